Context: an optimization exercise on an open-source flow, tuned for small area. The choices shown serve that exercise and are no tape-out recipe. Where RTL was checked, it was by simulation tests only, not by an equivalence proof against the original. The runs stand in the order in which they began. Some may have run side by side, so a run need not build on the results above it, and the first need not be the original design. Not every run is shown, and edits may drop behaviour that the tests do not exercise. No functional check of the RTL was part of runs 2, 4 and 6.

`design/flow/design.v`:
```
module mul 
#(parameter WI = 8, 
parameter WO = 2*WI)(
input [WI-1:0] w,
input [WI-1:0] x,
output[WO-1:0] y
);
assign y = $signed(x) * $signed(w);
endmodule
module mac #(
parameter WI = 8, 
parameter N  = 16, 
parameter WN = $clog2(N),
parameter WO = 2*WI + WN)(
input clk,
input rstn,
input vld_i, 
input [N*WI-1:0] win, 
input [N*WI-1:0] din, 
output[WO+1:0] acc_o,
output  vld_o
);
reg [WN:0] vld_d;
wire[2*WI+1:0] y0[0:N-1];	 
reg [2*WI+2:0] y1[0:N/2-1];	 
reg [2*WI+3:0] y2[0:N/4-1];	 
reg [2*WI+4:0] y3[0:N/8-1];	 
reg [2*WI+5:0] y4         ;	 
reg [N*(WI+1)-1:0] weight;
reg [N*(WI+1)-1:0] activation;
integer i;
always@(posedge clk, negedge rstn) begin
	if(~rstn) begin
		weight 		<= 0;
		activation 	<= 0;
	end
	else begin
		for(i = 0; i < N; i=i+1) begin
			weight[i*(WI+1)+:(WI+1)] 		<= $signed($signed({win[( i*WI)+:WI],1'b0})+1);
			activation[i*(WI+1)+:(WI+1)] 	<= $signed({1'b0,din[ i*WI+:WI]});
		end		
	end
end
mul #(.WI(WI+1)) u_mul_00(.w(weight[( 0*(WI+1))+:(WI+1)]),.x(activation[( 0*(WI+1))+:(WI+1)]),.y(y0[ 0]));
mul #(.WI(WI+1)) u_mul_01(.w(weight[( 1*(WI+1))+:(WI+1)]),.x(activation[( 1*(WI+1))+:(WI+1)]),.y(y0[ 1]));
mul #(.WI(WI+1)) u_mul_02(.w(weight[( 2*(WI+1))+:(WI+1)]),.x(activation[( 2*(WI+1))+:(WI+1)]),.y(y0[ 2]));
mul #(.WI(WI+1)) u_mul_03(.w(weight[( 3*(WI+1))+:(WI+1)]),.x(activation[( 3*(WI+1))+:(WI+1)]),.y(y0[ 3]));
mul #(.WI(WI+1)) u_mul_04(.w(weight[( 4*(WI+1))+:(WI+1)]),.x(activation[( 4*(WI+1))+:(WI+1)]),.y(y0[ 4]));
mul #(.WI(WI+1)) u_mul_05(.w(weight[( 5*(WI+1))+:(WI+1)]),.x(activation[( 5*(WI+1))+:(WI+1)]),.y(y0[ 5]));
mul #(.WI(WI+1)) u_mul_06(.w(weight[( 6*(WI+1))+:(WI+1)]),.x(activation[( 6*(WI+1))+:(WI+1)]),.y(y0[ 6]));
mul #(.WI(WI+1)) u_mul_07(.w(weight[( 7*(WI+1))+:(WI+1)]),.x(activation[( 7*(WI+1))+:(WI+1)]),.y(y0[ 7]));
mul #(.WI(WI+1)) u_mul_08(.w(weight[( 8*(WI+1))+:(WI+1)]),.x(activation[( 8*(WI+1))+:(WI+1)]),.y(y0[ 8]));
mul #(.WI(WI+1)) u_mul_09(.w(weight[( 9*(WI+1))+:(WI+1)]),.x(activation[( 9*(WI+1))+:(WI+1)]),.y(y0[ 9]));
mul #(.WI(WI+1)) u_mul_10(.w(weight[(10*(WI+1))+:(WI+1)]),.x(activation[(10*(WI+1))+:(WI+1)]),.y(y0[10]));
mul #(.WI(WI+1)) u_mul_11(.w(weight[(11*(WI+1))+:(WI+1)]),.x(activation[(11*(WI+1))+:(WI+1)]),.y(y0[11]));
mul #(.WI(WI+1)) u_mul_12(.w(weight[(12*(WI+1))+:(WI+1)]),.x(activation[(12*(WI+1))+:(WI+1)]),.y(y0[12]));
mul #(.WI(WI+1)) u_mul_13(.w(weight[(13*(WI+1))+:(WI+1)]),.x(activation[(13*(WI+1))+:(WI+1)]),.y(y0[13]));
mul #(.WI(WI+1)) u_mul_14(.w(weight[(14*(WI+1))+:(WI+1)]),.x(activation[(14*(WI+1))+:(WI+1)]),.y(y0[14]));
mul #(.WI(WI+1)) u_mul_15(.w(weight[(15*(WI+1))+:(WI+1)]),.x(activation[(15*(WI+1))+:(WI+1)]),.y(y0[15]));
always@(posedge clk, negedge rstn) begin
	if(~rstn) begin
		for(i = 0; i < N/2; i=i+1) begin
			y1[i] <= 0;
		end
		for( i = 0; i < N/4; i=i+1) begin
			y2[i] <= 0;
		end
		for( i = 0; i < N/8; i=i+1) begin
			y3[i] <= 0;
		end
		y4 <=0;
	end
	else begin
		y1[0] <= $signed(y0[ 0]) + $signed(y0[ 1]);
		y1[1] <= $signed(y0[ 2]) + $signed(y0[ 3]);
		y1[2] <= $signed(y0[ 4]) + $signed(y0[ 5]);
		y1[3] <= $signed(y0[ 6]) + $signed(y0[ 7]);
		y1[4] <= $signed(y0[ 8]) + $signed(y0[ 9]);
		y1[5] <= $signed(y0[10]) + $signed(y0[11]);
		y1[6] <= $signed(y0[12]) + $signed(y0[13]);
		y1[7] <= $signed(y0[14]) + $signed(y0[15]);
		y2[0] <= $signed(y1[0]) + $signed(y1[ 1]);
		y2[1] <= $signed(y1[2]) + $signed(y1[ 3]);
		y2[2] <= $signed(y1[4]) + $signed(y1[ 5]);
		y2[3] <= $signed(y1[6]) + $signed(y1[ 7]);
		y3[0] <= $signed(y2[0]) + $signed(y2[ 1]);
		y3[1] <= $signed(y2[2]) + $signed(y2[ 3]);
		y4    <= $signed(y3[0]) + $signed(y3[ 1]);
	end
end
always@(posedge clk, negedge rstn) begin
	if(~rstn) begin
		vld_d <= 0;
	end
	else begin
		vld_d <= {vld_d[WN-1:0],vld_i};
	end
end
assign vld_o = vld_d[WN];
assign acc_o = $signed(y4);
endmodule
module mac_kern #(
parameter WI = 8, 
parameter N  = 16, 
parameter WN = $clog2(N),
parameter WO = 2*(WI+1) + WN)(
clk,
rstn,
is_conv3x3,			 
vld_i, 
win, 
din, 
acc_o,
vld_o
);
localparam CONV3x3_DELAY 	= 9;
localparam CONV3x3_DELAY_W 	= 4;	
input clk;
input rstn;
input is_conv3x3;			 
input vld_i; 
input [N*WI-1:0] win; 
input [N*WI-1:0] din; 
output[WO+CONV3x3_DELAY_W:0] acc_o;
output  reg vld_o;
wire[WO-1:0] sub_acc_o;	
wire sub_vld_o;
reg [WN+1:0] is_conv3x3_d;
reg [CONV3x3_DELAY:0] sub_vld_o_d;
reg [WO+CONV3x3_DELAY_W:0] psum;
reg [3:0] pix_idx;
mac u_mac(
. clk(clk),
. rstn(rstn),
. vld_i(vld_i), 
. win(win), 
. din(din), 
. acc_o(sub_acc_o),
. vld_o(sub_vld_o)
);
always@(posedge clk, negedge rstn) begin
	if(~rstn) begin
		psum <= 0;
	end
	else begin
		if(sub_vld_o) begin
			if(pix_idx == 0)
				psum <= $signed(sub_acc_o);
			else
				psum <= $signed(psum) + $signed(sub_acc_o);
		end
	end
end
always@(posedge clk, negedge rstn) begin
	if(~rstn) begin
		is_conv3x3_d <= 0;
		sub_vld_o_d <= 0;
	end
	else begin
		is_conv3x3_d <= {is_conv3x3_d[WN:0],is_conv3x3};
		sub_vld_o_d	 <= {sub_vld_o_d[CONV3x3_DELAY-1:0],sub_vld_o};
	end
end
assign acc_o = $signed(psum);
always@(posedge clk, negedge rstn) begin
	if(~rstn) begin
		vld_o <= 1'b0;
	end
	else begin
		if(~is_conv3x3_d[WN])	 
			vld_o <= sub_vld_o;
		else begin				 
			if(pix_idx == 8)
				vld_o <= 1'b1;
			else
				vld_o <= 1'b0;
		end			
	end
end
always@(posedge clk, negedge rstn) begin
	if(~rstn) begin
        pix_idx <= 0;
    end
	else begin
		if(is_conv3x3_d[WN] && sub_vld_o) begin
			if(pix_idx == 8)
				pix_idx <= 0;
			else
				pix_idx <= pix_idx + 1;			
		end
	end
end
endmodule
`timescale 1ns/1ps
module bias_shifter(
    d_in,
    n_shift,
    d_out
    );
    parameter DATA_BITS = 48;
    parameter SHIFT_W = 5;
	parameter OUT_DATA_BITS = 48;
    input [DATA_BITS-1:0] d_in;
    input [SHIFT_W-1:0] n_shift;
    output [OUT_DATA_BITS-1:0] d_out;
    reg [DATA_BITS-1:0] d_out_r;
    always @*
    begin
        case (n_shift)
            'd5 : d_out_r = {{ 5{d_in[DATA_BITS-1]}}, d_in[DATA_BITS-1:5]};
            'd6 : d_out_r = {{ 6{d_in[DATA_BITS-1]}}, d_in[DATA_BITS-1:6]};
            'd7 : d_out_r = {{ 7{d_in[DATA_BITS-1]}}, d_in[DATA_BITS-1:7]};
            'd8 : d_out_r = {{ 8{d_in[DATA_BITS-1]}}, d_in[DATA_BITS-1:8]};
            'd9 : d_out_r = {{ 9{d_in[DATA_BITS-1]}}, d_in[DATA_BITS-1:9]};
            'd10: d_out_r = {{10{d_in[DATA_BITS-1]}}, d_in[DATA_BITS-1:10]};
            'd11: d_out_r = {{11{d_in[DATA_BITS-1]}}, d_in[DATA_BITS-1:11]};
            'd12: d_out_r = {{12{d_in[DATA_BITS-1]}}, d_in[DATA_BITS-1:12]};
            'd13: d_out_r = {{13{d_in[DATA_BITS-1]}}, d_in[DATA_BITS-1:13]};
            'd14: d_out_r = {{14{d_in[DATA_BITS-1]}}, d_in[DATA_BITS-1:14]};
            'd15: d_out_r = {{15{d_in[DATA_BITS-1]}}, d_in[DATA_BITS-1:15]};
            'd16: d_out_r = {{16{d_in[DATA_BITS-1]}}, d_in[DATA_BITS-1:16]};
            'd17: d_out_r = {{17{d_in[DATA_BITS-1]}}, d_in[DATA_BITS-1:17]};
            'd18: d_out_r = {{18{d_in[DATA_BITS-1]}}, d_in[DATA_BITS-1:18]};
            'd19: d_out_r = {{19{d_in[DATA_BITS-1]}}, d_in[DATA_BITS-1:19]};
            'd20: d_out_r = {{20{d_in[DATA_BITS-1]}}, d_in[DATA_BITS-1:20]};
            'd21: d_out_r = {{21{d_in[DATA_BITS-1]}}, d_in[DATA_BITS-1:21]};
            'd22: d_out_r = {{22{d_in[DATA_BITS-1]}}, d_in[DATA_BITS-1:22]};
            'd23: d_out_r = {{23{d_in[DATA_BITS-1]}}, d_in[DATA_BITS-1:23]};
            'd24: d_out_r = {{24{d_in[DATA_BITS-1]}}, d_in[DATA_BITS-1:24]};
            'd25: d_out_r = {{25{d_in[DATA_BITS-1]}}, d_in[DATA_BITS-1:25]};
            default: d_out_r = 'h0;
        endcase
    end
    assign d_out = d_out_r[OUT_DATA_BITS-1:0];
endmodule
`timescale 1ns/1ps
module act_shifter(
    d_in,
    n_shift,
    d_out
    );
    parameter DATA_BITS = 32;
    parameter SHIFT_W = 3;
    input [DATA_BITS-1:0] d_in;
    input [SHIFT_W-1:0] n_shift;
    output [DATA_BITS-1:0] d_out;
    reg [DATA_BITS-1:0] d_out_r;
    always @*
    begin
        case (n_shift)
            'd0: d_out_r = d_in;
            'd1: d_out_r = {{1{d_in[DATA_BITS-1]}}, d_in[DATA_BITS-1:1]};
            'd2: d_out_r = {{2{d_in[DATA_BITS-1]}}, d_in[DATA_BITS-1:2]};
            'd3: d_out_r = {{3{d_in[DATA_BITS-1]}}, d_in[DATA_BITS-1:3]};
            'd4: d_out_r = {{4{d_in[DATA_BITS-1]}}, d_in[DATA_BITS-1:4]};
            'd5: d_out_r = {{5{d_in[DATA_BITS-1]}}, d_in[DATA_BITS-1:5]};
            'd6: d_out_r = {{6{d_in[DATA_BITS-1]}}, d_in[DATA_BITS-1:6]};
            'd7: d_out_r = {{7{d_in[DATA_BITS-1]}}, d_in[DATA_BITS-1:7]};
            default: d_out_r = 'h0;
        endcase
    end
    assign d_out = d_out_r;
endmodule
module bnorm_quant_act(
    clk,
    resetn,
    is_last_layer,
    scale,
    bias,
    act_shift,
    bias_shift,
    accum_in,
    accum_vld_in,
    accum_out,
    accum_vld_out
    );
	parameter PARAM_BITS 	= 16;
	parameter WEIGHT_BITS 	= 8;
	parameter ACT_BITS		= 8;
	parameter DATA_BITS 	= 27;
	localparam N_DELAY = 4;
    input clk;
    input resetn;
    input is_last_layer;
    input [PARAM_BITS-1:0] scale;
    input [PARAM_BITS-1:0] bias;
    input [2:0] act_shift;
    input [4:0] bias_shift;
    input [DATA_BITS-1:0] accum_in;
    input accum_vld_in;
    output [ACT_BITS-1:0] accum_out;
    output accum_vld_out;
    reg [N_DELAY-1:0] accum_vld;
    reg [2:0] act_shift_r;
    reg [4:0] bias_shift_r;
	reg [PARAM_BITS:0] scale_r;		 
    reg [PARAM_BITS-1:0] bias_r;
    reg [DATA_BITS-1:0] accum_in_r;
    reg [DATA_BITS+PARAM_BITS-1:0] acc_mult;
    wire [DATA_BITS-1:0] acc_mult_shift; 
    wire [DATA_BITS-1:0] acc_mean_shift; 
    reg [DATA_BITS-1:0] acc_mean;
    wire signed [DATA_BITS-1:0] acc_quant;   
    wire signed [DATA_BITS-1:0] acc_relu;
    reg signed [ACT_BITS-1:0] accum_relu;
    reg [ACT_BITS-1:0] accum_final;
    always @(posedge clk)
    begin
        accum_in_r <= accum_in;
        act_shift_r <= act_shift;
        bias_shift_r <= bias_shift;
        scale_r <= scale;
        bias_r <= bias;
    end
    always @(posedge clk)
    begin
        acc_mult <= $signed(accum_in_r) * $signed(scale_r);
    end
    bias_shifter #(
        .DATA_BITS (DATA_BITS+PARAM_BITS),.OUT_DATA_BITS(DATA_BITS),
        .SHIFT_W (5)
    )
    u_bias_shift (
        .d_in (acc_mult),
        .n_shift (bias_shift_r),
        .d_out (acc_mult_shift)
    );
    always @(posedge clk) begin
        acc_mean <= $signed(acc_mult_shift) + $signed(bias_r);
    end
    act_shifter #(
        .DATA_BITS (DATA_BITS),
        .SHIFT_W (3)
    )
    u_act_shift (
        .d_in (acc_mean),
        .n_shift(act_shift_r),
        .d_out (acc_mean_shift)
    );
   assign acc_relu = $signed(~acc_mean_shift[DATA_BITS-1] ? acc_mean_shift : 'h0);   
   assign acc_quant = (~is_last_layer) ? acc_relu :acc_mean_shift;  
   always @(posedge clk or negedge resetn)
     if(!resetn)  
		accum_relu <= 'h0;
    else begin
		accum_relu <= (acc_quant > 255) ? 255 : acc_quant[ACT_BITS-1:0];
	end
    always @(posedge clk or negedge resetn)
        if(!resetn) 
			accum_final <= 'h0;
        else         
			accum_final <= acc_quant;			 
    assign accum_out = is_last_layer ? accum_final : accum_relu;    
    always @(posedge clk or negedge resetn)
    begin
        if(!resetn) accum_vld <= 'h0;
        else        accum_vld <= {accum_vld[N_DELAY-2:0], accum_vld_in};
    end 
    assign accum_vld_out = accum_vld[N_DELAY-1];
endmodule
module conv_kern(
clk,
rstn,
is_last_layer,
scale,
bias,
act_shift,
bias_shift,
is_conv3x3,			 
vld_i, 
win, 
din, 
acc_o,
vld_o
);
parameter WI = 8;
parameter N  = 16; 
parameter WN = $clog2(N);
parameter WO = 2*(WI+1) + WN;
parameter PARAM_BITS 	= 16;
parameter WEIGHT_BITS 	= 8;
parameter ACT_BITS		= 8;
localparam CONV3x3_DELAY 	= 9;
localparam CONV3x3_DELAY_W 	= 4;	
parameter DATA_BITS 	= WO + CONV3x3_DELAY_W+1;
input clk;
input rstn;
input is_last_layer;
input [PARAM_BITS-1:0] scale;
input [PARAM_BITS-1:0] bias;
input [2:0] act_shift;
input [4:0] bias_shift;
input is_conv3x3;			 
input vld_i; 
input [N*WI-1:0] win; 
input [N*WI-1:0] din; 
output [ACT_BITS-1:0] acc_o;
output vld_o;
wire[DATA_BITS-1:0]  mac_kern_acc_o;
wire  				mac_kern_acc_vld_o;
mac_kern u_mac_kern(
. clk(clk),
. rstn(rstn),
. is_conv3x3(is_conv3x3),
. vld_i(vld_i), 
. win(win), 
. din(din), 
. acc_o(mac_kern_acc_o),
. vld_o(mac_kern_acc_vld_o)
);
bnorm_quant_act #(.DATA_BITS(DATA_BITS))
u_bnorm_quant_act
(
. clk(clk),
. resetn(rstn),
. is_last_layer(is_last_layer),
. scale(scale),
. bias(bias),
. act_shift(act_shift),
. bias_shift(bias_shift),
. accum_in(mac_kern_acc_o),
. accum_vld_in(mac_kern_acc_vld_o),
. accum_out(acc_o),
. accum_vld_out(vld_o)
);
endmodule
```
`design/flow/run.sh`:
```
#!/bin/bash
# synth_recipe.tcl (not shown) runs the flow's synth.tcl, then flattens the netlist and writes it again
# the make line also repeats each setting of config.mk as NAME=value (left out here)
make -C /OpenROAD-flow-scripts/flow DESIGN_CONFIG=/design/flow/config.mk WORK_HOME=/design/flow/orfs CLKGATE_MAP_FILE= SYNTH_SCRIPT=/design/flow/synth_recipe.tcl finish
```
`design/flow/config.mk`:
```
export PLATFORM = sky130hd
export DESIGN_NAME = conv_kern
export DESIGN_NICKNAME = conv_kern
export VERILOG_FILES = /design/flow/design.v
export SDC_FILE = /design/flow/constraint.sdc
export NUM_CORES = 4
export LEC_CHECK = 0
export CAP_MARGIN = 20
export CORE_MARGIN = 2
export CORE_UTILIZATION = 40
export SLEW_MARGIN = 20
```
`design/flow/constraint.sdc`:
```
create_clock -name core_clock -period 8.0 [get_ports {clk}]
set_input_delay 1.6000 -clock core_clock [delete_from_list [all_inputs] [get_ports {clk}]]
set_output_delay 1.6000 -clock core_clock [all_outputs]
set_load 0.01 [all_outputs]
```
==> results.json, run 1 <==
{
  "status": "finished clean",
  "finalSetupViolations": 0,
  "grt_max_degree": 135,
  "ctsResizeCount": 0,
  "cts_setup_buffers": 0,
  "cts_buffer_depth": 3,
  "pin_count": 310,
  "yosysWarnings": 11,
  "netlist_instances": 8860,
  "grt_overflow": 0,
  "synth_edf_count": 0,
  "rsz0062_at_grt": "no",
  "dp.cells": 11800,
  "cts-root-buf": "clkbuf_16",
  "yosysTopAreaCellShare_pct": 30.3,
  "met1_usage_pct": 26.3,
  "maxSlewViolCount": 0,
  "yosysMostFrequentCell": "inv_1",
  "grt_pass1_wl_um": 354000,
  "drive_gt1_share_pct": 3.39,
  "nFillCells": 20500,
  "worstMarginPinSlew_ns": 1.18,
  "busiest_layer": "met2",
  "vias": 61200,
  "num_rows": 171,
  "ant_nets": 0,
  "use_met2_pct": 33.1,
  "fin_crit_sh_pct": 89.3,
  "path_clk_slew_ns": 0.06,
  "ys_ff_latch": 747,
  "hpwl_um": 168000,
  "yosys-top-cells-count": "inv_1, fa_1, ha_1, nand2_1, and2_1",
  "arrival_ns": 7.81,
  "max_freq_ghz": 0.140,
  "slew_headroom_pct": 21.2,
  "io_buffer_count": 309,
  "yosys_most_used_dff": "dfrtp_1",
  "avgSynthCellArea_um2": 9.90,
  "coreArea_um2": 218000,
  "gp_congestion": 0.886,
  "drc_errors": 0,
  "yosysTopAreaCell": "fa_1",
  "die_x_um": 472,
  "yosysSeqAreaShare_pct": 20.6,
  "setup_tns_ns": 0,
  "routed_wl_um": 212000,
  "h-tree-depth": 3,
  "cts_buffers": 92,
  "vias_per_cell": 5.10,
  "grt_pass1_vias": 66400,
  "synth_area_leaders": "fa_1, dfrtp_1, ha_1",
  "end_kind": "register",
  "crit_path_start_kind": "register",
  "path_class": "register to register",
  "synth_cell_types": 87,
  "gr-usage-all-layers_pct": 19.6,
  "hp-class": "register to register",
  "finalNonFillerCells": 12000,
  "nets": 11800,
  "async_reset_ff_share_pct": 82.3,
  "multi_input_area_um2": 62500,
  "use_met3_pct": 2.79,
  "area_delta_synth_final_pct": 10.7,
  "drt-pass1-iter-count": 7,
  "dr.first_iter.drc_count": 4011,
  "fin_crit_ns": 7.14,
  "clock-sinks": 747,
  "syn_area_um2": 87700,
  "crit_fanout": 76,
  "cp_data_required_time_ns": 8.67,
  "cts_tree": "done",
  "hold_viol": 0,
  "maxCapViolCount": 0,
  "clock_latency_ns": 0.75,
  "ff_latch_area_um2": 18000,
  "dieArea_um2": 223000,
  "initial_core_util_pct": 40.3,
  "die_height_um": 472,
  "wire_per_inst_um": 17.7,
  "cts_hold_buf": 0,
  "antenna_found_initial": 7,
  "fin_skew_ns": 0.0477
}
## critical path, stage by stage (launching register included)
cell	delay, ns
dfrtp_4	1.10
buf_4	0.37
nand2_1	0.11
fa_1	0.55
inv_1	0.05
fa_1	0.51
inv_1	0.06
fa_1	0.52
inv_1	0.05
fa_1	0.45
fa_1	0.48
inv_1	0.05
fa_1	0.48
inv_1	0.04
ha_1	0.27
ha_1	0.32
inv_1	0.09
o21bai_1	0.07
a21o_1	0.20
a21oi_1	0.20
o21ai_0	0.16
o41a_1	0.37
a21o_1	0.19
a21oi_1	0.16
xnor2_1	0.13
## worst paths after layout
kind / slack, ns / startpoint / to / cells after the start
worst max-delay path: 0.86 / u_mac_kern.u_mac.weight[135] / u_mac_kern.u_mac.y1[6][17] / 24
worst min-delay path: 0.35 / u_mac_kern.is_conv3x3_d[0] / u_mac_kern.is_conv3x3_d[1] / 0
worst max register to register: 0.86 / u_mac_kern.u_mac.weight[135] / u_mac_kern.u_mac.y1[6][17] / 24
worst min register to register: 0.35 / u_mac_kern.is_conv3x3_d[0] / u_mac_kern.is_conv3x3_d[1] / 0
max in group asynchronous: 5.84 / rstn / u_bnorm_quant_act.accum_relu[3] / 2
min in group asynchronous: 0.84 / rstn / u_mac_kern.u_mac.activation[48] / 1
## stage by stage
step	hold slack, ns	util (%)	cell area, um^2	setup slack, ns
finish	0.345	44.6	97100	0.857
global route	0.355	44.6	97100	0.457
CTS	0.348	44.6	97100	0.831
detailed placement	0.335	43.2	93900	0.858
global placement	0.332	43.2	93900	0.903
floorplan	0.331	-	87700	1.74
## placed cells by master, fill, tap and decap left out, types with 19 or more instances in the layout
master | Yosys | routed
or2_2 | 24 | 24
mux2i_1 | 21 | 21
nand4_1 | 52 | 52
nor3_1 | 74 | 68
and3_1 | 28 | 28
clkdlybuf4s50_1 | 0 | 308
nor2_1 | 269 | 266
o211ai_1 | 20 | 20
clkbuf_8 | 0 | 19
o22ai_1 | 20 | 20
nand2_1 | 833 | 833
and2_1 | 773 | 773
ha_1 | 1069 | 1069
a21oi_1 | 304 | 304
dfrtp_1 | 615 | 614
a22o_1 | 33 | 33
o21ai_0 | 106 | 106
a221oi_1 | 42 | 42
a22oi_1 | 138 | 138
o21bai_1 | 51 | 51
fa_1 | 1326 | 1326
xor2_1 | 111 | 111
a222oi_1 | 20 | 20
xnor2_1 | 240 | 240
nor2b_1 | 57 | 57
nand2b_1 | 109 | 109
o21a_1 | 28 | 28
dfxtp_1 | 132 | 129
nand3_1 | 84 | 84
inv_1 | 1647 | 1647
buf_4 | 0 | 60
a31oi_1 | 23 | 23
clkbuf_16 | 0 | 92
a21o_1 | 129 | 129
## metal layers
layer / vias up / share of wire, %
li1: 28400 / -
met1: 30900 / 44
met2: 1552 / 48
met3: 360 / 5.0
met4: 4 / 2.6
met5: - / 0.011
## kinds of logic after synthesis
family                     count (synthesis)  share of synthesized area, %
DFF                                      747                          20.6
xor gates and xnor gates                 351                          3.50
other                                      1                       0.00428
muxes                                     37                         0.458
buffers and inverters                   1918                          8.22
and+or+nand+nor                         2349                          13.5
AOI/OAI and AO/OA                       1062                          8.29
adders and majority gates               2395                          45.5
## sequential cells by signal (all words and copies together) (netlist names), 38 cells and up
| signal | flops |
|---|---|
| u_bnorm_quant_act.acc_mult | 38 |
| u_mac_kern.u_mac.activation | 128 |
| u_mac_kern.u_mac.weight | 129 |
| u_mac_kern.u_mac.y1 | 152 |
| u_mac_kern.u_mac.y2 | 80 |
| u_mac_kern.u_mac.y3 | 42 |
## area by class of cell
cell class	instances	area share, %
clock buffers	123	2.69
repair buffers	372	3.72
multi-input cells	6195	64.4
clock inverters	50	0.572
diodes	7	0.0180
well taps	2854	3.68
inverters	1648	6.37
flip-flops and latches	747	18.6
Power of run 1 is not shown: default switching activity piles up to over one toggle a cycle in this logic, so the estimate is an artifact.
## Run 2: large edit since run 1, in outline
design/flow/design.v: 426 -> 7467 lines; modules unchanged: 0
  mul: edited, 9 -> 1821 lines, not shown
  fa: new, 4 lines
  ha: new, 4 lines
  mac: edited, 92 -> 5463 lines, shown in part
  mac_kern: edited, 92 -> 42 lines
  bias_shifter: edited, 41 -> 14 lines
  act_shifter: edited, 27 -> 15 lines
  bnorm_quant_act: edited, 97 -> 50 lines
  conv_kern: edited, 66 -> 54 lines
  code outside the modules changed too, not shown
==> module fa as of run 2 <==
module fa (input a, input b, input c, output s, output co);
assign s  = a ^ b ^ c;
assign co = (a & b) | (c & (a ^ b));
endmodule
==> module ha as of run 2 <==
module ha (input a, input b, output s, output co);
assign s  = a ^ b;
assign co = a & b;
endmodule
==> module mac, changes in run 2, first 48 of 5554 lines <==
@@ -1,92 +1,5463 @@
-module mac #(
-parameter WI = 8, 
-parameter N  = 16, 
-parameter WN = $clog2(N),
-parameter WO = 2*WI + WN)(
-input clk,
-input rstn,
-input vld_i, 
-input [N*WI-1:0] win, 
-input [N*WI-1:0] din, 
-output[WO+1:0] acc_o,
-output  vld_o
+module mac (
+    input  [127:0] win,
+    input  [127:0] din,
+    output [24:0] s,
+    output [24:0] c
 );
-reg [WN:0] vld_d;
-wire[2*WI+1:0] y0[0:N-1];	 
-reg [2*WI+2:0] y1[0:N/2-1];	 
-reg [2*WI+3:0] y2[0:N/4-1];	 
-reg [2*WI+4:0] y3[0:N/8-1];	 
-reg [2*WI+5:0] y4         ;	 
-reg [N*(WI+1)-1:0] weight;
-reg [N*(WI+1)-1:0] activation;
-integer i;
-always@(posedge clk, negedge rstn) begin
-	if(~rstn) begin
-		weight 		<= 0;
-		activation 	<= 0;
-	end
-	else begin
-		for(i = 0; i < N; i=i+1) begin
-			weight[i*(WI+1)+:(WI+1)] 		<= $signed($signed({win[( i*WI)+:WI],1'b0})+1);
-			activation[i*(WI+1)+:(WI+1)] 	<= $signed({1'b0,din[ i*WI+:WI]});
-		end		
-	end
-end
-mul #(.WI(WI+1)) u_mul_00(.w(weight[( 0*(WI+1))+:(WI+1)]),.x(activation[( 0*(WI+1))+:(WI+1)]),.y(y0[ 0]));
-mul #(.WI(WI+1)) u_mul_01(.w(weight[( 1*(WI+1))+:(WI+1)]),.x(activation[( 1*(WI+1))+:(WI+1)]),.y(y0[ 1]));
-mul #(.WI(WI+1)) u_mul_02(.w(weight[( 2*(WI+1))+:(WI+1)]),.x(activation[( 2*(WI+1))+:(WI+1)]),.y(y0[ 2]));
-mul #(.WI(WI+1)) u_mul_03(.w(weight[( 3*(WI+1))+:(WI+1)]),.x(activation[( 3*(WI+1))+:(WI+1)]),.y(y0[ 3]));
-mul #(.WI(WI+1)) u_mul_04(.w(weight[( 4*(WI+1))+:(WI+1)]),.x(activation[( 4*(WI+1))+:(WI+1)]),.y(y0[ 4]));
-mul #(.WI(WI+1)) u_mul_05(.w(weight[( 5*(WI+1))+:(WI+1)]),.x(activation[( 5*(WI+1))+:(WI+1)]),.y(y0[ 5]));
-mul #(.WI(WI+1)) u_mul_06(.w(weight[( 6*(WI+1))+:(WI+1)]),.x(activation[( 6*(WI+1))+:(WI+1)]),.y(y0[ 6]));
-mul #(.WI(WI+1)) u_mul_07(.w(weight[( 7*(WI+1))+:(WI+1)]),.x(activation[( 7*(WI+1))+:(WI+1)]),.y(y0[ 7]));
==> module mac_kern as of run 2 <==
module mac_kern(
    input             clk,
    input             rstn,
    input             is_conv3x3,
    input             vld_i,
    input  [127:0]    win,
    input  [127:0]    din,
    output reg [24:0] acc_o,
    output reg        vld_o
);
reg [3:0] pix_idx;
wire first = ~is_conv3x3 | (pix_idx == 4'd0);
wire last  = ~is_conv3x3 | (pix_idx == 4'd8);
always @(posedge clk or negedge rstn)
    if (!rstn)
        pix_idx <= 4'd0;
    else if (vld_i & is_conv3x3)
        pix_idx <= (pix_idx == 4'd8) ? 4'd0 : pix_idx + 4'd1;
wire [24:0] dot_s, dot_c;
mac u_mac (
    .win (win),
    .din (din),
    .s   (dot_s),
    .c   (dot_c)
);
reg [24:0] dot_s_r, dot_c_r;
reg        first_r, last_r, vld_r;
always @(posedge clk) begin
    dot_s_r <= dot_s;
    dot_c_r <= dot_c;
    first_r <= first;
    last_r  <= last;
end
always @(posedge clk or negedge rstn)
    if (!rstn) vld_r <= 1'b0;
    else       vld_r <= vld_i;
always @(posedge clk)
    acc_o <= (first_r ? 25'd0 : acc_o) + dot_s_r + dot_c_r;
always @(posedge clk or negedge rstn)
    if (!rstn) vld_o <= 1'b0;
    else       vld_o <= vld_r & last_r;
endmodule
==> module bias_shifter as of run 2 <==
module bias_shifter(
    input  [40:0] d_in,
    input  [4:0]  n_shift,
    output [26:0] d_out
);
wire [4:0]         sh  = n_shift - 5'd5;
wire signed [35:0] d5  = d_in[40:5];
wire [35:0]        a16 = d5 >>> 16;
wire [35:0]        a8  = d5 >>> 8;
wire [33:0] s1 = sh[4] ? a16[33:0] : (sh[3] ? a8[33:0] : d5[33:0]);
wire [29:0] s2 = sh[2] ? s1[33:4] : s1[29:0];
wire [27:0] s3 = sh[1] ? s2[29:2] : s2[27:0];
assign d_out   = sh[0] ? s3[27:1] : s3[26:0];
endmodule
==> module act_shifter as of run 2 <==
module act_shifter(
    input  [26:0] d_in,
    input  [2:0]  n_shift,
    input         is_last_layer,
    output [7:0]  d_out
);
wire [10:0] s1 = n_shift[2] ? d_in[14:4] : d_in[10:0];
wire [8:0]  s2 = n_shift[1] ? s1[10:2]  : s1[8:0];
wire [7:0]  v  = n_shift[0] ? s2[8:1]   : s2[7:0];
wire [6:0] mask = 7'b1111111 << n_shift;
wire       over = (|d_in[25:15]) | (|(d_in[14:8] & mask));
wire neg  = ~is_last_layer & d_in[26];
wire clip = ~is_last_layer & over;
assign d_out = (v | {8{clip}}) & ~{8{neg}};
endmodule
==> module bnorm_quant_act as of run 2 <==
module bnorm_quant_act(
    input            clk,
    input            resetn,
    input            is_last_layer,
    input  [15:0]    scale,
    input  [15:0]    bias,
    input  [2:0]     act_shift,
    input  [4:0]     bias_shift,
    input  [24:0]    accum_in,
    input            accum_vld_in,
    output reg [7:0] accum_out,
    output reg       accum_vld_out
);
wire        shift_ok = (bias_shift >= 5'd5) && (bias_shift <= 5'd25);
wire [15:0] scale_m  = scale & {16{shift_ok}};
wire [40:0] mult_s, mult_c;
mul u_mul (
    .a (accum_in),
    .b (scale_m),
    .s (mult_s),
    .c (mult_c)
);
wire [40:0] mult = mult_s + mult_c;
wire [26:0] mult_shift;
bias_shifter u_bias_shift (
    .d_in    (mult),
    .n_shift (bias_shift),
    .d_out   (mult_shift)
);
reg [26:0] mult_shift_r;
reg        vld_r;
always @(posedge clk)
    mult_shift_r <= mult_shift;
always @(posedge clk or negedge resetn)
    if (!resetn) vld_r <= 1'b0;
    else         vld_r <= accum_vld_in;
wire [26:0] acc_mean = mult_shift_r + {{11{bias[15]}}, bias};
wire [7:0]  act;
act_shifter u_act_shift (
    .d_in          (acc_mean),
    .n_shift       (act_shift),
    .is_last_layer (is_last_layer),
    .d_out         (act)
);
always @(posedge clk)
    accum_out <= act;
always @(posedge clk or negedge resetn)
    if (!resetn) accum_vld_out <= 1'b0;
    else         accum_vld_out <= vld_r;
endmodule
==> module conv_kern as of run 2 <==
module conv_kern(
    clk,
    rstn,
    is_last_layer,
    scale,
    bias,
    act_shift,
    bias_shift,
    is_conv3x3,
    vld_i,
    win,
    din,
    acc_o,
    vld_o
);
input clk;
input rstn;
input is_last_layer;
input [15:0] scale;
input [15:0] bias;
input [2:0] act_shift;
input [4:0] bias_shift;
input is_conv3x3;
input vld_i;
input [127:0] win;
input [127:0] din;
output [7:0] acc_o;
output vld_o;
wire [24:0] sum;
wire        sum_vld;
mac_kern u_mac_kern (
    .clk        (clk),
    .rstn       (rstn),
    .is_conv3x3 (is_conv3x3),
    .vld_i      (vld_i),
    .win        (win),
    .din        (din),
    .acc_o      (sum),
    .vld_o      (sum_vld)
);
bnorm_quant_act u_bnorm_quant_act (
    .clk           (clk),
    .resetn        (rstn),
    .is_last_layer (is_last_layer),
    .scale         (scale),
    .bias          (bias),
    .act_shift     (act_shift),
    .bias_shift    (bias_shift),
    .accum_in      (sum),
    .accum_vld_in  (sum_vld),
    .accum_out     (acc_o),
    .accum_vld_out (vld_o)
);
endmodule
--- a/design/flow/config.mk
+++ b/design/flow/config.mk
@@ -9,3 +9,4 @@
 export CORE_MARGIN = 2
 export CORE_UTILIZATION = 40
 export SLEW_MARGIN = 20
+export SYNTH_HIERARCHICAL = 1
==> run 2 against run 1 <==
Non-clock buffer count rose by 623. Critical path depth rose by 5. Worst hold slack better by 0.0032 ns. Synthesized cell count decreased by 50%. Now fails the layout checks on negative setup slack. Die area is 42% lower. Global-route usage increased by 12 points. Clock skew fell by 0.035 ns.
==> results.json, run 2 <==
{
  "die_height_um": 359,
  "io_buffer_count": 309,
  "syn_area_um2": 50400,
  "netlist_instances": 4398,
  "dp_slack_ns": -1.34,
  "fin_skew_ns": 0.0130,
  "end_kind": "register",
  "worst_path_most_repeated_cell": "fa_1",
  "use_met3_pct": 7.17,
  "path_class": "primary input to register",
  "fin_crit_sh_pct": 104,
  "dieArea_um2": 129000,
  "fin_crit_ns": 8.31,
  "grt_pass1_vias": 42700,
  "crit_path_start_kind": "primary input",
  "clock-sinks": 120,
  "worst_path_max_delay_cell": "fa_1",
  "yosysWarnings": 8,
  "cp_data_required_time_ns": 8.35,
  "maxCapViolCount": 0,
  "ant_nets": 0,
  "fin_hold_ws_ns": 0.348,
  "cts_hold_buf": 0,
  "hold_viol": 0,
  "grt_pass1_wl_um": 294000,
  "vias_per_cell": 5.67,
  "antenna_found_initial": 13,
  "cts-root-buf": "clkbuf_16",
  "nFillCells": 11400,
  "rsz0062_at_grt": "yes",
  "arrival_ns": 8.66,
  "slew_headroom_pct": 27.2,
  "grt_overflow": 0,
  "failed_checks": "negative setup slack",
  "largest_reg_flops": 27,
  "wire_per_inst_um": 29.8,
  "cts_tree": "done",
  "min_delay_path_depth": 0,
  "use_met2_pct": 48.2,
  "initial_core_util_pct": 40.2,
  "final_common_cell": "fa_1",
  "maxSlewViolCount": 0,
  "grt_max_degree": 34,
  "path_clk_slew_ns": 0.06,
  "drt-pass1-iter-count": 5,
  "drive_gt1_share_pct": 19.9,
  "met1_usage_pct": 44.7,
  "setup_tns_ns": -2.69,
  "fin_util_pct": 48.9,
  "crit_fanout": 8,
  "pin_count": 310,
  "area_delta_synth_final_pct": 21.7,
  "hpwl_um": 179000,
  "nets": 7049,
  "clock_latency_ns": 0.47,
  "critPathMaxStageDelay_ns": 0.57,
  "finalSetupViolations": 26,
  "busiest_layer": "met2",
  "avgSynthCellArea_um2": 11.5,
  "reg2regPathDepth": 21,
  "gp_congestion": 1.09,
  "top_register": "u_bnorm_quant_act.mult_shift_r",
  "drc_errors": 0,
  "worst_slack_ns": -0.310,
  "dr.first_iter.drc_count": 4432,
  "worstMarginPinSlew_ns": 1.06,
  "num_rows": 130,
  "cts_buffer_depth": 2,
  "hp-class": "register to register",
  "coreArea_um2": 125000,
  "die_x_um": 359,
  "gr-usage-all-layers_pct": 31.8,
  "final_cell_mix": "fa_1, and2_1, buf_4, clkdlybuf4s50_1, nand2_1",
  "status": "failed layout checks",
  "routed_wl_um": 203000,
  "vias": 38700,
  "h-tree-depth": 4,
  "cts_buffers": 17,
  "max_freq_ghz": 0.120
}
==> run 2: what timing repair did <==
action / in CTS / in global routing
gates resized for setup: 153 / 127
gates cloned: 3 / 1
setup buffers: 28 / 25
pin swaps: 64 / 67
endpoints found under the setup margin: 27 / 27
==> run 2: per-stage QoR <==
stage	instance area, um^2	cells
2_1_floorplan	50500	4407
3_3_place_gp	59000	6736
3_5_place_dp	59000	6736
4_1_cts	60500	6795
5_1_grt	61300	6822
6_report	61300	6829
==> run 2: worst max-delay path, delay by kind of cell <==
kind            cells  cell delay, ns
compound gates      8            1.36
simple gates        3            0.61
buf+inv             8            1.04
xor+xnor            1            0.09
fa+ha+maj           7            3.19
mux                 2            0.74
==> run 2: layer usage <==
metal	up-vias	wire, um
li1	15500	-
met1	20700	84700
met2	2210	90100
met3	337	19700
met4	0	9020
met5	-	0
==> run 2: area by class of cell <==
| class | count | area (um^2) | share of cell area [%] |
|---|---|---|---|
| multi-input combinational | 3983 | 47200 | 77.1 |
| clock buffer | 18 | 439 | 0.717 |
| timing repair buffer | 995 | 8730 | 14.2 |
| clock inverter | 13 | 194 | 0.316 |
| sequential | 120 | 2440 | 3.99 |
| tap | 1650 | 2060 | 3.37 |
| inverter | 40 | 150 | 0.245 |
| antenna | 10 | 25.0 | 0.0408 |
==> run 2: path summary, 6_finish.rpt <==
| check | end | slack [ns] | start |
|---|---|---|---|
| max | u_bnorm_quant_act.mult_shift_r[13] | -0.31 | bias_shift[0] |
| min | u_bnorm_quant_act.vld_r | 0.35 | u_mac_kern.vld_o |
| max reg2reg | u_bnorm_quant_act.mult_shift_r[13] | 0.97 | u_mac_kern.acc_o[6] |
| min reg2reg | u_bnorm_quant_act.vld_r | 0.35 | u_mac_kern.vld_o |
| max in group asynchronous | u_mac_kern.pix_idx[2] | 6.33 | rstn |
| min in group asynchronous | u_bnorm_quant_act.accum_vld_out | 1.41 | rstn |
Power of run 2 is left out for the same reason.
==> run 3: too many edits to list; what changed since run 2 <==
design/flow/design.v: 7467 -> 7712 lines; modules unchanged: 4
  mul: edited, 1821 -> 1899 lines, not shown
  mac: edited, 5463 -> 5628 lines, shown in part
  bias_shifter: edited, 14 -> 14 lines
  bnorm_quant_act: edited, 50 -> 52 lines
  conv_kern: edited, 54 -> 54 lines
==> module mac, changes in run 3, first 128 of 6540 lines <==
@@ -4,1030 +4,1222 @@
     output [24:0] s,
     output [24:0] c
 );
+wire xn0_0;
+wire xn1_0;
+wire xn0_1;
+wire xn1_1;
+wire xn2_1;
+wire xn3_1;
+wire xn4_1;
+wire xn5_1;
+wire xn6_1;
+wire xn0_2;
+wire xn1_2;
+wire xn2_2;
+wire xn3_2;
+wire xn4_2;
+wire xn5_2;
+wire xn6_2;
+wire xn7_2;
+wire xn0_3;
+wire xn1_3;
+wire xn2_3;
+wire xn3_3;
+wire xn4_3;
+wire xn5_3;
+wire xn6_3;
+wire xn7_3;
+wire xn0_4;
+wire xn1_4;
+wire xn2_4;
+wire xn3_4;
+wire xn4_4;
+wire xn5_4;
+wire xn6_4;
+wire xn7_4;
+wire xn0_5;
+wire xn1_5;
+wire xn2_5;
+wire xn3_5;
+wire xn4_5;
+wire xn5_5;
+wire xn6_5;
+wire xn7_5;
+wire xn0_6;
+wire xn1_6;
+wire xn2_6;
+wire xn3_6;
+wire xn4_6;
+wire xn5_6;
+wire xn6_6;
+wire xn7_6;
+wire xn0_7;
+wire xn1_7;
+wire xn2_7;
+wire xn3_7;
+wire xn4_7;
+wire xn5_7;
+wire xn6_7;
+wire xn7_7;
+wire xn0_8;
+wire xn1_8;
+wire xn2_8;
+wire xn3_8;
+wire xn4_8;
+wire xn5_8;
+wire xn0_9;
 wire pp0_0_0;
-wire pp0_0_1;
-wire pp0_0_2;
-wire pp0_0_3;
-wire pp0_0_4;
-wire pp0_0_5;
-wire pp0_0_6;
-wire pp0_0_7;
 wire pp0_1_0;
-wire pp0_1_1;
-wire pp0_1_2;
-wire pp0_1_3;
-wire pp0_1_4;
-wire pp0_1_5;
-wire pp0_1_6;
-wire pp0_1_7;
 wire pp0_2_0;
-wire pp0_2_1;
-wire pp0_2_2;
-wire pp0_2_3;
-wire pp0_2_4;
-wire pp0_2_5;
-wire pp0_2_6;
-wire pp0_2_7;
 wire pp0_3_0;
-wire pp0_3_1;
-wire pp0_3_2;
-wire pp0_3_3;
-wire pp0_3_4;
-wire pp0_3_5;
-wire pp0_3_6;
-wire pp0_3_7;
 wire pp0_4_0;
-wire pp0_4_1;
-wire pp0_4_2;
-wire pp0_4_3;
-wire pp0_4_4;
-wire pp0_4_5;
-wire pp0_4_6;
-wire pp0_4_7;
 wire pp0_5_0;
-wire pp0_5_1;
-wire pp0_5_2;
-wire pp0_5_3;
-wire pp0_5_4;
-wire pp0_5_5;
-wire pp0_5_6;
-wire pp0_5_7;
 wire pp0_6_0;
+wire pn0_0;
+wire pp0_0_1;
+wire pp0_1_1;
+wire pp0_2_1;
+wire pp0_3_1;
+wire pp0_4_1;
+wire pp0_5_1;
 wire pp0_6_1;
+wire pn0_1;
+wire pp0_0_2;
+wire pp0_1_2;
==> module bias_shifter as of run 3 <==
module bias_shifter(
    input  [35:0] d_in,
    input  [4:0]  n_shift,
    output [26:0] d_out
);
wire [4:0]         sh  = n_shift - 5'd5;
wire signed [35:0] d5  = d_in;
wire [35:0]        a16 = d5 >>> 16;
wire [35:0]        a8  = d5 >>> 8;
wire [33:0] s1 = sh[4] ? a16[33:0] : (sh[3] ? a8[33:0] : d5[33:0]);
wire [29:0] s2 = sh[2] ? s1[33:4] : s1[29:0];
wire [27:0] s3 = sh[1] ? s2[29:2] : s2[27:0];
assign d_out   = sh[0] ? s3[27:1] : s3[26:0];
endmodule
==> module bnorm_quant_act as of run 3 <==
module bnorm_quant_act(
    input            clk,
    input            resetn,
    input            is_last_layer,
    input  [15:0]    scale,
    input  [15:0]    bias,
    input  [2:0]     act_shift,
    input  [4:0]     bias_shift,
    input  [24:0]    accum_in,
    input            accum_vld_in,
    output reg [7:0] accum_out,
    output reg       accum_vld_out
);
reg shift_ok;
always @(posedge clk)
    shift_ok <= (bias_shift >= 5'd5) && (bias_shift <= 5'd25);
wire [15:0] scale_m = scale & {16{shift_ok}};
wire [40:0] mult_s, mult_c;
mul u_mul (
    .a (accum_in),
    .b (scale_m),
    .s (mult_s),
    .c (mult_c)
);
wire [40:0] mult = mult_s + mult_c;
reg [35:0] mult_r;
reg        vld_r;
always @(posedge clk)
    mult_r <= mult[40:5];
always @(posedge clk or negedge resetn)
    if (!resetn) vld_r <= 1'b0;
    else         vld_r <= accum_vld_in;
wire [26:0] mult_shift;
bias_shifter u_bias_shift (
    .d_in    (mult_r),
    .n_shift (bias_shift),
    .d_out   (mult_shift)
);
wire [26:0] acc_mean = mult_shift + {{11{bias[15]}}, bias};
wire [7:0]  act;
act_shifter u_act_shift (
    .d_in          (acc_mean),
    .n_shift       (act_shift),
    .is_last_layer (is_last_layer),
    .d_out         (act)
);
always @(posedge clk)
    accum_out <= act;
always @(posedge clk or negedge resetn)
    if (!resetn) accum_vld_out <= 1'b0;
    else         accum_vld_out <= vld_r;
endmodule
==> module conv_kern, changes in run 3 <==
@@ -26,7 +26,7 @@
 input [127:0] din;
 output [7:0] acc_o;
 output vld_o;
-wire [24:0] sum;
+wire [24:0] sum;     
 wire        sum_vld;
 mac_kern u_mac_kern (
     .clk        (clk),
==> run 3 against run 2 <==
Clock skew decreased by 0.0019 ns. Fmax grew 8.8%. Critical endpoint is now u_mac_kern.dot_c_r[12]. The run now finishes clean. Synthesized cell count is 3.5% higher. Via count fell by 2.0%.
==> results.json, run 3 <==
{
  "status": "finished clean",
  "netlist_instances": 4551,
  "die_height_um": 353,
  "grt_pass1_vias": 41200,
  "yosys_most_used_dff": "dfxtp_1",
  "r2r_start": "u_bnorm_quant_act.shift_ok",
  "maxSlewViolCount": 0,
  "synth_area_leaders": "fa_1, nand2_1, dfxtp_1",
  "yosysMostFrequentCell": "fa_1",
  "slew_headroom_pct": 33.8,
  "cts_buffers": 17,
  "dieArea_um2": 125000,
  "worst_slack_ns": 0.359,
  "final_common_cell": "fa_1",
  "yosys-top-cells-count": "fa_1, nand2_1, and2_1, buf_4, ha_1",
  "clock_latency_ns": 0.48,
  "fin_crit_ns": 7.64,
  "hp-class": "register to register",
  "final_cell_mix": "fa_1, nand2_1, buf_4, clkdlybuf4s50_1, and2_1",
  "routed_wl_um": 202000,
  "gp_congestion": 1.06,
  "cts_tree": "done",
  "reg2regPathDepth": 18,
  "cts_hold_buf": 0,
  "syn_area_um2": 48800,
  "worst_path_most_repeated_cell": "fa_1",
  "min_delay_path_depth": 0,
  "grt_overflow": 0,
  "fin_crit_sh_pct": 95.5,
  "dp_slack_ns": -0.0669,
  "synth_edf_count": 0,
  "initial_core_util_pct": 40.2,
  "drive_gt1_share_pct": 11.1,
  "maxCapViolCount": 0,
  "die_x_um": 353,
  "arrival_ns": 8.00,
  "wire_per_inst_um": 30.5,
  "cts_setup_buffers": 0,
  "coreArea_um2": 121000,
  "worstHoldStart": "u_bnorm_quant_act.vld_r",
  "hpwl_um": 178000,
  "top_register": "u_bnorm_quant_act.mult_r",
  "ctsResizeCount": 0,
  "grt_max_degree": 30,
  "cp_data_required_time_ns": 8.36,
  "clock-sinks": 130,
  "max_freq_ghz": 0.131,
  "worst_path_max_delay_cell": "clkdlybuf4s50_1",
  "async_reset_ff_share_pct": 6.15,
  "rr_endpoint": "u_bnorm_quant_act.mult_r[34]",
  "crit_fanout": 5,
  "nets": 6882,
  "cts-root-buf": "clkbuf_16",
  "crit_path_start_kind": "primary input",
  "h-tree-depth": 4,
  "ys_ff_latch": 130,
  "cts_buffer_depth": 2,
  "area_delta_synth_final_pct": 15.0,
  "num_rows": 128,
  "yosysTopAreaCellShare_pct": 60.2,
  "yosysTopAreaCell": "fa_1",
  "crit_family": "adder cells",
  "vias": 37900,
  "crit_chain": "clkdlybuf4s50_1 -> nand2_1 -> fa_1 -> fa_1 -> fa_1 -> fa_1 -> fa_1 -> fa_1 -> fa_1 -> fa_1 -> fa_1 -> fa_1 -> fa_1",
  "path_class": "primary input to register",
  "hold_viol": 0,
  "ant_nets": 0,
  "path_clk_slew_ns": 0.07,
  "io_buffer_count": 309,
  "min_delay_worst_endpoint": "u_bnorm_quant_act.accum_vld_out",
  "synth_cell_types": 98,
  "worstMarginPinSlew_ns": 0.992,
  "grt_pass1_wl_um": 289000,
  "drt-pass1-iter-count": 7,
  "vias_per_cell": 5.74,
  "rsz0062_at_grt": "no",
  "dr.first_iter.drc_count": 4593,
  "regToRegSetupSlack_ns": 1.50,
  "end_kind": "register",
  "cp_num_buf_inv": 1,
  "drc_errors": 0,
  "yosysWarnings": 8,
  "pin_count": 310,
  "yosysSeqAreaShare_pct": 5.42,
  "largest_reg_flops": 36,
  "finalSetupViolations": 0,
  "avgSynthCellArea_um2": 10.7,
  "antenna_found_initial": 14,
  "gr-usage-all-layers_pct": 32.7,
  "critPathMaxStageDelay_ns": 0.73,
  "fin_skew_ns": 0.0111
}
-- run 3: metrics by stage --
step                TNS, ns  utilization (%)  area [um^2]  hold WS [ns]  cells
floorplan                 0                -        48800         0.331   4560
global route              0             46.2        56100         0.370   6609
CTS                       0             46.2        56100         0.370   6603
finish                    0             46.2        56100         0.363   6612
detailed placement   -0.202             45.7        55500         0.353   6572
global placement          0             45.7        55500         0.335   6572
-- run 3: final cells by class --
type / instances / area [um^2]
Fill cell: 11500 / 65300
Multi-Input combinational cell: 3917 / 43200
Timing Repair Buffer: 764 / 7070
Sequential cell: 130 / 2640
Tap cell: 1625 / 2030
Inverter: 136 / 510
Clock buffer: 17 / 425
Clock inverter: 14 / 178
Antenna cell: 9 / 22.5
-- run 3: Yosys stat by module, one instance, submodules excluded, excerpt --
module,area [um^2],cells inside,times used,flops+latches
bias_shifter,2140,304,1,0
bnorm_quant_act,4310,500,1,47
act_shifter,529,56,1,0
mac_kern,3770,333,1,83
fa,20.0,1,1440,0
mac,5540,1273,1,0
mul,3170,605,1,0
ha,12.5,1,40,0
-- run 3: metal layers --
metal	part of all wire [%]	up-vias	global-route usage, %
met2	43	2531	48.0
li1	-	15000	-
met5	0.026	-	0
met3	12	289	10.5
met1	41	20100	46.5
met4	3.2	8	8.86
-- run 3: worst max path at each step --
stage                             start  cells after the start                        endpoint  slack, ns
after global placement           win[9]                     13          u_mac_kern.dot_s_r[13]     0.0003
after floorplan                 win[10]                     14          u_mac_kern.dot_c_r[11]       0.81
after CTS                        win[9]                     13          u_mac_kern.dot_c_r[11]       0.46
after global routing      bias_shift[1]                     25  u_bnorm_quant_act.accum_out[3]       0.17
after detailed placement         win[9]                     13          u_mac_kern.dot_c_r[11]      -0.07
final                            win[9]                     13          u_mac_kern.dot_c_r[12]       0.36
-- run 3: logic make-up (layout without fill, tap and decap cells) --
group | Yosys count | in the layout | synth area share, %
xor+xnor | 83 | 83 | 1.52
compound gates | 389 | 389 | 5.61
fa+ha+maj | 1615 | 1615 | 64.0
buf+inv | 513 | 931 | 6.12
other cells | 4 | 22 | 0.0308
mux | 86 | 86 | 2.15
flops | 130 | 130 | 5.42
simple gates | 1731 | 1731 | 15.2
-- run 3: worst reg2reg max path, stage by stage (launching register included) --
cell and delay, ns:
dfxtp_1 0.65, and2_1 0.29, buf_12 0.20, nand2_1 0.12, fa_1 0.47, fa_1 0.50, fa_1 0.54, fa_1 0.40
fa_1 0.53, fa_1 0.43, ha_1 0.32, and4_1 0.21, and3_4 0.18, nor4b_4 0.12, a211o_1 0.28, or4b_4 0.59
a31oi_2 0.26, o41ai_1 0.14, xor2_1 0.15
Power of run 3 is left out for the same reason.
==> run 4: changes to the inputs <==
--- a/design/flow/design.v
+++ b/design/flow/design.v
@@ -1,8 +1,7 @@
 module mul (
     input  [24:0] a,
     input  [15:0] b,
-    output [40:0] s,
-    output [40:0] c
+    output [35:0] p
 );
 wire q0_0;
 wire q0_1;
@@ -1894,8 +1893,747 @@
 fa u_m_715 (.a(m_570), .b(m_641), .c(m_640), .s(m_715), .co(m_716));
 fa u_m_717 (.a(m_572), .b(m_643), .c(m_642), .s(m_717), .co(m_718));
 fa u_m_719 (.a(q23_15), .b(q24_14), .c(m_644), .s(m_719), .co(m_720));
-assign s = {1'b1, q24_15, m_719, m_717, m_715, m_713, m_711, m_709, m_706, m_705, m_703, m_701, m_699, m_696, m_694, m_692, m_690, m_688, m_686, m_684, m_682, m_680, m_678, m_676, m_674, m_672, m_670, m_668, m_666, m_664, m_662, m_660, m_658, m_656, m_654, m_652, m_650, m_648, q0_1, q1_0, 1'b1};
-assign c = {1'b0, m_720, m_718, m_716, m_714, m_712, m_710, m_708, m_707, m_704, m_702, m_700, m_698, m_697, m_695, m_693, m_691, m_689, m_687, m_685, m_683, m_681, m_679, m_677, m_675, m_673, m_671, m_669, m_667, m_665, m_663, m_661, m_659, m_657, m_655, m_653, m_651, m_649, m_647, m_645, q0_0};
+wire mc_1;
+wire mc_2;
+wire mc_3;
+wire mc_4;
+wire mc_5;
+wire mc_6;
+wire mc_7;
+wire mc_8;
+wire mc_9;
+wire mc_10;
+wire mc_11;
+wire mc_12;
+wire mc_13;
+wire mc_14;
+wire mc_15;
+wire mc_16;
+wire mc_17;
+wire mc_18;
+wire mc_19;
+wire mc_20;
+wire mc_21;
+wire mc_22;
+wire mc_23;
+wire mc_24;
+wire mc_25;
+wire mc_26;
+wire mc_27;
+wire mc_28;
+wire mc_29;
+wire mc_30;
+wire mc_31;
+wire mc_32;
+wire mc_33;
+wire mc_34;
+wire mc_35;
+wire mc_36;
+wire mc_37;
+wire mc_38;
+wire mc_39;
+wire mc_40;
+wire mc_41;
+wire mc_42;
+wire mc_43;
+wire mc_44;
+wire mc_45;
+wire mc_46;
+wire mc_47;
+wire mc_48;
+wire mc_49;
+wire mc_50;
+wire mc_51;
+wire mc_52;
+wire mc_53;
+wire mc_54;
+wire mc_55;
+wire mc_56;
+wire mc_57;
+wire mc_58;
+wire mc_59;
+wire mc_60;
+wire mc_61;
+wire mc_62;
+wire mc_63;
+wire mc_64;
+wire mc_65;
+wire mc_66;
+wire mc_67;
+wire mc_68;
+wire mc_69;
+wire mc_70;
+wire mc_71;
+wire mc_72;
+wire mc_73;
+wire mc_74;
+wire mc_75;
+wire mc_76;
+wire mc_77;
+wire mc_78;
+wire mc_79;
+wire mc_80;
+wire mc_81;
+wire mc_82;
+wire mc_83;
+wire mc_84;
+wire mc_85;
+wire mc_86;
+wire mc_87;
+wire mc_88;
+wire mc_89;
+wire mc_90;
+wire mc_91;
+wire mc_92;
+wire mc_93;
+wire mc_94;
+wire mc_95;
+wire mc_96;
+wire mc_97;
+wire mc_98;
+wire mc_99;
+wire mc_100;
+wire mc_101;
+wire mc_102;
+wire mc_103;
+wire mc_104;
+wire mc_105;
+wire mc_106;
+wire mc_107;
+wire mc_108;
+wire mc_109;
+wire mc_110;
+wire mc_111;
+wire mc_112;
+wire mc_113;
+wire mc_114;
+wire mc_115;
+wire mc_116;
+wire mc_117;
+wire mc_118;
+wire mc_119;
+wire mc_120;
+wire mc_121;
+wire mc_122;
+wire mc_123;
+wire mc_124;
+wire mc_125;
+wire mc_126;
+wire mc_127;
+wire mc_128;
+wire mc_129;
+wire mc_130;
+wire mc_131;
+wire mc_132;
+wire mc_133;
+wire mc_134;
+wire mc_135;
+wire mc_136;
+wire mc_137;
+wire mc_138;
+wire mc_139;
+wire mc_140;
+wire mc_141;
+wire mc_142;
+wire mc_143;
+wire mc_144;
+wire mc_145;
+wire mc_146;
+wire mc_147;
+wire mc_148;
+wire mc_149;
+wire mc_150;
+wire mc_151;
+wire mc_152;
+wire mc_153;
+wire mc_154;
+wire mc_155;
+wire mc_156;
+wire mc_157;
+wire mc_158;
+wire mc_159;
+wire mc_160;
+wire mc_161;
+wire mc_162;
+wire mc_163;
+wire mc_164;
+wire mc_165;
+wire mc_166;
+wire mc_167;
+wire mc_168;
+wire mc_169;
+wire mc_170;
+wire mc_171;
+wire mc_172;
+wire mc_173;
+wire mc_174;
+wire mc_175;
+wire mc_176;
+wire mc_177;
+wire mc_178;
+wire mc_179;
+wire mc_180;
+wire mc_181;
+wire mc_182;
+wire mc_183;
+wire mc_184;
+wire mc_185;
+wire mc_186;
+wire mc_187;
+wire mc_188;
+wire mc_189;
+wire mc_190;
+wire mc_191;
+wire mc_192;
+wire mc_193;
+wire mc_194;
+wire mc_195;
+wire mc_196;
+wire mc_197;
+wire mc_198;
+wire mc_199;
+wire mc_200;
+wire mc_201;
+wire mc_202;
+wire mc_203;
+wire mc_204;
+wire mc_205;
+wire mc_206;
+wire mc_207;
+wire mc_208;
+wire mc_209;
+wire mc_210;
+wire mc_211;
+wire mc_212;
+wire mc_213;
+wire mc_214;
+wire mc_215;
+wire mc_216;
+wire mc_217;
+wire mc_218;
+wire mc_219;
+wire mc_220;
+wire mc_221;
+wire mc_222;
+wire mc_223;
+wire mc_224;
+wire mc_225;
+wire mc_226;
+wire mc_227;
+wire mc_228;
+wire mc_229;
+wire mc_230;
+ha u_mc_1 (.a(1), .b(q0_0), .s(mc_1), .co(mc_2));
+fa u_mc_3 (.a(q1_0), .b(m_645), .c(mc_2), .s(mc_3), .co(mc_4));
+fa u_mc_5 (.a(q0_1), .b(m_647), .c(mc_4), .s(mc_5), .co(mc_6));
+fa u_mc_7 (.a(m_648), .b(m_649), .c(mc_6), .s(mc_7), .co(mc_8));
+fa u_mc_9 (.a(m_650), .b(m_651), .c(mc_8), .s(mc_9), .co(mc_10));
+fa u_mc_11 (.a(m_652), .b(m_653), .c(mc_10), .s(mc_11), .co(mc_12));
+fa u_mc_13 (.a(m_654), .b(m_655), .c(mc_12), .s(mc_13), .co(mc_14));
+fa u_mc_15 (.a(m_656), .b(m_657), .c(mc_14), .s(mc_15), .co(mc_16));
+ha u_mc_17 (.a(m_658), .b(m_659), .s(mc_17), .co(mc_18));
+ha u_mc_19 (.a(m_660), .b(m_661), .s(mc_19), .co(mc_20));
+ha u_mc_21 (.a(m_662), .b(m_663), .s(mc_21), .co(mc_22));
+ha u_mc_23 (.a(m_664), .b(m_665), .s(mc_23), .co(mc_24));
+ha u_mc_25 (.a(m_666), .b(m_667), .s(mc_25), .co(mc_26));
+ha u_mc_27 (.a(m_668), .b(m_669), .s(mc_27), .co(mc_28));
+ha u_mc_29 (.a(m_670), .b(m_671), .s(mc_29), .co(mc_30));
+ha u_mc_31 (.a(m_672), .b(m_673), .s(mc_31), .co(mc_32));
+ha u_mc_33 (.a(m_674), .b(m_675), .s(mc_33), .co(mc_34));
+ha u_mc_35 (.a(m_676), .b(m_677), .s(mc_35), .co(mc_36));
+ha u_mc_37 (.a(m_678), .b(m_679), .s(mc_37), .co(mc_38));
+ha u_mc_39 (.a(m_680), .b(m_681), .s(mc_39), .co(mc_40));
+ha u_mc_41 (.a(m_682), .b(m_683), .s(mc_41), .co(mc_42));
+ha u_mc_43 (.a(m_684), .b(m_685), .s(mc_43), .co(mc_44));
+ha u_mc_45 (.a(m_686), .b(m_687), .s(mc_45), .co(mc_46));
+ha u_mc_47 (.a(m_688), .b(m_689), .s(mc_47), .co(mc_48));
+ha u_mc_49 (.a(m_690), .b(m_691), .s(mc_49), .co(mc_50));
+ha u_mc_51 (.a(m_692), .b(m_693), .s(mc_51), .co(mc_52));
+ha u_mc_53 (.a(m_694), .b(m_695), .s(mc_53), .co(mc_54));
+ha u_mc_55 (.a(m_696), .b(m_697), .s(mc_55), .co(mc_56));
+ha u_mc_57 (.a(m_699), .b(m_698), .s(mc_57), .co(mc_58));
+ha u_mc_59 (.a(m_701), .b(m_700), .s(mc_59), .co(mc_60));
+ha u_mc_61 (.a(m_703), .b(m_702), .s(mc_61), .co(mc_62));
+ha u_mc_63 (.a(m_705), .b(m_704), .s(mc_63), .co(mc_64));
+ha u_mc_65 (.a(m_706), .b(m_707), .s(mc_65), .co(mc_66));
+ha u_mc_67 (.a(m_709), .b(m_708), .s(mc_67), .co(mc_68));
+ha u_mc_69 (.a(m_711), .b(m_710), .s(mc_69), .co(mc_70));
+ha u_mc_71 (.a(m_713), .b(m_712), .s(mc_71), .co(mc_72));
+ha u_mc_73 (.a(m_715), .b(m_714), .s(mc_73), .co(mc_74));
+ha u_mc_75 (.a(m_717), .b(m_716), .s(mc_75), .co(mc_76));
+ha u_mc_77 (.a(m_719), .b(m_718), .s(mc_77), .co(mc_78));
+ha u_mc_79 (.a(q24_15), .b(m_720), .s(mc_79), .co(mc_80));
+assign mc_81 = mc_18 | (mc_17 & mc_16);
+assign mc_82 = mc_20 | (mc_19 & mc_81);
+assign mc_83 = mc_19 & mc_17;
+assign mc_84 = mc_24 | (mc_23 & mc_22);
+assign mc_85 = mc_23 & mc_21;
+assign mc_86 = mc_28 | (mc_27 & mc_26);
+assign mc_87 = mc_27 & mc_25;
+assign mc_88 = mc_32 | (mc_31 & mc_30);
+assign mc_89 = mc_31 & mc_29;
+assign mc_90 = mc_36 | (mc_35 & mc_34);
+assign mc_91 = mc_35 & mc_33;
+assign mc_92 = mc_40 | (mc_39 & mc_38);
+assign mc_93 = mc_39 & mc_37;
+assign mc_94 = mc_44 | (mc_43 & mc_42);
+assign mc_95 = mc_43 & mc_41;
+assign mc_96 = mc_48 | (mc_47 & mc_46);
+assign mc_97 = mc_47 & mc_45;
+assign mc_98 = mc_52 | (mc_51 & mc_50);
+assign mc_99 = mc_51 & mc_49;
+assign mc_100 = mc_56 | (mc_55 & mc_54);
+assign mc_101 = mc_55 & mc_53;
+assign mc_102 = mc_60 | (mc_59 & mc_58);
+assign mc_103 = mc_59 & mc_57;
+assign mc_104 = mc_64 | (mc_63 & mc_62);
+assign mc_105 = mc_63 & mc_61;
+assign mc_106 = mc_68 | (mc_67 & mc_66);
+assign mc_107 = mc_67 & mc_65;
+assign mc_108 = mc_72 | (mc_71 & mc_70);
+assign mc_109 = mc_71 & mc_69;
+assign mc_110 = mc_76 | (mc_75 & mc_74);
+assign mc_111 = mc_75 & mc_73;
+assign mc_112 = mc_80 | (mc_79 & mc_78);
+assign mc_113 = mc_79 & mc_77;
+assign mc_114 = mc_84 | (mc_85 & mc_82);
+assign mc_115 = mc_85 & mc_83;
+assign mc_116 = mc_88 | (mc_89 & mc_86);
+assign mc_117 = mc_89 & mc_87;
+assign mc_118 = mc_92 | (mc_93 & mc_90);
+assign mc_119 = mc_93 & mc_91;
+assign mc_120 = mc_96 | (mc_97 & mc_94);
+assign mc_121 = mc_97 & mc_95;
+assign mc_122 = mc_100 | (mc_101 & mc_98);
+assign mc_123 = mc_101 & mc_99;
+assign mc_124 = mc_104 | (mc_105 & mc_102);
+assign mc_125 = mc_105 & mc_103;
+assign mc_126 = mc_108 | (mc_109 & mc_106);
+assign mc_127 = mc_109 & mc_107;
+assign mc_128 = mc_112 | (mc_113 & mc_110);
+assign mc_129 = mc_113 & mc_111;
+assign mc_130 = mc_116 | (mc_117 & mc_114);
+assign mc_131 = mc_117 & mc_115;
+assign mc_132 = mc_120 | (mc_121 & mc_118);
+assign mc_133 = mc_121 & mc_119;
+assign mc_134 = mc_124 | (mc_125 & mc_122);
+assign mc_135 = mc_125 & mc_123;
+assign mc_136 = mc_128 | (mc_129 & mc_126);
+assign mc_137 = mc_129 & mc_127;
+assign mc_138 = mc_132 | (mc_133 & mc_130);
+assign mc_139 = mc_133 & mc_131;
+assign mc_140 = mc_136 | (mc_137 & mc_134);
+assign mc_141 = mc_137 & mc_135;
+assign mc_142 = mc_140 | (mc_141 & mc_138);
+assign mc_143 = mc_141 & mc_139;
+assign mc_144 = mc_134 | (mc_135 & mc_138);
+assign mc_145 = mc_135 & mc_139;
+assign mc_146 = mc_118 | (mc_119 & mc_130);
+assign mc_147 = mc_119 & mc_131;
+assign mc_148 = mc_122 | (mc_123 & mc_138);
+assign mc_149 = mc_123 & mc_139;
+assign mc_150 = mc_126 | (mc_127 & mc_144);
+assign mc_151 = mc_127 & mc_145;
+assign mc_152 = mc_86 | (mc_87 & mc_114);
+assign mc_153 = mc_87 & mc_115;
+assign mc_154 = mc_90 | (mc_91 & mc_130);
+assign mc_155 = mc_91 & mc_131;
+assign mc_156 = mc_94 | (mc_95 & mc_146);
+assign mc_157 = mc_95 & mc_147;
+assign mc_158 = mc_98 | (mc_99 & mc_138);
+assign mc_159 = mc_99 & mc_139;
+assign mc_160 = mc_102 | (mc_103 & mc_148);
+assign mc_161 = mc_103 & mc_149;
+assign mc_162 = mc_106 | (mc_107 & mc_144);
+assign mc_163 = mc_107 & mc_145;
+assign mc_164 = mc_110 | (mc_111 & mc_150);
+assign mc_165 = mc_111 & mc_151;
+assign mc_166 = mc_22 | (mc_21 & mc_82);
+assign mc_167 = mc_21 & mc_83;
+assign mc_168 = mc_26 | (mc_25 & mc_114);
+assign mc_169 = mc_25 & mc_115;
+assign mc_170 = mc_30 | (mc_29 & mc_152);
+assign mc_171 = mc_29 & mc_153;
+assign mc_172 = mc_34 | (mc_33 & mc_130);
+assign mc_173 = mc_33 & mc_131;
+assign mc_174 = mc_38 | (mc_37 & mc_154);
+assign mc_175 = mc_37 & mc_155;
+assign mc_176 = mc_42 | (mc_41 & mc_146);
+assign mc_177 = mc_41 & mc_147;
+assign mc_178 = mc_46 | (mc_45 & mc_156);
+assign mc_179 = mc_45 & mc_157;
+assign mc_180 = mc_50 | (mc_49 & mc_138);
+assign mc_181 = mc_49 & mc_139;
+assign mc_182 = mc_54 | (mc_53 & mc_158);
+assign mc_183 = mc_53 & mc_159;
+assign mc_184 = mc_58 | (mc_57 & mc_148);
+assign mc_185 = mc_57 & mc_149;
+assign mc_186 = mc_62 | (mc_61 & mc_160);
+assign mc_187 = mc_61 & mc_161;
+assign mc_188 = mc_66 | (mc_65 & mc_144);
+assign mc_189 = mc_65 & mc_145;
+assign mc_190 = mc_70 | (mc_69 & mc_162);
+assign mc_191 = mc_69 & mc_163;
+assign mc_192 = mc_74 | (mc_73 & mc_150);
+assign mc_193 = mc_73 & mc_151;
+assign mc_194 = mc_78 | (mc_77 & mc_164);
+assign mc_195 = mc_77 & mc_165;
+assign mc_196 = 1 & mc_142;
+assign mc_197 = 1 & mc_143;
+assign mc_198 = mc_17 ^ mc_16;
+assign mc_199 = mc_19 ^ mc_81;
+assign mc_200 = mc_21 ^ mc_82;
+assign mc_201 = mc_23 ^ mc_166;
+assign mc_202 = mc_25 ^ mc_114;
+assign mc_203 = mc_27 ^ mc_168;
+assign mc_204 = mc_29 ^ mc_152;
+assign mc_205 = mc_31 ^ mc_170;
+assign mc_206 = mc_33 ^ mc_130;
+assign mc_207 = mc_35 ^ mc_172;
+assign mc_208 = mc_37 ^ mc_154;
+assign mc_209 = mc_39 ^ mc_174;
+assign mc_210 = mc_41 ^ mc_146;
+assign mc_211 = mc_43 ^ mc_176;
+assign mc_212 = mc_45 ^ mc_156;
+assign mc_213 = mc_47 ^ mc_178;
+assign mc_214 = mc_49 ^ mc_138;
+assign mc_215 = mc_51 ^ mc_180;
+assign mc_216 = mc_53 ^ mc_158;
+assign mc_217 = mc_55 ^ mc_182;
+assign mc_218 = mc_57 ^ mc_148;
+assign mc_219 = mc_59 ^ mc_184;
+assign mc_220 = mc_61 ^ mc_160;
+assign mc_221 = mc_63 ^ mc_186;
+assign mc_222 = mc_65 ^ mc_144;
+assign mc_223 = mc_67 ^ mc_188;
+assign mc_224 = mc_69 ^ mc_162;
+assign mc_225 = mc_71 ^ mc_190;
+assign mc_226 = mc_73 ^ mc_150;
+assign mc_227 = mc_75 ^ mc_192;
+assign mc_228 = mc_77 ^ mc_164;
+assign mc_229 = mc_79 ^ mc_194;
+assign mc_230 = 1 ^ mc_142;
+assign p = {mc_230, mc_229, mc_228, mc_227, mc_226, mc_225, mc_224, mc_223, mc_222, mc_221, mc_220, mc_219, mc_218, mc_217, mc_216, mc_215, mc_214, mc_213, mc_212, mc_211, mc_210, mc_209, mc_208, mc_207, mc_206, mc_205, mc_204, mc_203, mc_202, mc_201, mc_200, mc_199, mc_198, mc_15, mc_13, mc_11};
+endmodule
+module bias_add (
+    input  [26:0] a,
+    input  [15:0] b,
+    output [26:0] y
+);
+wire ba_1;
+wire ba_2;
+wire ba_3;
+wire ba_4;
+wire ba_5;
+wire ba_6;
+wire ba_7;
+wire ba_8;
+wire ba_9;
+wire ba_10;
+wire ba_11;
+wire ba_12;
+wire ba_13;
+wire ba_14;
+wire ba_15;
+wire ba_16;
+wire ba_17;
+wire ba_18;
+wire ba_19;
+wire ba_20;
+wire ba_21;
+wire ba_22;
+wire ba_23;
+wire ba_24;
+wire ba_25;
+wire ba_26;
+wire ba_27;
+wire ba_28;
+wire ba_29;
+wire ba_30;
+wire ba_31;
+wire ba_32;
+wire ba_33;
+wire ba_34;
+wire ba_35;
+wire ba_36;
+wire ba_37;
+wire ba_38;
+wire ba_39;
+wire ba_40;
+wire ba_41;
+wire ba_42;
+wire ba_43;
+wire ba_44;
+wire ba_45;
+wire ba_46;
+wire ba_47;
+wire ba_48;
+wire ba_49;
+wire ba_50;
+wire ba_51;
+wire ba_52;
+wire ba_53;
+wire ba_54;
+wire ba_55;
+wire ba_56;
+wire ba_57;
+wire ba_58;
+wire ba_59;
+wire ba_60;
+wire ba_61;
+wire ba_62;
+wire ba_63;
+wire ba_64;
+wire ba_65;
+wire ba_66;
+wire ba_67;
+wire ba_68;
+wire ba_69;
+wire ba_70;
+wire ba_71;
+wire ba_72;
+wire ba_73;
+wire ba_74;
+wire ba_75;
+wire ba_76;
+wire ba_77;
+wire ba_78;
+wire ba_79;
+wire ba_80;
+wire ba_81;
+wire ba_82;
+wire ba_83;
+wire ba_84;
+wire ba_85;
+wire ba_86;
+wire ba_87;
+wire ba_88;
+wire ba_89;
+wire ba_90;
+wire ba_91;
+wire ba_92;
+wire ba_93;
+wire ba_94;
+wire ba_95;
+wire ba_96;
+wire ba_97;
+wire ba_98;
+wire ba_99;
+wire ba_100;
+wire ba_101;
+wire ba_102;
+wire ba_103;
+wire ba_104;
+wire ba_105;
+wire ba_106;
+wire ba_107;
+wire ba_108;
+wire ba_109;
+wire ba_110;
+wire ba_111;
+wire ba_112;
+wire ba_113;
+wire ba_114;
+wire ba_115;
+wire ba_116;
+wire ba_117;
+wire ba_118;
+wire ba_119;
+wire ba_120;
+wire ba_121;
+wire ba_122;
+wire ba_123;
+wire ba_124;
+wire ba_125;
+wire ba_126;
+wire ba_127;
+wire ba_128;
+wire ba_129;
+wire ba_130;
+wire ba_131;
+wire ba_132;
+wire ba_133;
+wire ba_134;
+wire ba_135;
+wire ba_136;
+wire ba_137;
+wire ba_138;
+wire ba_139;
+wire ba_140;
+wire ba_141;
+wire ba_142;
+wire ba_143;
+wire ba_144;
+wire ba_145;
+wire ba_146;
+wire ba_147;
+wire ba_148;
+wire ba_149;
+wire ba_150;
+wire ba_151;
+wire ba_152;
+wire ba_153;
+wire ba_154;
+wire ba_155;
+wire ba_156;
+wire ba_157;
+wire ba_158;
+wire ba_159;
+wire ba_160;
+wire ba_161;
+wire ba_162;
+wire ba_163;
+wire ba_164;
+wire ba_165;
+wire ba_166;
+wire ba_167;
+wire ba_168;
+wire ba_169;
+wire ba_170;
+ha u_ba_1 (.a(a[0]), .b(b[0]), .s(ba_1), .co(ba_2));
+ha u_ba_3 (.a(a[1]), .b(b[1]), .s(ba_3), .co(ba_4));
+ha u_ba_5 (.a(a[2]), .b(b[2]), .s(ba_5), .co(ba_6));
+ha u_ba_7 (.a(a[3]), .b(b[3]), .s(ba_7), .co(ba_8));
+ha u_ba_9 (.a(a[4]), .b(b[4]), .s(ba_9), .co(ba_10));
+ha u_ba_11 (.a(a[5]), .b(b[5]), .s(ba_11), .co(ba_12));
+ha u_ba_13 (.a(a[6]), .b(b[6]), .s(ba_13), .co(ba_14));
+ha u_ba_15 (.a(a[7]), .b(b[7]), .s(ba_15), .co(ba_16));
+ha u_ba_17 (.a(a[8]), .b(b[8]), .s(ba_17), .co(ba_18));
+ha u_ba_19 (.a(a[9]), .b(b[9]), .s(ba_19), .co(ba_20));
+ha u_ba_21 (.a(a[10]), .b(b[10]), .s(ba_21), .co(ba_22));
+ha u_ba_23 (.a(a[11]), .b(b[11]), .s(ba_23), .co(ba_24));
+ha u_ba_25 (.a(a[12]), .b(b[12]), .s(ba_25), .co(ba_26));
+ha u_ba_27 (.a(a[13]), .b(b[13]), .s(ba_27), .co(ba_28));
+ha u_ba_29 (.a(a[14]), .b(b[14]), .s(ba_29), .co(ba_30));
+ha u_ba_31 (.a(a[15]), .b(b[15]), .s(ba_31), .co(ba_32));
+ha u_ba_33 (.a(a[16]), .b(b[15]), .s(ba_33), .co(ba_34));
+ha u_ba_35 (.a(a[17]), .b(b[15]), .s(ba_35), .co(ba_36));
+ha u_ba_37 (.a(a[18]), .b(b[15]), .s(ba_37), .co(ba_38));
+ha u_ba_39 (.a(a[19]), .b(b[15]), .s(ba_39), .co(ba_40));
+ha u_ba_41 (.a(a[20]), .b(b[15]), .s(ba_41), .co(ba_42));
+ha u_ba_43 (.a(a[21]), .b(b[15]), .s(ba_43), .co(ba_44));
+ha u_ba_45 (.a(a[22]), .b(b[15]), .s(ba_45), .co(ba_46));
+ha u_ba_47 (.a(a[23]), .b(b[15]), .s(ba_47), .co(ba_48));
+ha u_ba_49 (.a(a[24]), .b(b[15]), .s(ba_49), .co(ba_50));
+ha u_ba_51 (.a(a[25]), .b(b[15]), .s(ba_51), .co(ba_52));
+ha u_ba_53 (.a(a[26]), .b(b[15]), .s(ba_53), .co(ba_54));
+assign ba_55 = ba_4 | (ba_3 & ba_2);
+assign ba_56 = ba_3 & ba_1;
+assign ba_57 = ba_8 | (ba_7 & ba_6);
+assign ba_58 = ba_7 & ba_5;
+assign ba_59 = ba_12 | (ba_11 & ba_10);
+assign ba_60 = ba_11 & ba_9;
+assign ba_61 = ba_16 | (ba_15 & ba_14);
+assign ba_62 = ba_15 & ba_13;
+assign ba_63 = ba_20 | (ba_19 & ba_18);
+assign ba_64 = ba_19 & ba_17;
+assign ba_65 = ba_24 | (ba_23 & ba_22);
+assign ba_66 = ba_23 & ba_21;
+assign ba_67 = ba_28 | (ba_27 & ba_26);
+assign ba_68 = ba_27 & ba_25;
+assign ba_69 = ba_32 | (ba_31 & ba_30);
+assign ba_70 = ba_31 & ba_29;
+assign ba_71 = ba_36 | (ba_35 & ba_34);
+assign ba_72 = ba_35 & ba_33;
+assign ba_73 = ba_40 | (ba_39 & ba_38);
+assign ba_74 = ba_39 & ba_37;
+assign ba_75 = ba_44 | (ba_43 & ba_42);
+assign ba_76 = ba_43 & ba_41;
+assign ba_77 = ba_48 | (ba_47 & ba_46);
+assign ba_78 = ba_47 & ba_45;
+assign ba_79 = ba_52 | (ba_51 & ba_50);
+assign ba_80 = ba_51 & ba_49;
+assign ba_81 = ba_57 | (ba_58 & ba_55);
+assign ba_82 = ba_58 & ba_56;
+assign ba_83 = ba_61 | (ba_62 & ba_59);
+assign ba_84 = ba_62 & ba_60;
+assign ba_85 = ba_65 | (ba_66 & ba_63);
+assign ba_86 = ba_66 & ba_64;
+assign ba_87 = ba_69 | (ba_70 & ba_67);
+assign ba_88 = ba_70 & ba_68;
+assign ba_89 = ba_73 | (ba_74 & ba_71);
+assign ba_90 = ba_74 & ba_72;
+assign ba_91 = ba_77 | (ba_78 & ba_75);
+assign ba_92 = ba_78 & ba_76;
+assign ba_93 = ba_83 | (ba_84 & ba_81);
+assign ba_94 = ba_84 & ba_82;
+assign ba_95 = ba_87 | (ba_88 & ba_85);
+assign ba_96 = ba_88 & ba_86;
+assign ba_97 = ba_91 | (ba_92 & ba_89);
+assign ba_98 = ba_92 & ba_90;
+assign ba_99 = ba_95 | (ba_96 & ba_93);
+assign ba_100 = ba_96 & ba_94;
+assign ba_101 = ba_97 | (ba_98 & ba_99);
+assign ba_102 = ba_98 & ba_100;
+assign ba_103 = ba_85 | (ba_86 & ba_93);
+assign ba_104 = ba_86 & ba_94;
+assign ba_105 = ba_89 | (ba_90 & ba_99);
+assign ba_106 = ba_90 & ba_100;
+assign ba_107 = ba_59 | (ba_60 & ba_81);
+assign ba_108 = ba_60 & ba_82;
+assign ba_109 = ba_63 | (ba_64 & ba_93);
+assign ba_110 = ba_64 & ba_94;
+assign ba_111 = ba_67 | (ba_68 & ba_103);
+assign ba_112 = ba_68 & ba_104;
+assign ba_113 = ba_71 | (ba_72 & ba_99);
+assign ba_114 = ba_72 & ba_100;
+assign ba_115 = ba_75 | (ba_76 & ba_105);
+assign ba_116 = ba_76 & ba_106;
+assign ba_117 = ba_79 | (ba_80 & ba_101);
+assign ba_118 = ba_80 & ba_102;
+assign ba_119 = ba_6 | (ba_5 & ba_55);
+assign ba_120 = ba_5 & ba_56;
+assign ba_121 = ba_10 | (ba_9 & ba_81);
+assign ba_122 = ba_9 & ba_82;
+assign ba_123 = ba_14 | (ba_13 & ba_107);
+assign ba_124 = ba_13 & ba_108;
+assign ba_125 = ba_18 | (ba_17 & ba_93);
+assign ba_126 = ba_17 & ba_94;
+assign ba_127 = ba_22 | (ba_21 & ba_109);
+assign ba_128 = ba_21 & ba_110;
+assign ba_129 = ba_26 | (ba_25 & ba_103);
+assign ba_130 = ba_25 & ba_104;
+assign ba_131 = ba_30 | (ba_29 & ba_111);
+assign ba_132 = ba_29 & ba_112;
+assign ba_133 = ba_34 | (ba_33 & ba_99);
+assign ba_134 = ba_33 & ba_100;
+assign ba_135 = ba_38 | (ba_37 & ba_113);
+assign ba_136 = ba_37 & ba_114;
+assign ba_137 = ba_42 | (ba_41 & ba_105);
+assign ba_138 = ba_41 & ba_106;
+assign ba_139 = ba_46 | (ba_45 & ba_115);
+assign ba_140 = ba_45 & ba_116;
+assign ba_141 = ba_50 | (ba_49 & ba_101);
+assign ba_142 = ba_49 & ba_102;
+assign ba_143 = ba_54 | (ba_53 & ba_117);
+assign ba_144 = ba_53 & ba_118;
+assign ba_145 = ba_3 ^ ba_2;
+assign ba_146 = ba_5 ^ ba_55;
+assign ba_147 = ba_7 ^ ba_119;
+assign ba_148 = ba_9 ^ ba_81;
+assign ba_149 = ba_11 ^ ba_121;
+assign ba_150 = ba_13 ^ ba_107;
+assign ba_151 = ba_15 ^ ba_123;
+assign ba_152 = ba_17 ^ ba_93;
+assign ba_153 = ba_19 ^ ba_125;
+assign ba_154 = ba_21 ^ ba_109;
+assign ba_155 = ba_23 ^ ba_127;
+assign ba_156 = ba_25 ^ ba_103;
+assign ba_157 = ba_27 ^ ba_129;
+assign ba_158 = ba_29 ^ ba_111;
+assign ba_159 = ba_31 ^ ba_131;
+assign ba_160 = ba_33 ^ ba_99;
+assign ba_161 = ba_35 ^ ba_133;
+assign ba_162 = ba_37 ^ ba_113;
+assign ba_163 = ba_39 ^ ba_135;
+assign ba_164 = ba_41 ^ ba_105;
+assign ba_165 = ba_43 ^ ba_137;
+assign ba_166 = ba_45 ^ ba_115;
+assign ba_167 = ba_47 ^ ba_139;
+assign ba_168 = ba_49 ^ ba_101;
+assign ba_169 = ba_51 ^ ba_141;
+assign ba_170 = ba_53 ^ ba_117;
+assign y = {ba_170, ba_169, ba_168, ba_167, ba_166, ba_165, ba_164, ba_163, ba_162, ba_161, ba_160, ba_159, ba_158, ba_157, ba_156, ba_155, ba_154, ba_153, ba_152, ba_151, ba_150, ba_149, ba_148, ba_147, ba_146, ba_145, ba_1};
 endmodule
 module fa (input a, input b, input c, output s, output co);
 assign s  = a ^ b ^ c;
@@ -7533,6 +8271,375 @@
 assign s = {1'b1, 1'b1, 1'b1, 1'b1, 1'b1, d_2126, d_2161, d_2159, d_2157, d_2155, d_2152, d_2151, d_2148, d_2146, d_2144, d_2142, d_2140, d_2138, d_2136, d_2134, d_2132, d_2130, d_2128, d_2091, xn0_0};
 assign c = {1'b0, 1'b0, 1'b0, 1'b0, 1'b0, d_2162, d_2160, d_2158, d_2156, d_2154, d_2153, d_2150, d_2149, d_2147, d_2145, d_2143, d_2141, d_2139, d_2137, d_2135, d_2133, d_2131, d_2129, d_2127, xn1_0};
 endmodule
+module acc_add (
+    input  [24:0] a,
+    input  [24:0] s,
+    input  [24:0] c,
+    input         clr,
+    output [24:0] y
+);
+wire ac_1;
+wire ac_2;
+wire ac_3;
+wire ac_4;
+wire ac_5;
+wire ac_6;
+wire ac_7;
+wire ac_8;
+wire ac_9;
+wire ac_10;
+wire ac_11;
+wire ac_12;
+wire ac_13;
+wire ac_14;
+wire ac_15;
+wire ac_16;
+wire ac_17;
+wire ac_18;
+wire ac_19;
+wire ac_20;
+wire ac_21;
+wire ac_22;
+wire ac_23;
+wire ac_24;
+wire ac_25;
+wire ac_26;
+wire ac_27;
+wire ac_28;
+wire ac_29;
+wire ac_30;
+wire ac_31;
+wire ac_32;
+wire ac_33;
+wire ac_34;
+wire ac_35;
+wire ac_36;
+wire ac_37;
+wire ac_38;
+wire ac_39;
+wire ac_40;
+wire ac_41;
+wire ac_42;
+wire ac_43;
+wire ac_44;
+wire ac_45;
+wire ac_46;
+wire ac_47;
+wire ac_48;
+wire ac_49;
+wire ac_50;
+wire ac_51;
+wire ac_52;
+wire ac_53;
+wire ac_54;
+wire ac_55;
+wire ac_56;
+wire ac_57;
+wire ac_58;
+wire ac_59;
+wire ac_60;
+wire ac_61;
+wire ac_62;
+wire ac_63;
+wire ac_64;
+wire ac_65;
+wire ac_66;
+wire ac_67;
+wire ac_68;
+wire ac_69;
+wire ac_70;
+wire ac_71;
+wire ac_72;
+wire ac_73;
+wire ac_74;
+wire ac_75;
+wire ac_76;
+wire ac_77;
+wire ac_78;
+wire ac_79;
+wire ac_80;
+wire ac_81;
+wire ac_82;
+wire ac_83;
+wire ac_84;
+wire ac_85;
+wire ac_86;
+wire ac_87;
+wire ac_88;
+wire ac_89;
+wire ac_90;
+wire ac_91;
+wire ac_92;
+wire ac_93;
+wire ac_94;
+wire ac_95;
+wire ac_96;
+wire ac_97;
+wire ac_98;
+wire ac_99;
+wire ac_100;
+wire ac_101;
+wire ac_102;
+wire ac_103;
+wire ac_104;
+wire ac_105;
+wire ac_106;
+wire ac_107;
+wire ac_108;
+wire ac_109;
+wire ac_110;
+wire ac_111;
+wire ac_112;
+wire ac_113;
+wire ac_114;
+wire ac_115;
+wire ac_116;
+wire ac_117;
+wire ac_118;
+wire ac_119;
+wire ac_120;
+wire ac_121;
+wire ac_122;
+wire ac_123;
+wire ac_124;
+wire ac_125;
+wire ac_126;
+wire ac_127;
+wire ac_128;
+wire ac_129;
+wire ac_130;
+wire ac_131;
+wire ac_132;
+wire ac_133;
+wire ac_134;
+wire ac_135;
+wire ac_136;
+wire ac_137;
+wire ac_138;
+wire ac_139;
+wire ac_140;
+wire ac_141;
+wire ac_142;
+wire ac_143;
+wire ac_144;
+wire ac_145;
+wire ac_146;
+wire ac_147;
+wire ac_148;
+wire ac_149;
+wire ac_150;
+wire ac_151;
+wire ac_152;
+wire ac_153;
+wire ac_154;
+wire ac_155;
+wire ac_156;
+wire ac_157;
+wire ac_158;
+wire ac_159;
+wire ac_160;
+wire ac_161;
+wire ac_162;
+wire ac_163;
+wire ac_164;
+wire ac_165;
+wire ac_166;
+wire ac_167;
+wire ac_168;
+wire ac_169;
+wire ac_170;
+wire ac_171;
+wire ac_172;
+wire ac_173;
+wire ac_174;
+wire ac_175;
+wire ac_176;
+wire ac_177;
+wire ac_178;
+wire ac_179;
+wire ac_180;
+wire ac_181;
+wire ac_182;
+wire ac_183;
+wire ac_184;
+wire ac_185;
+wire ac_186;
+wire ac_187;
+wire ac_188;
+wire ac_189;
+wire ac_190;
+wire ac_191;
+wire ac_192;
+wire ac_193;
+wire ac_194;
+wire ac_195;
+wire ac_196;
+wire ac_197;
+wire ac_198;
+wire ac_199;
+wire ac_200;
+wire ac_201;
+wire ac_202;
+wire ac_203;
+wire ac_204;
+wire [24:0] am = a & {25{~clr}};
+fa u_ac_1 (.a(am[0]), .b(s[0]), .c(c[0]), .s(ac_1), .co(ac_2));
+fa u_ac_3 (.a(am[1]), .b(s[1]), .c(c[1]), .s(ac_3), .co(ac_4));
+fa u_ac_5 (.a(am[2]), .b(s[2]), .c(c[2]), .s(ac_5), .co(ac_6));
+fa u_ac_7 (.a(am[3]), .b(s[3]), .c(c[3]), .s(ac_7), .co(ac_8));
+fa u_ac_9 (.a(am[4]), .b(s[4]), .c(c[4]), .s(ac_9), .co(ac_10));
+fa u_ac_11 (.a(am[5]), .b(s[5]), .c(c[5]), .s(ac_11), .co(ac_12));
+fa u_ac_13 (.a(am[6]), .b(s[6]), .c(c[6]), .s(ac_13), .co(ac_14));
+fa u_ac_15 (.a(am[7]), .b(s[7]), .c(c[7]), .s(ac_15), .co(ac_16));
+fa u_ac_17 (.a(am[8]), .b(s[8]), .c(c[8]), .s(ac_17), .co(ac_18));
+fa u_ac_19 (.a(am[9]), .b(s[9]), .c(c[9]), .s(ac_19), .co(ac_20));
+fa u_ac_21 (.a(am[10]), .b(s[10]), .c(c[10]), .s(ac_21), .co(ac_22));
+fa u_ac_23 (.a(am[11]), .b(s[11]), .c(c[11]), .s(ac_23), .co(ac_24));
+fa u_ac_25 (.a(am[12]), .b(s[12]), .c(c[12]), .s(ac_25), .co(ac_26));
+fa u_ac_27 (.a(am[13]), .b(s[13]), .c(c[13]), .s(ac_27), .co(ac_28));
+fa u_ac_29 (.a(am[14]), .b(s[14]), .c(c[14]), .s(ac_29), .co(ac_30));
+fa u_ac_31 (.a(am[15]), .b(s[15]), .c(c[15]), .s(ac_31), .co(ac_32));
+fa u_ac_33 (.a(am[16]), .b(s[16]), .c(c[16]), .s(ac_33), .co(ac_34));
+fa u_ac_35 (.a(am[17]), .b(s[17]), .c(c[17]), .s(ac_35), .co(ac_36));
+fa u_ac_37 (.a(am[18]), .b(s[18]), .c(c[18]), .s(ac_37), .co(ac_38));
+fa u_ac_39 (.a(am[19]), .b(s[19]), .c(c[19]), .s(ac_39), .co(ac_40));
+fa u_ac_41 (.a(am[20]), .b(s[20]), .c(c[20]), .s(ac_41), .co(ac_42));
+fa u_ac_43 (.a(am[21]), .b(s[21]), .c(c[21]), .s(ac_43), .co(ac_44));
+fa u_ac_45 (.a(am[22]), .b(s[22]), .c(c[22]), .s(ac_45), .co(ac_46));
+fa u_ac_47 (.a(am[23]), .b(s[23]), .c(c[23]), .s(ac_47), .co(ac_48));
+fa u_ac_49 (.a(am[24]), .b(s[24]), .c(c[24]), .s(ac_49), .co(ac_50));
+ha u_ac_51 (.a(ac_3), .b(ac_2), .s(ac_51), .co(ac_52));
+ha u_ac_53 (.a(ac_5), .b(ac_4), .s(ac_53), .co(ac_54));
+ha u_ac_55 (.a(ac_7), .b(ac_6), .s(ac_55), .co(ac_56));
+ha u_ac_57 (.a(ac_9), .b(ac_8), .s(ac_57), .co(ac_58));
+ha u_ac_59 (.a(ac_11), .b(ac_10), .s(ac_59), .co(ac_60));
+ha u_ac_61 (.a(ac_13), .b(ac_12), .s(ac_61), .co(ac_62));
+ha u_ac_63 (.a(ac_15), .b(ac_14), .s(ac_63), .co(ac_64));
+ha u_ac_65 (.a(ac_17), .b(ac_16), .s(ac_65), .co(ac_66));
+ha u_ac_67 (.a(ac_19), .b(ac_18), .s(ac_67), .co(ac_68));
+ha u_ac_69 (.a(ac_21), .b(ac_20), .s(ac_69), .co(ac_70));
+ha u_ac_71 (.a(ac_23), .b(ac_22), .s(ac_71), .co(ac_72));
+ha u_ac_73 (.a(ac_25), .b(ac_24), .s(ac_73), .co(ac_74));
+ha u_ac_75 (.a(ac_27), .b(ac_26), .s(ac_75), .co(ac_76));
+ha u_ac_77 (.a(ac_29), .b(ac_28), .s(ac_77), .co(ac_78));
+ha u_ac_79 (.a(ac_31), .b(ac_30), .s(ac_79), .co(ac_80));
+ha u_ac_81 (.a(ac_33), .b(ac_32), .s(ac_81), .co(ac_82));
+ha u_ac_83 (.a(ac_35), .b(ac_34), .s(ac_83), .co(ac_84));
+ha u_ac_85 (.a(ac_37), .b(ac_36), .s(ac_85), .co(ac_86));
+ha u_ac_87 (.a(ac_39), .b(ac_38), .s(ac_87), .co(ac_88));
+ha u_ac_89 (.a(ac_41), .b(ac_40), .s(ac_89), .co(ac_90));
+ha u_ac_91 (.a(ac_43), .b(ac_42), .s(ac_91), .co(ac_92));
+ha u_ac_93 (.a(ac_45), .b(ac_44), .s(ac_93), .co(ac_94));
+ha u_ac_95 (.a(ac_47), .b(ac_46), .s(ac_95), .co(ac_96));
+ha u_ac_97 (.a(ac_49), .b(ac_48), .s(ac_97), .co(ac_98));
+assign ac_99 = ac_51 & ac_1;
+assign ac_100 = ac_56 | (ac_55 & ac_54);
+assign ac_101 = ac_55 & ac_53;
+assign ac_102 = ac_60 | (ac_59 & ac_58);
+assign ac_103 = ac_59 & ac_57;
+assign ac_104 = ac_64 | (ac_63 & ac_62);
+assign ac_105 = ac_63 & ac_61;
+assign ac_106 = ac_68 | (ac_67 & ac_66);
+assign ac_107 = ac_67 & ac_65;
+assign ac_108 = ac_72 | (ac_71 & ac_70);
+assign ac_109 = ac_71 & ac_69;
+assign ac_110 = ac_76 | (ac_75 & ac_74);
+assign ac_111 = ac_75 & ac_73;
+assign ac_112 = ac_80 | (ac_79 & ac_78);
+assign ac_113 = ac_79 & ac_77;
+assign ac_114 = ac_84 | (ac_83 & ac_82);
+assign ac_115 = ac_83 & ac_81;
+assign ac_116 = ac_88 | (ac_87 & ac_86);
+assign ac_117 = ac_87 & ac_85;
+assign ac_118 = ac_92 | (ac_91 & ac_90);
+assign ac_119 = ac_91 & ac_89;
+assign ac_120 = ac_96 | (ac_95 & ac_94);
+assign ac_121 = ac_95 & ac_93;
+assign ac_122 = ac_100 | (ac_101 & ac_52);
+assign ac_123 = ac_101 & ac_99;
+assign ac_124 = ac_104 | (ac_105 & ac_102);
+assign ac_125 = ac_105 & ac_103;
+assign ac_126 = ac_108 | (ac_109 & ac_106);
+assign ac_127 = ac_109 & ac_107;
+assign ac_128 = ac_112 | (ac_113 & ac_110);
+assign ac_129 = ac_113 & ac_111;
+assign ac_130 = ac_116 | (ac_117 & ac_114);
+assign ac_131 = ac_117 & ac_115;
+assign ac_132 = ac_120 | (ac_121 & ac_118);
+assign ac_133 = ac_121 & ac_119;
+assign ac_134 = ac_124 | (ac_125 & ac_122);
+assign ac_135 = ac_125 & ac_123;
+assign ac_136 = ac_128 | (ac_129 & ac_126);
+assign ac_137 = ac_129 & ac_127;
+assign ac_138 = ac_132 | (ac_133 & ac_130);
+assign ac_139 = ac_133 & ac_131;
+assign ac_140 = ac_136 | (ac_137 & ac_134);
+assign ac_141 = ac_137 & ac_135;
+assign ac_142 = ac_138 | (ac_139 & ac_140);
+assign ac_143 = ac_139 & ac_141;
+assign ac_144 = ac_126 | (ac_127 & ac_134);
+assign ac_145 = ac_127 & ac_135;
+assign ac_146 = ac_130 | (ac_131 & ac_140);
+assign ac_147 = ac_131 & ac_141;
+assign ac_148 = ac_102 | (ac_103 & ac_122);
+assign ac_149 = ac_103 & ac_123;
+assign ac_150 = ac_106 | (ac_107 & ac_134);
+assign ac_151 = ac_107 & ac_135;
+assign ac_152 = ac_110 | (ac_111 & ac_144);
+assign ac_153 = ac_111 & ac_145;
+assign ac_154 = ac_114 | (ac_115 & ac_140);
+assign ac_155 = ac_115 & ac_141;
+assign ac_156 = ac_118 | (ac_119 & ac_146);
+assign ac_157 = ac_119 & ac_147;
+assign ac_158 = ac_54 | (ac_53 & ac_52);
+assign ac_159 = ac_53 & ac_99;
+assign ac_160 = ac_58 | (ac_57 & ac_122);
+assign ac_161 = ac_57 & ac_123;
+assign ac_162 = ac_62 | (ac_61 & ac_148);
+assign ac_163 = ac_61 & ac_149;
+assign ac_164 = ac_66 | (ac_65 & ac_134);
+assign ac_165 = ac_65 & ac_135;
+assign ac_166 = ac_70 | (ac_69 & ac_150);
+assign ac_167 = ac_69 & ac_151;
+assign ac_168 = ac_74 | (ac_73 & ac_144);
+assign ac_169 = ac_73 & ac_145;
+assign ac_170 = ac_78 | (ac_77 & ac_152);
+assign ac_171 = ac_77 & ac_153;
+assign ac_172 = ac_82 | (ac_81 & ac_140);
+assign ac_173 = ac_81 & ac_141;
+assign ac_174 = ac_86 | (ac_85 & ac_154);
+assign ac_175 = ac_85 & ac_155;
+assign ac_176 = ac_90 | (ac_89 & ac_146);
+assign ac_177 = ac_89 & ac_147;
+assign ac_178 = ac_94 | (ac_93 & ac_156);
+assign ac_179 = ac_93 & ac_157;
+assign ac_180 = ac_98 | (ac_97 & ac_142);
+assign ac_181 = ac_97 & ac_143;
+assign ac_182 = ac_53 ^ ac_52;
+assign ac_183 = ac_55 ^ ac_158;
+assign ac_184 = ac_57 ^ ac_122;
+assign ac_185 = ac_59 ^ ac_160;
+assign ac_186 = ac_61 ^ ac_148;
+assign ac_187 = ac_63 ^ ac_162;
+assign ac_188 = ac_65 ^ ac_134;
+assign ac_189 = ac_67 ^ ac_164;
+assign ac_190 = ac_69 ^ ac_150;
+assign ac_191 = ac_71 ^ ac_166;
+assign ac_192 = ac_73 ^ ac_144;
+assign ac_193 = ac_75 ^ ac_168;
+assign ac_194 = ac_77 ^ ac_152;
+assign ac_195 = ac_79 ^ ac_170;
+assign ac_196 = ac_81 ^ ac_140;
+assign ac_197 = ac_83 ^ ac_172;
+assign ac_198 = ac_85 ^ ac_154;
+assign ac_199 = ac_87 ^ ac_174;
+assign ac_200 = ac_89 ^ ac_146;
+assign ac_201 = ac_91 ^ ac_176;
+assign ac_202 = ac_93 ^ ac_156;
+assign ac_203 = ac_95 ^ ac_178;
+assign ac_204 = ac_97 ^ ac_142;
+assign y = {ac_204, ac_203, ac_202, ac_201, ac_200, ac_199, ac_198, ac_197, ac_196, ac_195, ac_194, ac_193, ac_192, ac_191, ac_190, ac_189, ac_188, ac_187, ac_186, ac_185, ac_184, ac_183, ac_182, ac_51, ac_1};
+endmodule
 module mac_kern(
     input             clk,
     input             rstn,
@@ -7569,8 +8676,16 @@
 always @(posedge clk or negedge rstn)
     if (!rstn) vld_r <= 1'b0;
     else       vld_r <= vld_i;
+wire [24:0] acc_next;
+acc_add u_acc_add (
+    .a   (acc_o),
+    .s   (dot_s_r),
+    .c   (dot_c_r),
+    .clr (first_r),
+    .y   (acc_next)
+);
 always @(posedge clk)
-    acc_o <= (first_r ? 25'd0 : acc_o) + dot_s_r + dot_c_r;
+    acc_o <= acc_next;
 always @(posedge clk or negedge rstn)
     if (!rstn) vld_o <= 1'b0;
     else       vld_o <= vld_r & last_r;
@@ -7580,14 +8695,44 @@
     input  [4:0]  n_shift,
     output [26:0] d_out
 );
-wire [4:0]         sh  = n_shift - 5'd5;
-wire signed [35:0] d5  = d_in;
-wire [35:0]        a16 = d5 >>> 16;
-wire [35:0]        a8  = d5 >>> 8;
-wire [33:0] s1 = sh[4] ? a16[33:0] : (sh[3] ? a8[33:0] : d5[33:0]);
-wire [29:0] s2 = sh[2] ? s1[33:4] : s1[29:0];
-wire [27:0] s3 = sh[1] ? s2[29:2] : s2[27:0];
-assign d_out   = sh[0] ? s3[27:1] : s3[26:0];
+reg [2:0] a, b, c;
+always @* begin
+    case (n_shift)
+        5'd6,  5'd9,  5'd12, 5'd15, 5'd18, 5'd21, 5'd24: c = 3'b010;
+        5'd7,  5'd10, 5'd13, 5'd16, 5'd19, 5'd22, 5'd25: c = 3'b100;
+        default:                                          c = 3'b001;
+    endcase
+    case (n_shift)
+        5'd8,  5'd9,  5'd10, 5'd17, 5'd18, 5'd19:        b = 3'b010;
+        5'd11, 5'd12, 5'd13, 5'd20, 5'd21, 5'd22:        b = 3'b100;
+        default:                                          b = 3'b001;
+    endcase
+    if (n_shift >= 5'd23 && n_shift <= 5'd25)      a = 3'b100;
+    else if (n_shift >= 5'd14 && n_shift <= 5'd22) a = 3'b010;
+    else                                           a = 3'b001;
+end
+wire signed [35:0] d  = d_in;
+wire [35:0]        d9  = d >>> 9;
+wire [35:0]        d18 = d >>> 18;
+wire [34:0] s1n;
+wire [28:0] s2;
+wire [26:0] s3n;
+genvar i;
+generate
+    for (i = 0; i < 35; i = i + 1) begin : g_s1
+        mux3n u_mux (.a(d[i]), .b(d9[i]), .c(d18[i]), .sa(a[0]), .sb(a[1]), .sc(a[2]), .y(s1n[i]));
+    end
+    for (i = 0; i < 29; i = i + 1) begin : g_s2
+        mux3n u_mux (.a(s1n[i]), .b(s1n[i + 3]), .c(s1n[i + 6]), .sa(b[0]), .sb(b[1]), .sc(b[2]), .y(s2[i]));
+    end
+    for (i = 0; i < 27; i = i + 1) begin : g_s3
+        mux3n u_mux (.a(s2[i]), .b(s2[i + 1]), .c(s2[i + 2]), .sa(c[0]), .sb(c[1]), .sc(c[2]), .y(s3n[i]));
+    end
+endgenerate
+assign d_out = ~s3n;
+endmodule
+module mux3n (input a, input b, input c, input sa, input sb, input sc, output y);
+assign y = ~((sa & a) | (sb & b) | (sc & c));
 endmodule
 module act_shifter(
     input  [26:0] d_in,
@@ -7621,18 +8766,16 @@
 always @(posedge clk)
     shift_ok <= (bias_shift >= 5'd5) && (bias_shift <= 5'd25);
 wire [15:0] scale_m = scale & {16{shift_ok}};
-wire [40:0] mult_s, mult_c;
+wire [35:0] mult;
 mul u_mul (
     .a (accum_in),
     .b (scale_m),
-    .s (mult_s),
-    .c (mult_c)
+    .p (mult)
 );
-wire [40:0] mult = mult_s + mult_c;
 reg [35:0] mult_r;
 reg        vld_r;
 always @(posedge clk)
-    mult_r <= mult[40:5];
+    mult_r <= mult;
 always @(posedge clk or negedge resetn)
     if (!resetn) vld_r <= 1'b0;
     else         vld_r <= accum_vld_in;
@@ -7642,7 +8785,12 @@
     .n_shift (bias_shift),
     .d_out   (mult_shift)
 );
-wire [26:0] acc_mean = mult_shift + {{11{bias[15]}}, bias};
+wire [26:0] acc_mean;
+bias_add u_bias_add (
+    .a (mult_shift),
+    .b (bias),
+    .y (acc_mean)
+);
 wire [7:0]  act;
 act_shifter u_act_shift (
     .d_in          (acc_mean),
==> design/flow/flow/run.sh (new file) <==
#!/bin/bash
# The standard layout (standard.sh), with every port buffered by a
# sky130_fd_sc_hd__buf_2 cell instead of the cell buffer_ports picks itself.
set -uo pipefail
bash standard.sh synth > synth.log 2>&1 || exit 1
BUFFER_PORTS_ARGS="-buffer_cell sky130_fd_sc_hd__buf_2" bash standard.sh finish > finish.log 2>&1
==> design/flow/standard.sh (new file) <==
#!/bin/bash
# synth_recipe.tcl (not shown) runs the flow's synth.tcl, then flattens the netlist and writes it again
# the make line also repeats each setting of config.mk as NAME=value (left out here)
make -C /OpenROAD-flow-scripts/flow DESIGN_CONFIG=/design/flow/config.mk WORK_HOME=/design/flow/orfs CLKGATE_MAP_FILE= SYNTH_SCRIPT=/design/flow/synth_recipe.tcl "${@:-finish}"
--- a/design/flow/config.mk
+++ b/design/flow/config.mk
@@ -8,5 +8,6 @@
 export CAP_MARGIN = 20
 export CORE_MARGIN = 2
 export CORE_UTILIZATION = 40
+export GPL_TIMING_DRIVEN = 0
 export SLEW_MARGIN = 20
 export SYNTH_HIERARCHICAL = 1
removed: design/flow/run.sh
==> run 4 against run 3 <==
Synthesized area down 4.5%. Die area down 4.5%. Via count down 8.1%. Synthesized cell count down 7.7%. Cell area down 10%. Worst setup slack worse by 0.081 ns. Cell count down 9.2%. First-iteration DRC count up 2.7%. Critical path depth up 12. Critical path type unchanged. Largest cell class unchanged.
==> results.json, run 4 <==
{
  "arrival_ns": 8.13,
  "fin_util_pct": 43.5,
  "drc_errors": 0,
  "clock-sinks": 130,
  "vias_per_cell": 5.81,
  "yosysTopAreaCell": "fa_1",
  "worst_slack_ns": 0.278,
  "io_buffer_count": 199,
  "yosysWarnings": 10,
  "dp.cells": 5940,
  "hold_viol": 0,
  "antenna_found_initial": 29,
  "die_x_um": 345,
  "drt-pass1-iter-count": 12,
  "maxSlewViolCount": 0,
  "netlist_instances": 4202,
  "dieArea_um2": 119000,
  "ys_ff_latch": 130,
  "gp_congestion": 1.03,
  "grt_overflow": 0,
  "fin_skew_ns": 0.0190,
  "clock_latency_ns": 0.48,
  "slew_headroom_pct": 41.3,
  "worst_path_most_repeated_cell": "fa_1",
  "hpwl_um": 151000,
  "synth_edf_count": 0,
  "h-tree-depth": 4,
  "path_clk_slew_ns": 0.06,
  "area_delta_synth_final_pct": 8.16,
  "dr.first_iter.drc_count": 4718,
  "num_rows": 125,
  "crit_fanout": 10,
  "pin_count": 310,
  "yosysTopAreaCellShare_pct": 63.2,
  "wire_per_inst_um": 29.4,
  "final_common_cell": "fa_1",
  "vias": 34900,
  "final_cell_mix": "fa_1, nand2_1, buf_2, ha_1, and2_1",
  "cts_buffers": 17,
  "yosys_most_used_dff": "dfxtp_1",
  "cts_tree": "done",
  "worst_path_max_delay_cell": "fa_1",
  "largest_reg_flops": 36,
  "coreArea_um2": 116000,
  "end_kind": "register",
  "gr-usage-all-layers_pct": 30.0,
  "worstMarginPinSlew_ns": 0.880,
  "cts-root-buf": "clkbuf_16",
  "die_height_um": 345,
  "avgSynthCellArea_um2": 11.1,
  "nets": 6401,
  "grt_pass1_wl_um": 256000,
  "fin_crit_ns": 7.72,
  "crit_family": "adder cells",
  "grt_max_degree": 28,
  "cts_buffer_depth": 2,
  "critPathMaxStageDelay_ns": 0.54,
  "cp_data_required_time_ns": 8.41,
  "initial_core_util_pct": 40.2,
  "dp_slack_ns": -0.863,
  "finalNonFillerCells": 6002,
  "path_class": "primary input to register",
  "syn_area_um2": 46600,
  "setup_tns_ns": 0,
  "routed_wl_um": 176000,
  "maxCapViolCount": 0,
  "finalSetupViolations": 0,
  "max_freq_ghz": 0.130,
  "async_reset_ff_share_pct": 6.15,
  "crit_path_start_kind": "primary input",
  "top_register": "u_bnorm_quant_act.mult_r",
  "drive_gt1_share_pct": 12.8,
  "fin_crit_sh_pct": 96.5,
  "synth_cell_types": 80,
  "synth_area_leaders": "fa_1, nand2_1, dfxtp_1",
  "hp-class": "register to register",
  "grt_pass1_vias": 38300,
  "yosysSeqAreaShare_pct": 5.67,
  "cp_num_buf_inv": 3,
  "yosys-top-cells-count": "fa_1, nand2_1, ha_1, and2_1, inv_1",
  "status": "finished clean",
  "yosysMostFrequentCell": "fa_1",
  "ant_nets": 0
}
run 4: cell count changes after synthesis, sizes merged, moves of 33 or more:
cell | previous run | this run
nand2 | 1308 | 1274
a222oi | 0 | 91
o21ai | 88 | 33
buf | 328 | 255
a21oi | 88 | 37
mux2i | 62 | 17
clkbuf | 49 | 82
ha | 149 | 190
run 4: modules after synthesis, one instance, submodules excluded, excerpt:
module / flops+latches / cell area [um^2] / times used
mul: 0 / 3250 / 1
mac_kern: 83 / 1840 / 1
ha: 0 / 12.5 / 124
act_shifter: 0 / 529 / 1
bnorm_quant_act: 47 / 1100 / 1
mac: 0 / 5540 / 1
bias_add: 0 / 913 / 1
mux3n: 0 / 10.0 / 91
acc_add: 0 / 960 / 1
fa: 0 / 20.0 / 1472
bias_shifter: 0 / 529 / 1
run 4: final timing paths:
kind	start	endpoint	slack (ns)	cells after the start
max reg2reg	u_mac_kern.acc_o[1]	u_bnorm_quant_act.mult_r[26]	0.54	23
max in group asynchronous	rstn	u_mac_kern.pix_idx[1]	6.85	1
min reg2reg	u_mac_kern.vld_o	u_bnorm_quant_act.vld_r	0.34	0
max	scale[1]	u_bnorm_quant_act.mult_r[26]	0.28	25
min	u_mac_kern.vld_o	u_bnorm_quant_act.vld_r	0.34	0
min in group asynchronous	rstn	u_bnorm_quant_act.vld_r	0.97	1
run 4: what timing repair did:
action / in CTS / in global routing
hold buffers: 0 / 0
resized for setup: 4 / 12
buffers inserted: 0 / 5
gates cloned: 1 / 0
setup endpoints to repair: 17 / 11
pin swaps: 1 / 5
run 4: cells by family after synthesis:
logic type	Yosys count	share of synthesized area, %
AO/OA/AOI/OAI	239	4.29
XOR/XNOR	39	0.733
adder cells (fa/ha/maj)	1662	68.4
buffers and inverters	488	5.42
flip-flops	130	5.67
multiplexers	27	0.800
other	3	0.0242
AND/OR/NAND/NOR	1614	14.7
run 4: cell type report:
type | count | area, um^2
Timing Repair Buffer | 211 | 1130
Tap cell | 1524 | 1910
Inverter | 151 | 567
Clock buffer | 19 | 453
Clock inverter | 13 | 136
Antenna cell | 27 | 67.6
Buffer | 334 | 1960
Sequential cell | 130 | 2640
Multi-Input combinational cell | 3593 | 41500
Fill cell | 11200 | 65500
run 4: metal layers:
metal,up-vias,global-route usage [%],routed length [um]
met4,4,14.3,10200
met2,2435,45.9,78900
li1,13500,-,-
met5,-,0,27
met3,434,7.90,19500
met1,18500,39.8,67600
run 4: stage by stage:
stage / area, um^2 / hold WS, ns
floorplan: 46600 / 0.331
global route: 50400 / 0.366
finish: 50400 / 0.341
CTS: 50300 / 0.345
global placement: 49500 / 0.335
detailed placement: 49700 / 0.335
Power of run 4 is left out for the same reason.
==> run 5: changes to the inputs <==
--- a/design/flow/design.v
+++ b/design/flow/design.v
@@ -2120,200 +2120,195 @@
 wire mc_225;
 wire mc_226;
 wire mc_227;
-wire mc_228;
-wire mc_229;
-wire mc_230;
-ha u_mc_1 (.a(1), .b(q0_0), .s(mc_1), .co(mc_2));
-fa u_mc_3 (.a(q1_0), .b(m_645), .c(mc_2), .s(mc_3), .co(mc_4));
-fa u_mc_5 (.a(q0_1), .b(m_647), .c(mc_4), .s(mc_5), .co(mc_6));
-fa u_mc_7 (.a(m_648), .b(m_649), .c(mc_6), .s(mc_7), .co(mc_8));
-fa u_mc_9 (.a(m_650), .b(m_651), .c(mc_8), .s(mc_9), .co(mc_10));
-fa u_mc_11 (.a(m_652), .b(m_653), .c(mc_10), .s(mc_11), .co(mc_12));
-fa u_mc_13 (.a(m_654), .b(m_655), .c(mc_12), .s(mc_13), .co(mc_14));
-fa u_mc_15 (.a(m_656), .b(m_657), .c(mc_14), .s(mc_15), .co(mc_16));
-ha u_mc_17 (.a(m_658), .b(m_659), .s(mc_17), .co(mc_18));
-ha u_mc_19 (.a(m_660), .b(m_661), .s(mc_19), .co(mc_20));
-ha u_mc_21 (.a(m_662), .b(m_663), .s(mc_21), .co(mc_22));
-ha u_mc_23 (.a(m_664), .b(m_665), .s(mc_23), .co(mc_24));
-ha u_mc_25 (.a(m_666), .b(m_667), .s(mc_25), .co(mc_26));
-ha u_mc_27 (.a(m_668), .b(m_669), .s(mc_27), .co(mc_28));
-ha u_mc_29 (.a(m_670), .b(m_671), .s(mc_29), .co(mc_30));
-ha u_mc_31 (.a(m_672), .b(m_673), .s(mc_31), .co(mc_32));
-ha u_mc_33 (.a(m_674), .b(m_675), .s(mc_33), .co(mc_34));
-ha u_mc_35 (.a(m_676), .b(m_677), .s(mc_35), .co(mc_36));
-ha u_mc_37 (.a(m_678), .b(m_679), .s(mc_37), .co(mc_38));
-ha u_mc_39 (.a(m_680), .b(m_681), .s(mc_39), .co(mc_40));
-ha u_mc_41 (.a(m_682), .b(m_683), .s(mc_41), .co(mc_42));
-ha u_mc_43 (.a(m_684), .b(m_685), .s(mc_43), .co(mc_44));
-ha u_mc_45 (.a(m_686), .b(m_687), .s(mc_45), .co(mc_46));
-ha u_mc_47 (.a(m_688), .b(m_689), .s(mc_47), .co(mc_48));
-ha u_mc_49 (.a(m_690), .b(m_691), .s(mc_49), .co(mc_50));
-ha u_mc_51 (.a(m_692), .b(m_693), .s(mc_51), .co(mc_52));
-ha u_mc_53 (.a(m_694), .b(m_695), .s(mc_53), .co(mc_54));
-ha u_mc_55 (.a(m_696), .b(m_697), .s(mc_55), .co(mc_56));
-ha u_mc_57 (.a(m_699), .b(m_698), .s(mc_57), .co(mc_58));
-ha u_mc_59 (.a(m_701), .b(m_700), .s(mc_59), .co(mc_60));
-ha u_mc_61 (.a(m_703), .b(m_702), .s(mc_61), .co(mc_62));
-ha u_mc_63 (.a(m_705), .b(m_704), .s(mc_63), .co(mc_64));
-ha u_mc_65 (.a(m_706), .b(m_707), .s(mc_65), .co(mc_66));
-ha u_mc_67 (.a(m_709), .b(m_708), .s(mc_67), .co(mc_68));
-ha u_mc_69 (.a(m_711), .b(m_710), .s(mc_69), .co(mc_70));
-ha u_mc_71 (.a(m_713), .b(m_712), .s(mc_71), .co(mc_72));
-ha u_mc_73 (.a(m_715), .b(m_714), .s(mc_73), .co(mc_74));
-ha u_mc_75 (.a(m_717), .b(m_716), .s(mc_75), .co(mc_76));
-ha u_mc_77 (.a(m_719), .b(m_718), .s(mc_77), .co(mc_78));
-ha u_mc_79 (.a(q24_15), .b(m_720), .s(mc_79), .co(mc_80));
-assign mc_81 = mc_18 | (mc_17 & mc_16);
-assign mc_82 = mc_20 | (mc_19 & mc_81);
-assign mc_83 = mc_19 & mc_17;
-assign mc_84 = mc_24 | (mc_23 & mc_22);
-assign mc_85 = mc_23 & mc_21;
-assign mc_86 = mc_28 | (mc_27 & mc_26);
-assign mc_87 = mc_27 & mc_25;
-assign mc_88 = mc_32 | (mc_31 & mc_30);
-assign mc_89 = mc_31 & mc_29;
-assign mc_90 = mc_36 | (mc_35 & mc_34);
-assign mc_91 = mc_35 & mc_33;
-assign mc_92 = mc_40 | (mc_39 & mc_38);
-assign mc_93 = mc_39 & mc_37;
-assign mc_94 = mc_44 | (mc_43 & mc_42);
-assign mc_95 = mc_43 & mc_41;
-assign mc_96 = mc_48 | (mc_47 & mc_46);
-assign mc_97 = mc_47 & mc_45;
-assign mc_98 = mc_52 | (mc_51 & mc_50);
-assign mc_99 = mc_51 & mc_49;
-assign mc_100 = mc_56 | (mc_55 & mc_54);
-assign mc_101 = mc_55 & mc_53;
-assign mc_102 = mc_60 | (mc_59 & mc_58);
-assign mc_103 = mc_59 & mc_57;
-assign mc_104 = mc_64 | (mc_63 & mc_62);
-assign mc_105 = mc_63 & mc_61;
-assign mc_106 = mc_68 | (mc_67 & mc_66);
-assign mc_107 = mc_67 & mc_65;
-assign mc_108 = mc_72 | (mc_71 & mc_70);
-assign mc_109 = mc_71 & mc_69;
-assign mc_110 = mc_76 | (mc_75 & mc_74);
-assign mc_111 = mc_75 & mc_73;
-assign mc_112 = mc_80 | (mc_79 & mc_78);
-assign mc_113 = mc_79 & mc_77;
-assign mc_114 = mc_84 | (mc_85 & mc_82);
-assign mc_115 = mc_85 & mc_83;
-assign mc_116 = mc_88 | (mc_89 & mc_86);
-assign mc_117 = mc_89 & mc_87;
-assign mc_118 = mc_92 | (mc_93 & mc_90);
-assign mc_119 = mc_93 & mc_91;
-assign mc_120 = mc_96 | (mc_97 & mc_94);
-assign mc_121 = mc_97 & mc_95;
-assign mc_122 = mc_100 | (mc_101 & mc_98);
-assign mc_123 = mc_101 & mc_99;
-assign mc_124 = mc_104 | (mc_105 & mc_102);
-assign mc_125 = mc_105 & mc_103;
-assign mc_126 = mc_108 | (mc_109 & mc_106);
-assign mc_127 = mc_109 & mc_107;
-assign mc_128 = mc_112 | (mc_113 & mc_110);
-assign mc_129 = mc_113 & mc_111;
-assign mc_130 = mc_116 | (mc_117 & mc_114);
-assign mc_131 = mc_117 & mc_115;
-assign mc_132 = mc_120 | (mc_121 & mc_118);
-assign mc_133 = mc_121 & mc_119;
-assign mc_134 = mc_124 | (mc_125 & mc_122);
-assign mc_135 = mc_125 & mc_123;
-assign mc_136 = mc_128 | (mc_129 & mc_126);
-assign mc_137 = mc_129 & mc_127;
-assign mc_138 = mc_132 | (mc_133 & mc_130);
-assign mc_139 = mc_133 & mc_131;
-assign mc_140 = mc_136 | (mc_137 & mc_134);
-assign mc_141 = mc_137 & mc_135;
-assign mc_142 = mc_140 | (mc_141 & mc_138);
-assign mc_143 = mc_141 & mc_139;
-assign mc_144 = mc_134 | (mc_135 & mc_138);
-assign mc_145 = mc_135 & mc_139;
-assign mc_146 = mc_118 | (mc_119 & mc_130);
-assign mc_147 = mc_119 & mc_131;
-assign mc_148 = mc_122 | (mc_123 & mc_138);
-assign mc_149 = mc_123 & mc_139;
-assign mc_150 = mc_126 | (mc_127 & mc_144);
-assign mc_151 = mc_127 & mc_145;
-assign mc_152 = mc_86 | (mc_87 & mc_114);
-assign mc_153 = mc_87 & mc_115;
-assign mc_154 = mc_90 | (mc_91 & mc_130);
-assign mc_155 = mc_91 & mc_131;
-assign mc_156 = mc_94 | (mc_95 & mc_146);
-assign mc_157 = mc_95 & mc_147;
-assign mc_158 = mc_98 | (mc_99 & mc_138);
-assign mc_159 = mc_99 & mc_139;
-assign mc_160 = mc_102 | (mc_103 & mc_148);
-assign mc_161 = mc_103 & mc_149;
-assign mc_162 = mc_106 | (mc_107 & mc_144);
-assign mc_163 = mc_107 & mc_145;
-assign mc_164 = mc_110 | (mc_111 & mc_150);
-assign mc_165 = mc_111 & mc_151;
-assign mc_166 = mc_22 | (mc_21 & mc_82);
-assign mc_167 = mc_21 & mc_83;
-assign mc_168 = mc_26 | (mc_25 & mc_114);
-assign mc_169 = mc_25 & mc_115;
-assign mc_170 = mc_30 | (mc_29 & mc_152);
-assign mc_171 = mc_29 & mc_153;
-assign mc_172 = mc_34 | (mc_33 & mc_130);
-assign mc_173 = mc_33 & mc_131;
-assign mc_174 = mc_38 | (mc_37 & mc_154);
-assign mc_175 = mc_37 & mc_155;
-assign mc_176 = mc_42 | (mc_41 & mc_146);
-assign mc_177 = mc_41 & mc_147;
-assign mc_178 = mc_46 | (mc_45 & mc_156);
-assign mc_179 = mc_45 & mc_157;
-assign mc_180 = mc_50 | (mc_49 & mc_138);
-assign mc_181 = mc_49 & mc_139;
-assign mc_182 = mc_54 | (mc_53 & mc_158);
-assign mc_183 = mc_53 & mc_159;
-assign mc_184 = mc_58 | (mc_57 & mc_148);
-assign mc_185 = mc_57 & mc_149;
-assign mc_186 = mc_62 | (mc_61 & mc_160);
-assign mc_187 = mc_61 & mc_161;
-assign mc_188 = mc_66 | (mc_65 & mc_144);
-assign mc_189 = mc_65 & mc_145;
-assign mc_190 = mc_70 | (mc_69 & mc_162);
-assign mc_191 = mc_69 & mc_163;
-assign mc_192 = mc_74 | (mc_73 & mc_150);
-assign mc_193 = mc_73 & mc_151;
-assign mc_194 = mc_78 | (mc_77 & mc_164);
-assign mc_195 = mc_77 & mc_165;
-assign mc_196 = 1 & mc_142;
-assign mc_197 = 1 & mc_143;
-assign mc_198 = mc_17 ^ mc_16;
-assign mc_199 = mc_19 ^ mc_81;
-assign mc_200 = mc_21 ^ mc_82;
-assign mc_201 = mc_23 ^ mc_166;
-assign mc_202 = mc_25 ^ mc_114;
-assign mc_203 = mc_27 ^ mc_168;
-assign mc_204 = mc_29 ^ mc_152;
-assign mc_205 = mc_31 ^ mc_170;
-assign mc_206 = mc_33 ^ mc_130;
-assign mc_207 = mc_35 ^ mc_172;
-assign mc_208 = mc_37 ^ mc_154;
-assign mc_209 = mc_39 ^ mc_174;
-assign mc_210 = mc_41 ^ mc_146;
-assign mc_211 = mc_43 ^ mc_176;
-assign mc_212 = mc_45 ^ mc_156;
-assign mc_213 = mc_47 ^ mc_178;
-assign mc_214 = mc_49 ^ mc_138;
-assign mc_215 = mc_51 ^ mc_180;
-assign mc_216 = mc_53 ^ mc_158;
-assign mc_217 = mc_55 ^ mc_182;
-assign mc_218 = mc_57 ^ mc_148;
-assign mc_219 = mc_59 ^ mc_184;
-assign mc_220 = mc_61 ^ mc_160;
-assign mc_221 = mc_63 ^ mc_186;
-assign mc_222 = mc_65 ^ mc_144;
-assign mc_223 = mc_67 ^ mc_188;
-assign mc_224 = mc_69 ^ mc_162;
-assign mc_225 = mc_71 ^ mc_190;
-assign mc_226 = mc_73 ^ mc_150;
-assign mc_227 = mc_75 ^ mc_192;
-assign mc_228 = mc_77 ^ mc_164;
-assign mc_229 = mc_79 ^ mc_194;
-assign mc_230 = 1 ^ mc_142;
-assign p = {mc_230, mc_229, mc_228, mc_227, mc_226, mc_225, mc_224, mc_223, mc_222, mc_221, mc_220, mc_219, mc_218, mc_217, mc_216, mc_215, mc_214, mc_213, mc_212, mc_211, mc_210, mc_209, mc_208, mc_207, mc_206, mc_205, mc_204, mc_203, mc_202, mc_201, mc_200, mc_199, mc_198, mc_15, mc_13, mc_11};
+assign mc_1 = ~q0_0;
+fa u_mc_2 (.a(q1_0), .b(m_645), .c(q0_0), .s(mc_2), .co(mc_3));
+fa u_mc_4 (.a(q0_1), .b(m_647), .c(mc_3), .s(mc_4), .co(mc_5));
+fa u_mc_6 (.a(m_648), .b(m_649), .c(mc_5), .s(mc_6), .co(mc_7));
+fa u_mc_8 (.a(m_650), .b(m_651), .c(mc_7), .s(mc_8), .co(mc_9));
+fa u_mc_10 (.a(m_652), .b(m_653), .c(mc_9), .s(mc_10), .co(mc_11));
+fa u_mc_12 (.a(m_654), .b(m_655), .c(mc_11), .s(mc_12), .co(mc_13));
+fa u_mc_14 (.a(m_656), .b(m_657), .c(mc_13), .s(mc_14), .co(mc_15));
+ha u_mc_16 (.a(m_658), .b(m_659), .s(mc_16), .co(mc_17));
+ha u_mc_18 (.a(m_660), .b(m_661), .s(mc_18), .co(mc_19));
+ha u_mc_20 (.a(m_662), .b(m_663), .s(mc_20), .co(mc_21));
+ha u_mc_22 (.a(m_664), .b(m_665), .s(mc_22), .co(mc_23));
+ha u_mc_24 (.a(m_666), .b(m_667), .s(mc_24), .co(mc_25));
+ha u_mc_26 (.a(m_668), .b(m_669), .s(mc_26), .co(mc_27));
+ha u_mc_28 (.a(m_670), .b(m_671), .s(mc_28), .co(mc_29));
+ha u_mc_30 (.a(m_672), .b(m_673), .s(mc_30), .co(mc_31));
+ha u_mc_32 (.a(m_674), .b(m_675), .s(mc_32), .co(mc_33));
+ha u_mc_34 (.a(m_676), .b(m_677), .s(mc_34), .co(mc_35));
+ha u_mc_36 (.a(m_678), .b(m_679), .s(mc_36), .co(mc_37));
+ha u_mc_38 (.a(m_680), .b(m_681), .s(mc_38), .co(mc_39));
+ha u_mc_40 (.a(m_682), .b(m_683), .s(mc_40), .co(mc_41));
+ha u_mc_42 (.a(m_684), .b(m_685), .s(mc_42), .co(mc_43));
+ha u_mc_44 (.a(m_686), .b(m_687), .s(mc_44), .co(mc_45));
+ha u_mc_46 (.a(m_688), .b(m_689), .s(mc_46), .co(mc_47));
+ha u_mc_48 (.a(m_690), .b(m_691), .s(mc_48), .co(mc_49));
+ha u_mc_50 (.a(m_692), .b(m_693), .s(mc_50), .co(mc_51));
+ha u_mc_52 (.a(m_694), .b(m_695), .s(mc_52), .co(mc_53));
+ha u_mc_54 (.a(m_696), .b(m_697), .s(mc_54), .co(mc_55));
+ha u_mc_56 (.a(m_699), .b(m_698), .s(mc_56), .co(mc_57));
+ha u_mc_58 (.a(m_701), .b(m_700), .s(mc_58), .co(mc_59));
+ha u_mc_60 (.a(m_703), .b(m_702), .s(mc_60), .co(mc_61));
+ha u_mc_62 (.a(m_705), .b(m_704), .s(mc_62), .co(mc_63));
+ha u_mc_64 (.a(m_706), .b(m_707), .s(mc_64), .co(mc_65));
+ha u_mc_66 (.a(m_709), .b(m_708), .s(mc_66), .co(mc_67));
+ha u_mc_68 (.a(m_711), .b(m_710), .s(mc_68), .co(mc_69));
+ha u_mc_70 (.a(m_713), .b(m_712), .s(mc_70), .co(mc_71));
+ha u_mc_72 (.a(m_715), .b(m_714), .s(mc_72), .co(mc_73));
+ha u_mc_74 (.a(m_717), .b(m_716), .s(mc_74), .co(mc_75));
+ha u_mc_76 (.a(m_719), .b(m_718), .s(mc_76), .co(mc_77));
+ha u_mc_78 (.a(q24_15), .b(m_720), .s(mc_78), .co(mc_79));
+assign mc_80 = mc_17 | (mc_16 & mc_15);
+assign mc_81 = mc_19 | (mc_18 & mc_80);
+assign mc_82 = mc_18 & mc_16;
+assign mc_83 = mc_23 | (mc_22 & mc_21);
+assign mc_84 = mc_22 & mc_20;
+assign mc_85 = mc_27 | (mc_26 & mc_25);
+assign mc_86 = mc_26 & mc_24;
+assign mc_87 = mc_31 | (mc_30 & mc_29);
+assign mc_88 = mc_30 & mc_28;
+assign mc_89 = mc_35 | (mc_34 & mc_33);
+assign mc_90 = mc_34 & mc_32;
+assign mc_91 = mc_39 | (mc_38 & mc_37);
+assign mc_92 = mc_38 & mc_36;
+assign mc_93 = mc_43 | (mc_42 & mc_41);
+assign mc_94 = mc_42 & mc_40;
+assign mc_95 = mc_47 | (mc_46 & mc_45);
+assign mc_96 = mc_46 & mc_44;
+assign mc_97 = mc_51 | (mc_50 & mc_49);
+assign mc_98 = mc_50 & mc_48;
+assign mc_99 = mc_55 | (mc_54 & mc_53);
+assign mc_100 = mc_54 & mc_52;
+assign mc_101 = mc_59 | (mc_58 & mc_57);
+assign mc_102 = mc_58 & mc_56;
+assign mc_103 = mc_63 | (mc_62 & mc_61);
+assign mc_104 = mc_62 & mc_60;
+assign mc_105 = mc_67 | (mc_66 & mc_65);
+assign mc_106 = mc_66 & mc_64;
+assign mc_107 = mc_71 | (mc_70 & mc_69);
+assign mc_108 = mc_70 & mc_68;
+assign mc_109 = mc_75 | (mc_74 & mc_73);
+assign mc_110 = mc_74 & mc_72;
+assign mc_111 = mc_79 | (mc_78 & mc_77);
+assign mc_112 = mc_78 & mc_76;
+assign mc_113 = mc_83 | (mc_84 & mc_81);
+assign mc_114 = mc_84 & mc_82;
+assign mc_115 = mc_87 | (mc_88 & mc_85);
+assign mc_116 = mc_88 & mc_86;
+assign mc_117 = mc_91 | (mc_92 & mc_89);
+assign mc_118 = mc_92 & mc_90;
+assign mc_119 = mc_95 | (mc_96 & mc_93);
+assign mc_120 = mc_96 & mc_94;
+assign mc_121 = mc_99 | (mc_100 & mc_97);
+assign mc_122 = mc_100 & mc_98;
+assign mc_123 = mc_103 | (mc_104 & mc_101);
+assign mc_124 = mc_104 & mc_102;
+assign mc_125 = mc_107 | (mc_108 & mc_105);
+assign mc_126 = mc_108 & mc_106;
+assign mc_127 = mc_111 | (mc_112 & mc_109);
+assign mc_128 = mc_112 & mc_110;
+assign mc_129 = mc_115 | (mc_116 & mc_113);
+assign mc_130 = mc_116 & mc_114;
+assign mc_131 = mc_119 | (mc_120 & mc_117);
+assign mc_132 = mc_120 & mc_118;
+assign mc_133 = mc_123 | (mc_124 & mc_121);
+assign mc_134 = mc_124 & mc_122;
+assign mc_135 = mc_127 | (mc_128 & mc_125);
+assign mc_136 = mc_128 & mc_126;
+assign mc_137 = mc_131 | (mc_132 & mc_129);
+assign mc_138 = mc_132 & mc_130;
+assign mc_139 = mc_135 | (mc_136 & mc_133);
+assign mc_140 = mc_136 & mc_134;
+assign mc_141 = mc_139 | (mc_140 & mc_137);
+assign mc_142 = mc_140 & mc_138;
+assign mc_143 = mc_133 | (mc_134 & mc_137);
+assign mc_144 = mc_134 & mc_138;
+assign mc_145 = mc_117 | (mc_118 & mc_129);
+assign mc_146 = mc_118 & mc_130;
+assign mc_147 = mc_121 | (mc_122 & mc_137);
+assign mc_148 = mc_122 & mc_138;
+assign mc_149 = mc_125 | (mc_126 & mc_143);
+assign mc_150 = mc_126 & mc_144;
+assign mc_151 = mc_85 | (mc_86 & mc_113);
+assign mc_152 = mc_86 & mc_114;
+assign mc_153 = mc_89 | (mc_90 & mc_129);
+assign mc_154 = mc_90 & mc_130;
+assign mc_155 = mc_93 | (mc_94 & mc_145);
+assign mc_156 = mc_94 & mc_146;
+assign mc_157 = mc_97 | (mc_98 & mc_137);
+assign mc_158 = mc_98 & mc_138;
+assign mc_159 = mc_101 | (mc_102 & mc_147);
+assign mc_160 = mc_102 & mc_148;
+assign mc_161 = mc_105 | (mc_106 & mc_143);
+assign mc_162 = mc_106 & mc_144;
+assign mc_163 = mc_109 | (mc_110 & mc_149);
+assign mc_164 = mc_110 & mc_150;
+assign mc_165 = mc_21 | (mc_20 & mc_81);
+assign mc_166 = mc_20 & mc_82;
+assign mc_167 = mc_25 | (mc_24 & mc_113);
+assign mc_168 = mc_24 & mc_114;
+assign mc_169 = mc_29 | (mc_28 & mc_151);
+assign mc_170 = mc_28 & mc_152;
+assign mc_171 = mc_33 | (mc_32 & mc_129);
+assign mc_172 = mc_32 & mc_130;
+assign mc_173 = mc_37 | (mc_36 & mc_153);
+assign mc_174 = mc_36 & mc_154;
+assign mc_175 = mc_41 | (mc_40 & mc_145);
+assign mc_176 = mc_40 & mc_146;
+assign mc_177 = mc_45 | (mc_44 & mc_155);
+assign mc_178 = mc_44 & mc_156;
+assign mc_179 = mc_49 | (mc_48 & mc_137);
+assign mc_180 = mc_48 & mc_138;
+assign mc_181 = mc_53 | (mc_52 & mc_157);
+assign mc_182 = mc_52 & mc_158;
+assign mc_183 = mc_57 | (mc_56 & mc_147);
+assign mc_184 = mc_56 & mc_148;
+assign mc_185 = mc_61 | (mc_60 & mc_159);
+assign mc_186 = mc_60 & mc_160;
+assign mc_187 = mc_65 | (mc_64 & mc_143);
+assign mc_188 = mc_64 & mc_144;
+assign mc_189 = mc_69 | (mc_68 & mc_161);
+assign mc_190 = mc_68 & mc_162;
+assign mc_191 = mc_73 | (mc_72 & mc_149);
+assign mc_192 = mc_72 & mc_150;
+assign mc_193 = mc_77 | (mc_76 & mc_163);
+assign mc_194 = mc_76 & mc_164;
+assign mc_195 = mc_16 ^ mc_15;
+assign mc_196 = mc_18 ^ mc_80;
+assign mc_197 = mc_20 ^ mc_81;
+assign mc_198 = mc_22 ^ mc_165;
+assign mc_199 = mc_24 ^ mc_113;
+assign mc_200 = mc_26 ^ mc_167;
+assign mc_201 = mc_28 ^ mc_151;
+assign mc_202 = mc_30 ^ mc_169;
+assign mc_203 = mc_32 ^ mc_129;
+assign mc_204 = mc_34 ^ mc_171;
+assign mc_205 = mc_36 ^ mc_153;
+assign mc_206 = mc_38 ^ mc_173;
+assign mc_207 = mc_40 ^ mc_145;
+assign mc_208 = mc_42 ^ mc_175;
+assign mc_209 = mc_44 ^ mc_155;
+assign mc_210 = mc_46 ^ mc_177;
+assign mc_211 = mc_48 ^ mc_137;
+assign mc_212 = mc_50 ^ mc_179;
+assign mc_213 = mc_52 ^ mc_157;
+assign mc_214 = mc_54 ^ mc_181;
+assign mc_215 = mc_56 ^ mc_147;
+assign mc_216 = mc_58 ^ mc_183;
+assign mc_217 = mc_60 ^ mc_159;
+assign mc_218 = mc_62 ^ mc_185;
+assign mc_219 = mc_64 ^ mc_143;
+assign mc_220 = mc_66 ^ mc_187;
+assign mc_221 = mc_68 ^ mc_161;
+assign mc_222 = mc_70 ^ mc_189;
+assign mc_223 = mc_72 ^ mc_149;
+assign mc_224 = mc_74 ^ mc_191;
+assign mc_225 = mc_76 ^ mc_163;
+assign mc_226 = mc_78 ^ mc_193;
+assign mc_227 = ~mc_141;
+assign p = {mc_227, mc_226, mc_225, mc_224, mc_223, mc_222, mc_221, mc_220, mc_219, mc_218, mc_217, mc_216, mc_215, mc_214, mc_213, mc_212, mc_211, mc_210, mc_209, mc_208, mc_207, mc_206, mc_205, mc_204, mc_203, mc_202, mc_201, mc_200, mc_199, mc_198, mc_197, mc_196, mc_195, mc_14, mc_12, mc_10};
 endmodule
 module bias_add (
     input  [26:0] a,
@@ -2644,10 +2639,11 @@
 assign co = a & b;
 endmodule
 module mac (
-    input  [127:0] win,
-    input  [127:0] din,
-    output [24:0] s,
-    output [24:0] c
+    input             clk,
+    input  [127:0]    win,
+    input  [127:0]    din,
+    input             clr,
+    output reg [24:0] acc
 );
 wire xn0_0;
 wire xn1_0;
@@ -8268,16 +8264,100 @@
 fa u_d_2157 (.a(d_2082), .b(d_2121), .c(d_2120), .s(d_2157), .co(d_2158));
 fa u_d_2159 (.a(d_2086), .b(d_2123), .c(d_2122), .s(d_2159), .co(d_2160));
 fa u_d_2161 (.a(d_2125), .b(d_2090), .c(d_2124), .s(d_2161), .co(d_2162));
-assign s = {1'b1, 1'b1, 1'b1, 1'b1, 1'b1, d_2126, d_2161, d_2159, d_2157, d_2155, d_2152, d_2151, d_2148, d_2146, d_2144, d_2142, d_2140, d_2138, d_2136, d_2134, d_2132, d_2130, d_2128, d_2091, xn0_0};
-assign c = {1'b0, 1'b0, 1'b0, 1'b0, 1'b0, d_2162, d_2160, d_2158, d_2156, d_2154, d_2153, d_2150, d_2149, d_2147, d_2145, d_2143, d_2141, d_2139, d_2137, d_2135, d_2133, d_2131, d_2129, d_2127, xn1_0};
-endmodule
-module acc_add (
-    input  [24:0] a,
-    input  [24:0] s,
-    input  [24:0] c,
-    input         clr,
-    output [24:0] y
-);
+reg [24:0] dot0_r, dot1_r;
+always @(posedge clk) begin
+    dot0_r[0] <= xn0_0;
+    dot0_r[1] <= d_2091;
+    dot0_r[2] <= d_2128;
+    dot0_r[3] <= d_2130;
+    dot0_r[4] <= d_2132;
+    dot0_r[5] <= d_2134;
+    dot0_r[6] <= d_2136;
+    dot0_r[7] <= d_2138;
+    dot0_r[8] <= d_2140;
+    dot0_r[9] <= d_2142;
+    dot0_r[10] <= d_2144;
+    dot0_r[11] <= d_2146;
+    dot0_r[12] <= d_2148;
+    dot0_r[13] <= d_2151;
+    dot0_r[14] <= d_2152;
+    dot0_r[15] <= d_2155;
+    dot0_r[16] <= d_2157;
+    dot0_r[17] <= d_2159;
+    dot0_r[18] <= d_2161;
+    dot0_r[19] <= d_2126;
+    dot1_r[0] <= xn1_0;
+    dot1_r[1] <= d_2127;
+    dot1_r[2] <= d_2129;
+    dot1_r[3] <= d_2131;
+    dot1_r[4] <= d_2133;
+    dot1_r[5] <= d_2135;
+    dot1_r[6] <= d_2137;
+    dot1_r[7] <= d_2139;
+    dot1_r[8] <= d_2141;
+    dot1_r[9] <= d_2143;
+    dot1_r[10] <= d_2145;
+    dot1_r[11] <= d_2147;
+    dot1_r[12] <= d_2149;
+    dot1_r[13] <= d_2150;
+    dot1_r[14] <= d_2153;
+    dot1_r[15] <= d_2154;
+    dot1_r[16] <= d_2156;
+    dot1_r[17] <= d_2158;
+    dot1_r[18] <= d_2160;
+    dot1_r[19] <= d_2162;
+end
+wire [24:0] acc_m = acc & {25{~clr}};
+wire a_1;
+wire a_2;
+wire a_3;
+wire a_4;
+wire a_5;
+wire a_6;
+wire a_7;
+wire a_8;
+wire a_9;
+wire a_10;
+wire a_11;
+wire a_12;
+wire a_13;
+wire a_14;
+wire a_15;
+wire a_16;
+wire a_17;
+wire a_18;
+wire a_19;
+wire a_20;
+wire a_21;
+wire a_22;
+wire a_23;
+wire a_24;
+wire a_25;
+wire a_26;
+wire a_27;
+wire a_28;
+wire a_29;
+wire a_30;
+wire a_31;
+wire a_32;
+wire a_33;
+wire a_34;
+wire a_35;
+wire a_36;
+wire a_37;
+wire a_38;
+wire a_39;
+wire a_40;
+wire a_41;
+wire a_42;
+wire a_43;
+wire a_44;
+wire a_45;
+wire a_46;
+wire a_47;
+wire a_48;
+wire a_49;
+wire a_50;
 wire ac_1;
 wire ac_2;
 wire ac_3;
@@ -8436,219 +8516,176 @@
 wire ac_156;
 wire ac_157;
 wire ac_158;
-wire ac_159;
-wire ac_160;
-wire ac_161;
-wire ac_162;
-wire ac_163;
-wire ac_164;
-wire ac_165;
-wire ac_166;
-wire ac_167;
-wire ac_168;
-wire ac_169;
-wire ac_170;
-wire ac_171;
-wire ac_172;
-wire ac_173;
-wire ac_174;
-wire ac_175;
-wire ac_176;
-wire ac_177;
-wire ac_178;
-wire ac_179;
-wire ac_180;
-wire ac_181;
-wire ac_182;
-wire ac_183;
-wire ac_184;
-wire ac_185;
-wire ac_186;
-wire ac_187;
-wire ac_188;
-wire ac_189;
-wire ac_190;
-wire ac_191;
-wire ac_192;
-wire ac_193;
-wire ac_194;
-wire ac_195;
-wire ac_196;
-wire ac_197;
-wire ac_198;
-wire ac_199;
-wire ac_200;
-wire ac_201;
-wire ac_202;
-wire ac_203;
-wire ac_204;
-wire [24:0] am = a & {25{~clr}};
-fa u_ac_1 (.a(am[0]), .b(s[0]), .c(c[0]), .s(ac_1), .co(ac_2));
-fa u_ac_3 (.a(am[1]), .b(s[1]), .c(c[1]), .s(ac_3), .co(ac_4));
-fa u_ac_5 (.a(am[2]), .b(s[2]), .c(c[2]), .s(ac_5), .co(ac_6));
-fa u_ac_7 (.a(am[3]), .b(s[3]), .c(c[3]), .s(ac_7), .co(ac_8));
-fa u_ac_9 (.a(am[4]), .b(s[4]), .c(c[4]), .s(ac_9), .co(ac_10));
-fa u_ac_11 (.a(am[5]), .b(s[5]), .c(c[5]), .s(ac_11), .co(ac_12));
-fa u_ac_13 (.a(am[6]), .b(s[6]), .c(c[6]), .s(ac_13), .co(ac_14));
-fa u_ac_15 (.a(am[7]), .b(s[7]), .c(c[7]), .s(ac_15), .co(ac_16));
-fa u_ac_17 (.a(am[8]), .b(s[8]), .c(c[8]), .s(ac_17), .co(ac_18));
-fa u_ac_19 (.a(am[9]), .b(s[9]), .c(c[9]), .s(ac_19), .co(ac_20));
-fa u_ac_21 (.a(am[10]), .b(s[10]), .c(c[10]), .s(ac_21), .co(ac_22));
-fa u_ac_23 (.a(am[11]), .b(s[11]), .c(c[11]), .s(ac_23), .co(ac_24));
-fa u_ac_25 (.a(am[12]), .b(s[12]), .c(c[12]), .s(ac_25), .co(ac_26));
-fa u_ac_27 (.a(am[13]), .b(s[13]), .c(c[13]), .s(ac_27), .co(ac_28));
-fa u_ac_29 (.a(am[14]), .b(s[14]), .c(c[14]), .s(ac_29), .co(ac_30));
-fa u_ac_31 (.a(am[15]), .b(s[15]), .c(c[15]), .s(ac_31), .co(ac_32));
-fa u_ac_33 (.a(am[16]), .b(s[16]), .c(c[16]), .s(ac_33), .co(ac_34));
-fa u_ac_35 (.a(am[17]), .b(s[17]), .c(c[17]), .s(ac_35), .co(ac_36));
-fa u_ac_37 (.a(am[18]), .b(s[18]), .c(c[18]), .s(ac_37), .co(ac_38));
-fa u_ac_39 (.a(am[19]), .b(s[19]), .c(c[19]), .s(ac_39), .co(ac_40));
-fa u_ac_41 (.a(am[20]), .b(s[20]), .c(c[20]), .s(ac_41), .co(ac_42));
-fa u_ac_43 (.a(am[21]), .b(s[21]), .c(c[21]), .s(ac_43), .co(ac_44));
-fa u_ac_45 (.a(am[22]), .b(s[22]), .c(c[22]), .s(ac_45), .co(ac_46));
-fa u_ac_47 (.a(am[23]), .b(s[23]), .c(c[23]), .s(ac_47), .co(ac_48));
-fa u_ac_49 (.a(am[24]), .b(s[24]), .c(c[24]), .s(ac_49), .co(ac_50));
-ha u_ac_51 (.a(ac_3), .b(ac_2), .s(ac_51), .co(ac_52));
-ha u_ac_53 (.a(ac_5), .b(ac_4), .s(ac_53), .co(ac_54));
-ha u_ac_55 (.a(ac_7), .b(ac_6), .s(ac_55), .co(ac_56));
-ha u_ac_57 (.a(ac_9), .b(ac_8), .s(ac_57), .co(ac_58));
-ha u_ac_59 (.a(ac_11), .b(ac_10), .s(ac_59), .co(ac_60));
-ha u_ac_61 (.a(ac_13), .b(ac_12), .s(ac_61), .co(ac_62));
-ha u_ac_63 (.a(ac_15), .b(ac_14), .s(ac_63), .co(ac_64));
-ha u_ac_65 (.a(ac_17), .b(ac_16), .s(ac_65), .co(ac_66));
-ha u_ac_67 (.a(ac_19), .b(ac_18), .s(ac_67), .co(ac_68));
-ha u_ac_69 (.a(ac_21), .b(ac_20), .s(ac_69), .co(ac_70));
-ha u_ac_71 (.a(ac_23), .b(ac_22), .s(ac_71), .co(ac_72));
-ha u_ac_73 (.a(ac_25), .b(ac_24), .s(ac_73), .co(ac_74));
-ha u_ac_75 (.a(ac_27), .b(ac_26), .s(ac_75), .co(ac_76));
-ha u_ac_77 (.a(ac_29), .b(ac_28), .s(ac_77), .co(ac_78));
-ha u_ac_79 (.a(ac_31), .b(ac_30), .s(ac_79), .co(ac_80));
-ha u_ac_81 (.a(ac_33), .b(ac_32), .s(ac_81), .co(ac_82));
-ha u_ac_83 (.a(ac_35), .b(ac_34), .s(ac_83), .co(ac_84));
-ha u_ac_85 (.a(ac_37), .b(ac_36), .s(ac_85), .co(ac_86));
-ha u_ac_87 (.a(ac_39), .b(ac_38), .s(ac_87), .co(ac_88));
-ha u_ac_89 (.a(ac_41), .b(ac_40), .s(ac_89), .co(ac_90));
-ha u_ac_91 (.a(ac_43), .b(ac_42), .s(ac_91), .co(ac_92));
-ha u_ac_93 (.a(ac_45), .b(ac_44), .s(ac_93), .co(ac_94));
-ha u_ac_95 (.a(ac_47), .b(ac_46), .s(ac_95), .co(ac_96));
-ha u_ac_97 (.a(ac_49), .b(ac_48), .s(ac_97), .co(ac_98));
-assign ac_99 = ac_51 & ac_1;
-assign ac_100 = ac_56 | (ac_55 & ac_54);
-assign ac_101 = ac_55 & ac_53;
-assign ac_102 = ac_60 | (ac_59 & ac_58);
-assign ac_103 = ac_59 & ac_57;
-assign ac_104 = ac_64 | (ac_63 & ac_62);
-assign ac_105 = ac_63 & ac_61;
-assign ac_106 = ac_68 | (ac_67 & ac_66);
-assign ac_107 = ac_67 & ac_65;
-assign ac_108 = ac_72 | (ac_71 & ac_70);
-assign ac_109 = ac_71 & ac_69;
-assign ac_110 = ac_76 | (ac_75 & ac_74);
-assign ac_111 = ac_75 & ac_73;
-assign ac_112 = ac_80 | (ac_79 & ac_78);
-assign ac_113 = ac_79 & ac_77;
-assign ac_114 = ac_84 | (ac_83 & ac_82);
-assign ac_115 = ac_83 & ac_81;
-assign ac_116 = ac_88 | (ac_87 & ac_86);
-assign ac_117 = ac_87 & ac_85;
-assign ac_118 = ac_92 | (ac_91 & ac_90);
-assign ac_119 = ac_91 & ac_89;
-assign ac_120 = ac_96 | (ac_95 & ac_94);
-assign ac_121 = ac_95 & ac_93;
-assign ac_122 = ac_100 | (ac_101 & ac_52);
-assign ac_123 = ac_101 & ac_99;
-assign ac_124 = ac_104 | (ac_105 & ac_102);
-assign ac_125 = ac_105 & ac_103;
-assign ac_126 = ac_108 | (ac_109 & ac_106);
-assign ac_127 = ac_109 & ac_107;
-assign ac_128 = ac_112 | (ac_113 & ac_110);
-assign ac_129 = ac_113 & ac_111;
-assign ac_130 = ac_116 | (ac_117 & ac_114);
-assign ac_131 = ac_117 & ac_115;
-assign ac_132 = ac_120 | (ac_121 & ac_118);
-assign ac_133 = ac_121 & ac_119;
-assign ac_134 = ac_124 | (ac_125 & ac_122);
-assign ac_135 = ac_125 & ac_123;
-assign ac_136 = ac_128 | (ac_129 & ac_126);
-assign ac_137 = ac_129 & ac_127;
-assign ac_138 = ac_132 | (ac_133 & ac_130);
-assign ac_139 = ac_133 & ac_131;
-assign ac_140 = ac_136 | (ac_137 & ac_134);
-assign ac_141 = ac_137 & ac_135;
-assign ac_142 = ac_138 | (ac_139 & ac_140);
-assign ac_143 = ac_139 & ac_141;
-assign ac_144 = ac_126 | (ac_127 & ac_134);
-assign ac_145 = ac_127 & ac_135;
-assign ac_146 = ac_130 | (ac_131 & ac_140);
-assign ac_147 = ac_131 & ac_141;
-assign ac_148 = ac_102 | (ac_103 & ac_122);
-assign ac_149 = ac_103 & ac_123;
-assign ac_150 = ac_106 | (ac_107 & ac_134);
-assign ac_151 = ac_107 & ac_135;
-assign ac_152 = ac_110 | (ac_111 & ac_144);
-assign ac_153 = ac_111 & ac_145;
-assign ac_154 = ac_114 | (ac_115 & ac_140);
-assign ac_155 = ac_115 & ac_141;
-assign ac_156 = ac_118 | (ac_119 & ac_146);
-assign ac_157 = ac_119 & ac_147;
-assign ac_158 = ac_54 | (ac_53 & ac_52);
-assign ac_159 = ac_53 & ac_99;
-assign ac_160 = ac_58 | (ac_57 & ac_122);
-assign ac_161 = ac_57 & ac_123;
-assign ac_162 = ac_62 | (ac_61 & ac_148);
-assign ac_163 = ac_61 & ac_149;
-assign ac_164 = ac_66 | (ac_65 & ac_134);
-assign ac_165 = ac_65 & ac_135;
-assign ac_166 = ac_70 | (ac_69 & ac_150);
-assign ac_167 = ac_69 & ac_151;
-assign ac_168 = ac_74 | (ac_73 & ac_144);
-assign ac_169 = ac_73 & ac_145;
-assign ac_170 = ac_78 | (ac_77 & ac_152);
-assign ac_171 = ac_77 & ac_153;
-assign ac_172 = ac_82 | (ac_81 & ac_140);
-assign ac_173 = ac_81 & ac_141;
-assign ac_174 = ac_86 | (ac_85 & ac_154);
-assign ac_175 = ac_85 & ac_155;
-assign ac_176 = ac_90 | (ac_89 & ac_146);
-assign ac_177 = ac_89 & ac_147;
-assign ac_178 = ac_94 | (ac_93 & ac_156);
-assign ac_179 = ac_93 & ac_157;
-assign ac_180 = ac_98 | (ac_97 & ac_142);
-assign ac_181 = ac_97 & ac_143;
-assign ac_182 = ac_53 ^ ac_52;
-assign ac_183 = ac_55 ^ ac_158;
-assign ac_184 = ac_57 ^ ac_122;
-assign ac_185 = ac_59 ^ ac_160;
-assign ac_186 = ac_61 ^ ac_148;
-assign ac_187 = ac_63 ^ ac_162;
-assign ac_188 = ac_65 ^ ac_134;
-assign ac_189 = ac_67 ^ ac_164;
-assign ac_190 = ac_69 ^ ac_150;
-assign ac_191 = ac_71 ^ ac_166;
-assign ac_192 = ac_73 ^ ac_144;
-assign ac_193 = ac_75 ^ ac_168;
-assign ac_194 = ac_77 ^ ac_152;
-assign ac_195 = ac_79 ^ ac_170;
-assign ac_196 = ac_81 ^ ac_140;
-assign ac_197 = ac_83 ^ ac_172;
-assign ac_198 = ac_85 ^ ac_154;
-assign ac_199 = ac_87 ^ ac_174;
-assign ac_200 = ac_89 ^ ac_146;
-assign ac_201 = ac_91 ^ ac_176;
-assign ac_202 = ac_93 ^ ac_156;
-assign ac_203 = ac_95 ^ ac_178;
-assign ac_204 = ac_97 ^ ac_142;
-assign y = {ac_204, ac_203, ac_202, ac_201, ac_200, ac_199, ac_198, ac_197, ac_196, ac_195, ac_194, ac_193, ac_192, ac_191, ac_190, ac_189, ac_188, ac_187, ac_186, ac_185, ac_184, ac_183, ac_182, ac_51, ac_1};
+ha u_a_1 (.a(dot0_r[0]), .b(dot1_r[0]), .s(a_1), .co(a_2));
+fa u_a_3 (.a(dot0_r[1]), .b(dot1_r[1]), .c(acc_m[1]), .s(a_3), .co(a_4));
+fa u_a_5 (.a(dot0_r[2]), .b(dot1_r[2]), .c(acc_m[2]), .s(a_5), .co(a_6));
+fa u_a_7 (.a(dot0_r[3]), .b(dot1_r[3]), .c(acc_m[3]), .s(a_7), .co(a_8));
+fa u_a_9 (.a(dot0_r[4]), .b(dot1_r[4]), .c(acc_m[4]), .s(a_9), .co(a_10));
+fa u_a_11 (.a(dot0_r[5]), .b(dot1_r[5]), .c(acc_m[5]), .s(a_11), .co(a_12));
+fa u_a_13 (.a(dot0_r[6]), .b(dot1_r[6]), .c(acc_m[6]), .s(a_13), .co(a_14));
+fa u_a_15 (.a(dot0_r[7]), .b(dot1_r[7]), .c(acc_m[7]), .s(a_15), .co(a_16));
+fa u_a_17 (.a(dot0_r[8]), .b(dot1_r[8]), .c(acc_m[8]), .s(a_17), .co(a_18));
+fa u_a_19 (.a(dot0_r[9]), .b(dot1_r[9]), .c(acc_m[9]), .s(a_19), .co(a_20));
+fa u_a_21 (.a(dot0_r[10]), .b(dot1_r[10]), .c(acc_m[10]), .s(a_21), .co(a_22));
+fa u_a_23 (.a(dot0_r[11]), .b(dot1_r[11]), .c(acc_m[11]), .s(a_23), .co(a_24));
+fa u_a_25 (.a(dot0_r[12]), .b(dot1_r[12]), .c(acc_m[12]), .s(a_25), .co(a_26));
+fa u_a_27 (.a(dot0_r[13]), .b(dot1_r[13]), .c(acc_m[13]), .s(a_27), .co(a_28));
+fa u_a_29 (.a(dot0_r[14]), .b(dot1_r[14]), .c(acc_m[14]), .s(a_29), .co(a_30));
+fa u_a_31 (.a(dot0_r[15]), .b(dot1_r[15]), .c(acc_m[15]), .s(a_31), .co(a_32));
+fa u_a_33 (.a(dot0_r[16]), .b(dot1_r[16]), .c(acc_m[16]), .s(a_33), .co(a_34));
+fa u_a_35 (.a(dot0_r[17]), .b(dot1_r[17]), .c(acc_m[17]), .s(a_35), .co(a_36));
+fa u_a_37 (.a(dot0_r[18]), .b(dot1_r[18]), .c(acc_m[18]), .s(a_37), .co(a_38));
+fa u_a_39 (.a(dot0_r[19]), .b(dot1_r[19]), .c(acc_m[19]), .s(a_39), .co(a_40));
+assign a_41 = ~acc_m[20];
+assign a_43 = ~acc_m[21];
+assign a_45 = ~acc_m[22];
+assign a_47 = ~acc_m[23];
+assign a_49 = ~acc_m[24];
+ha u_ac_1 (.a(acc_m[0]), .b(a_1), .s(ac_1), .co(ac_2));
+ha u_ac_3 (.a(a_2), .b(a_3), .s(ac_3), .co(ac_4));
+ha u_ac_5 (.a(a_4), .b(a_5), .s(ac_5), .co(ac_6));
+ha u_ac_7 (.a(a_6), .b(a_7), .s(ac_7), .co(ac_8));
+ha u_ac_9 (.a(a_8), .b(a_9), .s(ac_9), .co(ac_10));
+ha u_ac_11 (.a(a_10), .b(a_11), .s(ac_11), .co(ac_12));
+ha u_ac_13 (.a(a_12), .b(a_13), .s(ac_13), .co(ac_14));
+ha u_ac_15 (.a(a_14), .b(a_15), .s(ac_15), .co(ac_16));
+ha u_ac_17 (.a(a_16), .b(a_17), .s(ac_17), .co(ac_18));
+ha u_ac_19 (.a(a_18), .b(a_19), .s(ac_19), .co(ac_20));
+ha u_ac_21 (.a(a_20), .b(a_21), .s(ac_21), .co(ac_22));
+ha u_ac_23 (.a(a_22), .b(a_23), .s(ac_23), .co(ac_24));
+ha u_ac_25 (.a(a_24), .b(a_25), .s(ac_25), .co(ac_26));
+ha u_ac_27 (.a(a_26), .b(a_27), .s(ac_27), .co(ac_28));
+ha u_ac_29 (.a(a_28), .b(a_29), .s(ac_29), .co(ac_30));
+ha u_ac_31 (.a(a_30), .b(a_31), .s(ac_31), .co(ac_32));
+ha u_ac_33 (.a(a_32), .b(a_33), .s(ac_33), .co(ac_34));
+ha u_ac_35 (.a(a_34), .b(a_35), .s(ac_35), .co(ac_36));
+ha u_ac_37 (.a(a_36), .b(a_37), .s(ac_37), .co(ac_38));
+ha u_ac_39 (.a(a_38), .b(a_39), .s(ac_39), .co(ac_40));
+ha u_ac_41 (.a(a_41), .b(a_40), .s(ac_41), .co(ac_42));
+ha u_ac_43 (.a(acc_m[20]), .b(a_43), .s(ac_43), .co(ac_44));
+ha u_ac_45 (.a(acc_m[21]), .b(a_45), .s(ac_45), .co(ac_46));
+ha u_ac_47 (.a(acc_m[22]), .b(a_47), .s(ac_47), .co(ac_48));
+ha u_ac_49 (.a(acc_m[23]), .b(a_49), .s(ac_49), .co(ac_50));
+assign ac_51 = ac_4 | (ac_3 & ac_2);
+assign ac_52 = ac_3 & ac_1;
+assign ac_53 = ac_8 | (ac_7 & ac_6);
+assign ac_54 = ac_7 & ac_5;
+assign ac_55 = ac_12 | (ac_11 & ac_10);
+assign ac_56 = ac_11 & ac_9;
+assign ac_57 = ac_16 | (ac_15 & ac_14);
+assign ac_58 = ac_15 & ac_13;
+assign ac_59 = ac_20 | (ac_19 & ac_18);
+assign ac_60 = ac_19 & ac_17;
+assign ac_61 = ac_24 | (ac_23 & ac_22);
+assign ac_62 = ac_23 & ac_21;
+assign ac_63 = ac_28 | (ac_27 & ac_26);
+assign ac_64 = ac_27 & ac_25;
+assign ac_65 = ac_32 | (ac_31 & ac_30);
+assign ac_66 = ac_31 & ac_29;
+assign ac_67 = ac_36 | (ac_35 & ac_34);
+assign ac_68 = ac_35 & ac_33;
+assign ac_69 = ac_40 | (ac_39 & ac_38);
+assign ac_70 = ac_39 & ac_37;
+assign ac_71 = ac_44 | (ac_43 & ac_42);
+assign ac_72 = ac_43 & ac_41;
+assign ac_73 = ac_48 | (ac_47 & ac_46);
+assign ac_74 = ac_47 & ac_45;
+assign ac_75 = ac_53 | (ac_54 & ac_51);
+assign ac_76 = ac_54 & ac_52;
+assign ac_77 = ac_57 | (ac_58 & ac_55);
+assign ac_78 = ac_58 & ac_56;
+assign ac_79 = ac_61 | (ac_62 & ac_59);
+assign ac_80 = ac_62 & ac_60;
+assign ac_81 = ac_65 | (ac_66 & ac_63);
+assign ac_82 = ac_66 & ac_64;
+assign ac_83 = ac_69 | (ac_70 & ac_67);
+assign ac_84 = ac_70 & ac_68;
+assign ac_85 = ac_73 | (ac_74 & ac_71);
+assign ac_86 = ac_74 & ac_72;
+assign ac_87 = ac_77 | (ac_78 & ac_75);
+assign ac_88 = ac_78 & ac_76;
+assign ac_89 = ac_81 | (ac_82 & ac_79);
+assign ac_90 = ac_82 & ac_80;
+assign ac_91 = ac_85 | (ac_86 & ac_83);
+assign ac_92 = ac_86 & ac_84;
+assign ac_93 = ac_89 | (ac_90 & ac_87);
+assign ac_94 = ac_90 & ac_88;
+assign ac_95 = ac_91 | (ac_92 & ac_93);
+assign ac_96 = ac_92 & ac_94;
+assign ac_97 = ac_79 | (ac_80 & ac_87);
+assign ac_98 = ac_80 & ac_88;
+assign ac_99 = ac_83 | (ac_84 & ac_93);
+assign ac_100 = ac_84 & ac_94;
+assign ac_101 = ac_55 | (ac_56 & ac_75);
+assign ac_102 = ac_56 & ac_76;
+assign ac_103 = ac_59 | (ac_60 & ac_87);
+assign ac_104 = ac_60 & ac_88;
+assign ac_105 = ac_63 | (ac_64 & ac_97);
+assign ac_106 = ac_64 & ac_98;
+assign ac_107 = ac_67 | (ac_68 & ac_93);
+assign ac_108 = ac_68 & ac_94;
+assign ac_109 = ac_71 | (ac_72 & ac_99);
+assign ac_110 = ac_72 & ac_100;
+assign ac_111 = ac_6 | (ac_5 & ac_51);
+assign ac_112 = ac_5 & ac_52;
+assign ac_113 = ac_10 | (ac_9 & ac_75);
+assign ac_114 = ac_9 & ac_76;
+assign ac_115 = ac_14 | (ac_13 & ac_101);
+assign ac_116 = ac_13 & ac_102;
+assign ac_117 = ac_18 | (ac_17 & ac_87);
+assign ac_118 = ac_17 & ac_88;
+assign ac_119 = ac_22 | (ac_21 & ac_103);
+assign ac_120 = ac_21 & ac_104;
+assign ac_121 = ac_26 | (ac_25 & ac_97);
+assign ac_122 = ac_25 & ac_98;
+assign ac_123 = ac_30 | (ac_29 & ac_105);
+assign ac_124 = ac_29 & ac_106;
+assign ac_125 = ac_34 | (ac_33 & ac_93);
+assign ac_126 = ac_33 & ac_94;
+assign ac_127 = ac_38 | (ac_37 & ac_107);
+assign ac_128 = ac_37 & ac_108;
+assign ac_129 = ac_42 | (ac_41 & ac_99);
+assign ac_130 = ac_41 & ac_100;
+assign ac_131 = ac_46 | (ac_45 & ac_109);
+assign ac_132 = ac_45 & ac_110;
+assign ac_133 = ac_50 | (ac_49 & ac_95);
+assign ac_134 = ac_49 & ac_96;
+assign ac_135 = ac_3 ^ ac_2;
+assign ac_136 = ac_5 ^ ac_51;
+assign ac_137 = ac_7 ^ ac_111;
+assign ac_138 = ac_9 ^ ac_75;
+assign ac_139 = ac_11 ^ ac_113;
+assign ac_140 = ac_13 ^ ac_101;
+assign ac_141 = ac_15 ^ ac_115;
+assign ac_142 = ac_17 ^ ac_87;
+assign ac_143 = ac_19 ^ ac_117;
+assign ac_144 = ac_21 ^ ac_103;
+assign ac_145 = ac_23 ^ ac_119;
+assign ac_146 = ac_25 ^ ac_97;
+assign ac_147 = ac_27 ^ ac_121;
+assign ac_148 = ac_29 ^ ac_105;
+assign ac_149 = ac_31 ^ ac_123;
+assign ac_150 = ac_33 ^ ac_93;
+assign ac_151 = ac_35 ^ ac_125;
+assign ac_152 = ac_37 ^ ac_107;
+assign ac_153 = ac_39 ^ ac_127;
+assign ac_154 = ac_41 ^ ac_99;
+assign ac_155 = ac_43 ^ ac_129;
+assign ac_156 = ac_45 ^ ac_109;
+assign ac_157 = ac_47 ^ ac_131;
+assign ac_158 = ac_49 ^ ac_95;
+always @(posedge clk)
+    acc <= {ac_158, ac_157, ac_156, ac_155, ac_154, ac_153, ac_152, ac_151, ac_150, ac_149, ac_148, ac_147, ac_146, ac_145, ac_144, ac_143, ac_142, ac_141, ac_140, ac_139, ac_138, ac_137, ac_136, ac_135, ac_1};
 endmodule
 module mac_kern(
-    input             clk,
-    input             rstn,
-    input             is_conv3x3,
-    input             vld_i,
-    input  [127:0]    win,
-    input  [127:0]    din,
-    output reg [24:0] acc_o,
-    output reg        vld_o
+    input         clk,
+    input         rstn,
+    input         is_conv3x3,
+    input         vld_i,
+    input  [127:0] win,
+    input  [127:0] din,
+    output [24:0] acc_o,
+    output reg    vld_o
 );
 reg [3:0] pix_idx;
 wire first = ~is_conv3x3 | (pix_idx == 4'd0);
@@ -8658,34 +8695,21 @@
         pix_idx <= 4'd0;
     else if (vld_i & is_conv3x3)
         pix_idx <= (pix_idx == 4'd8) ? 4'd0 : pix_idx + 4'd1;
-wire [24:0] dot_s, dot_c;
-mac u_mac (
-    .win (win),
-    .din (din),
-    .s   (dot_s),
-    .c   (dot_c)
-);
-reg [24:0] dot_s_r, dot_c_r;
-reg        first_r, last_r, vld_r;
+reg first_r, last_r, vld_r;
 always @(posedge clk) begin
-    dot_s_r <= dot_s;
-    dot_c_r <= dot_c;
     first_r <= first;
     last_r  <= last;
 end
 always @(posedge clk or negedge rstn)
     if (!rstn) vld_r <= 1'b0;
     else       vld_r <= vld_i;
-wire [24:0] acc_next;
-acc_add u_acc_add (
-    .a   (acc_o),
-    .s   (dot_s_r),
-    .c   (dot_c_r),
+mac u_mac (
+    .clk (clk),
+    .win (win),
+    .din (din),
     .clr (first_r),
-    .y   (acc_next)
+    .acc (acc_o)
 );
-always @(posedge clk)
-    acc_o <= acc_next;
 always @(posedge clk or negedge rstn)
     if (!rstn) vld_o <= 1'b0;
     else       vld_o <= vld_r & last_r;
==> run 5 against run 4 <==
Cell count down 2.0%. Largest cell class unchanged. Critical path depth is 12 lower. Flip-flop and latch count fell by 10. Worst setup slack lost 0.22 ns. Still clean on timing, DRC and antenna.
==> results.json, run 5 <==
{
  "largest_reg_flops": 36,
  "maxSlewViolCount": 0,
  "grt_max_degree": 28,
  "multi_input_area_um2": 41400,
  "routed_wl_um": 178000,
  "drc_errors": 0,
  "top_regs": "u_bnorm_quant_act.mult_r: 36 flops, u_mac_kern.u_mac.acc: 25 flops",
  "die_x_um": 342,
  "slew_headroom_pct": 30.1,
  "synth_edf_count": 0,
  "dr.first_iter.drc_count": 4419,
  "worst_path_max_delay_cell": "clkbuf_1",
  "crit_fanout": 8,
  "pin_count": 310,
  "drive_gt1_share_pct": 8.93,
  "use_met2_pct": 45.9,
  "finalSetupViolations": 0,
  "crit_path_start_kind": "primary input",
  "cts_hold_buf": 0,
  "syn_area_um2": 45600,
  "path_clk_slew_ns": 0.06,
  "end_kind": "register",
  "hpwl_um": 153000,
  "final_common_cell": "fa_1",
  "netlist_instances": 4117,
  "vias": 34700,
  "vias_per_cell": 5.90,
  "avgSynthCellArea_um2": 11.1,
  "nets": 6303,
  "antenna_found_initial": 30,
  "io_buffer_count": 198,
  "grt_pass1_wl_um": 257000,
  "final_cell_mix": "fa_1, nand2_1, buf_2, ha_1, and2_1",
  "busiest_layer": "met2",
  "ff_latch_area_um2": 2440,
  "async_reset_ff_share_pct": 6.67,
  "maxCapViolCount": 0,
  "yosysMostFrequentCell": "fa_1",
  "nFillCells": 10800,
  "place_area_um2": 48600,
  "cts_buffers": 17,
  "grt_overflow": 0,
  "drt-pass1-iter-count": 12,
  "grt_pass1_vias": 38300,
  "max_freq_ghz": 0.126,
  "yosysWarnings": 10,
  "yosysTopAreaCell": "fa_1",
  "cts_buffer_depth": 2,
  "wire_per_inst_um": 30.3,
  "synth_cell_types": 82,
  "fin_crit_sh_pct": 99.2,
  "finish.instance_area_um2": 49400,
  "met1_usage_pct": 41.1,
  "worst_path_most_repeated_cell": "fa_1",
  "hold_viol": 0,
  "yosys_most_used_dff": "dfxtp_1",
  "top_register": "u_bnorm_quant_act.mult_r",
  "yosysTopAreaCellShare_pct": 64.3,
  "path_class": "primary input to register",
  "cp_data_required_time_ns": 8.34,
  "clock-sinks": 120,
  "clock_latency_ns": 0.48,
  "dieArea_um2": 117000,
  "critPathMaxStageDelay_ns": 0.76,
  "yosys-top-cells-count": "fa_1, nand2_1, ha_1, clkbuf_1, and2_1",
  "num_rows": 123,
  "cts_tree": "done",
  "use_met3_pct": 9.63,
  "ant_nets": 0,
  "crit_chain": "clkbuf_1 -> nand2_1 -> fa_1 -> fa_1 -> fa_1 -> fa_1 -> fa_1 -> fa_1 -> fa_1 -> fa_1 -> fa_1 -> fa_1 -> fa_1",
  "worstMarginPinSlew_ns": 1.05,
  "initial_core_util_pct": 40.4,
  "yosysSeqAreaShare_pct": 5.35,
  "ys_ff_latch": 120,
  "hp-class": "register to register",
  "fin_skew_ns": 0.0234,
  "cts-root-buf": "clkbuf_16",
  "h-tree-depth": 4,
  "die_height_um": 342,
  "fin_crit_ns": 7.94,
  "status": "finished clean",
  "synth_area_leaders": "fa_1, nand2_1, ha_1",
  "area_delta_synth_final_pct": 8.22,
  "gp_congestion": 1.04,
  "coreArea_um2": 113000,
  "arrival_ns": 8.28,
  "gr-usage-all-layers_pct": 30.9
}
run 5: cell count changes in the layout (fill, tap and decap cells not counted), sizes merged, moves of 5 or more:
cell and change:
clkbuf +105, nor2b -5, dfxtp -10, conb -11, a21o +7, fa -6
nand2b +6, buf -182, a21oi -5
run 5: path summary, 6_finish.rpt:
path                       slack [ns]  cells past startpoint                            to                    start
setup reg to reg                 0.40                     23  u_bnorm_quant_act.mult_r[26]  u_mac_kern.u_mac.acc[1]
setup / recovery                 0.06                     13   u_mac_kern.u_mac.dot1_r[11]                  win[10]
min in group asynchronous        0.97                      1         u_mac_kern.pix_idx[2]                     rstn
max in group asynchronous        6.86                      1       u_bnorm_quant_act.vld_r                     rstn
hold / removal                   0.36                      0       u_bnorm_quant_act.vld_r         u_mac_kern.vld_o
hold reg to reg                  0.36                      0       u_bnorm_quant_act.vld_r         u_mac_kern.vld_o
run 5: Yosys stat by module, one instance, submodules excluded, excerpt:
module        copies in the design  cells
mul                              1    664
act_shifter                      1     56
mac_kern                         1     31
bias_add                         1    126
mac                              1   1406
ha                             125      1
mux3n                           91      1
bias_shifter                     1     84
run 5: logic make-up (layout without fill, tap and decap cells):
family | count (synthesis) | after routing | synth area share (%)
fa+ha+maj | 1658 | 1658 | 69.6
simple gates | 1615 | 1615 | 15.1
buf+inv | 418 | 657 | 4.04
compound gates | 240 | 241 | 4.37
flops | 120 | 120 | 5.35
xor+xnor | 39 | 39 | 0.749
mux | 27 | 27 | 0.817
other cells | 0 | 25 | 0
run 5: stage by stage:
stage / TNS (ns) / cells / setup slack (ns) / utilization [%] / hold slack (ns)
floorplan: 0 / 4117 / 0.268 / - / 0.331
global placement: -19.47 / 5815 / -1.07 / 43.0 / 0.335
detailed placement: -16.26 / 5822 / -0.911 / 43.1 / 0.347
CTS: 0 / 5852 / 0.0512 / 43.6 / 0.365
global route: -0.0304 / 5877 / -0.0304 / 43.8 / 0.368
finish: 0 / 5882 / 0.0614 / 43.8 / 0.358
run 5: per-layer routing:
metal	up-vias	routed length (um)
met1	18300	66800
met3	493	22200
li1	13300	-
met5	-	38
met2	2563	78000
met4	8	11200
run 5: timing repair:
action,4_1_cts,5_1_grt
gates cloned,1,0
buffers inserted,0,5
gates resized for setup,4,14
setup endpoints to repair,18,12
pin swaps,1,2
run 5: worst max-delay path, delay by kind of cell:
family	cells	cell delay (ns)
and+or+nand+nor	1	0.19
adders and majority gates	11	5.72
buffers and inverters	1	0.76
run 5: cell type report:
cell class	count	share of cell area, %
Clock inverter	15	0.372
Clock buffer	17	0.862
Antenna cell	25	0.127
Inverter	155	1.18
Sequential cell	120	4.95
Tap cell	1500	3.80
Multi-Input combinational cell	3580	83.9
Buffer	260	2.57
Timing Repair Buffer	210	2.24
Power of run 5 is left out for the same reason.
==> run 6: changes to the inputs <==
--- a/design/flow/design.v
+++ b/design/flow/design.v
@@ -8468,54 +8468,6 @@
 wire ac_108;
 wire ac_109;
 wire ac_110;
-wire ac_111;
-wire ac_112;
-wire ac_113;
-wire ac_114;
-wire ac_115;
-wire ac_116;
-wire ac_117;
-wire ac_118;
-wire ac_119;
-wire ac_120;
-wire ac_121;
-wire ac_122;
-wire ac_123;
-wire ac_124;
-wire ac_125;
-wire ac_126;
-wire ac_127;
-wire ac_128;
-wire ac_129;
-wire ac_130;
-wire ac_131;
-wire ac_132;
-wire ac_133;
-wire ac_134;
-wire ac_135;
-wire ac_136;
-wire ac_137;
-wire ac_138;
-wire ac_139;
-wire ac_140;
-wire ac_141;
-wire ac_142;
-wire ac_143;
-wire ac_144;
-wire ac_145;
-wire ac_146;
-wire ac_147;
-wire ac_148;
-wire ac_149;
-wire ac_150;
-wire ac_151;
-wire ac_152;
-wire ac_153;
-wire ac_154;
-wire ac_155;
-wire ac_156;
-wire ac_157;
-wire ac_158;
 ha u_a_1 (.a(dot0_r[0]), .b(dot1_r[0]), .s(a_1), .co(a_2));
 fa u_a_3 (.a(dot0_r[1]), .b(dot1_r[1]), .c(acc_m[1]), .s(a_3), .co(a_4));
 fa u_a_5 (.a(dot0_r[2]), .b(dot1_r[2]), .c(acc_m[2]), .s(a_5), .co(a_6));
@@ -8542,15 +8494,15 @@
 assign a_47 = ~acc_m[23];
 assign a_49 = ~acc_m[24];
 ha u_ac_1 (.a(acc_m[0]), .b(a_1), .s(ac_1), .co(ac_2));
-ha u_ac_3 (.a(a_2), .b(a_3), .s(ac_3), .co(ac_4));
-ha u_ac_5 (.a(a_4), .b(a_5), .s(ac_5), .co(ac_6));
-ha u_ac_7 (.a(a_6), .b(a_7), .s(ac_7), .co(ac_8));
-ha u_ac_9 (.a(a_8), .b(a_9), .s(ac_9), .co(ac_10));
-ha u_ac_11 (.a(a_10), .b(a_11), .s(ac_11), .co(ac_12));
-ha u_ac_13 (.a(a_12), .b(a_13), .s(ac_13), .co(ac_14));
-ha u_ac_15 (.a(a_14), .b(a_15), .s(ac_15), .co(ac_16));
-ha u_ac_17 (.a(a_16), .b(a_17), .s(ac_17), .co(ac_18));
-ha u_ac_19 (.a(a_18), .b(a_19), .s(ac_19), .co(ac_20));
+fa u_ac_3 (.a(a_2), .b(a_3), .c(ac_2), .s(ac_3), .co(ac_4));
+fa u_ac_5 (.a(a_4), .b(a_5), .c(ac_4), .s(ac_5), .co(ac_6));
+fa u_ac_7 (.a(a_6), .b(a_7), .c(ac_6), .s(ac_7), .co(ac_8));
+fa u_ac_9 (.a(a_8), .b(a_9), .c(ac_8), .s(ac_9), .co(ac_10));
+fa u_ac_11 (.a(a_10), .b(a_11), .c(ac_10), .s(ac_11), .co(ac_12));
+fa u_ac_13 (.a(a_12), .b(a_13), .c(ac_12), .s(ac_13), .co(ac_14));
+fa u_ac_15 (.a(a_14), .b(a_15), .c(ac_14), .s(ac_15), .co(ac_16));
+fa u_ac_17 (.a(a_16), .b(a_17), .c(ac_16), .s(ac_17), .co(ac_18));
+fa u_ac_19 (.a(a_18), .b(a_19), .c(ac_18), .s(ac_19), .co(ac_20));
 ha u_ac_21 (.a(a_20), .b(a_21), .s(ac_21), .co(ac_22));
 ha u_ac_23 (.a(a_22), .b(a_23), .s(ac_23), .co(ac_24));
 ha u_ac_25 (.a(a_24), .b(a_25), .s(ac_25), .co(ac_26));
@@ -8566,116 +8518,68 @@
 ha u_ac_45 (.a(acc_m[21]), .b(a_45), .s(ac_45), .co(ac_46));
 ha u_ac_47 (.a(acc_m[22]), .b(a_47), .s(ac_47), .co(ac_48));
 ha u_ac_49 (.a(acc_m[23]), .b(a_49), .s(ac_49), .co(ac_50));
-assign ac_51 = ac_4 | (ac_3 & ac_2);
-assign ac_52 = ac_3 & ac_1;
-assign ac_53 = ac_8 | (ac_7 & ac_6);
-assign ac_54 = ac_7 & ac_5;
-assign ac_55 = ac_12 | (ac_11 & ac_10);
-assign ac_56 = ac_11 & ac_9;
-assign ac_57 = ac_16 | (ac_15 & ac_14);
-assign ac_58 = ac_15 & ac_13;
-assign ac_59 = ac_20 | (ac_19 & ac_18);
-assign ac_60 = ac_19 & ac_17;
-assign ac_61 = ac_24 | (ac_23 & ac_22);
-assign ac_62 = ac_23 & ac_21;
-assign ac_63 = ac_28 | (ac_27 & ac_26);
-assign ac_64 = ac_27 & ac_25;
-assign ac_65 = ac_32 | (ac_31 & ac_30);
-assign ac_66 = ac_31 & ac_29;
-assign ac_67 = ac_36 | (ac_35 & ac_34);
-assign ac_68 = ac_35 & ac_33;
-assign ac_69 = ac_40 | (ac_39 & ac_38);
-assign ac_70 = ac_39 & ac_37;
-assign ac_71 = ac_44 | (ac_43 & ac_42);
-assign ac_72 = ac_43 & ac_41;
-assign ac_73 = ac_48 | (ac_47 & ac_46);
-assign ac_74 = ac_47 & ac_45;
-assign ac_75 = ac_53 | (ac_54 & ac_51);
-assign ac_76 = ac_54 & ac_52;
-assign ac_77 = ac_57 | (ac_58 & ac_55);
-assign ac_78 = ac_58 & ac_56;
-assign ac_79 = ac_61 | (ac_62 & ac_59);
-assign ac_80 = ac_62 & ac_60;
-assign ac_81 = ac_65 | (ac_66 & ac_63);
-assign ac_82 = ac_66 & ac_64;
-assign ac_83 = ac_69 | (ac_70 & ac_67);
-assign ac_84 = ac_70 & ac_68;
-assign ac_85 = ac_73 | (ac_74 & ac_71);
-assign ac_86 = ac_74 & ac_72;
-assign ac_87 = ac_77 | (ac_78 & ac_75);
-assign ac_88 = ac_78 & ac_76;
-assign ac_89 = ac_81 | (ac_82 & ac_79);
-assign ac_90 = ac_82 & ac_80;
-assign ac_91 = ac_85 | (ac_86 & ac_83);
-assign ac_92 = ac_86 & ac_84;
-assign ac_93 = ac_89 | (ac_90 & ac_87);
-assign ac_94 = ac_90 & ac_88;
-assign ac_95 = ac_91 | (ac_92 & ac_93);
-assign ac_96 = ac_92 & ac_94;
-assign ac_97 = ac_79 | (ac_80 & ac_87);
-assign ac_98 = ac_80 & ac_88;
-assign ac_99 = ac_83 | (ac_84 & ac_93);
-assign ac_100 = ac_84 & ac_94;
-assign ac_101 = ac_55 | (ac_56 & ac_75);
-assign ac_102 = ac_56 & ac_76;
-assign ac_103 = ac_59 | (ac_60 & ac_87);
-assign ac_104 = ac_60 & ac_88;
-assign ac_105 = ac_63 | (ac_64 & ac_97);
-assign ac_106 = ac_64 & ac_98;
-assign ac_107 = ac_67 | (ac_68 & ac_93);
-assign ac_108 = ac_68 & ac_94;
-assign ac_109 = ac_71 | (ac_72 & ac_99);
-assign ac_110 = ac_72 & ac_100;
-assign ac_111 = ac_6 | (ac_5 & ac_51);
-assign ac_112 = ac_5 & ac_52;
-assign ac_113 = ac_10 | (ac_9 & ac_75);
-assign ac_114 = ac_9 & ac_76;
-assign ac_115 = ac_14 | (ac_13 & ac_101);
-assign ac_116 = ac_13 & ac_102;
-assign ac_117 = ac_18 | (ac_17 & ac_87);
-assign ac_118 = ac_17 & ac_88;
-assign ac_119 = ac_22 | (ac_21 & ac_103);
-assign ac_120 = ac_21 & ac_104;
-assign ac_121 = ac_26 | (ac_25 & ac_97);
-assign ac_122 = ac_25 & ac_98;
-assign ac_123 = ac_30 | (ac_29 & ac_105);
-assign ac_124 = ac_29 & ac_106;
-assign ac_125 = ac_34 | (ac_33 & ac_93);
-assign ac_126 = ac_33 & ac_94;
-assign ac_127 = ac_38 | (ac_37 & ac_107);
-assign ac_128 = ac_37 & ac_108;
-assign ac_129 = ac_42 | (ac_41 & ac_99);
-assign ac_130 = ac_41 & ac_100;
-assign ac_131 = ac_46 | (ac_45 & ac_109);
-assign ac_132 = ac_45 & ac_110;
-assign ac_133 = ac_50 | (ac_49 & ac_95);
-assign ac_134 = ac_49 & ac_96;
-assign ac_135 = ac_3 ^ ac_2;
-assign ac_136 = ac_5 ^ ac_51;
-assign ac_137 = ac_7 ^ ac_111;
-assign ac_138 = ac_9 ^ ac_75;
-assign ac_139 = ac_11 ^ ac_113;
-assign ac_140 = ac_13 ^ ac_101;
-assign ac_141 = ac_15 ^ ac_115;
-assign ac_142 = ac_17 ^ ac_87;
-assign ac_143 = ac_19 ^ ac_117;
-assign ac_144 = ac_21 ^ ac_103;
-assign ac_145 = ac_23 ^ ac_119;
-assign ac_146 = ac_25 ^ ac_97;
-assign ac_147 = ac_27 ^ ac_121;
-assign ac_148 = ac_29 ^ ac_105;
-assign ac_149 = ac_31 ^ ac_123;
-assign ac_150 = ac_33 ^ ac_93;
-assign ac_151 = ac_35 ^ ac_125;
-assign ac_152 = ac_37 ^ ac_107;
-assign ac_153 = ac_39 ^ ac_127;
-assign ac_154 = ac_41 ^ ac_99;
-assign ac_155 = ac_43 ^ ac_129;
-assign ac_156 = ac_45 ^ ac_109;
-assign ac_157 = ac_47 ^ ac_131;
-assign ac_158 = ac_49 ^ ac_95;
+assign ac_51 = ac_22 | (ac_21 & ac_20);
+assign ac_52 = ac_24 | (ac_23 & ac_51);
+assign ac_53 = ac_23 & ac_21;
+assign ac_54 = ac_28 | (ac_27 & ac_26);
+assign ac_55 = ac_27 & ac_25;
+assign ac_56 = ac_32 | (ac_31 & ac_30);
+assign ac_57 = ac_31 & ac_29;
+assign ac_58 = ac_36 | (ac_35 & ac_34);
+assign ac_59 = ac_35 & ac_33;
+assign ac_60 = ac_40 | (ac_39 & ac_38);
+assign ac_61 = ac_39 & ac_37;
+assign ac_62 = ac_44 | (ac_43 & ac_42);
+assign ac_63 = ac_43 & ac_41;
+assign ac_64 = ac_48 | (ac_47 & ac_46);
+assign ac_65 = ac_47 & ac_45;
+assign ac_66 = ac_54 | (ac_55 & ac_52);
+assign ac_67 = ac_55 & ac_53;
+assign ac_68 = ac_58 | (ac_59 & ac_56);
+assign ac_69 = ac_59 & ac_57;
+assign ac_70 = ac_62 | (ac_63 & ac_60);
+assign ac_71 = ac_63 & ac_61;
+assign ac_72 = ac_68 | (ac_69 & ac_66);
+assign ac_73 = ac_69 & ac_67;
+assign ac_74 = ac_70 | (ac_71 & ac_72);
+assign ac_75 = ac_71 & ac_73;
+assign ac_76 = ac_56 | (ac_57 & ac_66);
+assign ac_77 = ac_57 & ac_67;
+assign ac_78 = ac_60 | (ac_61 & ac_72);
+assign ac_79 = ac_61 & ac_73;
+assign ac_80 = ac_64 | (ac_65 & ac_74);
+assign ac_81 = ac_65 & ac_75;
+assign ac_82 = ac_26 | (ac_25 & ac_52);
+assign ac_83 = ac_25 & ac_53;
+assign ac_84 = ac_30 | (ac_29 & ac_66);
+assign ac_85 = ac_29 & ac_67;
+assign ac_86 = ac_34 | (ac_33 & ac_76);
+assign ac_87 = ac_33 & ac_77;
+assign ac_88 = ac_38 | (ac_37 & ac_72);
+assign ac_89 = ac_37 & ac_73;
+assign ac_90 = ac_42 | (ac_41 & ac_78);
+assign ac_91 = ac_41 & ac_79;
+assign ac_92 = ac_46 | (ac_45 & ac_74);
+assign ac_93 = ac_45 & ac_75;
+assign ac_94 = ac_50 | (ac_49 & ac_80);
+assign ac_95 = ac_49 & ac_81;
+assign ac_96 = ac_21 ^ ac_20;
+assign ac_97 = ac_23 ^ ac_51;
+assign ac_98 = ac_25 ^ ac_52;
+assign ac_99 = ac_27 ^ ac_82;
+assign ac_100 = ac_29 ^ ac_66;
+assign ac_101 = ac_31 ^ ac_84;
+assign ac_102 = ac_33 ^ ac_76;
+assign ac_103 = ac_35 ^ ac_86;
+assign ac_104 = ac_37 ^ ac_72;
+assign ac_105 = ac_39 ^ ac_88;
+assign ac_106 = ac_41 ^ ac_78;
+assign ac_107 = ac_43 ^ ac_90;
+assign ac_108 = ac_45 ^ ac_74;
+assign ac_109 = ac_47 ^ ac_92;
+assign ac_110 = ac_49 ^ ac_80;
 always @(posedge clk)
-    acc <= {ac_158, ac_157, ac_156, ac_155, ac_154, ac_153, ac_152, ac_151, ac_150, ac_149, ac_148, ac_147, ac_146, ac_145, ac_144, ac_143, ac_142, ac_141, ac_140, ac_139, ac_138, ac_137, ac_136, ac_135, ac_1};
+    acc <= {ac_110, ac_109, ac_108, ac_107, ac_106, ac_105, ac_104, ac_103, ac_102, ac_101, ac_100, ac_99, ac_98, ac_97, ac_96, ac_19, ac_17, ac_15, ac_13, ac_11, ac_9, ac_7, ac_5, ac_3, ac_1};
 endmodule
 module mac_kern(
     input         clk,
==> design/flow/flow/run.sh (replaced) <==
#!/bin/bash
# The standard layout (standard.sh) with two changes after synthesis:
# the buffers synthesis put in are removed at floorplan, and every port
# is buffered by a sky130_fd_sc_hd__buf_2 cell.
set -uo pipefail
bash standard.sh synth > synth.log 2>&1 || exit 1
REMOVE_ABC_BUFFERS=1 BUFFER_PORTS_ARGS="-buffer_cell sky130_fd_sc_hd__buf_2" bash standard.sh finish > finish.log 2>&1
==> run 6 against run 5 <==
First-iteration DRC count increased by 3.2%. Highest routed layer unchanged. Worst hold slack got worse by 0.0030 ns. Still clean. Largest cell class unchanged. Sequential share of layout area increased by 0.10 points. Synthesized cell count decreased by 0.85%. Wire length decreased by 4.6%.
==> results.json, run 6 <==
{
  "drt-pass1-iter-count": 14,
  "yosys.area_share.simple_pct": 15.0,
  "min_delay_worst_endpoint": "u_bnorm_quant_act.accum_vld_out",
  "vias": 33800,
  "area_delta_synth_final_pct": 6.49,
  "crit_chain": "buf_2 -> and2_4 -> nand2_1 -> fa_1 -> fa_1 -> fa_1 -> fa_1 -> fa_1 -> fa_1 -> fa_1 -> ha_1 -> or2_2 -> ha_1 -> o211ai_1 -> a211oi_2 -> nor3_4 -> o31ai_4 -> a41oi_1 -> inv_1 -> a31o_1 -> ha_1 -> nor2_1 -> xnor2_1",
  "crit_path_start_kind": "primary input",
  "hp-class": "register to register",
  "coreArea_um2": 113000,
  "regToRegSetupSlack_ns": 0.75,
  "routed_wl_um": 170000,
  "maxSlewViolCount": 0,
  "top_regs": "u_bnorm_quant_act.mult_r: 36 flops, u_mac_kern.u_mac.acc: 25 flops",
  "worst_path_max_delay_cell": "fa_1",
  "nFillCells": 10800,
  "crit_fanout": 25,
  "path_depth": 23,
  "cts_buffer_depth": 2,
  "wire_per_inst_um": 30.0,
  "min_delay_path_depth": 0,
  "slew_headroom_pct": 30.9,
  "avgSynthCellArea_um2": 11.1,
  "final_common_cell": "fa_1",
  "nets": 6110,
  "antenna_found_initial": 10,
  "rr_endpoint": "u_mac_kern.u_mac.acc[23]",
  "synth_edf_count": 0,
  "synth_fa_ha_area_share_pct": 69.9,
  "cts_buffers": 17,
  "synth-compound-area-share_pct": 4.13,
  "worstMarginPinSlew_ns": 1.04,
  "cp_num_buf_inv": 2,
  "grt_pass1_vias": 37200,
  "fin_skew_ns": 0.0138,
  "yosysMostFrequentCell": "fa_1",
  "cts_tree": "done",
  "grt_overflow": 0,
  "worst_path_most_repeated_cell": "fa_1",
  "worstHoldStart": "u_bnorm_quant_act.vld_r",
  "grt_pass1_wl_um": 248000,
  "dieArea_um2": 116000,
  "hold_viol": 0,
  "fin_crit_sh_pct": 95.8,
  "syn_area_um2": 45400,
  "top_register": "u_bnorm_quant_act.mult_r",
  "finish.instance_area_um2": 48400,
  "yosysTopAreaCellShare_pct": 65.0,
  "netlist_instances": 4082,
  "synth_top_family_by_area": "adder cells",
  "die_height_um": 341,
  "cts_hold_buf": 0,
  "ys_ff_latch": 120,
  "cts-root-buf": "clkbuf_16",
  "gr-usage-all-layers_pct": 29.7,
  "hpwl_um": 143000,
  "drc_errors": 0,
  "path_class": "primary input to register",
  "io_buffer_count": 309,
  "initial_core_util_pct": 40.3,
  "pin_count": 310,
  "final_cell_mix": "fa_1, nand2_1, buf_2, and2_1, ha_1",
  "path_clk_slew_ns": 0.06,
  "crit_family": "adder cells",
  "finalSetupViolations": 0,
  "synthXorXnorAreaFrac_pct": 0.655,
  "async_reset_ff_share_pct": 6.67,
  "num_rows": 123,
  "arrival_ns": 8.06,
  "fin_hold_ws_ns": 0.355,
  "yosys-top-cells-count": "fa_1, nand2_1, clkbuf_1, and2_1, ha_1",
  "maxCapViolCount": 0,
  "r2r_start": "u_mac_kern.u_mac.acc[1]",
  "critPathMaxStageDelay_ns": 0.58,
  "drive_gt1_share_pct": 10.1,
  "max_freq_ghz": 0.130,
  "yosysWarnings": 10,
  "gp_congestion": 1.02,
  "synth_area_leaders": "fa_1, nand2_1, dfxtp_1",
  "clock_latency_ns": 0.47,
  "cp_data_required_time_ns": 8.39,
  "die_x_um": 341,
  "yosysTopAreaCell": "fa_1",
  "yosysSeqAreaShare_pct": 5.37,
  "end_kind": "register",
  "synth_cell_types": 78,
  "synth_mux_area_share_pct": 0.821,
  "rsz0062_at_grt": "no",
  "reg2regPathDepth": 22,
  "grt_max_degree": 36,
  "status": "finished clean",
  "fin_crit_ns": 7.67,
  "largest_reg_flops": 36,
  "clock-sinks": 120,
  "place_area_um2": 47700,
  "ant_nets": 0,
  "yosys_most_used_dff": "dfxtp_1",
  "vias_per_cell": 5.95,
  "dr.first_iter.drc_count": 4559,
  "h-tree-depth": 4
}
-- run 6: changes by cell type after synthesis, moves of 2 or more --
cell,change
a21o_2,-2
fa_1,+9
a21o_1,-7
o21ai_0,-2
ha_1,-13
nor2_1,-3
and3_2,-2
a31oi_1,-2
a21oi_1,-5
xnor2_1,-5
-- run 6: through the flow --
| step | std cells | setup WS, ns | setup TNS, ns | utilization, % |
|---|---|---|---|---|
| after floorplan | 3819 | -0.0276 | -0.221 | - |
| after global placement | 5628 | -1.87 | -16.22 | 42.3 |
| after detailed placement | 5634 | -0.400 | -2.37 | 42.4 |
| after CTS | 5666 | 0.0961 | 0 | 42.9 |
| after global routing | 5674 | 0.0111 | 0 | 42.9 |
| final | 5678 | 0.332 | 0 | 43.0 |
-- run 6: per-module statistics from Yosys (local to each module, per instance), excerpt --
| module | flops+latches | area, um^2 |
|---|---|---|
| act_shifter | 0 | 529 |
| bias_add | 0 | 913 |
| bias_shifter | 0 | 529 |
| bnorm_quant_act | 47 | 1100 |
| fa | 0 | 20.0 |
| ha | 0 | 12.5 |
| mac | 65 | 6890 |
| mac_kern | 8 | 335 |
| mul | 0 | 3260 |
| mux3n | 0 | 10.0 |
-- run 6: worst max path at each step --
| stage | startpoint | to |
|---|---|---|
| global placement | bias_shift[1] | u_bnorm_quant_act.accum_out[5] |
| global route | scale[4] | u_bnorm_quant_act.mult_r[30] |
| finish | scale[2] | u_bnorm_quant_act.mult_r[30] |
| detailed placement | scale[1] | u_bnorm_quant_act.mult_r[30] |
| floorplan | bias_shift[1] | u_bnorm_quant_act.accum_out[0] |
| CTS | scale[1] | u_bnorm_quant_act.mult_r[30] |
-- run 6: cells by family (layout without fill, tap and decap cells) --
group                    count (synthesis)  in the layout
AND/OR/NAND/NOR                       1607           1607
adder cells (fa/ha/maj)               1654           1654
other                                    0             10
buffers and inverters                  418            504
XOR/XNOR                                34             34
AO/OA/AOI/OAI                          222            222
flip-flops                             120            120
multiplexers                            27             27
-- run 6: area by class of cell --
class | count | area [um^2] | area share, %
well taps | 1500 | 1880 | 3.88
multi-input cells | 3544 | 41200 | 85.2
repair buffers | 317 | 1650 | 3.40
clock buffers | 18 | 439 | 0.908
inverters | 155 | 582 | 1.20
diodes | 10 | 25.0 | 0.0517
clock inverters | 14 | 165 | 0.341
flip-flops and latches | 120 | 2440 | 5.05
-- run 6: metal layers --
metal  up-vias  global-route usage (%)  part of all wire [%]
met1     18000                    39.4                    37
met3       436                    7.97                    12
met5         -                       0                 0.026
met4         6                    14.6                   6.0
met2      2481                    45.4                    45
li1      12800                       -                     -
-- run 6: what timing repair did --
action	in CTS	in global routing
setup buffers	0	2
endpoints found under the setup margin	0	14
gates resized for setup	0	4
Power of run 6 is left out for the same reason.
==> run 7: changes to the inputs <==
==> design/flow/design.v: back to that of run 5 <==
==> design/flow/flow/run.sh (replaced) <==
#!/bin/bash
# The standard layout (standard.sh), with every port buffered by a
# sky130_fd_sc_hd__buf_2 cell instead of the cell buffer_ports picks itself.
set -uo pipefail
bash standard.sh synth > synth.log 2>&1 || exit 1
BUFFER_PORTS_ARGS="-buffer_cell sky130_fd_sc_hd__buf_2" bash standard.sh finish > finish.log 2>&1
--- a/design/flow/config.mk
+++ b/design/flow/config.mk
@@ -7,7 +7,8 @@
 export LEC_CHECK = 0
 export CAP_MARGIN = 20
 export CORE_MARGIN = 2
-export CORE_UTILIZATION = 40
+export CORE_UTILIZATION = 60
 export GPL_TIMING_DRIVEN = 0
+export PLACE_DENSITY = 0.72
 export SLEW_MARGIN = 20
 export SYNTH_HIERARCHICAL = 1
==> run 7 against run 6 <==
Still clean on timing, DRC and antenna. Register-to-register slack about the same. First-iteration DRC count increased by 21%. Wire length increased by 0.92%. Utilization increased by 21 points. Fmax decreased by 0.28%. Critical path depth increased by 2. Worst hold slack got worse by 0.0094 ns. Critical path type unchanged.
==> results.json, run 7 <==
{
  "status": "finished clean",
  "dieArea_um2": 78300,
  "synth_cell_types": 82,
  "grt_pass1_vias": 38500,
  "gp_congestion": 1.06,
  "end_kind": "register",
  "top_regs": "u_bnorm_quant_act.mult_r: 36 flops, u_mac_kern.u_mac.acc: 25 flops",
  "crit_start": "scale[2]",
  "rsz0062_at_grt": "no",
  "fin_skew_ns": 0.0141,
  "hold_viol": 0,
  "largest_reg_flops": 36,
  "finalSetupViolations": 0,
  "pin_count": 310,
  "rr_endpoint": "u_bnorm_quant_act.mult_r[24]",
  "grt_max_degree": 36,
  "gr-usage-all-layers_pct": 45.2,
  "dr.first_iter.drc_count": 5530,
  "dp_slack_ns": -0.806,
  "drc_errors": 0,
  "fin_util_pct": 64.3,
  "nets": 6300,
  "worst_slack_ns": 0.311,
  "avgSynthCellArea_um2": 11.1,
  "route.met3.wl_um": 25900,
  "crit_fanout": 10,
  "top_register": "u_bnorm_quant_act.mult_r",
  "arrival_ns": 8.09,
  "maxCapViolCount": 0,
  "path_clk_slew_ns": 0.07,
  "r2r_start": "u_mac_kern.u_mac.acc[3]",
  "io_buffer_count": 198,
  "initial_core_util_pct": 60.4,
  "crit_path_start_kind": "primary input",
  "slew_headroom_pct": 27.5,
  "fin_crit_sh_pct": 96.1,
  "routed_wl_um": 172000,
  "ant_nets": 0,
  "cts_buffers": 17,
  "dp.cells": 5300,
  "dr_wl_met2_um": 72300,
  "worstMarginPinSlew_ns": 1.09,
  "drt-met1-wl_um": 59800,
  "vias_per_cell": 6.68,
  "hp-class": "register to register",
  "yosysMostFrequentCell": "fa_1",
  "path_class": "primary input to register",
  "async_reset_ff_share_pct": 6.67,
  "h-tree-depth": 4,
  "final_common_cell": "fa_1",
  "drt-pass1-iter-count": 14,
  "yosysWarnings": 10,
  "ys_ff_latch": 120,
  "area_delta_synth_final_pct": 6.57,
  "maxSlewViolCount": 0,
  "cts_buffer_depth": 2,
  "grt_pass1_wl_um": 248000,
  "maxUsedRoutingLayer": "met5",
  "fin_crit_ns": 7.69,
  "yosysTopAreaCell": "fa_1",
  "clock-sinks": 120,
  "yosys_most_used_dff": "dfxtp_1",
  "vias": 35700,
  "die_x_um": 280,
  "num_rows": 101,
  "coreArea_um2": 75600,
  "drive_gt1_share_pct": 8.93,
  "synth_edf_count": 0,
  "regToRegSetupSlack_ns": 0.74,
  "hpwl_um": 145000,
  "yosysSeqAreaShare_pct": 5.35,
  "cp_data_required_time_ns": 8.40,
  "max_freq_ghz": 0.130,
  "cts-root-buf": "clkbuf_16",
  "synth_area_leaders": "fa_1, nand2_1, ha_1",
  "grt_overflow": 0,
  "netlist_instances": 4117,
  "yosysTopAreaCellShare_pct": 64.3,
  "clock_latency_ns": 0.46,
  "die_height_um": 280,
  "yosys-top-cells-count": "fa_1, nand2_1, ha_1, clkbuf_1, and2_1",
  "wire_per_inst_um": 32.1,
  "antenna_found_initial": 19,
  "finalNonFillerCells": 5345,
  "cts_tree": "done",
  "cts_hold_buf": 0,
  "syn_area_um2": 45600,
  "crit_path_end": "u_bnorm_quant_act.mult_r[24]",
  "final_cell_mix": "fa_1, nand2_1, buf_2, ha_1, and2_1",
  "reg2regPathDepth": 24
}
==> run 7: worst min path at each step <==
stage	startpoint	to	cells after the start
after floorplan	u_bnorm_quant_act.vld_r	u_bnorm_quant_act.accum_vld_out	0
after global placement	u_bnorm_quant_act.vld_r	u_bnorm_quant_act.accum_vld_out	0
after detailed placement	u_mac_kern.vld_o	u_bnorm_quant_act.vld_r	0
after CTS	u_mac_kern.vld_o	u_bnorm_quant_act.vld_r	0
after global routing	u_mac_kern.vld_o	u_bnorm_quant_act.vld_r	0
final	u_mac_kern.vld_o	u_bnorm_quant_act.vld_r	0
==> run 7: cell type report <==
cell class | count | area [um^2]
well taps | 978 | 1220
fillers | 6143 | 26900
multi-input cells | 3579 | 41400
repair buffers | 208 | 1100
plain buffers | 260 | 1270
clock buffers | 17 | 425
clock inverters | 15 | 143
flip-flops and latches | 120 | 2440
diodes | 13 | 32.5
inverters | 155 | 582
==> run 7: metrics by stage <==
step	area [um^2]	hold slack, ns	setup TNS [ns]
6_report	48600	0.346	0
5_1_grt	48600	0.356	0
4_1_cts	48500	0.347	0
3_5_place_dp	48000	0.335	-11.77
3_3_place_gp	47900	0.332	-17.78
2_1_floorplan	45600	0.331	0
==> run 7: worst max-delay path: stages <==
cell and delay, ns:
buf_2 0.07, and2_4 0.23, buf_6 0.17, nand2_1 0.08
fa_1 0.57, fa_1 0.45, fa_1 0.45, fa_1 0.41
fa_1 0.39, fa_1 0.40, fa_1 0.40, ha_1 0.21
or2_2 0.30, ha_1 0.20, o211ai_1 0.27, a211oi_2 0.14
nor3_4 0.34, o31ai_4 0.14, a31o_4 0.28, a21o_1 0.17
a21o_1 0.17, ha_1 0.18, nor2_1 0.11, xnor2_1 0.18
buf_4 0.16
==> run 7: repair_timing <==
item                                    CTS  global route
gates resized for setup                   3            20
buffers inserted                          0             3
gates cloned                              0             0
endpoints found under the setup margin   12            16
pin swaps                                 0             3
==> run 7: layer usage <==
metal	GRT usage [%]	up-vias
met5	0	-
met4	27.3	14
met3	16.7	742
met2	63.6	3274
met1	60.3	18400
li1	-	13300
==> run 7: logic make-up (layout without fill, tap and decap cells) <==
group,count (synthesis),after routing,synth area share [%]
compound gates,240,240,4.37
buf+inv,418,655,4.04
simple gates,1615,1615,15.1
xor+xnor,39,39,0.749
mux,27,27,0.817
other cells,0,13,0
fa+ha+maj,1658,1658,69.6
flops,120,120,5.35
==> run 7: modules after synthesis, one instance, submodules excluded, excerpt <==
module,flip-flops and latches,cells inside
bias_add,0,126
mul,0,664
mac_kern,8,31
mux3n,0,1
ha,0,1
bias_shifter,0,84
bnorm_quant_act,47,68
fa,0,1
act_shifter,0,56
mac,65,1406
Power of run 7 is left out for the same reason.
==> run 8: changes to the inputs <==
--- a/design/flow/design.v
+++ b/design/flow/design.v
@@ -8468,54 +8468,6 @@
 wire ac_108;
 wire ac_109;
 wire ac_110;
-wire ac_111;
-wire ac_112;
-wire ac_113;
-wire ac_114;
-wire ac_115;
-wire ac_116;
-wire ac_117;
-wire ac_118;
-wire ac_119;
-wire ac_120;
-wire ac_121;
-wire ac_122;
-wire ac_123;
-wire ac_124;
-wire ac_125;
-wire ac_126;
-wire ac_127;
-wire ac_128;
-wire ac_129;
-wire ac_130;
-wire ac_131;
-wire ac_132;
-wire ac_133;
-wire ac_134;
-wire ac_135;
-wire ac_136;
-wire ac_137;
-wire ac_138;
-wire ac_139;
-wire ac_140;
-wire ac_141;
-wire ac_142;
-wire ac_143;
-wire ac_144;
-wire ac_145;
-wire ac_146;
-wire ac_147;
-wire ac_148;
-wire ac_149;
-wire ac_150;
-wire ac_151;
-wire ac_152;
-wire ac_153;
-wire ac_154;
-wire ac_155;
-wire ac_156;
-wire ac_157;
-wire ac_158;
 ha u_a_1 (.a(dot0_r[0]), .b(dot1_r[0]), .s(a_1), .co(a_2));
 fa u_a_3 (.a(dot0_r[1]), .b(dot1_r[1]), .c(acc_m[1]), .s(a_3), .co(a_4));
 fa u_a_5 (.a(dot0_r[2]), .b(dot1_r[2]), .c(acc_m[2]), .s(a_5), .co(a_6));
@@ -8542,15 +8494,15 @@
 assign a_47 = ~acc_m[23];
 assign a_49 = ~acc_m[24];
 ha u_ac_1 (.a(acc_m[0]), .b(a_1), .s(ac_1), .co(ac_2));
-ha u_ac_3 (.a(a_2), .b(a_3), .s(ac_3), .co(ac_4));
-ha u_ac_5 (.a(a_4), .b(a_5), .s(ac_5), .co(ac_6));
-ha u_ac_7 (.a(a_6), .b(a_7), .s(ac_7), .co(ac_8));
-ha u_ac_9 (.a(a_8), .b(a_9), .s(ac_9), .co(ac_10));
-ha u_ac_11 (.a(a_10), .b(a_11), .s(ac_11), .co(ac_12));
-ha u_ac_13 (.a(a_12), .b(a_13), .s(ac_13), .co(ac_14));
-ha u_ac_15 (.a(a_14), .b(a_15), .s(ac_15), .co(ac_16));
-ha u_ac_17 (.a(a_16), .b(a_17), .s(ac_17), .co(ac_18));
-ha u_ac_19 (.a(a_18), .b(a_19), .s(ac_19), .co(ac_20));
+fa u_ac_3 (.a(a_2), .b(a_3), .c(ac_2), .s(ac_3), .co(ac_4));
+fa u_ac_5 (.a(a_4), .b(a_5), .c(ac_4), .s(ac_5), .co(ac_6));
+fa u_ac_7 (.a(a_6), .b(a_7), .c(ac_6), .s(ac_7), .co(ac_8));
+fa u_ac_9 (.a(a_8), .b(a_9), .c(ac_8), .s(ac_9), .co(ac_10));
+fa u_ac_11 (.a(a_10), .b(a_11), .c(ac_10), .s(ac_11), .co(ac_12));
+fa u_ac_13 (.a(a_12), .b(a_13), .c(ac_12), .s(ac_13), .co(ac_14));
+fa u_ac_15 (.a(a_14), .b(a_15), .c(ac_14), .s(ac_15), .co(ac_16));
+fa u_ac_17 (.a(a_16), .b(a_17), .c(ac_16), .s(ac_17), .co(ac_18));
+fa u_ac_19 (.a(a_18), .b(a_19), .c(ac_18), .s(ac_19), .co(ac_20));
 ha u_ac_21 (.a(a_20), .b(a_21), .s(ac_21), .co(ac_22));
 ha u_ac_23 (.a(a_22), .b(a_23), .s(ac_23), .co(ac_24));
 ha u_ac_25 (.a(a_24), .b(a_25), .s(ac_25), .co(ac_26));
@@ -8566,116 +8518,68 @@
 ha u_ac_45 (.a(acc_m[21]), .b(a_45), .s(ac_45), .co(ac_46));
 ha u_ac_47 (.a(acc_m[22]), .b(a_47), .s(ac_47), .co(ac_48));
 ha u_ac_49 (.a(acc_m[23]), .b(a_49), .s(ac_49), .co(ac_50));
-assign ac_51 = ac_4 | (ac_3 & ac_2);
-assign ac_52 = ac_3 & ac_1;
-assign ac_53 = ac_8 | (ac_7 & ac_6);
-assign ac_54 = ac_7 & ac_5;
-assign ac_55 = ac_12 | (ac_11 & ac_10);
-assign ac_56 = ac_11 & ac_9;
-assign ac_57 = ac_16 | (ac_15 & ac_14);
-assign ac_58 = ac_15 & ac_13;
-assign ac_59 = ac_20 | (ac_19 & ac_18);
-assign ac_60 = ac_19 & ac_17;
-assign ac_61 = ac_24 | (ac_23 & ac_22);
-assign ac_62 = ac_23 & ac_21;
-assign ac_63 = ac_28 | (ac_27 & ac_26);
-assign ac_64 = ac_27 & ac_25;
-assign ac_65 = ac_32 | (ac_31 & ac_30);
-assign ac_66 = ac_31 & ac_29;
-assign ac_67 = ac_36 | (ac_35 & ac_34);
-assign ac_68 = ac_35 & ac_33;
-assign ac_69 = ac_40 | (ac_39 & ac_38);
-assign ac_70 = ac_39 & ac_37;
-assign ac_71 = ac_44 | (ac_43 & ac_42);
-assign ac_72 = ac_43 & ac_41;
-assign ac_73 = ac_48 | (ac_47 & ac_46);
-assign ac_74 = ac_47 & ac_45;
-assign ac_75 = ac_53 | (ac_54 & ac_51);
-assign ac_76 = ac_54 & ac_52;
-assign ac_77 = ac_57 | (ac_58 & ac_55);
-assign ac_78 = ac_58 & ac_56;
-assign ac_79 = ac_61 | (ac_62 & ac_59);
-assign ac_80 = ac_62 & ac_60;
-assign ac_81 = ac_65 | (ac_66 & ac_63);
-assign ac_82 = ac_66 & ac_64;
-assign ac_83 = ac_69 | (ac_70 & ac_67);
-assign ac_84 = ac_70 & ac_68;
-assign ac_85 = ac_73 | (ac_74 & ac_71);
-assign ac_86 = ac_74 & ac_72;
-assign ac_87 = ac_77 | (ac_78 & ac_75);
-assign ac_88 = ac_78 & ac_76;
-assign ac_89 = ac_81 | (ac_82 & ac_79);
-assign ac_90 = ac_82 & ac_80;
-assign ac_91 = ac_85 | (ac_86 & ac_83);
-assign ac_92 = ac_86 & ac_84;
-assign ac_93 = ac_89 | (ac_90 & ac_87);
-assign ac_94 = ac_90 & ac_88;
-assign ac_95 = ac_91 | (ac_92 & ac_93);
-assign ac_96 = ac_92 & ac_94;
-assign ac_97 = ac_79 | (ac_80 & ac_87);
-assign ac_98 = ac_80 & ac_88;
-assign ac_99 = ac_83 | (ac_84 & ac_93);
-assign ac_100 = ac_84 & ac_94;
-assign ac_101 = ac_55 | (ac_56 & ac_75);
-assign ac_102 = ac_56 & ac_76;
-assign ac_103 = ac_59 | (ac_60 & ac_87);
-assign ac_104 = ac_60 & ac_88;
-assign ac_105 = ac_63 | (ac_64 & ac_97);
-assign ac_106 = ac_64 & ac_98;
-assign ac_107 = ac_67 | (ac_68 & ac_93);
-assign ac_108 = ac_68 & ac_94;
-assign ac_109 = ac_71 | (ac_72 & ac_99);
-assign ac_110 = ac_72 & ac_100;
-assign ac_111 = ac_6 | (ac_5 & ac_51);
-assign ac_112 = ac_5 & ac_52;
-assign ac_113 = ac_10 | (ac_9 & ac_75);
-assign ac_114 = ac_9 & ac_76;
-assign ac_115 = ac_14 | (ac_13 & ac_101);
-assign ac_116 = ac_13 & ac_102;
-assign ac_117 = ac_18 | (ac_17 & ac_87);
-assign ac_118 = ac_17 & ac_88;
-assign ac_119 = ac_22 | (ac_21 & ac_103);
-assign ac_120 = ac_21 & ac_104;
-assign ac_121 = ac_26 | (ac_25 & ac_97);
-assign ac_122 = ac_25 & ac_98;
-assign ac_123 = ac_30 | (ac_29 & ac_105);
-assign ac_124 = ac_29 & ac_106;
-assign ac_125 = ac_34 | (ac_33 & ac_93);
-assign ac_126 = ac_33 & ac_94;
-assign ac_127 = ac_38 | (ac_37 & ac_107);
-assign ac_128 = ac_37 & ac_108;
-assign ac_129 = ac_42 | (ac_41 & ac_99);
-assign ac_130 = ac_41 & ac_100;
-assign ac_131 = ac_46 | (ac_45 & ac_109);
-assign ac_132 = ac_45 & ac_110;
-assign ac_133 = ac_50 | (ac_49 & ac_95);
-assign ac_134 = ac_49 & ac_96;
-assign ac_135 = ac_3 ^ ac_2;
-assign ac_136 = ac_5 ^ ac_51;
-assign ac_137 = ac_7 ^ ac_111;
-assign ac_138 = ac_9 ^ ac_75;
-assign ac_139 = ac_11 ^ ac_113;
-assign ac_140 = ac_13 ^ ac_101;
-assign ac_141 = ac_15 ^ ac_115;
-assign ac_142 = ac_17 ^ ac_87;
-assign ac_143 = ac_19 ^ ac_117;
-assign ac_144 = ac_21 ^ ac_103;
-assign ac_145 = ac_23 ^ ac_119;
-assign ac_146 = ac_25 ^ ac_97;
-assign ac_147 = ac_27 ^ ac_121;
-assign ac_148 = ac_29 ^ ac_105;
-assign ac_149 = ac_31 ^ ac_123;
-assign ac_150 = ac_33 ^ ac_93;
-assign ac_151 = ac_35 ^ ac_125;
-assign ac_152 = ac_37 ^ ac_107;
-assign ac_153 = ac_39 ^ ac_127;
-assign ac_154 = ac_41 ^ ac_99;
-assign ac_155 = ac_43 ^ ac_129;
-assign ac_156 = ac_45 ^ ac_109;
-assign ac_157 = ac_47 ^ ac_131;
-assign ac_158 = ac_49 ^ ac_95;
+assign ac_51 = ac_22 | (ac_21 & ac_20);
+assign ac_52 = ac_24 | (ac_23 & ac_51);
+assign ac_53 = ac_23 & ac_21;
+assign ac_54 = ac_28 | (ac_27 & ac_26);
+assign ac_55 = ac_27 & ac_25;
+assign ac_56 = ac_32 | (ac_31 & ac_30);
+assign ac_57 = ac_31 & ac_29;
+assign ac_58 = ac_36 | (ac_35 & ac_34);
+assign ac_59 = ac_35 & ac_33;
+assign ac_60 = ac_40 | (ac_39 & ac_38);
+assign ac_61 = ac_39 & ac_37;
+assign ac_62 = ac_44 | (ac_43 & ac_42);
+assign ac_63 = ac_43 & ac_41;
+assign ac_64 = ac_48 | (ac_47 & ac_46);
+assign ac_65 = ac_47 & ac_45;
+assign ac_66 = ac_54 | (ac_55 & ac_52);
+assign ac_67 = ac_55 & ac_53;
+assign ac_68 = ac_58 | (ac_59 & ac_56);
+assign ac_69 = ac_59 & ac_57;
+assign ac_70 = ac_62 | (ac_63 & ac_60);
+assign ac_71 = ac_63 & ac_61;
+assign ac_72 = ac_68 | (ac_69 & ac_66);
+assign ac_73 = ac_69 & ac_67;
+assign ac_74 = ac_70 | (ac_71 & ac_72);
+assign ac_75 = ac_71 & ac_73;
+assign ac_76 = ac_56 | (ac_57 & ac_66);
+assign ac_77 = ac_57 & ac_67;
+assign ac_78 = ac_60 | (ac_61 & ac_72);
+assign ac_79 = ac_61 & ac_73;
+assign ac_80 = ac_64 | (ac_65 & ac_74);
+assign ac_81 = ac_65 & ac_75;
+assign ac_82 = ac_26 | (ac_25 & ac_52);
+assign ac_83 = ac_25 & ac_53;
+assign ac_84 = ac_30 | (ac_29 & ac_66);
+assign ac_85 = ac_29 & ac_67;
+assign ac_86 = ac_34 | (ac_33 & ac_76);
+assign ac_87 = ac_33 & ac_77;
+assign ac_88 = ac_38 | (ac_37 & ac_72);
+assign ac_89 = ac_37 & ac_73;
+assign ac_90 = ac_42 | (ac_41 & ac_78);
+assign ac_91 = ac_41 & ac_79;
+assign ac_92 = ac_46 | (ac_45 & ac_74);
+assign ac_93 = ac_45 & ac_75;
+assign ac_94 = ac_50 | (ac_49 & ac_80);
+assign ac_95 = ac_49 & ac_81;
+assign ac_96 = ac_21 ^ ac_20;
+assign ac_97 = ac_23 ^ ac_51;
+assign ac_98 = ac_25 ^ ac_52;
+assign ac_99 = ac_27 ^ ac_82;
+assign ac_100 = ac_29 ^ ac_66;
+assign ac_101 = ac_31 ^ ac_84;
+assign ac_102 = ac_33 ^ ac_76;
+assign ac_103 = ac_35 ^ ac_86;
+assign ac_104 = ac_37 ^ ac_72;
+assign ac_105 = ac_39 ^ ac_88;
+assign ac_106 = ac_41 ^ ac_78;
+assign ac_107 = ac_43 ^ ac_90;
+assign ac_108 = ac_45 ^ ac_74;
+assign ac_109 = ac_47 ^ ac_92;
+assign ac_110 = ac_49 ^ ac_80;
 always @(posedge clk)
-    acc <= {ac_158, ac_157, ac_156, ac_155, ac_154, ac_153, ac_152, ac_151, ac_150, ac_149, ac_148, ac_147, ac_146, ac_145, ac_144, ac_143, ac_142, ac_141, ac_140, ac_139, ac_138, ac_137, ac_136, ac_135, ac_1};
+    acc <= {ac_110, ac_109, ac_108, ac_107, ac_106, ac_105, ac_104, ac_103, ac_102, ac_101, ac_100, ac_99, ac_98, ac_97, ac_96, ac_19, ac_17, ac_15, ac_13, ac_11, ac_9, ac_7, ac_5, ac_3, ac_1};
 endmodule
 module mac_kern(
     input         clk,
@@ -8764,14 +8668,29 @@
     input         is_last_layer,
     output [7:0]  d_out
 );
-wire [10:0] s1 = n_shift[2] ? d_in[14:4] : d_in[10:0];
-wire [8:0]  s2 = n_shift[1] ? s1[10:2]  : s1[8:0];
-wire [7:0]  v  = n_shift[0] ? s2[8:1]   : s2[7:0];
+wire [10:0] s1n;
+wire [8:0]  s2;
+wire [7:0]  vn;
+genvar i;
+generate
+    for (i = 0; i < 11; i = i + 1) begin : g_s1
+        mux2n u_mux (.a(d_in[i]), .b(d_in[i + 4]), .s(n_shift[2]), .y(s1n[i]));
+    end
+    for (i = 0; i < 9; i = i + 1) begin : g_s2
+        mux2n u_mux (.a(s1n[i]), .b(s1n[i + 2]), .s(n_shift[1]), .y(s2[i]));
+    end
+    for (i = 0; i < 8; i = i + 1) begin : g_s3
+        mux2n u_mux (.a(s2[i]), .b(s2[i + 1]), .s(n_shift[0]), .y(vn[i]));
+    end
+endgenerate
 wire [6:0] mask = 7'b1111111 << n_shift;
 wire       over = (|d_in[25:15]) | (|(d_in[14:8] & mask));
 wire neg  = ~is_last_layer & d_in[26];
 wire clip = ~is_last_layer & over;
-assign d_out = (v | {8{clip}}) & ~{8{neg}};
+assign d_out = ~((vn & {8{~clip}}) | {8{neg}});
+endmodule
+module mux2n (input a, input b, input s, output y);
+assign y = ~(s ? b : a);
 endmodule
 module bnorm_quant_act(
     input            clk,
==> design/flow/flow/run.sh (replaced) <==
#!/bin/bash
# The standard layout (standard.sh) with two changes after synthesis:
# the buffers synthesis put in are removed at floorplan, and every port
# is buffered by a sky130_fd_sc_hd__buf_2 cell.
set -uo pipefail
bash standard.sh synth > synth.log 2>&1 || exit 1
REMOVE_ABC_BUFFERS=1 BUFFER_PORTS_ARGS="-buffer_cell sky130_fd_sc_hd__buf_2" bash standard.sh finish > finish.log 2>&1
--- a/design/flow/config.mk
+++ b/design/flow/config.mk
@@ -7,8 +7,7 @@
 export LEC_CHECK = 0
 export CAP_MARGIN = 20
 export CORE_MARGIN = 2
-export CORE_UTILIZATION = 60
+export CORE_UTILIZATION = 40
 export GPL_TIMING_DRIVEN = 0
-export PLACE_DENSITY = 0.72
 export SLEW_MARGIN = 20
 export SYNTH_HIERARCHICAL = 1
==> run 8 against run 7 <==
Worst setup slack got worse by 0.038 ns. Via count decreased by 5.6%. Non-clock buffer count decreased by 153. Critical path type unchanged. Wire length decreased by 1.7%. Still clean on timing, DRC and antenna. Critical endpoint is now u_bnorm_quant_act.mult_r[30]. Synthesized area decreased by 0.60%. Worst hold slack improved by 0.0074 ns.
==> results.json, run 8 <==
{
  "status": "finished clean",
  "yosys.area_share.simple_pct": 15.1,
  "async_reset_ff_share_pct": 6.67,
  "drt-pass1-iter-count": 14,
  "synthXorXnorAreaFrac_pct": 0.637,
  "grt_overflow": 0,
  "dr.first_iter.drc_count": 4369,
  "reg2regPathDepth": 22,
  "cts_tree": "done",
  "fin_hold_ws_ns": 0.353,
  "grt_max_degree": 38,
  "synth_edf_count": 0,
  "path_class": "primary input to register",
  "dieArea_um2": 116000,
  "synth_top_family_by_area": "adder cells",
  "io_buffer_count": 309,
  "crit_path_start_kind": "primary input",
  "clock_latency_ns": 0.47,
  "worstHoldStart": "u_bnorm_quant_act.vld_r",
  "synth_mux_area_share_pct": 0.742,
  "cts_hold_buf": 0,
  "pin_count": 310,
  "crit_fanout": 25,
  "synth-compound-area-share_pct": 4.10,
  "yosysMostFrequentCell": "fa_1",
  "fin_crit_ns": 7.73,
  "crit_start": "scale[0]",
  "rsz0062_at_grt": "no",
  "cts_setup_buffers": 0,
  "routed_wl_um": 169000,
  "hold_viol": 0,
  "slew_headroom_pct": 31.0,
  "cts_buffer_depth": 2,
  "avgSynthCellArea_um2": 11.1,
  "gr-usage-all-layers_pct": 29.4,
  "netlist_instances": 4079,
  "final_common_cell": "fa_1",
  "coreArea_um2": 112000,
  "fin_crit_sh_pct": 96.6,
  "end_kind": "register",
  "yosysTopAreaCellShare_pct": 65.1,
  "r2r_start": "u_mac_kern.u_mac.acc[1]",
  "vias_per_cell": 5.94,
  "yosys_most_used_dff": "dfxtp_1",
  "die_x_um": 341,
  "min_delay_worst_endpoint": "u_bnorm_quant_act.accum_vld_out",
  "largest_reg_flops": 36,
  "wire_per_inst_um": 29.7,
  "yosysSeqAreaShare_pct": 5.38,
  "vias": 33700,
  "hp-class": "register to register",
  "num_rows": 123,
  "ff_latch_area_um2": 2440,
  "cp_data_required_time_ns": 8.39,
  "area_delta_synth_final_pct": 6.48,
  "arrival_ns": 8.12,
  "finalSetupViolations": 0,
  "final_cell_mix": "fa_1, nand2_1, buf_2, and2_1, ha_1",
  "hpwl_um": 142000,
  "initial_core_util_pct": 40.3,
  "path_clk_slew_ns": 0.07,
  "min_delay_path_depth": 0,
  "nets": 6110,
  "finalNonFillerCells": 5679,
  "max_freq_ghz": 0.129,
  "grt_pass1_vias": 37200,
  "dp_slack_ns": -0.371,
  "ys_ff_latch": 120,
  "rr_endpoint": "u_mac_kern.u_mac.acc[23]",
  "dp.cells": 5635,
  "synth_area_leaders": "fa_1, nand2_1, dfxtp_1",
  "yosysWarnings": 10,
  "cts-root-buf": "clkbuf_16",
  "fin_skew_ns": 0.0138,
  "synth_fa_ha_area_share_pct": 70.0,
  "top_register": "u_bnorm_quant_act.mult_r",
  "cts_buffers": 17,
  "maxSlewViolCount": 0,
  "multi_input_area_um2": 41200,
  "syn_area_um2": 45400,
  "ant_nets": 0,
  "worst_slack_ns": 0.272,
  "drive_gt1_share_pct": 9.81,
  "antenna_found_initial": 12,
  "top_regs": "u_bnorm_quant_act.mult_r: 36 flops, u_mac_kern.u_mac.acc: 25 flops",
  "h-tree-depth": 4,
  "regToRegSetupSlack_ns": 0.69,
  "die_height_um": 341,
  "drc_errors": 0,
  "yosysTopAreaCell": "fa_1",
  "nFillCells": 10800,
  "yosys-top-cells-count": "fa_1, nand2_1, clkbuf_1, and2_1, ha_1",
  "synth_cell_types": 73,
  "clock-sinks": 120,
  "grt_pass1_wl_um": 246000,
  "worstMarginPinSlew_ns": 1.03,
  "maxCapViolCount": 0,
  "gp_congestion": 1.05
}
==> run 8: cell count changes after synthesis, sizes merged, moves of 2 or more <==
cell / delta
mux2i: +14
ha: -13
o21ai: -12
fa: +9
a21o: -8
mux4: -8
xnor2: -5
buf: -4
and3: -3
and4: -2
nand2: -2
nor2: -2
nor3b: +2
==> run 8: worst max-delay path by stage <==
stage / depth (start not counted) / to
global route: 26 / u_bnorm_quant_act.accum_out[3]
global placement: 26 / u_bnorm_quant_act.accum_out[0]
finish: 23 / u_bnorm_quant_act.mult_r[30]
detailed placement: 25 / u_bnorm_quant_act.accum_out[3]
floorplan: 25 / u_bnorm_quant_act.accum_out[0]
CTS: 25 / u_bnorm_quant_act.accum_out[3]
==> run 8: Yosys stat by module, one instance, submodules excluded, excerpt <==
module | copies in the design | area [um^2] | cells inside
mac_kern | 1 | 335 | 31
mac | 1 | 6890 | 1371
ha | 116 | 12.5 | 1
bias_add | 1 | 913 | 126
act_shifter | 1 | 185 | 27
bias_shifter | 1 | 507 | 82
bnorm_quant_act | 1 | 1100 | 68
==> run 8: routing by layer <==
layer	vias up	GRT usage (%)	wire, um
li1	12800	-	-
met4	8	14.1	9970
met1	18100	38.9	63800
met3	435	7.55	18600
met5	-	0	51
met2	2366	45.4	76300
==> run 8: logic make-up after synthesis <==
logic type,count (synthesis)
multiplexers,33
AO/OA/AOI/OAI,217
AND/OR/NAND/NOR,1609
adder cells (fa/ha/maj),1654
flip-flops,120
XOR/XNOR,33
buffers and inverters,413
==> run 8: critical path, cell delays in order <==
cell      delay, ns
buf_2          0.07
and2_2         0.58
nand2_1        0.15
fa_1           0.53
fa_1           0.44
fa_1           0.42
fa_1           0.42
fa_1           0.40
fa_1           0.43
fa_1           0.39
ha_1           0.20
or2_2          0.30
ha_1           0.21
o211ai_1       0.27
a211oi_2       0.14
nor3_4         0.28
o31ai_4        0.10
a41oi_1        0.38
inv_1          0.12
a31o_1         0.24
ha_1           0.17
nor2_1         0.11
xnor2_1        0.12
==> run 8: through the flow <==
step,area [um^2],util [%],setup TNS [ns]
after floorplan,44100,-,0
after global placement,47500,42.3,-12.32
after detailed placement,47600,42.4,-4.08
after CTS,48200,42.9,0
after global routing,48300,42.9,0
final,48300,42.9,0
==> run 8: layout make-up <==
cell class / instances / share of cell area, %
clock buffers: 17 / 0.881
multi-input cells: 3547 / 85.2
well taps: 1500 / 3.89
clock inverters: 15 / 0.329
repair buffers: 315 / 3.34
diodes: 11 / 0.0570
inverters: 154 / 1.20
flip-flops and latches: 120 / 5.06
==> run 8: timing repair <==
item	CTS	global route
gates resized for setup	0	5
setup endpoints to repair	0	11
hold endpoints to repair	0	0
Power of run 8 is left out for the same reason.
==> run 9: changes to the inputs <==
==> design/flow/flow/run.sh (replaced) <==
#!/bin/bash
# The standard layout (standard.sh) with two changes after synthesis:
# the buffers synthesis put in are removed at floorplan, and every port
# is buffered by a sky130_fd_sc_hd__buf_1 cell.
set -uo pipefail
bash standard.sh synth > synth.log 2>&1 || exit 1
REMOVE_ABC_BUFFERS=1 BUFFER_PORTS_ARGS="-buffer_cell sky130_fd_sc_hd__buf_1" bash standard.sh finish > finish.log 2>&1
==> run 9 against run 8 <==
Still clean on timing, DRC and antenna. Die area unchanged. Clock skew rose by 0.0017 ns. Worst hold slack lost 0.013 ns.
==> results.json, run 9 <==
{
  "area_delta_synth_final_pct": 5.69,
  "maxUsedRoutingLayer": "met5",
  "antenna_found_initial": 13,
  "coreArea_um2": 112000,
  "dieArea_um2": 116000,
  "synth_edf_count": 0,
  "avgSynthCellArea_um2": 11.1,
  "yosys_most_used_dff": "dfxtp_1",
  "cts_hold_buf": 0,
  "worst_slack_ns": 0.335,
  "worst_path_max_delay_cell": "buf_1",
  "slew_headroom_pct": 11.8,
  "cp_data_required_time_ns": 8.34,
  "rsz0062_at_grt": "no",
  "gr-usage-all-layers_pct": 29.8,
  "yosysSeqAreaShare_pct": 5.38,
  "largest_reg_flops": 36,
  "arrival_ns": 8.01,
  "pin_count": 310,
  "ys_ff_latch": 120,
  "drc_errors": 0,
  "syn_area_um2": 45400,
  "worstMarginPinSlew_ns": 1.32,
  "hp-class": "register to register",
  "vias_per_cell": 5.98,
  "place_area_um2": 47300,
  "dp_slack_ns": -0.664,
  "async_reset_ff_share_pct": 6.67,
  "initial_core_util_pct": 40.3,
  "crit_chain": "buf_1 -> nand2_1 -> fa_1 -> fa_1 -> fa_1 -> fa_1 -> fa_1 -> fa_1 -> fa_1 -> fa_1 -> fa_1 -> fa_1 -> fa_1",
  "fin_util_pct": 42.6,
  "nets": 6112,
  "path_clk_slew_ns": 0.07,
  "clock-sinks": 120,
  "num_rows": 123,
  "max_freq_ghz": 0.130,
  "wire_per_inst_um": 30.2,
  "cts-root-buf": "clkbuf_16",
  "finalSetupViolations": 0,
  "critPathMaxStageDelay_ns": 0.71,
  "grt_overflow": 0,
  "cts_tree": "done",
  "fin_crit_ns": 7.67,
  "die_height_um": 341,
  "clock_latency_ns": 0.48,
  "maxSlewViolCount": 0,
  "hpwl_um": 143000,
  "path_class": "primary input to register",
  "drt-met1-wl_um": 64900,
  "cts_buffer_depth": 2,
  "h-tree-depth": 4,
  "ant_nets": 0,
  "route.met3.wl_um": 19600,
  "yosys-top-cells-count": "fa_1, nand2_1, clkbuf_1, and2_1, ha_1",
  "dr.first_iter.drc_count": 4252,
  "nFillCells": 10700,
  "die_x_um": 341,
  "drt-pass1-iter-count": 9,
  "crit_path_start_kind": "primary input",
  "grt_pass1_vias": 37400,
  "gp_congestion": 1.06,
  "yosysTopAreaCell": "fa_1",
  "synth_cell_types": 73,
  "final_common_cell": "fa_1",
  "worst_path_most_repeated_cell": "fa_1",
  "maxCapViolCount": 0,
  "yosysWarnings": 10,
  "fin_skew_ns": 0.0154,
  "fin_crit_sh_pct": 95.8,
  "grt_pass1_wl_um": 248000,
  "routed_wl_um": 172000,
  "vias": 34000,
  "synth_area_leaders": "fa_1, nand2_1, dfxtp_1",
  "cts_buffers": 17,
  "io_buffer_count": 309,
  "regToRegSetupSlack_ns": 0.75,
  "yosysTopAreaCellShare_pct": 65.1,
  "end_kind": "register",
  "top_register": "u_bnorm_quant_act.mult_r",
  "status": "finished clean",
  "drive_gt1_share_pct": 2.59,
  "hold_viol": 0,
  "grt_max_degree": 38,
  "top_regs": "u_bnorm_quant_act.mult_r: 36 flops, u_mac_kern.u_mac.acc: 25 flops",
  "final_cell_mix": "fa_1, nand2_1, buf_1, and2_1, ha_1",
  "netlist_instances": 4079,
  "dr_wl_met2_um": 77100,
  "yosysMostFrequentCell": "fa_1",
  "crit_fanout": 9,
  "finish.instance_area_um2": 47900
}
## run 9: cell counts after synthesis
Identical to the previous run, type by type.
## run 9: critical path, delay by kind of cell
kind | cells | cell delay [ns]
adder cells (fa/ha/maj) | 11 | 5.50
buffers and inverters | 1 | 0.71
AND/OR/NAND/NOR | 1 | 0.19
## run 9: cell type report
| class | instances | area, um^2 | area share [%] |
|---|---|---|---|
| inverters | 154 | 578 | 1.21 |
| well taps | 1500 | 1880 | 3.92 |
| clock buffers | 17 | 425 | 0.887 |
| multi-input cells | 3548 | 41200 | 85.9 |
| repair buffers | 316 | 1240 | 2.59 |
| flip-flops and latches | 120 | 2440 | 5.10 |
| clock inverters | 15 | 155 | 0.324 |
| diodes | 13 | 32.5 | 0.0679 |
## run 9: Yosys stat by module (local to each module, per instance), excerpt
module	cell area, um^2	cells
mac_kern	335	31
bnorm_quant_act	1100	68
bias_add	913	126
bias_shifter	507	82
mac	6890	1371
mux2n	10.0	1
act_shifter	185	27
mul	3260	664
mux3n	10.0	1
ha	12.5	1
fa	20.0	1
## run 9: worst paths after layout
path                                              start                         endpoint  cells past startpoint
worst max-delay path                            din[27]      u_mac_kern.u_mac.dot1_r[11]                     13
worst min-delay path            u_bnorm_quant_act.vld_r  u_bnorm_quant_act.accum_vld_out                      0
worst max register to register  u_mac_kern.u_mac.acc[1]         u_mac_kern.u_mac.acc[23]                     22
worst min register to register  u_bnorm_quant_act.vld_r  u_bnorm_quant_act.accum_vld_out                      0
max in group asynchronous                          rstn            u_mac_kern.pix_idx[3]                      1
min in group asynchronous                          rstn                 u_mac_kern.vld_r                      1
## run 9: cell families (layout without fill, tap and decap cells)
| kind of cell | Yosys count | count (layout) | share of synthesized area [%] |
|---|---|---|---|
| other | 0 | 13 | 0 |
| multiplexers | 33 | 33 | 0.742 |
| flip-flops | 120 | 120 | 5.38 |
| AO/OA/AOI/OAI | 217 | 218 | 4.10 |
| buffers and inverters | 413 | 502 | 4.00 |
| AND/OR/NAND/NOR | 1609 | 1610 | 15.1 |
| adder cells (fa/ha/maj) | 1654 | 1654 | 70.0 |
| XOR/XNOR | 33 | 33 | 0.637 |
## run 9: layer usage
layer	vias up	global-route usage (%)
met5	-	0
met4	2	14.5
li1	12800	-
met1	18200	39.6
met2	2529	45.5
met3	444	7.69
## run 9: timing repair
item | 4_1_cts | 5_1_grt
gates cloned | 0 | 2
buffers inserted | 0 | 1
setup endpoints to repair | 8 | 10
pin swaps | 0 | 3
resized for setup | 1 | 8
## run 9: metrics by stage
stage | cells | setup TNS (ns) | hold WS, ns
floorplan | 3820 | 0 | 0.331
detailed placement | 5635 | -6.25 | 0.341
CTS | 5667 | 0 | 0.345
global route | 5679 | 0 | 0.346
finish | 5683 | 0 | 0.340
global placement | 5629 | -14.02 | 0.336
Power of run 9 is left out for the same reason.
==> run 10: changes to the inputs <==
--- a/design/flow/config.mk
+++ b/design/flow/config.mk
@@ -7,7 +7,8 @@
 export LEC_CHECK = 0
 export CAP_MARGIN = 20
 export CORE_MARGIN = 2
-export CORE_UTILIZATION = 40
+export CORE_UTILIZATION = 55
 export GPL_TIMING_DRIVEN = 0
+export PLACE_DENSITY = 0.68
 export SLEW_MARGIN = 20
 export SYNTH_HIERARCHICAL = 1
==> run 10 against run 9 <==
Still clean on timing, DRC and antenna. Synthesized cell count unchanged. Worst hold slack better by 0.0068 ns. Wire length fell by 5.4%. Worst setup slack worse by 0.098 ns. Sequential share of layout area rose by 0.055 points. Synthesized area is the same. Cell area is 1.1% lower. Die area is 27% lower. Critical path type unchanged. Critical endpoint unchanged. Largest cell class unchanged. Highest routed layer unchanged.
==> results.json, run 10 <==
{
  "status": "finished clean",
  "area_delta_synth_final_pct": 4.55,
  "arrival_ns": 8.10,
  "hp-class": "register to register",
  "grt_pass1_vias": 37000,
  "vias_per_cell": 6.52,
  "crit_fanout": 9,
  "yosysWarnings": 10,
  "syn_area_um2": 45400,
  "netlist_instances": 4079,
  "die_x_um": 291,
  "grt_overflow": 0,
  "maxSlewViolCount": 0,
  "regToRegSetupSlack_ns": 0.73,
  "cts_setup_buffers": 0,
  "rr_endpoint": "u_mac_kern.u_mac.acc[23]",
  "clock-sinks": 120,
  "final_common_cell": "fa_1",
  "dieArea_um2": 84800,
  "finalSetupViolations": 0,
  "synth_edf_count": 0,
  "fin_skew_ns": 0.0165,
  "yosys_most_used_dff": "dfxtp_1",
  "reg2regPathDepth": 22,
  "worstHoldStart": "u_bnorm_quant_act.vld_r",
  "path_class": "primary input to register",
  "pin_count": 310,
  "slew_headroom_pct": 18.3,
  "synth_area_leaders": "fa_1, nand2_1, dfxtp_1",
  "die_height_um": 291,
  "worstMarginPinSlew_ns": 1.23,
  "min_delay_path_depth": 0,
  "min_delay_worst_endpoint": "u_bnorm_quant_act.accum_vld_out",
  "yosysSeqAreaShare_pct": 5.38,
  "top_regs": "u_bnorm_quant_act.mult_r: 36 flops, u_mac_kern.u_mac.acc: 25 flops",
  "clock_latency_ns": 0.46,
  "initial_core_util_pct": 55.4,
  "gr-usage-all-layers_pct": 39.4,
  "cp_data_required_time_ns": 8.33,
  "final_cell_mix": "fa_1, nand2_1, buf_1, and2_1, ha_1",
  "vias": 34200,
  "end_kind": "register",
  "dp.cells": 5206,
  "yosys-top-cells-count": "fa_1, nand2_1, clkbuf_1, and2_1, ha_1",
  "largest_reg_flops": 36,
  "drc_errors": 0,
  "grt_pass1_wl_um": 239000,
  "ant_nets": 0,
  "avgSynthCellArea_um2": 11.1,
  "coreArea_um2": 81800,
  "num_rows": 105,
  "yosysMostFrequentCell": "fa_1",
  "wire_per_inst_um": 30.9,
  "drt-pass1-iter-count": 12,
  "rsz0062_at_grt": "no",
  "cts_tree": "done",
  "h-tree-depth": 4,
  "io_buffer_count": 309,
  "yosysTopAreaCellShare_pct": 65.1,
  "fin_crit_sh_pct": 97.0,
  "top_register": "u_bnorm_quant_act.mult_r",
  "antenna_found_initial": 7,
  "dr.first_iter.drc_count": 4786,
  "gp_congestion": 1.13,
  "cts_buffer_depth": 2,
  "drive_gt1_share_pct": 2.40,
  "routed_wl_um": 162000,
  "maxCapViolCount": 0,
  "fin_crit_ns": 7.76,
  "hpwl_um": 134000,
  "crit_path_start_kind": "primary input",
  "cts_buffers": 17,
  "max_freq_ghz": 0.129,
  "r2r_start": "u_mac_kern.u_mac.acc[1]",
  "async_reset_ff_share_pct": 6.67,
  "finalNonFillerCells": 5245,
  "path_clk_slew_ns": 0.07,
  "grt_max_degree": 38,
  "hold_viol": 0,
  "ys_ff_latch": 120,
  "synth_cell_types": 73,
  "nFillCells": 6949,
  "cts-root-buf": "clkbuf_16",
  "yosysTopAreaCell": "fa_1",
  "nets": 6110
}
run 10: cell types whose count changed in the layout (fill, tap and decap cells not counted), moves of 2 or more:
| cell | change |
|---|---|
| clkinv_8 | -2 |
| inv_6 | +2 |
| clkbuf_2 | -2 |
| buf_6 | -4 |
| bufinv_16 | +3 |
| diode_2 | -6 |
| buf_1 | +4 |
| clkinv_4 | -3 |
| buf_8 | +5 |
| buf_2 | -2 |
run 10: area by class of cell:
class	count	area, um^2	area share (%)
multi-input combinational	3546	41200	86.8
sequential	120	2440	5.15
tap	1070	1340	2.82
timing repair buffer	316	1260	2.65
inverter	154	578	1.22
clock buffer	17	425	0.897
clock inverter	15	204	0.430
antenna	7	17.5	0.0369
run 10: cells by family (layout without fill, tap and decap cells):
logic type / after synthesis / after routing / share of synthesized area (%)
other cells: 0 / 7 / 0
buf+inv: 413 / 502 / 4.00
simple gates: 1609 / 1609 / 15.1
xor+xnor: 33 / 33 / 0.637
compound gates: 217 / 217 / 4.10
flops: 120 / 120 / 5.38
mux: 33 / 33 / 0.742
fa+ha+maj: 1654 / 1654 / 70.0
run 10: worst max path at each step:
| stage | from | to | slack, ns | cells past startpoint |
|---|---|---|---|---|
| after floorplan | bias_shift[1] | u_bnorm_quant_act.accum_out[0] | 0.31 | 25 |
| after global placement | bias_shift[1] | u_bnorm_quant_act.accum_out[2] | -1.45 | 26 |
| after detailed placement | bias_shift[2] | u_bnorm_quant_act.accum_out[2] | -0.47 | 25 |
| after CTS | scale[2] | u_bnorm_quant_act.mult_r[24] | 0.24 | 23 |
| after global routing | scale[0] | u_bnorm_quant_act.mult_r[24] | 0.01 | 23 |
| final | din[61] | u_mac_kern.u_mac.dot1_r[11] | 0.24 | 13 |
run 10: through the flow:
step	hold WS, ns	area, um^2	setup slack (ns)	utilization [%]	setup TNS [ns]
floorplan	0.331	44100	0.312	-	0
global placement	0.332	46600	-1.45	57.0	-12.00
detailed placement	0.336	46700	-0.474	57.1	-4.43
CTS	0.348	47400	0.244	57.9	0
global route	0.360	47400	0.0146	57.9	0
finish	0.346	47400	0.237	57.9	0
run 10: repair_timing:
item / 4_1_cts / 5_1_grt
hold buffers: 0 / 0
gates resized for setup: 1 / 6
setup endpoints to repair: 1 / 10
run 10: routing by layer:
layer	global-route usage, %	vias to the layer above	wire length (um)
li1	-	12800	-
met1	52.4	17700	58100
met2	56.1	3033	69200
met3	16.0	635	24500
met4	19.8	2	10600
met5	0	-	9
run 10: Yosys stat by module, one instance, submodules excluded, excerpt:
module | copies in the design | cells inside | cell area, um^2
mul | 1 | 664 | 3260
ha | 116 | 1 | 12.5
mac | 1 | 1371 | 6890
mux3n | 91 | 1 | 10.0
fa | 1475 | 1 | 20.0
bias_add | 1 | 126 | 913
act_shifter | 1 | 27 | 185
bnorm_quant_act | 1 | 68 | 1100
bias_shifter | 1 | 82 | 507
mac_kern | 1 | 31 | 335
mux2n | 28 | 1 | 10.0
run 10: critical path: stages:
cell	delay (ns)
buf_1	0.86
nand2_1	0.22
fa_1	0.50
fa_1	0.41
fa_1	0.57
fa_1	0.45
fa_1	0.62
fa_1	0.49
fa_1	0.59
fa_1	0.44
fa_1	0.40
fa_1	0.51
fa_1	0.41
Power of run 10 is left out for the same reason.

[separate check: timing with driven ports]
No port has a modelled driver above. Below, the same layouts with a new extraction and two added sets of constraints.
Step 1 assumes that a clkbuf_16 drives the clock port and a buf_2 every other input.
Step 2 adds t to the input delays and takes it off the output delays; t is the mean of the earliest and latest rising clock arrival at the registers after step 1. Input paths then give back, and output paths get back, about the clock's delay inside the block.
Slacks: ideal ports / drivers / drivers and shift; pairs: ideal ports / drivers.
| run | t, ns | setup WS [ns] | hold slack, ns | worst register clock-pin slew, ns |
|---|---|---|---|---|
| run 1 | 0.825 | 0.857 / 0.857 / 0.857 | 0.345 / 0.345 / 0.345 | 0.08 / 0.08 |
| run 2 | 0.532 | -0.310 / -0.284 / -0.817 | 0.348 / 0.348 / 0.348 | 0.06 / 0.06 |
| run 3 | 0.538 | 0.359 / 0.395 / -0.142 | 0.363 / 0.363 / 0.363 | 0.07 / 0.07 |
| run 4 | 0.530 | 0.278 / 0.304 / -0.226 | 0.341 / 0.341 / 0.341 | 0.07 / 0.07 |
| run 5 | 0.520 | 0.061 / 0.089 / -0.432 | 0.358 / 0.358 / 0.358 | 0.08 / 0.08 |
| run 6 | 0.519 | 0.332 / 0.365 / -0.154 | 0.355 / 0.355 / 0.355 | 0.07 / 0.07 |
| run 7 | 0.515 | 0.311 / 0.344 / -0.171 | 0.346 / 0.346 / 0.346 | 0.07 / 0.07 |
| run 8 | 0.521 | 0.272 / 0.307 / -0.214 | 0.353 / 0.353 / 0.353 | 0.07 / 0.07 |
| run 9 | 0.530 | 0.335 / 0.364 / -0.166 | 0.340 / 0.340 / 0.340 | 0.07 / 0.07 |
| run 10 | 0.507 | 0.237 / 0.264 / -0.243 | 0.346 / 0.346 / 0.346 | 0.07 / 0.07 |
With both steps, setup timing fails in 8 of these runs, where it was met with ideal ports. For run 2, which loses most, drivers alone change the setup slack by +0.026 ns; drivers and shift together by -0.507 ns.
